Background: an optimization exercise with open tools, aiming at small area. Do not read the settings as production practice.
At most, simulation tests tie the RTL to the original design; equivalence was not proved.
The runs stand in the order in which they began. Some may have run side by side, so a run need not build on the results above it, and the first need not be the original design.
Not every run is shown, and edits may drop behaviour that the tests do not exercise.
Only the layout flow was run in runs 1 to 4, 6 to 10 and 14; the RTL was not checked for function there.
In runs 10, 11, 13 and 15 to 20 the design's own scripts or RTL, not TritonCTS, make the clock network.
No driver is modelled on the clock port, so clock power and skew are understated where the tree is cut down; a real chip needs a root buffer or a tree.
No activity file was given, so power comes from the tool's default toggle rates.

### config.mk
export PLATFORM = sky130hd
export DESIGN_NAME = VGAanimatedObject
export DESIGN_NICKNAME = VGAanimatedObject
export VERILOG_FILES = /design/flow/design.v
export SDC_FILE = /design/flow/constraint.sdc
export NUM_CORES = 4
export LEC_CHECK = 0
export CAP_MARGIN = 20
export CORE_MARGIN = 2
export CORE_UTILIZATION = 40
export SLEW_MARGIN = 20
### constraint.sdc
create_clock -name core_clock -period 10.0 [get_ports {clk}]
set_input_delay 2.0000 -clock core_clock [delete_from_list [all_inputs] [get_ports {clk}]]
set_output_delay 2.0000 -clock core_clock [all_outputs]
set_load 0.01 [all_outputs]
### design.v
module vgaSync (clk, rst, hsync, vsync, video_on, pixel_x, pixel_y);
input         clk, rst;
output        hsync, vsync, video_on;
output  [9:0] pixel_x, pixel_y;
reg    [11:0] t;
reg     [9:0] v;
reg           h_sync, v_sync;
wire    [9:0] h = t[11:2];
wire          t_end = t[11] & t[10] & (&t[6:0]);    
wire          v_end = v[9] & v[3] & v[2];            
always @(posedge clk) begin
  if (rst) begin
    t <= 12'd3;
    v <= 10'd0;
    h_sync <= 1'b0;
    v_sync <= 1'b0;
  end else begin
    t <= t_end ? 12'd0 : t + 12'd1;
    if (t_end)
      v <= v_end ? 10'd0 : v + 10'd1;
    h_sync <= h[9] & h[7] & (h[6] | h[5] | h[4]) & ~(h[6] & h[5] & h[4]);  
    v_sync <= v[9] & ~v[3] & ~v[2] & (v[1] ^ v[0]);                        
  end
end
assign hsync = h_sync;
assign vsync = v_sync;
assign video_on = ~(h[9] & (h[8] | h[7])) & ~(v[9] | (&v[8:5]));   
assign pixel_x = h;
assign pixel_y = v;
endmodule
module pixelGeneration (clk, rst, switch, pixel_x, pixel_y, push, video_on, rgb);
input               clk, rst, switch;
input       [9:  0] pixel_x, pixel_y;
input               video_on;
input       [3:  0] push;
output      [2:  0] rgb;
localparam [16:0] R0 = 17'h00001;
localparam [16:0] R_LAST = 17'h0938c;
reg  [16:0] r;
reg  [2:0]  q;
reg         s;
reg  [3:0]  push_q1;
reg         mv_y, mv_x, mv_dec;    
reg  [8:0]  xa, ya;                
wire        r_end = (r == R_LAST);
wire        ge_mid = switch ? q[2] : (|q);
wire        ge_max = switch ? (&q & r_end) : (q[2] | q[1] | (q[0] & r_end));
wire        slow_en = ~s & ge_mid;
wire [3:0]  d_next = push & push_q1;
always @(posedge clk) begin
  if (rst) begin
    r <= R0;
    q <= 3'd0;
    s <= 1'b0;
  end else begin
    s <= ge_mid;
    if (ge_max) begin
      r <= R0;
      q <= 3'd0;
    end else if (r_end) begin
      r <= R0;
      q <= q + 3'd1;
    end else begin
      r <= {r[15:0], r[16] ^ r[13]};
    end
  end
end
always @(posedge clk) begin
  if (rst) begin
    push_q1 <= 4'd0;
    mv_y <= 1'b0;
    mv_x <= 1'b0;
    mv_dec <= 1'b0;
    xa <= 9'd160;
    ya <= 9'd110;
  end else if (slow_en) begin
    push_q1 <= push;
    mv_y <= d_next[0] | d_next[3];
    mv_x <= d_next[2] | d_next[1];
    mv_dec <= ~d_next[0] & (d_next[3] | d_next[2]);
    if (mv_y)
      ya <= mv_dec ? ya - 9'd5 : ya + 9'd5;
    else if (mv_x)
      xa <= mv_dec ? xa - 9'd5 : xa + 9'd5;
  end
end
wire [9:0]  dx = {1'b0, pixel_x[9:1]} - {1'b0, xa};
wire [9:0]  dy = {1'b0, pixel_y[9:1]} - {1'b0, ya};
wire        x_on = (dx[9:5] == 5'd0) & (dx[4:0] < 5'd20) & ((|dx[4:0]) | pixel_x[0]);
wire        y_on = (dy[9:5] == 5'd0) & (dy[4:0] < 5'd20) & ((|dy[4:0]) | pixel_y[0]);
wire        square_on = x_on & y_on;
assign rgb = {1'b0, video_on & square_on, video_on & ~square_on};
endmodule
module VGAanimatedObject (clk, rst, switch, push, hsync, vsync, rgb);
input         clk, rst;
input         switch;
input   [3:0] push;
output        hsync, vsync;
output  [2:0] rgb;
wire          video_on;
wire    [9:0] pixel_x, pixel_y;
vgaSync vgaSync(
  .clk(clk),
  .rst(rst),
  .hsync(hsync),
  .vsync(vsync),
  .video_on(video_on),
  .pixel_x(pixel_x),
  .pixel_y(pixel_y)
);
pixelGeneration pixelGeneration(
  .clk(clk),
  .rst(rst),
  .push(push),
  .switch(switch),
  .pixel_x(pixel_x),
  .pixel_y(pixel_y),
  .video_on(video_on),
  .rgb(rgb)
);
endmodule
### run.sh
#!/bin/bash
# synth_recipe.tcl (not shown) runs the flow's synth.tcl, then flattens the netlist and writes it again
# the make line also repeats each setting of config.mk as NAME=value (left out here)
make -C /OpenROAD-flow-scripts/flow DESIGN_CONFIG=/design/flow/config.mk WORK_HOME=/design/flow/orfs CLKGATE_MAP_FILE= SYNTH_SCRIPT=/design/flow/synth_recipe.tcl finish
==> metrics.md, run 1 <==
| Metric | Value |
|---|---|
| Mapped Avg Cell Area | 8.75 um2 |
| Post-detailed-route count of antenna-violating nets | 0 |
| Crit Path Class | flip-flop to output pin |
| Worst-path clk slew | 70 ps |
| # resized after CTS | 0 |
| Clock tree buffer depth | 2 |
| Largest cells by area after synthesis | dfxtp_1, ha_1, nor2_1 |
| Number of placement rows | 37 |
| PortBufs | 10 |
| Synth Net Count | 530 |
| Post-synth EDFFs | 0 |
| FILL cells | 1040 |
| Largest net degree at the start of global routing | 41 |
| Setup crit start | vgaSync.t[3] |
| Worst-Skew Late Latency | 350 ps |
| PD cells | 113 nW/um2 |
| Peak Freq | 191 MHz |
| Max Cap Viol | 0 |
| Total setup buffers inserted after CTS | 0 |
| Initial antenna violation count | 0 |
| H-tree levels | 3 |
| Design area | 4620 um2 |
| Most common cell in the netlist | dfxtp_1 |
| Full die area | 11400 um2 |
| Leakage Power | 1.84 nW |
| Clock sinks | 70 |
| Worst EP arrival | 3240 ps |
| CTS tree | yes |
| Gr usage total | 15.7% |
| Critical Path Sink Type | output pin |
| R2R Path Start | pixelGeneration.mv_dec |
| Synth Warn # | 2 |
| Min Clock Period, post-route | 5240 ps |
| Half-perimeter wire length after placement | 6010 um |
| Antenna cells | 0 |
| HP Class | flip-flop to flip-flop |
| Seq cells post-synth | 70 |
| End of the critical path | rgb[1] |
| Vias in the first global route | 3072 |
| Synth unique cells | 70 |
| Outcome | finished clean |
| DR WL/cell | 13.0 um |
| Minimum setup slack among reg-to-reg paths | 7060 ps |
| Initial Utilization | 41.0% |
| Startpoint Class | flip-flop |
| Overall power | 0.521 mW |
| Worst Max-Slew Pin Slew | 895 ps |
| Unrepaired setup endpoints after global routing | no |
| Post-DP Area | 4440 um2 |
| Max rail drop VDD | 0.109 mV |
| Area Growth Syn to Fin | 9.64% |
| Post-Synthesis Cells | 482 |
| Vias | 3262 |
| R2R Path End | pixelGeneration.ya[8] |
| Endpoints failing setup | 0 |
| Wire length of the first global-routing pass | 14200 um |
| Synth top area share | 33.2% |
| IO Pins | 12 |
| Die Y | 107 um |
| GRT overflow | 0 |
| Vias per cell | 5.15 |
| Pre-antenna DRT Iters | 4 |
| Area of the core | 10300 um2 |
| Seq/Total Area, Yosys | 33.2% |
| Netlist Area Pre-Place | 4220 um2 |
| Async S/R FF share, synth | 0% |
| Layout Nets | 541 |
| Routed wire length | 8260 um |
| Worst-path maximum fanout | 3 |
| Most frequent cells after synthesis | dfxtp_1, nor2_1, ha_1, inv_1, a21oi_1 |
| # hold bufs at CTS | 0 |
| TNS Setup | 0 ps |
| Share of cells above drive strength 1 | 7.03% |
| Area leader, netlist | dfxtp_1 |
| Residual DRC | 0 |
| Period utilization | 52.4% |
| Routability cong. | 0.864 |
| Die X | 107 um |
| Most used DFF post-synth | dfxtp_1 |
| Reg2Reg Depth | 9 |
| Initial DRC count | 94 |
| CP Data Required Time | 8000 ps |
| Final-report hold violation count | 0 |
| Skew final | 5.78 ps |
| Root buf cell | clkbuf_8 |
| Slew HR | 40.2% |
| Final slew viol count | 0 |
| CTS buffer count | 9 |
==> flip-flops by register name, summed over array words and instances, names as in the netlist <==
| name | count |
|---|---|
| pixelGeneration.mv_y | 1 |
| pixelGeneration.s | 1 |
| vgaSync.h_sync | 1 |
| vgaSync.v_sync | 1 |
| pixelGeneration.q | 3 |
| vgaSync.v | 10 |
| pixelGeneration.ya | 9 |
| pixelGeneration.mv_x | 1 |
| pixelGeneration.xa | 9 |
| pixelGeneration.r | 17 |
| pixelGeneration.push_q1 | 4 |
| pixelGeneration.mv_dec | 1 |
| vgaSync.t | 12 |
==> final cells by class <==
class / instances / area (um2) / share of cell area, %
Inverter: 36 / 135 / 2.92
Multi-Input combinational cell: 365 / 2630 / 56.8
Clock buffer: 12 / 135 / 2.92
Timing Repair Buffer: 11 / 108 / 2.33
Clock inverter: 4 / 47.5 / 1.03
Sequential cell: 70 / 1400 / 30.3
Tap cell: 136 / 170 / 3.68
==> placed cells by master, fill, tap and decap left out, types with 3 or more instances in the layout <==
| cell | Yosys | layout |
|---|---|---|
| dfxtp_1 | 70 | 70 |
| nor2_1 | 65 | 65 |
| ha_1 | 37 | 37 |
| inv_1 | 36 | 36 |
| a21oi_1 | 26 | 26 |
| nand2_1 | 23 | 23 |
| xnor2_1 | 21 | 21 |
| xor2_1 | 18 | 18 |
| and2_1 | 17 | 17 |
| o21ai_0 | 14 | 14 |
| mux2i_1 | 14 | 14 |
| nor3_1 | 14 | 14 |
| clkdlybuf4s50_1 | 0 | 10 |
| nand3_1 | 9 | 9 |
| clkbuf_8 | 0 | 9 |
| nand4_1 | 8 | 8 |
| nor2b_1 | 6 | 6 |
| o21bai_1 | 6 | 6 |
| o21a_1 | 5 | 5 |
| nand2b_1 | 5 | 5 |
| nor4_1 | 5 | 5 |
| a211o_1 | 5 | 5 |
| fa_1 | 4 | 4 |
| nor4b_1 | 3 | 3 |
| a22oi_1 | 3 | 3 |
| a211oi_1 | 3 | 3 |
| a21o_1 | 3 | 3 |
| clkbuf_1 | 7 | 3 |
==> report_power, final <==
group | switching (mW) | internal, mW | total (mW)
clock | 0.104 | 0.115 | 0.219
sequential | 0.00312 | 0.282 | 0.285
combinational | 0.00979 | 0.00809 | 0.0179
total | 0.117 | 0.405 | 0.521
==> logic make-up after synthesis <==
| logic type | Yosys count | share of synthesized area [%] |
|---|---|---|
| flip-flops | 70 | 33.2 |
| AND/OR/NAND/NOR | 181 | 23.0 |
| adder cells (fa/ha/maj) | 41 | 12.9 |
| XOR/XNOR | 39 | 8.10 |
| other | 1 | 0.0889 |
| buffers and inverters | 47 | 4.48 |
| AO/OA/AOI/OAI | 88 | 14.7 |
| multiplexers | 15 | 3.59 |
==> through the flow <==
| step | hold slack, ps | std cells | util [%] | setup slack (ps) |
|---|---|---|---|---|
| 2_1_floorplan | 420 | 482 | - | 5770 |
| 3_3_place_gp | 438 | 618 | 43.2 | 5160 |
| 3_5_place_dp | 436 | 618 | 43.2 | 5110 |
| 4_1_cts | 453 | 634 | 45.0 | 4710 |
| 5_1_grt | 472 | 634 | 45.0 | 4480 |
| 6_report | 456 | 634 | 45.0 | 4760 |
==> how the worst min path moves through the flow <==
stage                                from                    end  slack [ps]  depth (start not counted)
floorplan            pixelGeneration.r[5]   pixelGeneration.r[6]         420                          1
global placement    pixelGeneration.r[15]  pixelGeneration.r[16]         440                          1
detailed placement   pixelGeneration.r[5]   pixelGeneration.r[6]         440                          1
CTS                  pixelGeneration.r[2]   pixelGeneration.r[3]         450                          1
global route        pixelGeneration.r[14]  pixelGeneration.r[15]         470                          1
finish               pixelGeneration.r[2]   pixelGeneration.r[3]         460                          1
==> per-layer routing <==
layer / vias to the layer above / wire length [um] / share of wire, % / GRT usage (%)
li1: 1702 / - / - / -
met1: 1527 / 4130 / 50 / 20.2
met2: 31 / 3840 / 47 / 25.2
met3: 2 / 227 / 2.7 / 4.74
met4: 0 / 53 / 0.64 / 5.01
met5: - / 0 / 0 / 0
==> critical path, cell delays in order (launching register included) <==
cell	delay, ps
dfxtp_1	370
inv_1	80
ha_1	210
fa_1	410
nand2b_1	200
a211oi_2	230
o21ai_0	140
mux2i_1	170
o31a_1	140
nand4_1	120
nor4b_2	260
clkdlybuf4s50_1	560
==> run 2: changes to the inputs <==
--- a/config.mk
+++ b/config.mk
@@ -9,3 +9,6 @@
 export CORE_MARGIN = 2
 export CORE_UTILIZATION = 40
+export CTS_BUF_LIST = sky130_fd_sc_hd__clkbuf_4 sky130_fd_sc_hd__clkbuf_8
+export CTS_CLUSTER_DIAMETER = 500
+export CTS_CLUSTER_SIZE = 100
 export SLEW_MARGIN = 20
==> metrics.md, run 2 <==
| Metric | Value |
|---|---|
| Layout Nets | 541 (unchanged) |
| Initial Utilization | 41.0% (unchanged) |
| Number of placement rows | 37 (unchanged) |
| Async S/R FF share, synth | 0% (unchanged) |
| HP Class | flip-flop to flip-flop |
| Area Growth Syn to Fin | 9.91% |
| Synth top area share | 33.2% (unchanged) |
| Largest cells by area after synthesis | dfxtp_1, ha_1, nor2_1 |
| Synth Net Count | 530 (unchanged) |
| Wire length of the first global-routing pass | 14200 um (about the same) |
| Worst-path maximum fanout | 3 (unchanged) |
| CP Data Required Time | 8000 ps (about the same) |
| Crit Path Class | flip-flop to output pin |
| Synth unique cells | 70 (unchanged) |
| Startpoint Class | flip-flop |
| Max FFs per register | 17 (unchanged) |
| Most common cell in the netlist | dfxtp_1 |
| Slew HR | 40.2% (about the same) |
| Post-synth EDFFs | 0 (unchanged) |
| Skew final | 5.62 ps (-0.161 ps) |
| Antenna cells | 0 (unchanged) |
| PortBufs | 10 (unchanged) |
| H-tree levels | 3 (unchanged) |
| Post-Synthesis Cells | 482 (unchanged) |
| Final-report hold violation count | 0 (unchanged) |
| Full die area | 11400 um2 (unchanged) |
| Final slew viol count | 0 (unchanged) |
| Clock sinks | 70 (unchanged) |
| TNS Setup | 0 ps (unchanged) |
| PD cells | 114 nW/um2 (+1.3%) |
| Reg with most FFs | pixelGeneration.r |
| Period utilization | 52.5% (+0.10 points) |
| Mapped Avg Cell Area | 8.75 um2 (unchanged) |
| Seq/Total Area, Yosys | 33.2% (unchanged) |
| Die Y | 107 um (unchanged) |
| # resized after CTS | 0 (unchanged) |
| Routed wire length | 8200 um (-0.64%) |
| Seq cells post-synth | 70 (unchanged) |
| Overall power | 0.530 mW (+1.5%) |
| Synth Warn # | 2 (unchanged) |
| Worst Max-Slew Pin Slew | 895 ps (-0.358 ps) |
| Share of cells above drive strength 1 | 7.63% (+0.60 points) |
| Gr usage total | 15.7% (about the same) |
| Max Cap Viol | 0 (unchanged) |
| # hold bufs at CTS | 0 (unchanged) |
| Unrepaired setup endpoints after global routing | no |
| Area leader, netlist | dfxtp_1 |
| Initial antenna violation count | 0 (unchanged) |
| Peak Freq | 190 MHz (-0.19%) |
| Met3 Wirelength | 232 um (+2.2%) |
| Top layer reached by signal wires | met4 |
| Commonest cells after routing, fill and taps aside | dfxtp_1, nor2_1, ha_1, inv_1, a21oi_1 |
| GRT overflow | 0 (unchanged) |
| Min Clock Period, post-route | 5250 ps (+9.98 ps) |
| Half-perimeter wire length after placement | 6010 um (unchanged) |
| Residual DRC | 0 (unchanged) |
| Vias | 3257 (-0.15%) |
| Post-detailed-route count of antenna-violating nets | 0 (unchanged) |
| Clock tree buffer depth | 2 (unchanged) |
| Worst EP arrival | 3250 ps (about the same) |
| Largest regs | pixelGeneration.r: 17 flops, vgaSync.t: 12 flops, vgaSync.v: 10 flops |
| CTS tree | yes |
| Endpoints failing setup | 0 (unchanged) |
| Initial DRC count | 106 (+13%) |
| Commonest non-fill, non-tap cell in the layout | dfxtp_1 |
| Root buf cell | clkbuf_8 |
| Worst-path clk slew | 70 ps (about the same) |
| M1 WL | 4100 um (-0.73%) |
| Routed met2 length | 3810 um (-0.96%) |
| CTS buffer count | 9 (unchanged) |
| FILL cells | 1039 (-0.096%) |
| Final Core Density | 45.1% (+0.11 points) |
| Pre-antenna DRT Iters | 4 (unchanged) |
| Routability cong. | 0.864 (unchanged) |
| Largest net degree at the start of global routing | 41 (unchanged) |
| IO Pins | 12 (unchanged) |
| Most used DFF post-synth | dfxtp_1 |
| Die X | 107 um (unchanged) |
| Area of the core | 10300 um2 (unchanged) |
| Total setup buffers inserted after CTS | 0 (unchanged) |
| DR WL/cell | 12.9 um (-0.64%) |
| Critical Path Sink Type | output pin |
| Most frequent cells after synthesis | dfxtp_1, nor2_1, ha_1, inv_1, a21oi_1 |
| Vias per cell | 5.14 (-0.15%) |
| Leakage Power | 1.85 nW (+0.56%) |
| Outcome | finished clean |
| Worst-Skew Late Latency | 350 ps (about the same) |
| Max rail drop VDD | 0.114 mV (+5.4%) |
| Vias in the first global route | 3081 (+0.29%) |
| Netlist Area Pre-Place | 4220 um2 (unchanged) |
-- run 2: area by class of cell --
type / count / area [um2] / area share (%)
clock buffer: 12 / 146 / 3.16
clock inverter: 4 / 47.5 / 1.03
inverter: 36 / 135 / 2.91
multi-input combinational: 365 / 2630 / 56.7
sequential: 70 / 1400 / 30.2
tap: 136 / 170 / 3.67
timing repair buffer: 11 / 108 / 2.32
-- run 2: kinds of logic (layout without fill, tap and decap cells) --
family	count (synthesis)	count (layout)	synth area share, %
buffers and inverters	47	63	4.48
muxes	15	15	3.59
DFF	70	70	33.2
and+or+nand+nor	181	181	23.0
other	1	1	0.0889
xor gates and xnor gates	39	39	8.10
AOI/OAI and AO/OA	88	88	14.7
adders and majority gates	41	41	12.9
-- run 2: final timing paths --
path	from	end	slack [ps]	depth (start not counted)
max reg2reg	pixelGeneration.mv_dec	pixelGeneration.ya[8]	7110	9
min reg2reg	pixelGeneration.r[2]	pixelGeneration.r[3]	450	1
max	vgaSync.t[3]	rgb[1]	4750	11
min	pixelGeneration.r[2]	pixelGeneration.r[3]	450	1
-- run 2: metal layers --
metal / global-route usage, % / vias up
li1: - / 1698
met1: 20.1 / 1526
met2: 25.3 / 29
met3: 4.74 / 4
met4: 5.01 / 0
met5: 0 / -
-- run 2: metrics by stage --
stage | cell area (um2) | hold WS (ps) | cells | setup slack [ps]
floorplan | 4220 | 420 | 482 | 5770
global placement | 4440 | 438 | 618 | 5160
detailed placement | 4440 | 436 | 618 | 5110
CTS | 4640 | 452 | 634 | 4710
global route | 4640 | 471 | 634 | 4480
finish | 4640 | 455 | 634 | 4750
-- run 2: where the power goes --
part / leakage, nW / internal [mW] / switching [mW]
clock network: 0.101 / 0.123 / 0.104
registers: 0.566 / 0.282 / 0.00313
logic: 1.19 / 0.00809 / 0.00991
-- run 2: critical path: stages, from the launching register on --
cell and delay, ps:
dfxtp_1 370, inv_1 80, ha_1 210, fa_1 410, nand2b_1 200, a211oi_2 230
o21ai_0 140, mux2i_1 170, o31a_1 140, nand4_1 120, nor4b_2 270, clkdlybuf4s50_1 560
==> run 3: changes to the inputs <==
--- a/config.mk
+++ b/config.mk
@@ -9,5 +9,4 @@
 export CORE_MARGIN = 2
 export CORE_UTILIZATION = 40
-export CTS_BUF_LIST = sky130_fd_sc_hd__clkbuf_4 sky130_fd_sc_hd__clkbuf_8
 export CTS_CLUSTER_DIAMETER = 500
 export CTS_CLUSTER_SIZE = 100
==> metrics.md, run 3 <==
| Metric | Value |
|---|---|
| Max rail drop VDD | 0.109 mV (-5.1%) |
| Final slew viol count | 0 (unchanged) |
| Commonest non-fill, non-tap cell in the layout | dfxtp_1 |
| Netlist Area Pre-Place | 4220 um2 (unchanged) |
| Endpoints failing setup | 0 (unchanged) |
| Worst EP arrival | 3240 ps (about the same) |
| Outcome | finished clean |
| TNS Setup | 0 ps (unchanged) |
| Seq cells post-synth | 70 (unchanged) |
| Final-report hold violation count | 0 (unchanged) |
| Reg with most FFs | pixelGeneration.r |
| Largest cells by area after synthesis | dfxtp_1, ha_1, nor2_1 |
| Wire length of the first global-routing pass | 14200 um (about the same) |
| Initial DRC count | 94 (-11%) |
| Max incr delay on CP | 560 ps (about the same) |
| Mapped Avg Cell Area | 8.75 um2 (unchanged) |
| Commonest cells after routing, fill and taps aside | dfxtp_1, nor2_1, ha_1, inv_1, a21oi_1 |
| Post-detailed-route count of antenna-violating nets | 0 (unchanged) |
| Int Power | 0.405 mW (-2.0%) |
| Vias per cell | 5.15 (+0.15%) |
| Layout Nets | 541 (unchanged) |
| Gr usage total | 15.7% (about the same) |
| WHS Path Cells | 1 (unchanged) |
| DR WL/cell | 13.0 um (+0.65%) |
| Residual DRC | 0 (unchanged) |
| Slew HR | 40.2% (about the same) |
| # hold bufs at CTS | 0 (unchanged) |
| R2R Path Start | pixelGeneration.mv_dec |
| Clock sinks | 70 (unchanged) |
| Minimum setup slack among reg-to-reg paths | 7060 ps (-50 ps) |
| Seq/Total Area, Yosys | 33.2% (unchanged) |
| Clock power share | 41.9% (-0.9 points) |
| Worst-Skew Late Latency | 350 ps (about the same) |
| CP Data Required Time | 8000 ps (about the same) |
| Crit Path Class | flip-flop to output pin |
| Routability cong. | 0.864 (unchanged) |
| Met3 Wirelength | 227 um (-2.2%) |
| Max Cap Viol | 0 (unchanged) |
| Synth Warn # | 2 (unchanged) |
| Top delay family on crit path | buffers and inverters |
| Peak Freq | 191 MHz (+0.19%) |
| Initial antenna violation count | 0 (unchanged) |
| Initial Utilization | 41.0% (unchanged) |
| Final Non-Filler Cells | 634 (unchanged) |
| Min Clock Period, post-route | 5240 ps (-9.98 ps) |
| Largest net degree at the start of global routing | 41 (unchanged) |
| Worst Max-Slew Pin Slew | 895 ps (+0.358 ps) |
| FILL cells | 1040 (+0.096%) |
| Vias in the first global route | 3072 (-0.29%) |
| Routed wire length | 8260 um (+0.65%) |
| Worst-path clk slew | 70 ps (about the same) |
| Total setup buffers inserted after CTS | 0 (unchanged) |
| R2R Path End | pixelGeneration.ya[8] |
| Post-Synthesis Cells | 482 (unchanged) |
| Area leader, netlist | dfxtp_1 |
| WP buf/inv | 2 (unchanged) |
| Leakage Power | 1.84 nW (-0.55%) |
| Most used DFF post-synth | dfxtp_1 |
| Skew final | 5.78 ps (+0.161 ps) |
| Critical Path Sink Type | output pin |
| Post-DP Area | 4440 um2 (unchanged) |
| Root buf cell | clkbuf_8 |
| Post-synth EDFFs | 0 (unchanged) |
| Antenna cells | 0 (unchanged) |
| Most common cell in the netlist | dfxtp_1 |
| Most frequent cells after synthesis | dfxtp_1, nor2_1, ha_1, inv_1, a21oi_1 |
| PD cells | 113 nW/um2 (-1.3%) |
| Synth Net Count | 530 (unchanged) |
| Period utilization | 52.4% (-0.10 points) |
| WHS Endpoint | pixelGeneration.r[3] |
| CTS tree | yes |
| CTS buffer count | 9 (unchanged) |
| Comb pwr share | 3.4% (about the same) |
| Register share of total power | 54.6% (+0.8 points) |
| Unrepaired setup endpoints after global routing | no |
| Vias | 3262 (+0.15%) |
| Sw Share | 22.4% (+0.35 points) |
| Largest regs | pixelGeneration.r: 17 flops, vgaSync.t: 12 flops, vgaSync.v: 10 flops |
| # resized after CTS | 0 (unchanged) |
| Die X | 107 um (unchanged) |
| Startpoint Class | flip-flop |
| Multi-input logic area | 2630 um2 (unchanged) |
| Levels on crit path | 11 (unchanged) |
| IO Pins | 12 (unchanged) |
| Area of the core | 10300 um2 (unchanged) |
| Area Growth Syn to Fin | 9.64% |
| H-tree levels | 3 (unchanged) |
| Number of placement rows | 37 (unchanged) |
| GRT overflow | 0 (unchanged) |
| Clock tree buffer depth | 2 (unchanged) |
| Sw Pwr | 0.117 mW (about the same) |
| Worst-path maximum fanout | 3 (unchanged) |
| PortBufs | 10 (unchanged) |
| Synth unique cells | 70 (unchanged) |
| Half-perimeter wire length after placement | 6010 um (unchanged) |
| Placed insts | 618 (unchanged) |
| CP max stage cell | clkdlybuf4s50_1 |
| Overall power | 0.521 mW (-1.5%) |
| Top layer reached by signal wires | met4 |
| Full die area | 11400 um2 (unchanged) |
| Synth top area share | 33.2% (unchanged) |
| Share of cells above drive strength 1 | 7.03% (-0.60 points) |
| Pre-antenna DRT Iters | 4 (unchanged) |
| Routed met2 length | 3840 um (+0.97%) |
| M1 WL | 4130 um (+0.73%) |
| Die Y | 107 um (unchanged) |
| Reg2Reg Depth | 9 (unchanged) |
| Async S/R FF share, synth | 0% (unchanged) |
| Max FFs per register | 17 (unchanged) |
| HP Class | flip-flop to flip-flop |
| CP Cell Sequence | inv_1, ha_1, fa_1, nand2b_1, a211oi_2, o21ai_0, mux2i_1, o31a_1, nand4_1, nor4b_2, clkdlybuf4s50_1 |
| Critical hold path startpoint | pixelGeneration.r[2] |
| Design area | 4620 um2 (-0.24%) |
| Register area | 1400 um2 (unchanged) |
==> run 3: changes by cell type in the layout (fill, tap and decap cells not counted) <==
cell,before,now
clkbuf_1,0,3
clkbuf_4,3,0
==> run 3: kinds of logic (layout without fill, tap and decap cells) <==
group / count (synthesis) / after routing / share of synthesized area [%]
xor+xnor: 39 / 39 / 8.10
other cells: 1 / 1 / 0.0889
mux: 15 / 15 / 3.59
compound gates: 88 / 88 / 14.7
buf+inv: 47 / 63 / 4.48
fa+ha+maj: 41 / 41 / 12.9
simple gates: 181 / 181 / 23.0
flops: 70 / 70 / 33.2
==> run 3: power by group through the flow <==
stage	clock, mW	sequential [mW]	combinational, mW
finish	0.219	0.285	0.0179
global route	0.240	0.285	0.0208
CTS	0.230	0.285	0.0182
detailed placement	0	0.291	0.0180
global placement	0	0.291	0.0180
floorplan	0	0.291	0.0126
==> run 3: worst max-delay path by stage <==
| stage | start | endpoint | slack (ps) |
|---|---|---|---|
| floorplan | vgaSync.t[3] | rgb[1] | 5770 |
| global placement | vgaSync.t[3] | rgb[1] | 5160 |
| detailed placement | vgaSync.t[3] | rgb[1] | 5110 |
| CTS | vgaSync.t[3] | rgb[1] | 4710 |
| global route | vgaSync.t[3] | rgb[1] | 4480 |
| finish | vgaSync.t[3] | rgb[1] | 4760 |
==> run 3: final cells by class <==
| class | count | share of cell area, % |
|---|---|---|
| Multi-Input combinational cell | 365 | 56.8 |
| Sequential cell | 70 | 30.3 |
| Tap cell | 136 | 3.68 |
| Clock buffer | 12 | 2.92 |
| Inverter | 36 | 2.92 |
| Timing Repair Buffer | 11 | 2.33 |
| Clock inverter | 4 | 1.03 |
==> run 3: layer usage <==
metal | GRT usage (%) | vias to the layer above
met2 | 25.2 | 31
met1 | 20.2 | 1527
li1 | - | 1702
met5 | 0 | -
met3 | 4.74 | 2
met4 | 5.01 | 0
==> run 3: per-stage QoR <==
step / setup WS, ps / utilization, % / hold WS [ps]
2_1_floorplan: 5770 / - / 420
3_3_place_gp: 5160 / 43.2 / 438
3_5_place_dp: 5110 / 43.2 / 436
4_1_cts: 4710 / 45.0 / 453
5_1_grt: 4480 / 45.0 / 472
6_report: 4760 / 45.0 / 456
==> run 4: changes to the inputs <==
==> design.v (replaced) <==
module vgaSync (clk, rst, hsync, vsync, video_on, pixel_x, pixel_y,
                x_step, x_wrap, y_step, y_wrap);
input         clk, rst;
output        hsync, vsync, video_on;
output  [9:0] pixel_x, pixel_y;
output        x_step;    
output        x_wrap;    
output        y_step;    
output        y_wrap;    
reg    [11:0] t;
reg     [9:0] v;
reg           h_sync, v_sync;
wire    [9:0] h = t[11:2];
wire          t_end = t[11] & t[10] & (&t[6:0]);    
wire          v_end = v[9] & v[3] & v[2];            
reg    [11:0] t_inc;
reg     [9:0] v_inc;
reg           c;
integer       i;
always @(*) begin
  c = 1'b1;
  for (i = 0; i < 12; i = i + 1) begin
    t_inc[i] = t[i] ^ c;
    c = t[i] & c;
  end
  c = 1'b1;
  for (i = 0; i < 10; i = i + 1) begin
    v_inc[i] = v[i] ^ c;
    c = v[i] & c;
  end
end
always @(posedge clk) begin
  if (rst) begin
    t <= 12'd3;
    v <= 10'd0;
    h_sync <= 1'b0;
    v_sync <= 1'b0;
  end else begin
    t <= t_end ? 12'd0 : t_inc;
    if (t_end)
      v <= v_end ? 10'd0 : v_inc;
    h_sync <= h[9] & h[7] & (h[6] | h[5] | h[4]) & ~(h[6] & h[5] & h[4]);  
    v_sync <= v[9] & ~v[3] & ~v[2] & (v[1] ^ v[0]);                        
  end
end
assign hsync = h_sync;
assign vsync = v_sync;
assign video_on = ~(h[9] & (h[8] | h[7])) & ~(v[9] | (&v[8:5]));   
assign pixel_x = h;
assign pixel_y = v;
assign x_step = &t[2:0];
assign x_wrap = t_end;
assign y_step = t_end & v[0];
assign y_wrap = t_end & v_end;
endmodule
module pixelGeneration (clk, rst, switch, pixel_x, pixel_y, push,
                        x_step, x_wrap, y_step, y_wrap, video_on, rgb);
input               clk, rst, switch;
input       [9:  0] pixel_x, pixel_y;
input               x_step, x_wrap, y_step, y_wrap;
input               video_on;
input       [3:  0] push;
output      [2:  0] rgb;
localparam [16:0] R0 = 17'h00000;
localparam [16:0] R_LAST = 17'h0f4f8;
reg  [16:0] r;
reg  [2:0]  q;
reg         s;
wire        r_end = (r == R_LAST);
wire        ge_mid = switch ? q[2] : (|q);                                    
wire        ge_max = switch ? (&q & r_end) : (q[2] | q[1] | (q[0] & r_end));  
wire        slow_en = ~rst & ~s & ge_mid;
wire        r_clr = rst | ge_max | r_end;
wire [2:0]  q_inc = {q[2] ^ (q[1] & q[0]), q[1] ^ q[0], ~q[0]};
always @(posedge clk) begin
  r <= r_clr ? R0 : {~r[15:0], r[16] ^ r[13]};
  if (rst | ge_max)
    q <= 3'd0;
  else if (r_end)
    q <= q_inc;
  s <= ~rst & ge_mid;
end
reg  [3:0]  push_q1;
reg         mv_y, mv_x, mv_dec;
wire [3:0]  d_next = push & push_q1;
always @(posedge clk) begin
  if (rst) begin
    push_q1 <= 4'd0;
    mv_y <= 1'b0;
    mv_x <= 1'b0;
    mv_dec <= 1'b0;
  end else if (slow_en) begin
    push_q1 <= push;
    mv_y <= d_next[0] | d_next[3];
    mv_x <= d_next[2] | d_next[1];
    mv_dec <= ~d_next[0] & (d_next[3] | d_next[2]);
  end
end
reg  [8:0]  rx, ry;
wire        move_y = slow_en & mv_y;
wire        move_x = slow_en & ~mv_y & mv_x;
wire [8:0]  kx = (x_wrap ? 9'd113 : x_step ? 9'd1 : 9'd0) + (move_x ? (mv_dec ? 9'd5 : 9'd507) : 9'd0);
wire [8:0]  ky = (y_wrap ? 9'd250 : y_step ? 9'd1 : 9'd0) + (move_y ? (mv_dec ? 9'd5 : 9'd507) : 9'd0);
reg  [8:0]  rx_sum, ry_sum;
reg         cx, cy;
integer     i;
always @(*) begin
  cx = 1'b0;
  cy = 1'b0;
  for (i = 0; i < 9; i = i + 1) begin
    rx_sum[i] = rx[i] ^ kx[i] ^ cx;
    cx = (rx[i] & kx[i]) | ((rx[i] ^ kx[i]) & cx);
    ry_sum[i] = ry[i] ^ ky[i] ^ cy;
    cy = (ry[i] & ky[i]) | ((ry[i] ^ ky[i]) & cy);
  end
end
always @(posedge clk) begin
  if (rst) begin
    rx <= 9'd352;    
    ry <= 9'd402;    
  end else begin
    rx <= rx_sum;
    ry <= ry_sum;
  end
end
function le5;
  input [4:0] a, b;
  integer j;
  reg l;
  begin
    l = 1'b1;
    for (j = 0; j < 5; j = j + 1)
      l = (~a[j] & b[j]) | (~(a[j] ^ b[j]) & l);
    le5 = l;
  end
endfunction
wire        x_on = (rx[8:5] == 4'd0) & ~(rx[4] & (rx[3] | rx[2])) & ((|rx[4:0]) | pixel_x[0]) &
                   ((|pixel_x[9:6]) | le5(rx[4:0], pixel_x[5:1]));
wire        y_on = (ry[8:5] == 4'd0) & ~(ry[4] & (ry[3] | ry[2])) & ((|ry[4:0]) | pixel_y[0]) &
                   ((|pixel_y[9:6]) | le5(ry[4:0], pixel_y[5:1]));
wire        square_on = x_on & y_on;
assign rgb = {1'b0, video_on & square_on, video_on & ~square_on};
endmodule
module VGAanimatedObject (clk, rst, switch, push, hsync, vsync, rgb);
input         clk, rst;
input         switch;
input   [3:0] push;
output        hsync, vsync;
output  [2:0] rgb;
wire          video_on;
wire    [9:0] pixel_x, pixel_y;
wire          x_step, x_wrap, y_step, y_wrap;
vgaSync vgaSync(
  .clk(clk),
  .rst(rst),
  .hsync(hsync),
  .vsync(vsync),
  .video_on(video_on),
  .pixel_x(pixel_x),
  .pixel_y(pixel_y),
  .x_step(x_step),
  .x_wrap(x_wrap),
  .y_step(y_step),
  .y_wrap(y_wrap)
);
pixelGeneration pixelGeneration(
  .clk(clk),
  .rst(rst),
  .push(push),
  .switch(switch),
  .pixel_x(pixel_x),
  .pixel_y(pixel_y),
  .x_step(x_step),
  .x_wrap(x_wrap),
  .y_step(y_step),
  .y_wrap(y_wrap),
  .video_on(video_on),
  .rgb(rgb)
);
endmodule
--- a/config.mk
+++ b/config.mk
@@ -9,5 +9,3 @@
 export CORE_MARGIN = 2
 export CORE_UTILIZATION = 40
-export CTS_CLUSTER_DIAMETER = 500
-export CTS_CLUSTER_SIZE = 100
 export SLEW_MARGIN = 20
==> metrics.md, run 4 <==
| Metric | Value |
|---|---|
| Outcome | finished clean |
| CP Cell Sequence | clkdlybuf4s50_1, nor3_2, and2_2, ha_1, inv_1, fa_1, fa_1, fa_1, fa_1, fa_1, fa_1, fa_1, fa_1, xor2_1, xnor2_1, xnor2_1, nand2b_1 |
| Total setup buffers inserted after CTS | 0 (unchanged) |
| PortBufs | 10 (unchanged) |
| Largest regs | pixelGeneration.r: 17 flops, vgaSync.t: 12 flops, vgaSync.v: 10 flops |
| Reg with most FFs | pixelGeneration.r |
| Final-report hold violation count | 0 (unchanged) |
| Period utilization | 76.9% (+25 points) |
| Initial Utilization | 41.0% (-0.052 points) |
| Max rail drop VDD | 0.0932 mV (-14%) |
| CTS buffer count | 9 (unchanged) |
| Worst-path clk slew | 90 ps (+20 ps) |
| Root buf cell | clkbuf_8 |
| HP Class | flip-flop to flip-flop |
| Initial DRC count | 60 (-36%) |
| Final slew viol count | 0 (unchanged) |
| Clock sinks | 70 (unchanged) |
| Die Y | 98.1 um (-8.1%) |
| H-tree levels | 3 (unchanged) |
| Gr usage total | 14.7% (-0.94 points) |
| Commonest cells after routing, fill and taps aside | dfxtp_1, nor2_1, ha_1, inv_1, fa_1 |
| Antenna cells | 0 (unchanged) |
| Synth Net Count | 413 (-22%) |
| Worst-path maximum fanout | 14 (+11) |
| Slew HR | 43.5% (+3.4 points) |
| Vias in the first global route | 2467 (-20%) |
| Crit Path Class | input pin to flip-flop |
| Synth Warn # | 2 (unchanged) |
| IO Pins | 12 (unchanged) |
| Final Core Density | 45.5% (+0.54 points) |
| Post-synth EDFFs | 0 (unchanged) |
| Worst-Skew Late Latency | 350 ps (about the same) |
| Vias per cell | 5.10 (-0.87%) |
| GRT overflow | 0 (unchanged) |
| Seq cells post-synth | 70 (unchanged) |
| Netlist Area Pre-Place | 3540 um2 (-16%) |
| Skew final | 9.18 ps (+3.41 ps) |
| CTS tree | yes |
| PD cells | 138 nW/um2 (+23%) |
| Max Cap Viol | 0 (unchanged) |
| Routed wire length | 6340 um (-23%) |
| Area of the core | 8640 um2 (-16%) |
| Simple-gate share of the synthesized area | 20.9% (-2.1 points) |
| Synth Area in Adders | 22.3% (+9.5 points) |
| Number of placement rows | 34 (-8.1%) |
| Leakage Power | 1.61 nW (-13%) |
| Post-synthesis compound-gate area fraction | 8.70% (-6.0 points) |
| Unrepaired setup endpoints after global routing | no |
| Most used DFF post-synth | dfxtp_1 |
| Half-perimeter wire length after placement | 4710 um (-22%) |
| Area leader, netlist | dfxtp_1 |
| Full die area | 9620 um2 (-15%) |
| Routability cong. | 0.766 (-11%) |
| Met3 Wirelength | 201 um (-11%) |
| CP max stage cell | nor3_2 |
| Initial antenna violation count | 0 (unchanged) |
| Share of cells above drive strength 1 | 7.03% (about the same) |
| Clock tree buffer depth | 2 (unchanged) |
| Synth top area share | 39.6% (+6.4 points) |
| Wire length of the first global-routing pass | 11500 um (-19%) |
| Routed met2 length | 2990 um (-22%) |
| Post-synthesis mux area share | 0.566% (-3.0 points) |
| Commonest non-fill, non-tap cell in the layout | dfxtp_1 |
| Largest family of logic cells by synthesized area | adder cells |
| Layout Nets | 425 (-21%) |
| Endpoints failing setup | 0 (unchanged) |
| Largest net degree at the start of global routing | 37 (-9.8%) |
| Startpoint Class | input pin |
| Synth unique cells | 54 (-23%) |
| Seq/Total Area, Yosys | 39.6% (+6.4 points) |
| TNS Setup | 0 ps (unchanged) |
| Worst EP arrival | 7940 ps (+4700 ps) |
| Mapped Avg Cell Area | 10.0 um2 (+15%) |
| Area Growth Syn to Fin | 11.1% |
| Die X | 98.1 um (-8.1%) |
| Most common cell in the netlist | dfxtp_1 |
| Peak Freq | 130 MHz (-32%) |
| Top layer reached by signal wires | met4 |
| Worst Max-Slew Pin Slew | 840 ps (-55.7 ps) |
| M1 WL | 3090 um (-25%) |
| # hold bufs at CTS | 0 (unchanged) |
| XOR/XNOR Fraction of Synth Area | 3.61% (-4.5 points) |
| Post-detailed-route count of antenna-violating nets | 0 (unchanged) |
| DR WL/cell | 13.3 um (+1.8%) |
| Most frequent CP cell | fa_1 |
| Largest cells by area after synthesis | dfxtp_1, ha_1, fa_1 |
| Post-Synthesis Cells | 353 (-27%) |
| Min Clock Period, post-route | 7690 ps (+2450 ps) |
| Max incr delay on CP | 730 ps (+170 ps) |
| Residual DRC | 0 (unchanged) |
| Most frequent cells after synthesis | dfxtp_1, nor2_1, ha_1, inv_1, fa_1 |
| CP Data Required Time | 10250 ps (+2250 ps) |
| # resized after CTS | 0 (unchanged) |
| Pre-antenna DRT Iters | 4 (unchanged) |
| Critical Path Sink Type | flip-flop |
| Vias | 2438 (-25%) |
| Async S/R FF share, synth | 0% (unchanged) |
| Max FFs per register | 17 (unchanged) |
-- run 4: routing by layer --
layer,vias up,global-route usage [%]
li1,1234,-
met1,1170,19.5
met2,29,23.2
met3,5,4.01
met4,0,5.56
met5,-,0
-- run 4: through the flow --
step           std cells  power, mW  setup WS, ps  instance area (um2)  hold WS, ps
2_1_floorplan        353      0.312          2890                 3540          383
3_3_place_gp         462      0.321          2050                 3740          392
3_5_place_dp         462      0.322          1890                 3740          395
4_1_cts              478      0.552          2260                 3930          411
5_1_grt              478      0.570          1910                 3930          423
6_report             478      0.544          2310                 3930          407
-- run 4: cell families after synthesis --
| group | count (synthesis) |
|---|---|
| and+or+nand+nor | 127 |
| DFF | 70 |
| adders and majority gates | 53 |
| AOI/OAI and AO/OA | 49 |
| buffers and inverters | 38 |
| xor gates and xnor gates | 13 |
| muxes | 2 |
| other | 1 |
-- run 4: where the power goes --
group,total [mW],internal (mW),switching [mW]
clock,0.229,0.0996,0.130
sequential,0.292,0.287,0.00488
combinational,0.0230,0.0107,0.0123
total,0.544,0.397,0.147
-- run 4: final cells by class --
| type | count | area, um2 |
|---|---|---|
| fillers | 834 | 4700 |
| multi-input cells | 245 | 1990 |
| flip-flops and latches | 70 | 1400 |
| well taps | 108 | 135 |
| clock buffers | 9 | 124 |
| repair buffers | 11 | 108 |
| inverters | 28 | 105 |
| clock inverters | 7 | 71.3 |
-- run 4: worst paths after layout --
check | to | from | slack (ps) | cells after the start
max reg2reg | pixelGeneration.ry[8] | vgaSync.t[0] | 3570 | 18
min reg2reg | pixelGeneration.r[12] | pixelGeneration.r[11] | 410 | 1
min | pixelGeneration.r[12] | pixelGeneration.r[11] | 410 | 1
max | pixelGeneration.ry[8] | rst | 2310 | 17
-- run 4: worst max-delay path: cells and delay by family --
family	cells	cell delay (ps)
adder cells (fa/ha/maj)	9	3680
AND/OR/NAND/NOR	3	1070
buffers and inverters	2	710
XOR/XNOR	3	470
==> run 5: changes to the inputs <==
--- a/design.v
+++ b/design.v
@@ -100,6 +100,22 @@
 wire        move_y = slow_en & mv_y;
 wire        move_x = slow_en & ~mv_y & mv_x;
-wire [8:0]  kx = (x_wrap ? 9'd113 : x_step ? 9'd1 : 9'd0) + (move_x ? (mv_dec ? 9'd5 : 9'd507) : 9'd0);
-wire [8:0]  ky = (y_wrap ? 9'd250 : y_step ? 9'd1 : 9'd0) + (move_y ? (mv_dec ? 9'd5 : 9'd507) : 9'd0);
+wire [8:0]  kx = step_const(x_wrap, x_step, move_x, mv_dec, 9'd113);
+wire [8:0]  ky = step_const(y_wrap, y_step, move_y, mv_dec, 9'd250);
+function [8:0] step_const;
+  input       wrap, step, mv, dec;
+  input [8:0] wk;
+  begin
+    casez ({wrap, step, mv, dec})
+      4'b1?0?: step_const = wk;
+      4'b1?11: step_const = wk + 9'd5;
+      4'b1?10: step_const = wk - 9'd5;
+      4'b010?: step_const = 9'd1;
+      4'b0111: step_const = 9'd6;
+      4'b0110: step_const = 9'd508;
+      4'b001?: step_const = dec ? 9'd5 : 9'd507;
+      default: step_const = 9'd0;
+    endcase
+  end
+endfunction
 reg  [8:0]  rx_sum, ry_sum;
 reg         cx, cy;
==> metrics.md, run 5 <==
| Metric | Value |
|---|---|
| Routability cong. | 0.770 (+0.54%) |
| Leakage Power | 1.63 nW (+1.4%) |
| Synth Net Count | 396 (-4.1%) |
| Most frequent CP cell | fa_1 |
| Seq/Total Area, Yosys | 41.2% (+1.6 points) |
| Post-Synthesis Cells | 344 (-2.5%) |
| Largest regs | pixelGeneration.r: 17 flops, vgaSync.t: 12 flops, vgaSync.v: 10 flops |
| Die Y | 96.2 um (-1.9%) |
| Critical Path Sink Type | flip-flop |
| Final slew viol count | 0 (unchanged) |
| Max incr delay on CP | 470 ps (-260 ps) |
| Root buf cell | clkbuf_8 |
| Most used DFF post-synth | dfxtp_1 |
| Slew HR | 55.2% (+12 points) |
| H-tree levels | 3 (unchanged) |
| Post-detailed-route count of antenna-violating nets | 0 (unchanged) |
| Max rail drop VDD | 0.101 mV (+8.0%) |
| Initial DRC count | 58 (-3.3%) |
| Most frequent cells after synthesis | dfxtp_1, nor2_1, ha_1, a21oi_1 |
| Clock tree buffer depth | 2 (unchanged) |
| Synth top area share | 41.2% (+1.6 points) |
| Largest net degree at the start of global routing | 36 (-2.7%) |
| Most common cell in the netlist | dfxtp_1 |
| Async S/R FF share, synth | 0% (unchanged) |
| Final Non-Filler Cells | 460 (-3.8%) |
| Placed insts | 443 (-4.1%) |
| Layout Nets | 402 (-5.4%) |
| Area leader, netlist | dfxtp_1 |
| Gr usage total | 14.7% (about the same) |
| GRT overflow | 0 (unchanged) |
| Min Clock Period, post-route | 6840 ps (-850 ps) |
| Max FFs per register | 17 (unchanged) |
| Endpoints failing setup | 0 (unchanged) |
| Seq cells post-synth | 70 (unchanged) |
| Share of cells above drive strength 1 | 8.73% (+1.7 points) |
| R2R Path Start | vgaSync.t[0] |
| Antenna cells | 0 (unchanged) |
| # resized after CTS | 0 (unchanged) |
| Full die area | 9260 um2 (-3.7%) |
| Half-perimeter wire length after placement | 4380 um (-7.0%) |
| Netlist Area Pre-Place | 3400 um2 (-3.9%) |
| Initial Utilization | 41.4% (+0.42 points) |
| Total setup buffers inserted after CTS | 0 (unchanged) |
| HP Class | flip-flop to flip-flop |
| Vias in the first global route | 2263 (-8.3%) |
| Period utilization | 68.4% (-8.5 points) |
| Peak Freq | 146 MHz (+12%) |
| Post-synth EDFFs | 0 (unchanged) |
| Routed wire length | 6120 um (-3.4%) |
| Minimum setup slack among reg-to-reg paths | 4540 ps (+970 ps) |
| # hold bufs at CTS | 0 (unchanged) |
| Synth unique cells | 50 (-7.4%) |
| Mapped Avg Cell Area | 9.89 um2 (-1.4%) |
| Worst EP arrival | 7070 ps (-870 ps) |
| Worst-path clk slew | 80 ps (about the same) |
| Commonest non-fill, non-tap cell in the layout | dfxtp_1 |
| PD cells | 146 nW/um2 (+5.4%) |
| Unrepaired setup endpoints after global routing | no |
| Die X | 96.2 um (-1.9%) |
| Pre-antenna DRT Iters | 4 (unchanged) |
| Area of the core | 8220 um2 (-4.9%) |
| Top delay family on crit path | adder cells |
| Commonest cells after routing, fill and taps aside | dfxtp_1, nor2_1, ha_1, a21oi_1 |
| Wire length of the first global-routing pass | 10400 um (-9.7%) |
| Clock sinks | 70 (unchanged) |
| WP buf/inv | 3 (+1) |
| DR WL/cell | 13.3 um (+0.42%) |
| Critical hold path startpoint | pixelGeneration.r[9] |
| Area Growth Syn to Fin | 10.8% |
| CP max stage cell | nor3_2 |
| Skew final | 10.0 ps (+0.858 ps) |
| Max Cap Viol | 0 (unchanged) |
| Final-report hold violation count | 0 (unchanged) |
| Reg with most FFs | pixelGeneration.r |
| CTS tree | yes |
| Setup crit start | switch |
| PortBufs | 10 (unchanged) |
| Vias | 2416 (-0.90%) |
| Worst-path maximum fanout | 10 (-4) |
| Worst-Skew Late Latency | 340 ps (about the same) |
| Synth Warn # | 2 (unchanged) |
| CP Data Required Time | 10230 ps (-20 ps) |
| Startpoint Class | input pin |
| Residual DRC | 0 (unchanged) |
| CTS buffer count | 9 (unchanged) |
| Crit Path Class | input pin to flip-flop |
| IO Pins | 12 (unchanged) |
| Worst Max-Slew Pin Slew | 672 ps (-168 ps) |
| TNS Setup | 0 ps (unchanged) |
| Number of placement rows | 33 (-2.9%) |
| Outcome | finished clean |
| Largest cells by area after synthesis | dfxtp_1, ha_1, fa_1 |
| Initial antenna violation count | 0 (unchanged) |
| Vias per cell | 5.25 (+3.0%) |
| CP Cell Sequence | clkdlybuf4s50_1, o21ba_1, nor3_2, and3b_1, xor2_1, ha_1, inv_1, fa_1, inv_1, fa_1, fa_1, fa_1, fa_1, fa_1, fa_1, xor2_1, a211oi_1, a21oi_1 |
## run 5: changes by cell type after synthesis, sizes merged, moves of 9 or more
| cell | previous run | this run |
|---|---|---|
| and2 | 11 | 1 |
| and3 | 2 | 11 |
| inv | 28 | 15 |
| nand2b | 13 | 1 |
## run 5: cells by family after synthesis
kind of cell    after synthesis  synth area share [%]
fa+ha+maj                    45                  19.6
simple gates                131                  22.1
xor+xnor                      9                  2.32
mux                           2                 0.588
other cells                   1                 0.110
compound gates               54                  9.97
buf+inv                      32                  4.08
flops                        70                  41.2
## run 5: metal layers
layer / global-route usage [%] / vias to the layer above / routed length, um
li1: - / 1224 / -
met1: 19.5 / 1159 / 3100
met2: 22.7 / 27 / 2790
met3: 3.99 / 6 / 167
met4: 6.07 / 0 / 72
met5: 0 / - / 0
## run 5: path summary, 6_finish.rpt
check,end,depth (start not counted)
hold / removal,pixelGeneration.r[10],1
setup / recovery,pixelGeneration.rx[8],18
setup reg to reg,pixelGeneration.ry[8],16
hold reg to reg,pixelGeneration.r[10],1
## run 5: area by class of cell
cell class / instances / area (um2)
flip-flops and latches: 70 / 1400
well taps: 105 / 131
inverters: 15 / 56.3
clock inverters: 7 / 80.1
clock buffers: 9 / 124
repair buffers: 12 / 115
fillers: 776 / 4450
multi-input cells: 242 / 1860
## run 5: worst reg2reg max path: stages (launching register included)
cell	delay [ps]
dfxtp_1	330
ha_1	180
nand4_1	480
or2_2	720
o21bai_1	260
o32a_1	230
fa_1	180
inv_1	50
fa_1	400
fa_1	420
fa_1	420
fa_1	420
fa_1	420
fa_1	410
xnor2_1	190
o311a_1	190
nor2_1	40
## run 5: power breakdown
group          total (mW)  internal [mW]  switching (mW)
Sequential          0.292          0.287         0.00492
Clock               0.236          0.119           0.117
Combinational      0.0221         0.0104          0.0117
Total               0.550          0.416           0.134
## run 5: through the flow
stage          power, mW  setup slack [ps]  util [%]  hold WS (ps)  cell area, um2
2_1_floorplan      0.312              3510         -           384            3400
3_3_place_gp       0.320              2860      43.3           387            3560
3_5_place_dp       0.320              2750      43.3           394            3560
4_1_cts            0.558              3110      45.8           406            3760
5_1_grt            0.574              2830      45.9           418            3770
6_report           0.550              3160      45.9           402            3770
==> run 6: changes to the inputs <==
--- a/design.v
+++ b/design.v
@@ -24,5 +24,5 @@
     c = t[i] & c;
   end
-  c = 1'b1;
+  c = t_end;
   for (i = 0; i < 10; i = i + 1) begin
     v_inc[i] = v[i] ^ c;
@@ -30,4 +30,5 @@
   end
 end
+wire          v_clr = t_end & v_end;
 always @(posedge clk) begin
   if (rst) begin
@@ -37,7 +38,6 @@
     v_sync <= 1'b0;
   end else begin
-    t <= t_end ? 12'd0 : t_inc;
-    if (t_end)
-      v <= v_end ? 10'd0 : v_inc;
+    t <= {t_inc[11:10] & {2{~t_end}}, t_inc[9:8], t_inc[7] & ~t_end, t_inc[6:0]};
+    v <= {v_inc[9] & ~v_clr, v_inc[8:4], v_inc[3:2] & {2{~v_clr}}, v_inc[1], v_inc[0] & ~v_clr};
     h_sync <= h[9] & h[7] & (h[6] | h[5] | h[4]) & ~(h[6] & h[5] & h[4]);  
     v_sync <= v[9] & ~v[3] & ~v[2] & (v[1] ^ v[0]);                        
@@ -72,11 +72,9 @@
 wire        slow_en = ~rst & ~s & ge_mid;
 wire        r_clr = rst | ge_max | r_end;
-wire [2:0]  q_inc = {q[2] ^ (q[1] & q[0]), q[1] ^ q[0], ~q[0]};
+wire        q_clr = rst | ge_max;
+wire [2:0]  q_inc = {q[2] ^ (q[1] & q[0] & r_end), q[1] ^ (q[0] & r_end), q[0] ^ r_end};
 always @(posedge clk) begin
-  r <= r_clr ? R0 : {~r[15:0], r[16] ^ r[13]};
-  if (rst | ge_max)
-    q <= 3'd0;
-  else if (r_end)
-    q <= q_inc;
+  r <= {~(r[15:0] | {16{r_clr}}), (r[16] ^ r[13]) & ~r_clr};    
+  q <= q_inc & {3{~q_clr}};
   s <= ~rst & ge_mid;
 end
==> flow/run.sh (new file) <==
#!/bin/bash
# Standard ORFS layout (standard.sh), with plain buf_1 port buffers and a clock
# tree without dummy loads.
set -euo pipefail
bash standard.sh \
  "BUFFER_PORTS_ARGS=-buffer_cell sky130_fd_sc_hd__buf_1" \
  "CTS_ARGS=-sink_clustering_enable -repair_clock_nets -dont_use_dummy_load" \
  finish > make_finish.log 2>&1
==> standard.sh (new file) <==
#!/bin/bash
# synth_recipe.tcl (not shown) runs the flow's synth.tcl, then flattens the netlist and writes it again
# the make line also repeats each setting of config.mk as NAME=value (left out here)
make -C /OpenROAD-flow-scripts/flow DESIGN_CONFIG=/design/flow/config.mk WORK_HOME=/design/flow/orfs CLKGATE_MAP_FILE= SYNTH_SCRIPT=/design/flow/synth_recipe.tcl "${@:-finish}"
removed: run.sh
==> metrics.md, run 6 <==
| Metric | Value |
|---|---|
| Residual DRC | 0 (unchanged) |
| Worst-path maximum fanout | 40 (+30) |
| Final slew viol count | 0 (unchanged) |
| Initial Utilization | 40.7% (-0.68 points) |
| Max incr delay on CP | 720 ps (+250 ps) |
| Clock sinks | 70 (unchanged) |
| Seq cells post-synth | 70 (unchanged) |
| Full die area | 8980 um2 (-3.0%) |
| Share of cells above drive strength 1 | 7.25% (-1.5 points) |
| GRT overflow | 0 (unchanged) |
| Total setup buffers inserted after CTS | 0 (unchanged) |
| Max rail drop VDD | 0.0908 mV (-9.7%) |
| Synth Net Count | 373 (-5.8%) |
| TNS Setup | 0 ps (unchanged) |
| Design area | 3550 um2 (-5.8%) |
| Clock tree buffer depth | 2 (unchanged) |
| Post-synth EDFFs | 0 (unchanged) |
| Routed wire length | 5700 um (-6.8%) |
| Die X | 94.8 um (-1.5%) |
| # hold bufs at CTS | 0 (unchanged) |
| Largest net degree at the start of global routing | 41 (+14%) |
| IO Pins | 12 (unchanged) |
| Most frequent CP cell | fa_1 |
| Commonest cells after routing, fill and taps aside | dfxtp_1, nor2_1, ha_1, nor2b_1, inv_1 |
| Startpoint Class | input pin |
| HP Class | flip-flop to flip-flop |
| Final-report hold violation count | 0 (unchanged) |
| Slew HR | 38.4% (-17 points) |
| Leakage Power | 1.52 nW (-7.1%) |
| Max FFs per register | 17 (unchanged) |
| Initial DRC count | 29 (-50%) |
| Unrepaired setup endpoints after global routing | no |
| Worst-Skew Late Latency | 340 ps (about the same) |
| CTS tree | yes |
| Max Cap Viol | 0 (unchanged) |
| Period utilization | 68.7% (+0.25 points) |
| Antenna cells | 0 (unchanged) |
| Routability cong. | 0.766 (-0.61%) |
| Largest cells by area after synthesis | dfxtp_1, ha_1, fa_1 |
| Outcome | finished clean |
| Most frequent cells after synthesis | dfxtp_1, nor2_1, ha_1, nor2b_1, inv_1 |
| Synth top area share | 42.5% (+1.3 points) |
| Multi-input logic area | 1780 um2 (-4.4%) |
| Area of the core | 8090 um2 (-1.5%) |
| PD cells | 137 nW/um2 (-6.2%) |
| Skew final | 18.8 ps (+8.80 ps) |
| # resized after CTS | 0 (unchanged) |
| CTS buffer count | 9 (unchanged) |
| Worst EP arrival | 7090 ps (+20 ps) |
| Root buf cell | clkbuf_8 |
| Crit Path Class | input pin to flip-flop |
| H-tree levels | 3 (unchanged) |
| CP max stage cell | a211oi_2 |
| Top delay family on crit path | adder cells |
| Area Growth Syn to Fin | 7.75% |
| DR WL/cell | 13.1 um (-1.7%) |
| Reg with most FFs | pixelGeneration.r |
| Most used DFF post-synth | dfxtp_1 |
| Largest regs | pixelGeneration.r: 17 flops, vgaSync.t: 12 flops, vgaSync.v: 10 flops |
| Layout Nets | 384 (-4.5%) |
| Synth unique cells | 56 (+12%) |
| Mapped Avg Cell Area | 10.2 um2 (+3.5%) |
| Critical Path Sink Type | flip-flop |
| Final Core Density | 43.9% (-2.0 points) |
| Seq/Total Area, Yosys | 42.5% (+1.3 points) |
| Area leader, netlist | dfxtp_1 |
| Gr usage total | 14.6% (-0.088 points) |
| Synth Warn # | 2 (unchanged) |
| Worst-path clk slew | 70 ps (about the same) |
| Wire length of the first global-routing pass | 10200 um (-2.5%) |
| Endpoints failing setup | 0 (unchanged) |
| Min Clock Period, post-route | 6870 ps (+24.8 ps) |
| Vias | 2189 (-9.4%) |
| Async S/R FF share, synth | 0% (unchanged) |
| Post-detailed-route count of antenna-violating nets | 0 (unchanged) |
| CP Cell Sequence | clkbuf_2, buf_4, a211oi_2, nand3_1, xnor2_1, ha_1, inv_1, fa_1, inv_1, fa_1, fa_1, fa_1, fa_1, fa_1, fa_1, xnor2_1, nand2_1, mux2_4 |
| Most common cell in the netlist | dfxtp_1 |
| Peak Freq | 146 MHz (-0.36%) |
| Initial antenna violation count | 0 (unchanged) |
| CP Data Required Time | 10230 ps (about the same) |
| Die Y | 94.8 um (-1.5%) |
| Register area | 1400 um2 (unchanged) |
| Worst Max-Slew Pin Slew | 918 ps (+246 ps) |
| FILL cells | 803 (+3.5%) |
| Vias per cell | 5.02 (-4.4%) |
| PortBufs | 10 (unchanged) |
| WP buf/inv | 4 (+1) |
| Half-perimeter wire length after placement | 4250 um (-2.9%) |
| Number of placement rows | 33 (unchanged) |
| Vias in the first global route | 2208 (-2.4%) |
| Post-Synthesis Cells | 322 (-6.4%) |
| Commonest non-fill, non-tap cell in the layout | dfxtp_1 |
| Netlist Area Pre-Place | 3300 um2 (-3.1%) |
| Pre-antenna DRT Iters | 4 (unchanged) |
| Post-DP Area | 3430 um2 (-3.7%) |
-- run 6: worst reg2reg max path, stage by stage, from the launching register on --
cell and delay, ps:
dfxtp_1 420, o21bai_2 150, a211oi_2 710, nand3_1 280, xnor2_1 190, ha_1 210, inv_1 70, fa_1 170
inv_1 50, fa_1 410, fa_1 420, fa_1 420, fa_1 430, fa_1 440, fa_1 420, xnor2_1 180
nand2_1 70, mux2_4 270
-- run 6: cells by family (layout without fill, tap and decap cells) --
logic type      count (synthesis)  in the layout  synth area share (%)
simple gates                  120            120                  20.3
flops                          70             70                  42.5
fa+ha+maj                      44             44                  19.9
compound gates                 41             41                  8.85
buf+inv                        29             38                  3.45
xor+xnor                       12             12                  3.19
mux                             5              5                  1.71
other cells                     1              1                 0.114
-- run 6: power by group --
part           switching [mW]  total, mW  leakage [nW]  internal (mW)
combinational          0.0126     0.0227         0.883         0.0101
clock                  0.0902      0.170        0.0647         0.0802
sequential            0.00561      0.293         0.571          0.287
-- run 6: cell type report --
type / count / area share (%)
multi-input combinational: 223 / 50.1
sequential: 70 / 39.5
tap: 105 / 3.70
clock buffer: 9 / 3.49
inverter: 18 / 1.90
timing repair buffer: 11 / 1.30
-- run 6: per-stage QoR --
| step | instances | hold WS, ps | setup slack, ps | total power, mW |
|---|---|---|---|---|
| 2_1_floorplan | 322 | 371 | 3530 | 0.315 |
| 3_3_place_gp | 427 | 381 | 2870 | 0.321 |
| 3_5_place_dp | 427 | 390 | 2750 | 0.322 |
| 4_1_cts | 436 | 405 | 3110 | 0.495 |
| 5_1_grt | 436 | 421 | 2720 | 0.510 |
| 6_report | 436 | 400 | 3130 | 0.486 |
-- run 6: final timing paths --
path / start / endpoint / slack (ps) / depth (start not counted)
worst max-delay path: rst / pixelGeneration.rx[8] / 3130 / 18
worst min-delay path: vgaSync.t[0] / vgaSync.t[0] / 400 / 1
worst max register to register: pixelGeneration.q[1] / pixelGeneration.rx[8] / 4570 / 17
worst min register to register: vgaSync.t[0] / vgaSync.t[0] / 400 / 1
-- run 6: layer usage --
layer	routed length, um	vias to the layer above	share of wire, %	global-route usage, %
li1	-	1123	-	-
met2	2550	21	45	22.6
met4	122	0	2.1	6.88
met5	0	-	0	0
met3	148	10	2.6	3.19
met1	2880	1035	50	19.6
==> run 7: changes to the inputs <==
--- a/flow/run.sh
+++ b/flow/run.sh
@@ -5,4 +5,4 @@
 bash standard.sh \
   "BUFFER_PORTS_ARGS=-buffer_cell sky130_fd_sc_hd__buf_1" \
-  "CTS_ARGS=-sink_clustering_enable -repair_clock_nets -dont_use_dummy_load" \
+  "CTS_ARGS=-sink_clustering_enable -repair_clock_nets -dont_use_dummy_load -sink_clustering_size 100 -sink_clustering_max_diameter 500 -root_buf sky130_fd_sc_hd__clkbuf_16 -buf_list sky130_fd_sc_hd__clkbuf_16" \
   finish > make_finish.log 2>&1
==> metrics.md, run 7 <==
| Metric | Value |
|---|---|
| Pre-antenna DRT Iters | 4 (unchanged) |
| Area Growth Syn to Fin | 10.8% |
| Final-report hold violation count | 0 (unchanged) |
| PD cells | 157 nW/um2 (+14%) |
| Layout Nets | 384 (unchanged) |
| Mapped Avg Cell Area | 10.2 um2 (unchanged) |
| Synth top area share | 42.5% (unchanged) |
| Max FFs per register | 17 (unchanged) |
| Netlist Area Pre-Place | 3300 um2 (unchanged) |
| IO Pins | 12 (unchanged) |
| # hold bufs at CTS | 0 (unchanged) |
| Post-Synthesis Cells | 322 (unchanged) |
| Leakage Power | 1.56 nW (+3.0%) |
| Worst hold slack | 397 ps (-2.71 ps) |
| Most frequent cells after synthesis | dfxtp_1, nor2_1, ha_1, nor2b_1, inv_1 |
| Commonest cells after routing, fill and taps aside | dfxtp_1, nor2_1, ha_1, nor2b_1, inv_1 |
| Overall power | 0.572 mW (+18%) |
| Worst EP arrival | 7140 ps (+50 ps) |
| Most Crowded Layer GR | met2 |
| DR WL/cell | 13.3 um (+1.6%) |
| Routability cong. | 0.766 (unchanged) |
| Vias per cell | 5.08 (+1.1%) |
| Final Core Density | 45.1% (+1.3 points) |
| Gr usage total | 14.7% (about the same) |
| Design area | 3650 um2 (+2.9%) |
| Most frequent CP cell | fa_1 |
| HP Class | flip-flop to flip-flop |
| Period utilization | 69.4% (+0.68 points) |
| Place WS | 2750 ps (unchanged) |
| R2R Path Start | pixelGeneration.q[1] |
| Antenna cells | 0 (unchanged) |
| Root buf cell | clkbuf_16 |
| GRT overflow | 0 (unchanged) |
| Endpoints failing setup | 0 (unchanged) |
| Max incr delay on CP | 720 ps (about the same) |
| Critical Path Sink Type | flip-flop |
| Peak Freq | 144 MHz (-0.99%) |
| Placed insts | 427 (unchanged) |
| Skew final | 13.7 ps (-5.14 ps) |
| Outcome | finished clean |
| Startpoint Class | input pin |
| Worst-Skew Late Latency | 320 ps (-20 ps) |
| Final slew viol count | 0 (unchanged) |
| FILL cells | 792 (-1.4%) |
| Largest cells by area after synthesis | dfxtp_1, ha_1, fa_1 |
| Half-perimeter wire length after placement | 4250 um (unchanged) |
| Synth Net Count | 373 (unchanged) |
| Slew HR | 38.5% (+0.12 points) |
| Area of the core | 8090 um2 (unchanged) |
| Met3 Use GR | 4.39% (+1.2 points) |
| Min Clock Period, post-route | 6940 ps (+68.5 ps) |
| Async S/R FF share, synth | 0% (unchanged) |
| Vias in the first global route | 2224 (+0.72%) |
| Worst-path clk slew | 50 ps (-20 ps) |
| Met1 usage | 19.6% (+0.040 points) |
| Setup crit start | rst |
| Wire length of the first global-routing pass | 10200 um (+0.68%) |
| Synth unique cells | 56 (unchanged) |
| Die X | 94.8 um (unchanged) |
| Vias | 2214 (+1.1%) |
| Number of placement rows | 33 (unchanged) |
| Clock sinks | 70 (unchanged) |
| Max rail drop VDD | 0.0901 mV (-0.86%) |
| Routed wire length | 5790 um (+1.6%) |
| End of the critical path | pixelGeneration.rx[8] |
| CTS tree | yes |
| Unrepaired setup endpoints after global routing | no |
| Reg2Reg Depth | 17 (unchanged) |
| Synth Warn # | 2 (unchanged) |
| Initial antenna violation count | 0 (unchanged) |
| Area leader, netlist | dfxtp_1 |
| Final Non-Filler Cells | 436 (unchanged) |
| Largest net degree at the start of global routing | 41 (unchanged) |
| Seq cells post-synth | 70 (unchanged) |
| Clock tree buffer depth | 2 (unchanged) |
| Max Cap Viol | 0 (unchanged) |
| Initial Utilization | 40.7% (unchanged) |
| Worst Max-Slew Pin Slew | 916 ps (-1.84 ps) |
| CTS buffer count | 9 (unchanged) |
| Most used DFF post-synth | dfxtp_1 |
| TNS Setup | 0 ps (unchanged) |
| Met2 Use GR | 22.8% (+0.18 points) |
| Minimum setup slack among reg-to-reg paths | 4530 ps (-40 ps) |
| Crit Path Class | input pin to flip-flop |
| Worst-path maximum fanout | 40 (unchanged) |
| PortBufs | 10 (unchanged) |
| Post-synth EDFFs | 0 (unchanged) |
| CP Data Required Time | 10200 ps (-30 ps) |
| R2R Path End | pixelGeneration.rx[8] |
| CP Cell Sequence | clkbuf_2, buf_4, a211oi_2, nand3_1, xnor2_1, ha_1, inv_1, fa_1, inv_1, fa_1, fa_1, fa_1, fa_1, fa_1, fa_1, xnor2_1, nand2_1, mux2_4 |
| Full die area | 8980 um2 (unchanged) |
| Most common cell in the netlist | dfxtp_1 |
| Post-detailed-route count of antenna-violating nets | 0 (unchanged) |
| Residual DRC | 0 (unchanged) |
| Post-DP Area | 3430 um2 (unchanged) |
| Total setup buffers inserted after CTS | 0 (unchanged) |
| Die Y | 94.8 um (unchanged) |
| Initial DRC count | 41 (+41%) |
| Seq/Total Area, Yosys | 42.5% (unchanged) |
| # resized after CTS | 0 (unchanged) |
| CP max stage cell | a211oi_2 |
| Reg with most FFs | pixelGeneration.r |
| WHS Path Cells | 1 (unchanged) |
| Largest regs | pixelGeneration.r: 17 flops, vgaSync.t: 12 flops, vgaSync.v: 10 flops |
| Share of cells above drive strength 1 | 7.25% (unchanged) |
| H-tree levels | 3 (unchanged) |
| Commonest non-fill, non-tap cell in the layout | dfxtp_1 |
| Worst path setup slack after routing | 3060 ps (-68.5 ps) |
run 7: cell counts after synthesis:
No cell type changed its count.
run 7: area by class of cell:
class,count,area (um2),share of cell area [%]
multi-input combinational,223,1780,48.7
sequential,70,1400,38.4
clock buffer,9,225,6.17
tap,105,131,3.60
inverter,18,67.6,1.85
timing repair buffer,11,46.3,1.27
run 7: per-layer routing:
metal | vias to the layer above | part of all wire, %
met4 | 0 | 1.3
met3 | 8 | 3.6
met5 | - | 0
li1 | 1123 | -
met2 | 29 | 46
met1 | 1054 | 49
run 7: cell families after synthesis:
kind of cell,count (synthesis),synth area share (%)
compound gates,41,8.85
xor+xnor,12,3.19
fa+ha+maj,44,19.9
buf+inv,29,3.45
flops,70,42.5
mux,5,1.71
other cells,1,0.114
simple gates,120,20.3
run 7: worst min-delay path by stage:
stage,endpoint,slack [ps],startpoint
floorplan,vgaSync.t[0],370,vgaSync.t[0]
global placement,vgaSync.t[0],380,vgaSync.t[0]
detailed placement,vgaSync.t[0],390,vgaSync.t[0]
finish,vgaSync.t[0],400,vgaSync.t[0]
global route,vgaSync.t[0],420,vgaSync.t[0]
CTS,vgaSync.t[0],400,vgaSync.t[0]
run 7: power by group:
group	internal, mW	switching, mW	total, mW
Clock	0.157	0.0985	0.256
Combinational	0.0101	0.0127	0.0228
Sequential	0.288	0.00572	0.293
run 7: worst max-delay path: cells and delay by family:
family	cells	cell delay, ps
xor gates and xnor gates	2	380
buffers and inverters	4	450
muxes	1	270
adders and majority gates	8	2950
and+or+nand+nor	2	360
AOI/OAI and AO/OA	1	720
==> run 8: changes to the inputs <==
==> flow/run.sh (replaced) <==
#!/bin/bash
# Standard ORFS layout (standard.sh), with plain buf_1 port buffers and a clock
# tree without dummy loads.
set -euo pipefail
bash standard.sh \
  "BUFFER_PORTS_ARGS=-buffer_cell sky130_fd_sc_hd__buf_1" \
  "CTS_ARGS=-repair_clock_nets -dont_use_dummy_load -root_buf sky130_fd_sc_hd__clkbuf_16 -buf_list sky130_fd_sc_hd__clkbuf_16" \
  finish > make_finish.log 2>&1
==> metrics.md, run 8 <==
| Metric | Value |
|---|---|
| Pre-antenna DRT Iters | 4 (unchanged) |
| Vias per cell | 5.08 (unchanged) |
| Top delay family on crit path | adder cells |
| Clock sinks | 70 (unchanged) |
| Vias in the first global route | 2224 (unchanged) |
| Final-report hold violation count | 0 (unchanged) |
| H-tree levels | 3 (unchanged) |
| Max FFs per register | 17 (unchanged) |
| Slew HR | 38.5% (unchanged) |
| Worst EP arrival | 7140 ps (about the same) |
| Largest net degree at the start of global routing | 41 (unchanged) |
| # resized after CTS | 0 (unchanged) |
| Levels on crit path | 18 (unchanged) |
| Worst hold slack | 397 ps (unchanged) |
| Area leader, netlist | dfxtp_1 |
| Seq/Total Area, Yosys | 42.5% (unchanged) |
| Die X | 94.8 um (unchanged) |
| Number of placement rows | 33 (unchanged) |
| Commonest non-fill, non-tap cell in the layout | dfxtp_1 |
| Total setup buffers inserted after CTS | 0 (unchanged) |
| Critical Path Sink Type | flip-flop |
| Layout Nets | 384 (unchanged) |
| Worst Max-Slew Pin Slew | 916 ps (unchanged) |
| CP max stage cell | a211oi_2 |
| GRT overflow | 0 (unchanged) |
| Reg2Reg Depth | 17 (unchanged) |
| Full die area | 8980 um2 (unchanged) |
| Antenna cells | 0 (unchanged) |
| Half-perimeter wire length after placement | 4250 um (unchanged) |
| Mapped Avg Cell Area | 10.2 um2 (unchanged) |
| Final Core Density | 45.1% (unchanged) |
| Endpoints failing setup | 0 (unchanged) |
| PD cells | 157 nW/um2 (unchanged) |
| Initial Utilization | 40.7% (unchanged) |
| Initial antenna violation count | 0 (unchanged) |
| R2R Path End | pixelGeneration.rx[8] |
| CP Cell Sequence | clkbuf_2, buf_4, a211oi_2, nand3_1, xnor2_1, ha_1, inv_1, fa_1, inv_1, fa_1, fa_1, fa_1, fa_1, fa_1, fa_1, xnor2_1, nand2_1, mux2_4 |
| Commonest cells after routing, fill and taps aside | dfxtp_1, nor2_1, ha_1, nor2b_1, inv_1 |
| Gr usage total | 14.7% (unchanged) |
| Skew final | 13.7 ps (unchanged) |
| Worst-Skew Late Latency | 320 ps (about the same) |
| Final Non-Filler Cells | 436 (unchanged) |
| Routed wire length | 5790 um (unchanged) |
| Peak Freq | 144 MHz (unchanged) |
| Minimum setup slack among reg-to-reg paths | 4530 ps (about the same) |
| Placed insts | 427 (unchanged) |
| # hold bufs at CTS | 0 (unchanged) |
| Root buf cell | clkbuf_16 |
| Most common cell in the netlist | dfxtp_1 |
| R2R Path Start | pixelGeneration.q[1] |
| Min Clock Period, post-route | 6940 ps (unchanged) |
| TNS Setup | 0 ps (unchanged) |
| Vias | 2214 (unchanged) |
| Crit Path Class | input pin to flip-flop |
| CP Data Required Time | 10200 ps (about the same) |
| Post-synth EDFFs | 0 (unchanged) |
| Die Y | 94.8 um (unchanged) |
| CTS tree | yes |
| FILL cells | 792 (unchanged) |
| WP buf/inv | 4 (unchanged) |
| Register area | 1400 um2 (unchanged) |
| Synth unique cells | 56 (unchanged) |
| Largest regs | pixelGeneration.r: 17 flops, vgaSync.t: 12 flops, vgaSync.v: 10 flops |
| Area of the core | 8090 um2 (unchanged) |
| Setup crit start | rst |
| Clock tree buffer depth | 2 (unchanged) |
| Largest cells by area after synthesis | dfxtp_1, ha_1, fa_1 |
| Max Cap Viol | 0 (unchanged) |
| Reg with most FFs | pixelGeneration.r |
| Wire length of the first global-routing pass | 10200 um (unchanged) |
| Seq cells post-synth | 70 (unchanged) |
| IO Pins | 12 (unchanged) |
| Async S/R FF share, synth | 0% (unchanged) |
| Startpoint Class | input pin |
| DR WL/cell | 13.3 um (unchanged) |
| Place WS | 2750 ps (unchanged) |
| Synth Net Count | 373 (unchanged) |
| Initial DRC count | 41 (unchanged) |
| Post-detailed-route count of antenna-violating nets | 0 (unchanged) |
| HP Class | flip-flop to flip-flop |
| Outcome | finished clean |
| Residual DRC | 0 (unchanged) |
| Period utilization | 69.4% (unchanged) |
| Worst path setup slack after routing | 3060 ps (unchanged) |
| Max rail drop VDD | 0.0901 mV (unchanged) |
| Post-Synthesis Cells | 322 (unchanged) |
| Design area | 3650 um2 (unchanged) |
| Netlist Area Pre-Place | 3300 um2 (unchanged) |
| WHS Path Cells | 1 (unchanged) |
| Routability cong. | 0.766 (unchanged) |
| Area Growth Syn to Fin | 10.8% (unchanged) |
| Synth Warn # | 2 (unchanged) |
| Final slew viol count | 0 (unchanged) |
| Unrepaired setup endpoints after global routing | no |
| Overall power | 0.572 mW (unchanged) |
| WHS Endpoint | vgaSync.t[0] |
| Synth top area share | 42.5% (unchanged) |
| Leakage Power | 1.56 nW (unchanged) |
| Worst-path clk slew | 50 ps (about the same) |
| Share of cells above drive strength 1 | 7.25% (unchanged) |
| Worst-path maximum fanout | 40 (unchanged) |
| Most frequent CP cell | fa_1 |
| Post-DP Area | 3430 um2 (unchanged) |
| Most frequent cells after synthesis | dfxtp_1, nor2_1, ha_1, nor2b_1, inv_1 |
| PortBufs | 10 (unchanged) |
| Most used DFF post-synth | dfxtp_1 |
| Critical hold path startpoint | vgaSync.t[0] |
| CTS buffer count | 9 (unchanged) |
| Max incr delay on CP | 720 ps (about the same) |
| Multi-input logic area | 1780 um2 (unchanged) |
## run 8: cell counts after synthesis
No cell type changed its count.
## run 8: how the worst max path moves through the flow
| stage | endpoint |
|---|---|
| after floorplan | pixelGeneration.rx[8] |
| final | pixelGeneration.rx[8] |
| after global placement | pixelGeneration.rx[8] |
| after global routing | pixelGeneration.rx[8] |
| after CTS | pixelGeneration.rx[8] |
| after detailed placement | pixelGeneration.rx[8] |
## run 8: where the power goes
part / internal, mW / total [mW] / switching [mW]
clock network: 0.157 / 0.256 / 0.0985
logic: 0.0101 / 0.0228 / 0.0127
registers: 0.288 / 0.293 / 0.00572
total: 0.455 / 0.572 / 0.117
## run 8: layer usage
metal  GRT usage, %  vias to the layer above  routed length [um]
met1           19.6                     1054                2860
met2           22.8                       29                2650
li1               -                     1123                   -
met4           4.71                        0                  74
met3           4.39                        8                 209
met5              0                        -                   0
## run 8: final cells by class
class                      count  area share, %
clock buffer                   9           6.17
sequential                    70           38.4
multi-input combinational    223           48.7
timing repair buffer          11           1.27
inverter                      18           1.85
tap                          105           3.60
## run 8: cells by family (layout without fill, tap and decap cells)
family	after synthesis	in the layout	share of synthesized area, %
fa+ha+maj	44	44	19.9
xor+xnor	12	12	3.19
other cells	1	1	0.114
flops	70	70	42.5
simple gates	120	120	20.3
mux	5	5	1.71
compound gates	41	41	8.85
buf+inv	29	38	3.45
==> run 9: changes to the inputs <==
==> flow/run.sh (replaced) <==
#!/bin/bash
# Standard ORFS layout (standard.sh), with plain buf_1 port buffers and a clock
# tree without dummy loads.
set -euo pipefail
bash standard.sh \
  "BUFFER_PORTS_ARGS=-buffer_cell sky130_fd_sc_hd__buf_1" \
  "CTS_ARGS=-sink_clustering_enable -repair_clock_nets -dont_use_dummy_load" \
  finish > make_finish.log 2>&1
--- a/config.mk
+++ b/config.mk
@@ -8,4 +8,4 @@
 export CAP_MARGIN = 20
 export CORE_MARGIN = 2
-export CORE_UTILIZATION = 40
+export CORE_UTILIZATION = 70
 export SLEW_MARGIN = 20
==> metrics.md, run 9 <==
| Metric | Value |
|---|---|
| # resized after CTS | 0 (unchanged) |
| Max FFs per register | 17 (unchanged) |
| IO Pins | 12 (unchanged) |
| Vias per cell | 5.69 (+12%) |
| Largest net degree at the start of global routing | 41 (unchanged) |
| Worst EP arrival | 7330 ps (+190 ps) |
| DR WL/cell | 14.6 um (+10%) |
| Clock tree buffer depth | 2 (unchanged) |
| Unrepaired setup endpoints after global routing | no |
| Worst-path clk slew | 70 ps (+20 ps) |
| Root buf cell | clkbuf_8 |
| Commonest cells after routing, fill and taps aside | dfxtp_1, nor2_1, ha_1, nor2b_1, inv_1 |
| CTS buffer count | 9 (unchanged) |
| Seq/Total Area, Yosys | 42.5% (unchanged) |
| Worst Max-Slew Pin Slew | 904 ps (-12.0 ps) |
| Outcome | finished clean |
| Endpoints failing setup | 0 (unchanged) |
| Synth unique cells | 56 (unchanged) |
| Area of the core | 4440 um2 (-45%) |
| Post-synthesis compound-gate area fraction | 8.85% (unchanged) |
| Commonest non-fill, non-tap cell in the layout | dfxtp_1 |
| PortBufs | 10 (unchanged) |
| Gr usage total | 23.4% (+8.8 points) |
| Most used DFF post-synth | dfxtp_1 |
| Routability cong. | 0.782 (+2.1%) |
| Most common cell in the netlist | dfxtp_1 |
| Worst-Skew Late Latency | 330 ps (about the same) |
| Synth top area share | 42.5% (unchanged) |
| Number of placement rows | 24 (-27%) |
| Antenna cells | 0 (unchanged) |
| Min Clock Period, post-route | 7110 ps (+173 ps) |
| Post-Synthesis Cells | 322 (unchanged) |
| Max Cap Viol | 0 (unchanged) |
| CTS tree | yes |
| Peak Freq | 141 MHz (-2.4%) |
| Critical Path Sink Type | flip-flop |
| Total setup buffers inserted after CTS | 0 (unchanged) |
| Final Core Density | 78.2% (+33 points) |
| Largest regs | pixelGeneration.r: 17 flops, vgaSync.t: 12 flops, vgaSync.v: 10 flops |
| Post-detailed-route count of antenna-violating nets | 0 (unchanged) |
| Netlist Area Pre-Place | 3300 um2 (unchanged) |
| Initial DRC count | 78 (+90%) |
| Worst hold slack | 396 ps (-1.91 ps) |
| FILL cells | 297 (-63%) |
| Slew HR | 39.1% (+0.57 points) |
| Multi-input logic area | 1780 um2 (unchanged) |
| Register area | 1400 um2 (unchanged) |
| XOR/XNOR Fraction of Synth Area | 3.19% (unchanged) |
| Leakage Power | 1.51 nW (-3.3%) |
| Mapped Avg Cell Area | 10.2 um2 (unchanged) |
| Pre-antenna DRT Iters | 4 (unchanged) |
| Placed insts | 373 (-13%) |
| Startpoint Class | input pin |
| Residual DRC | 0 (unchanged) |
| Initial Utilization | 74.2% (+33 points) |
| H-tree levels | 3 (unchanged) |
| Reg with most FFs | pixelGeneration.r |
| Share of cells above drive strength 1 | 6.97% (-0.28 points) |
| Synth Warn # | 2 (unchanged) |
| Largest cells by area after synthesis | dfxtp_1, ha_1, fa_1 |
| Synth Net Count | 373 (unchanged) |
| Post-synth EDFFs | 0 (unchanged) |
| Clock sinks | 70 (unchanged) |
| Worst-path maximum fanout | 40 (unchanged) |
| Seq cells post-synth | 70 (unchanged) |
| Final Non-Filler Cells | 382 (-12%) |
| Most frequent cells after synthesis | dfxtp_1, nor2_1, ha_1, nor2b_1, inv_1 |
| Area Growth Syn to Fin | 5.50% |
| Period utilization | 71.1% (+1.7 points) |
| Final-report hold violation count | 0 (unchanged) |
| Routed wire length | 5590 um (-3.4%) |
| Post-synthesis mux area share | 1.71% (unchanged) |
| Skew final | 21.4 ps (+7.69 ps) |
| Largest family of logic cells by synthesized area | simple AND/OR/NAND/NOR gates |
| Final slew viol count | 0 (unchanged) |
| Vias in the first global route | 2187 (-1.7%) |
| CP Data Required Time | 10220 ps (+20 ps) |
| TNS Setup | 0 ps (unchanged) |
| Vias | 2172 (-1.9%) |
| Synth Area in Adders | 19.9% (unchanged) |
| Initial antenna violation count | 0 (unchanged) |
| Die X | 72.6 um (-23%) |
| Area leader, netlist | dfxtp_1 |
| Worst path setup slack after routing | 2890 ps (-173 ps) |
| Half-perimeter wire length after placement | 4130 um (-2.9%) |
| GRT overflow | 0 (unchanged) |
| PD cells | 138 nW/um2 (-12%) |
| Simple-gate share of the synthesized area | 20.3% (unchanged) |
| HP Class | flip-flop to flip-flop |
| Full die area | 5270 um2 (-41%) |
| Wire length of the first global-routing pass | 9520 um (-6.9%) |
| Die Y | 72.6 um (-23%) |
| Place WS | 2510 ps (-239 ps) |
| Max rail drop VDD | 0.102 mV (+13%) |
| # hold bufs at CTS | 0 (unchanged) |
| Async S/R FF share, synth | 0% (unchanged) |
| Crit Path Class | input pin to flip-flop |
| Layout Nets | 383 (-0.26%) |
run 9: changes by cell type in the layout (fill, tap and decap cells not counted), sizes merged:
| cell | previous run | this run |
|---|---|---|
| buf | 10 | 9 |
run 9: metal layers:
metal,global-route usage (%),up-vias,part of all wire [%]
li1,-,1119,-
met1,29.0,1011,47
met2,40.0,31,48
met3,3.73,11,2.1
met4,11.1,0,2.1
met5,0,-,0
run 9: cells by family after synthesis:
kind of cell | count (synthesis)
AO/OA/AOI/OAI | 41
XOR/XNOR | 12
multiplexers | 5
adder cells (fa/ha/maj) | 44
flip-flops | 70
other | 1
AND/OR/NAND/NOR | 120
buffers and inverters | 29
run 9: through the flow:
step	area [um2]	total power [mW]
2_1_floorplan	3300	0.315
3_3_place_gp	3350	0.320
3_5_place_dp	3350	0.321
4_1_cts	3480	0.484
5_1_grt	3480	0.498
6_report	3480	0.479
run 9: worst max-delay path, cell delays in order:
cell	delay, ps
clkbuf_2	460
a211oi_2	850
nand3_1	270
xnor2_1	190
ha_1	200
inv_1	70
fa_1	170
inv_1	50
fa_1	410
fa_1	420
fa_1	430
fa_1	430
fa_1	420
fa_1	410
xnor2_1	190
nand2_1	80
mux2_4	270
run 9: power breakdown:
group          internal (mW)  switching, mW
clock network         0.0801         0.0845
logic                0.00981         0.0123
registers              0.287        0.00560
run 9: worst paths after layout:
check	from	to	slack (ps)	cells past startpoint
hold reg to reg	vgaSync.t[0]	vgaSync.t[0]	400	1
setup / recovery	rst	pixelGeneration.rx[8]	2890	17
hold / removal	vgaSync.t[0]	vgaSync.t[0]	400	1
setup reg to reg	pixelGeneration.q[1]	pixelGeneration.rx[8]	4590	17
run 9: cell type report:
cell class                 instances  area share (%)
clock buffer                       9            3.56
sequential                        70            40.3
inverter                          18            1.94
timing repair buffer              10            1.12
multi-input combinational        223            51.2
tap                               52            1.87
==> run 10: changes to the inputs <==
==> flow/run.sh (replaced) <==
#!/bin/bash
# Standard ORFS layout (standard.sh) with two changes: plain buf_1 port
# buffers, and a clock tree of a few clock buffers straight from the clock port
# (flow/pre_cts.tcl) in place of TritonCTS's H-tree. make's output goes to
# make_finish.log, each ORFS step's to orfs/logs/.
set -euo pipefail
here=$(pwd)
export MANUAL_CTS_GROUPS=4
export MANUAL_CTS_BUF=sky130_fd_sc_hd__clkbuf_8
export MANUAL_CTS_ROOT=
bash standard.sh \
  "BUFFER_PORTS_ARGS=-buffer_cell sky130_fd_sc_hd__buf_1" \
  "PRE_CTS_TCL=$here/flow/pre_cts.tcl" \
  finish > make_finish.log 2>&1
==> flow/manual_cts.tcl (new file) <==
# Manual clock buffering: split the flip-flops into NGROUPS groups by position
# and drive each group from its own clock buffer, placed at the group's centre,
# straight from the clock port.
proc my_manual_cts {ngroups bufcell {rootcell ""}} {

  set block [ord::get_db_block]
  set pts {}
  foreach pin [get_pins -hierarchical */CLK] {
    set inst [[sta::sta_to_db_pin $pin] getInst]
    set bb [$inst getBBox]
    lappend pts [list [expr {([$bb xMin] + [$bb xMax]) / 2}] [expr {([$bb yMin] + [$bb yMax]) / 2}] [get_full_name $pin]]
  }
  # k-means on the pin positions, started from points spread along x
  set pts [lsort -integer -index 0 $pts]
  set n [llength $pts]
  set cs {}
  for {set k 0} {$k < $ngroups} {incr k} {
    set p [lindex $pts [expr {int(($k + 0.5) * $n / $ngroups)}]]
    lappend cs [list [lindex $p 0] [lindex $p 1]]
  }
  for {set it 0} {$it < 50} {incr it} {
    set groups {}
    for {set k 0} {$k < $ngroups} {incr k} { lappend groups {} }
    foreach p $pts {
      set best 0; set bd 1e30
      for {set k 0} {$k < $ngroups} {incr k} {
        set c [lindex $cs $k]
        set d [expr {abs([lindex $p 0] - [lindex $c 0]) + abs([lindex $p 1] - [lindex $c 1])}]
        if {$d < $bd} { set bd $d; set best $k }
      }
      lset groups $best [concat [lindex $groups $best] [list $p]]
    }
    set cs {}
    foreach g $groups {
      set sx 0; set sy 0
      foreach p $g { incr sx [lindex $p 0]; incr sy [lindex $p 1] }
      set m [expr {max(1, [llength $g])}]
      lappend cs [list [expr {$sx / $m}] [expr {$sy / $m}]]
    }
  }
  set src clk
  if {$rootcell ne ""} {
    insert_buffer -buffer_cell $rootcell -net clk -buffer_name clkbuf_root -net_name clknet_root
    set rootinst ""
    foreach inst [$block getInsts] {
      if {[string match clkbuf_root* [$inst getName]]} { set rootinst $inst }
    }
    set src [[[$rootinst findITerm X] getNet] getName]
    puts "root buffer drives net $src"
  }
  set dbu [$block getDbUnitsPerMicron]
  set k 0
  foreach g $groups c $cs {
    if {![llength $g]} continue
    set pins {}
    foreach p $g { lappend pins [get_pins [lindex $p 2]] }
    puts "clock group $k: [llength $pins] sinks at [expr {[lindex $c 0] / double($dbu)}] [expr {[lindex $c 1] / double($dbu)}]"
    insert_buffer -buffer_cell $bufcell -net $src -load_pins $pins \
      -location [list [expr {[lindex $c 0] / double($dbu)}] [expr {[lindex $c 1] / double($dbu)}]] \
      -buffer_name clkbuf_leaf_$k -net_name clknet_leaf_$k
    incr k
  }
  if {$rootcell ne ""} {
    set sx 0; set sy 0; set m 0
    foreach c $cs { incr sx [lindex $c 0]; incr sy [lindex $c 1]; incr m }
    $rootinst setLocation [expr {$sx / $m}] [expr {$sy / $m}]
  }
}
==> flow/pre_cts.tcl (new file) <==
# Sourced by ORFS's cts.tcl (PRE_CTS_TCL) before clock_tree_synthesis: put a
# few clock buffers in by hand, then make the clock_tree_synthesis call that
# follows a no-op.
source [file join [file dirname [info script]] manual_cts.tcl]
my_manual_cts $::env(MANUAL_CTS_GROUPS) $::env(MANUAL_CTS_BUF) $::env(MANUAL_CTS_ROOT)
rename clock_tree_synthesis ""
proc clock_tree_synthesis {args} { puts "clock buffers were placed by pre_cts.tcl" }
==> metrics.md, run 10 <==
| Metric | Value |
|---|---|
| WHS Path Cells | 1 (unchanged) |
| Netlist Area Pre-Place | 3300 um2 (unchanged) |
| Min Clock Period, post-route | 7240 ps (+131 ps) |
| Peak Freq | 138 MHz (-1.8%) |
| Largest net degree at the start of global routing | 41 (unchanged) |
| Total setup buffers inserted after CTS | 0 (unchanged) |
| Worst-Skew Late Latency | 170 ps (-160 ps) |
| Share of cells above drive strength 1 | 5.54% (-1.4 points) |
| Most common cell in the netlist | dfxtp_1 |
| Post-DP Area | 3350 um2 (unchanged) |
| Vias per cell | 5.75 (+1.1%) |
| PortBufs | 10 (unchanged) |
| Max rail drop VDD | 0.108 mV (+6.7%) |
| Layout Nets | 378 (-1.3%) |
| Unrepaired setup endpoints after global routing | no |
| CP Data Required Time | 10080 ps (-140 ps) |
| R2R Path End | pixelGeneration.rx[8] |
| # resized after CTS | 0 (unchanged) |
| Area leader, netlist | dfxtp_1 |
| Final-report hold violation count | 0 (unchanged) |
| Final slew viol count | 0 (unchanged) |
| Area Growth Syn to Fin | 3.42% |
| Number of placement rows | 24 (unchanged) |
| Most frequent cells after synthesis | dfxtp_1, nor2_1, ha_1, nor2b_1, inv_1 |
| Max FFs per register | 17 (unchanged) |
| End of the critical path | pixelGeneration.rx[8] |
| Outcome | finished clean |
| Leakage Power | 1.48 nW (-2.4%) |
| Register area | 1400 um2 (unchanged) |
| Async S/R FF share, synth | 0% (unchanged) |
| Worst hold slack | 411 ps (+15.2 ps) |
| Vias in the first global route | 2119 (-3.1%) |
| Initial Utilization | 74.2% (unchanged) |
| GRT overflow | 0 (unchanged) |
| IO Pins | 12 (unchanged) |
| Multi-input logic area | 1780 um2 (unchanged) |
| Residual DRC | 0 (unchanged) |
| Final Core Density | 76.7% (-1.5 points) |
| Synth Warn # | 2 (unchanged) |
| Startpoint Class | input pin |
| Post-synthesis compound-gate area fraction | 8.85% (unchanged) |
| Seq cells post-synth | 70 (unchanged) |
| Antenna cells | 0 (unchanged) |
| Initial DRC count | 62 (-21%) |
| Half-perimeter wire length after placement | 4130 um (unchanged) |
| Vias | 2168 (-0.18%) |
| Commonest cells after routing, fill and taps aside | dfxtp_1, nor2_1, ha_1, nor2b_1, inv_1 |
| Worst-path clk slew | 120 ps (+50 ps) |
| Overall power | 0.418 mW (-13%) |
| # hold bufs at CTS | 0 (unchanged) |
| XOR/XNOR Fraction of Synth Area | 3.19% (unchanged) |
| Synth Net Count | 373 (unchanged) |
| Largest cells by area after synthesis | dfxtp_1, ha_1, fa_1 |
| Endpoints failing setup | 0 (unchanged) |
| Seq/Total Area, Yosys | 42.5% (unchanged) |
| Reg with most FFs | pixelGeneration.r |
| Initial antenna violation count | 0 (unchanged) |
| Routed wire length | 5390 um (-3.6%) |
| Largest regs | pixelGeneration.r: 17 flops, vgaSync.t: 12 flops, vgaSync.v: 10 flops |
| Routability cong. | 0.782 (unchanged) |
| PD cells | 123 nW/um2 (-11%) |
| FILL cells | 310 (+4.4%) |
| Area of the core | 4440 um2 (unchanged) |
| HP Class | flip-flop to flip-flop |
| Synth Area in Adders | 19.9% (unchanged) |
| Minimum setup slack among reg-to-reg paths | 4580 ps (about the same) |
| Setup crit start | rst |
| TNS Setup | 0 ps (unchanged) |
| Worst EP arrival | 7320 ps (about the same) |
| Mapped Avg Cell Area | 10.2 um2 (unchanged) |
| Max Cap Viol | 0 (unchanged) |
| Crit Path Class | input pin to flip-flop |
| Period utilization | 72.4% (+1.3 points) |
| Worst Max-Slew Pin Slew | 902 ps (-1.72 ps) |
| Post-synthesis mux area share | 1.71% (unchanged) |
| Full die area | 5270 um2 (unchanged) |
| Largest family of logic cells by synthesized area | simple AND/OR/NAND/NOR gates |
| Reg2Reg Depth | 17 (unchanged) |
| Wire length of the first global-routing pass | 9210 um (-3.3%) |
| Post-Synthesis Cells | 322 (unchanged) |
| Skew final | 30.7 ps (+9.30 ps) |
| Most used DFF post-synth | dfxtp_1 |
| Post-synth EDFFs | 0 (unchanged) |
| DR WL/cell | 14.3 um (-2.3%) |
| Pre-antenna DRT Iters | 4 (unchanged) |
| Die Y | 72.6 um (unchanged) |
| Synth unique cells | 56 (unchanged) |
| Critical Path Sink Type | flip-flop |
| Simple-gate share of the synthesized area | 20.3% (unchanged) |
| Die X | 72.6 um (unchanged) |
| Commonest non-fill, non-tap cell in the layout | dfxtp_1 |
| Design area | 3410 um2 (-2.0%) |
| Synth top area share | 42.5% (unchanged) |
| R2R Path Start | pixelGeneration.q[1] |
| Post-detailed-route count of antenna-violating nets | 0 (unchanged) |
| Worst-path maximum fanout | 40 (unchanged) |
| Gr usage total | 21.2% (-2.2 points) |
| Slew HR | 39.2% (+0.12 points) |
==> run 10: cell counts after synthesis <==
Identical to the previous run, type by type.
==> run 10: worst min-delay path by stage <==
stage                       startpoint            to
after floorplan           vgaSync.t[0]  vgaSync.t[0]
after global placement    vgaSync.t[0]  vgaSync.t[0]
after detailed placement  vgaSync.t[0]  vgaSync.t[0]
after CTS                 vgaSync.t[0]  vgaSync.t[0]
after global routing      vgaSync.t[0]  vgaSync.t[0]
final                     vgaSync.t[0]  vgaSync.t[0]
==> run 10: per-stage QoR <==
| stage | setup WS [ps] | instances |
|---|---|---|
| finish | 2760 | 377 |
| CTS | 2510 | 377 |
| floorplan | 3530 | 322 |
| global route | 2320 | 377 |
| detailed placement | 2510 | 373 |
| global placement | 2630 | 373 |
==> run 10: cell families (layout without fill, tap and decap cells) <==
| family | Yosys count | in the layout |
|---|---|---|
| other | 1 | 1 |
| AO/OA/AOI/OAI | 41 | 41 |
| multiplexers | 5 | 5 |
| buffers and inverters | 29 | 32 |
| AND/OR/NAND/NOR | 120 | 120 |
| XOR/XNOR | 12 | 12 |
| adder cells (fa/ha/maj) | 44 | 44 |
| flip-flops | 70 | 70 |
==> run 10: cell type report, without the clock buffers <==
class / count / share of cell area, %
Tap cell: 52 / 1.91
Inverter: 18 / 1.98
Timing Repair Buffer: 10 / 1.14
Sequential cell: 70 / 41.1
Multi-Input combinational cell: 223 / 52.2
==> run 10: power by group <==
| group | switching [mW] | internal, mW | total [mW] |
|---|---|---|---|
| Sequential | 0.00552 | 0.287 | 0.292 |
| Combinational | 0.0123 | 0.00985 | 0.0222 |
| Clock | 0.0662 | 0.0372 | 0.103 |
| Total | 0.0841 | 0.334 | 0.418 |
==> run 10: per-layer routing <==
metal  track usage, %  part of all wire [%]
met1             27.3                    47
met2             40.1                    49
met3             1.38                   2.5
met4             2.47                  0.82
met5                0                     0
==> run 10: worst max-delay path, cell delays in order <==
cell and delay, ps:
clkbuf_2 460, a211oi_2 850, nand3_1 270, xnor2_1 190, ha_1 200, inv_1 70, fa_1 170, inv_1 50
fa_1 410, fa_1 420, fa_1 430, fa_1 430, fa_1 420, fa_1 410, xnor2_1 200, nand2_1 80
mux2_4 270
==> run 11: changes to the inputs <==
--- a/design.v
+++ b/design.v
@@ -1,11 +1,9 @@
 module vgaSync (clk, rst, hsync, vsync, video_on, pixel_x, pixel_y,
-                x_step, x_wrap, y_step, y_wrap);
+                x_step, y_step);
 input         clk, rst;
 output        hsync, vsync, video_on;
 output  [9:0] pixel_x, pixel_y;
 output        x_step;    
-output        x_wrap;    
 output        y_step;    
-output        y_wrap;    
 reg    [11:0] t;
 reg     [9:0] v;
@@ -49,14 +47,14 @@
 assign pixel_x = h;
 assign pixel_y = v;
-assign x_step = &t[2:0];
-assign x_wrap = t_end;
-assign y_step = t_end & v[0];
-assign y_wrap = t_end & v_end;
+wire          h_odd_end = &t[2:0];
+assign x_step = (h_odd_end & ~(h[9] & (h[8] | h[7]))) | (h[9] & h[7] & ~h[6] & ~(h[5] & h[4]));
+assign y_step = (t_end & v[0] & ~(v[9] | (&v[8:5]))) |
+                ((&v[8:5]) & ~(|v[4:0]) & h_odd_end & (~h[9] | ~(|h[8:5])));
 endmodule
 module pixelGeneration (clk, rst, switch, pixel_x, pixel_y, push,
-                        x_step, x_wrap, y_step, y_wrap, video_on, rgb);
+                        x_step, y_step, video_on, rgb);
 input               clk, rst, switch;
 input       [9:  0] pixel_x, pixel_y;
-input               x_step, x_wrap, y_step, y_wrap;
+input               x_step, y_step;
 input               video_on;
 input       [3:  0] push;
@@ -98,18 +96,16 @@
 wire        move_y = slow_en & mv_y;
 wire        move_x = slow_en & ~mv_y & mv_x;
-wire [8:0]  kx = step_const(x_wrap, x_step, move_x, mv_dec, 9'd113);
-wire [8:0]  ky = step_const(y_wrap, y_step, move_y, mv_dec, 9'd250);
+wire [8:0]  kx = step_const(x_step, move_x, mv_dec);
+wire [8:0]  ky = step_const(y_step, move_y, mv_dec);
 function [8:0] step_const;
-  input       wrap, step, mv, dec;
-  input [8:0] wk;
+  input       step, mv, dec;
   begin
-    casez ({wrap, step, mv, dec})
-      4'b1?0?: step_const = wk;
-      4'b1?11: step_const = wk + 9'd5;
-      4'b1?10: step_const = wk - 9'd5;
-      4'b010?: step_const = 9'd1;
-      4'b0111: step_const = 9'd6;
-      4'b0110: step_const = 9'd508;
-      4'b001?: step_const = dec ? 9'd5 : 9'd507;
+    case ({step, mv, dec})
+      3'b100:  step_const = 9'd1;
+      3'b101:  step_const = 9'd1;
+      3'b011:  step_const = 9'd5;
+      3'b010:  step_const = 9'd507;
+      3'b111:  step_const = 9'd6;
+      3'b110:  step_const = 9'd508;
       default: step_const = 9'd0;
     endcase
@@ -164,5 +160,5 @@
 wire          video_on;
 wire    [9:0] pixel_x, pixel_y;
-wire          x_step, x_wrap, y_step, y_wrap;
+wire          x_step, y_step;
 vgaSync vgaSync(
   .clk(clk),
@@ -174,7 +170,5 @@
   .pixel_y(pixel_y),
   .x_step(x_step),
-  .x_wrap(x_wrap),
-  .y_step(y_step),
-  .y_wrap(y_wrap)
+  .y_step(y_step)
 );
 pixelGeneration pixelGeneration(
@@ -186,7 +180,5 @@
   .pixel_y(pixel_y),
   .x_step(x_step),
-  .x_wrap(x_wrap),
   .y_step(y_step),
-  .y_wrap(y_wrap),
   .video_on(video_on),
   .rgb(rgb)
--- a/config.mk
+++ b/config.mk
@@ -8,4 +8,4 @@
 export CAP_MARGIN = 20
 export CORE_MARGIN = 2
-export CORE_UTILIZATION = 70
+export CORE_UTILIZATION = 85
 export SLEW_MARGIN = 20
==> metrics.md, run 11 <==
| Metric | Value |
|---|---|
| Clock power share | 24.8% (about the same) |
| Register area | 1400 um2 (unchanged) |
| Register share of total power | 69.9% (about the same) |
| # hold bufs at CTS | 0 (unchanged) |
| Largest net degree at the start of global routing | 49 (+20%) |
| TNS Setup | 0 ps (unchanged) |
| Pre-antenna DRT Iters | 4 (unchanged) |
| Residual DRC | 0 (unchanged) |
| Full die area | 4290 um2 (-19%) |
| Wire length of the first global-routing pass | 9890 um (+7.4%) |
| Synth unique cells | 45 (-20%) |
| Routability cong. | 0.758 (-3.0%) |
| Area leader, netlist | dfxtp_1 |
| Synth top area share | 43.6% (+1.1 points) |
| Post-synth EDFFs | 0 (unchanged) |
| Leakage Power | 1.44 nW (-2.6%) |
| HP Class | flip-flop to flip-flop |
| Worst hold slack | 407 ps (-3.34 ps) |
| Worst-path maximum fanout | 48 (+20%) |
| Crit Path Class | input pin to flip-flop |
| Synth Warn # | 2 (unchanged) |
| # resized after CTS | 0 (unchanged) |
| Multi-input logic area | 1700 um2 (-4.7%) |
| Comb pwr share | 5.4% (about the same) |
| Vias per cell | 5.90 (+2.5%) |
| CP max stage cell | a211oi_2 |
| Max FFs per register | 17 (unchanged) |
| Min Clock Period, post-route | 7350 ps (+115 ps) |
| Critical hold path startpoint | pixelGeneration.r[2] |
| Vias | 2152 (-0.74%) |
| Seq cells post-synth | 70 (unchanged) |
| Antenna cells | 0 (unchanged) |
| Final Core Density | 91.4% (+15 points) |
| Post-detailed-route count of antenna-violating nets | 0 (unchanged) |
| Period utilization | 73.5% (+1.1 points) |
| Setup crit start | rst |
| Slew HR | 38.9% (-0.34 points) |
| Routed wire length | 5900 um (+9.3%) |
| Worst-Skew Late Latency | 160 ps (about the same) |
| Int Power | 0.334 mW (-0.11%) |
| Outcome | finished clean |
| Startpoint Class | input pin |
| Largest cells by area after synthesis | dfxtp_1, ha_1, fa_1 |
| Initial DRC count | 159 (+160%) |
| Reg with most FFs | pixelGeneration.r |
| Sw Share | 20.2% (+0.037 points) |
| Initial Utilization | 88.4% (+14 points) |
| Critical Path Sink Type | flip-flop |
| Most common cell in the netlist | dfxtp_1 |
| Commonest cells after routing, fill and taps aside | dfxtp_1, nor2_1, ha_1, nor2b_1, inv_1 |
| Peak Freq | 136 MHz (-1.6%) |
| Largest regs | pixelGeneration.r: 17 flops, vgaSync.t: 12 flops, vgaSync.v: 10 flops |
| Mapped Avg Cell Area | 10.3 um2 (+0.54%) |
| Vias in the first global route | 2245 (+5.9%) |
| Initial antenna violation count | 0 (unchanged) |
| Layout Nets | 371 (-1.9%) |
| Most used DFF post-synth | dfxtp_1 |
| PD cells | 126 nW/um2 (+2.6%) |
| Final slew viol count | 0 (unchanged) |
| Gr usage total | 29.1% (+7.9 points) |
| WHS Path Cells | 1 (unchanged) |
| Worst-path clk slew | 100 ps (-20 ps) |
| Endpoints failing setup | 0 (unchanged) |
| PortBufs | 10 (unchanged) |
| Worst EP arrival | 7410 ps (+90 ps) |
| Most frequent cells after synthesis | dfxtp_1, nor2_1, ha_1, nor2b_1, inv_1 |
| DR WL/cell | 16.2 um (+13%) |
| Final-report hold violation count | 0 (unchanged) |
| R2R Path Start | pixelGeneration.q[1] |
| Netlist Area Pre-Place | 3210 um2 (-2.6%) |
| CP Data Required Time | 10050 ps (-30 ps) |
| Sw Pwr | 0.0842 mW (+0.12%) |
| Share of cells above drive strength 1 | 4.42% (-1.1 points) |
| Max Cap Viol | 0 (unchanged) |
| Half-perimeter wire length after placement | 4570 um (+11%) |
| Max rail drop VDD | 0.123 mV (+14%) |
| Total setup buffers inserted after CTS | 0 (unchanged) |
| Die Y | 65.5 um (-9.9%) |
| CP Cell Sequence | clkbuf_2, a211oi_2, nand3b_1, xor2_1, ha_1, inv_1, fa_1, inv_1, fa_1, fa_1, fa_1, fa_1, fa_1, fa_1, xor2_1, xnor2_1, nand2b_1 |
| Async S/R FF share, synth | 0% (unchanged) |
| Design area | 3320 um2 (-2.6%) |
| IO Pins | 12 (unchanged) |
| Minimum setup slack among reg-to-reg paths | 4610 ps (+30 ps) |
| Die X | 65.5 um (-9.9%) |
| Worst Max-Slew Pin Slew | 915 ps (+12.9 ps) |
| Post-DP Area | 3260 um2 (-2.6%) |
| Max incr delay on CP | 960 ps (+110 ps) |
| Area of the core | 3630 um2 (-18%) |
| Seq/Total Area, Yosys | 43.6% (+1.1 points) |
| Commonest non-fill, non-tap cell in the layout | dfxtp_1 |
| Synth Net Count | 364 (-2.4%) |
| Post-Synthesis Cells | 312 (-3.1%) |
| FILL cells | 149 (-52%) |
| Skew final | 19.4 ps (-11.3 ps) |
| Area Growth Syn to Fin | 3.39% (about the same) |
| Most frequent CP cell | fa_1 |
| Number of placement rows | 22 (-8.3%) |
| Reg2Reg Depth | 17 (unchanged) |
| Unrepaired setup endpoints after global routing | no |
| GRT overflow | 0 (unchanged) |
[run 11: cell types whose count changed after synthesis, sizes merged, moves of 4 or more]
cell    before  now
xnor2       10    6
nand2b       3    9
o21ai       12    8
and2         0    7
nor3b        0    4
nand2       16   12
and3         5    1
[run 11: cell type report, without the clock buffers]
cell class                      count  area share, %
Tap cell                           48           1.81
Multi-Input combinational cell    215           51.1
Timing Repair Buffer               10           1.17
Sequential cell                    70           42.2
Inverter                           18           2.04
[run 11: power by group through the flow]
stage | Combinational (mW) | Clock (mW) | Sequential (mW)
after floorplan | 0.0164 | 0 | 0.297
after global placement | 0.0199 | 0 | 0.298
after detailed placement | 0.0222 | 0 | 0.298
after CTS | 0.0225 | 0.0791 | 0.298
after global routing | 0.0249 | 0.113 | 0.293
final | 0.0224 | 0.103 | 0.292
[run 11: worst paths after layout]
path                                               to
worst max-delay path            pixelGeneration.rx[8]
worst min-delay path             pixelGeneration.r[3]
worst max register to register  pixelGeneration.rx[8]
worst min register to register   pixelGeneration.r[3]
[run 11: per-stage QoR]
| step | total power, mW | setup slack (ps) | instances |
|---|---|---|---|
| global placement | 0.318 | 2700 | 361 |
| CTS | 0.400 | 2470 | 365 |
| global route | 0.431 | 2280 | 365 |
| detailed placement | 0.320 | 2480 | 361 |
| finish | 0.418 | 2650 | 365 |
| floorplan | 0.313 | 3690 | 312 |
[run 11: per-layer routing]
| layer | global-route usage (%) | up-vias | share of wire [%] |
|---|---|---|---|
| met4 | 5.21 | 0 | 2.0 |
| met3 | 1.37 | 11 | 3.7 |
| li1 | - | 1064 | - |
| met5 | 0 | - | 0 |
| met1 | 36.3 | 1027 | 41 |
| met2 | 56.3 | 50 | 53 |
[run 11: cells by family (layout without fill, tap and decap cells)]
family	after synthesis	in the layout	share of synthesized area, %
adders and majority gates	45	45	20.8
muxes	2	2	0.624
other	1	1	0.117
DFF	70	70	43.6
AOI/OAI and AO/OA	36	36	7.44
xor gates and xnor gates	11	11	3.00
buffers and inverters	27	32	3.51
and+or+nand+nor	120	120	20.8
[run 11: critical path: cells and delay by family]
kind | cells | cell delay, ps
adders and majority gates | 8 | 2930
AOI/OAI and AO/OA | 1 | 960
buffers and inverters | 3 | 600
xor gates and xnor gates | 3 | 540
and+or+nand+nor | 2 | 340
==> run 12: changes to the inputs <==
==> flow/manual_cts.tcl (replaced) <==
# Hand-made clock tree: split the flip-flops into NGROUPS groups of equal size
# by position (recursive bisection) and drive each group from its own clock
# buffer at the group's centre. The group buffers hang off the clock port, or
# off one root buffer when ROOTCELL is given.
proc my_manual_cts {ngroups bufcell {rootcell ""}} {
  set block [ord::get_db_block]
  set dbu [$block getDbUnitsPerMicron]
  set pts {}
  foreach pin [get_pins -hierarchical */CLK] {
    set inst [[sta::sta_to_db_pin $pin] getInst]
    set bb [$inst getBBox]
    lappend pts [list [expr {([$bb xMin] + [$bb xMax]) / 2}] [expr {([$bb yMin] + [$bb yMax]) / 2}] [get_full_name $pin]]
  }
  set groups [my_bisect $pts $ngroups]
  set cs {}
  foreach g $groups {
    set sx 0; set sy 0
    foreach p $g { incr sx [lindex $p 0]; incr sy [lindex $p 1] }
    set m [expr {max(1, [llength $g])}]
    lappend cs [list [expr {$sx / $m}] [expr {$sy / $m}]]
  }
  set src clk
  if {$rootcell ne ""} {
    insert_buffer -buffer_cell $rootcell -net clk -buffer_name clkbuf_root -net_name clknet_root
    set rootinst ""
    foreach inst [$block getInsts] {
      if {[string match clkbuf_root* [$inst getName]]} { set rootinst $inst }
    }
    set src [[[$rootinst findITerm X] getNet] getName]
    set sx 0; set sy 0; set m 0
    foreach c $cs { incr sx [lindex $c 0]; incr sy [lindex $c 1]; incr m }
    $rootinst setLocation [expr {$sx / $m}] [expr {$sy / $m}]
    puts "root buffer [$rootinst getName] drives net $src"
  }
  set k 0
  foreach g $groups c $cs {
    if {![llength $g]} continue
    set pins {}
    foreach p $g { lappend pins [get_pins [lindex $p 2]] }
    set x [expr {[lindex $c 0] / double($dbu)}]
    set y [expr {[lindex $c 1] / double($dbu)}]
    puts "clock group $k: [llength $pins] sinks at $x $y"
    insert_buffer -buffer_cell $bufcell -net $src -load_pins $pins -location [list $x $y] \
      -buffer_name clkbuf_leaf_$k -net_name clknet_leaf_$k
    incr k
  }
}

proc my_bisect {pts ngroups} {
  if {$ngroups <= 1} { return [list $pts] }
  set xs {}; set ys {}
  foreach p $pts { lappend xs [lindex $p 0]; lappend ys [lindex $p 1] }
  set xs [lsort -integer $xs]; set ys [lsort -integer $ys]
  set ax [expr {([lindex $xs end] - [lindex $xs 0]) >= ([lindex $ys end] - [lindex $ys 0]) ? 0 : 1}]
  set pts [lsort -integer -index $ax $pts]
  set g1 [expr {$ngroups / 2}]
  set n1 [expr {int(round([llength $pts] * double($g1) / $ngroups))}]
  return [concat [my_bisect [lrange $pts 0 [expr {$n1 - 1}]] $g1] \
                 [my_bisect [lrange $pts $n1 end] [expr {$ngroups - $g1}]]]
}
--- a/config.mk
+++ b/config.mk
@@ -8,4 +8,4 @@
 export CAP_MARGIN = 20
 export CORE_MARGIN = 2
-export CORE_UTILIZATION = 85
+export CORE_UTILIZATION = 90
 export SLEW_MARGIN = 20
==> metrics.md, run 12 <==
| Metric | Value |
|---|---|
| Outcome | did not finish |
| Synth unique cells | 45 (unchanged) |
| Most frequent cells after synthesis | dfxtp_1, nor2_1, ha_1, nor2b_1, inv_1 |
| Die X | 63.7 um (-2.7%) |
| Die Y | 63.7 um (-2.7%) |
| Number of placement rows | 21 (-4.5%) |
| Most common cell in the netlist | dfxtp_1 |
| Synth Net Count | 364 (unchanged) |
| Halt Stage | global placement without I/O |
| Most used DFF post-synth | dfxtp_1 |
| Tool error | [ERROR GPL-0301] Utilization 102.621 % exceeds 100%. |
| Initial Utilization | 94.7% (+6.4 points) |
| Seq cells post-synth | 70 (unchanged) |
| Mapped Avg Cell Area | 10.3 um2 (unchanged) |
| Netlist Area Pre-Place | 3210 um2 (unchanged) |
| Area leader, netlist | dfxtp_1 |
| Synth Warn # | 2 (unchanged) |
| Largest cells by area after synthesis | dfxtp_1, ha_1, fa_1 |
| Seq/Total Area, Yosys | 43.6% (unchanged) |
| Post-Synthesis Cells | 312 (unchanged) |
| Synth top area share | 43.6% (unchanged) |
| Async S/R FF share, synth | 0% (unchanged) |
| Post-synth EDFFs | 0 (unchanged) |
## run 12: kinds of logic after synthesis
family,count (synthesis),share of synthesized area (%)
AO/OA/AOI/OAI,36,7.44
XOR/XNOR,11,3.00
flip-flops,70,43.6
multiplexers,2,0.624
other,1,0.117
buffers and inverters,27,3.51
AND/OR/NAND/NOR,120,20.8
adder cells (fa/ha/maj),45,20.8
==> run 13: changes to the inputs <==
--- a/config.mk
+++ b/config.mk
@@ -8,4 +8,4 @@
 export CAP_MARGIN = 20
 export CORE_MARGIN = 2
-export CORE_UTILIZATION = 90
+export CORE_UTILIZATION = 85
 export SLEW_MARGIN = 20
==> metrics.md, run 13 <==
| Metric | Value |
|---|---|
| Vias per cell | 5.95 |
| Async S/R FF share, synth | 0% (unchanged) |
| Worst-path clk slew | 110 ps |
| Endpoints failing setup | 0 |
| Critical Path Sink Type | flip-flop |
| Layout Nets | 371 |
| Final Core Density | 91.4% |
| Max Cap Viol | 0 |
| Post-Synthesis Cells | 312 (unchanged) |
| Largest cells by area after synthesis | dfxtp_1, ha_1, fa_1 |
| Initial antenna violation count | 0 |
| Synth top area share | 43.6% (unchanged) |
| Wire length of the first global-routing pass | 9940 um |
| Most common cell in the netlist | dfxtp_1 |
| Max FFs per register | 17 |
| IO Pins | 12 |
| R2R Path Start | pixelGeneration.q[1] |
| Commonest non-fill, non-tap cell in the layout | dfxtp_1 |
| Vias | 2171 |
| HP Class | flip-flop to flip-flop |
| Area Growth Syn to Fin | 3.39% |
| Leakage Power | 1.44 nW |
| CP Cell Sequence | clkbuf_2, a211oi_2, nand2_1, xor2_1, ha_1, inv_1, fa_1, inv_1, fa_1, fa_1, fa_1, fa_1, fa_1, fa_1, xor2_1, nor2_1, mux2i_1 |
| Final Non-Filler Cells | 365 |
| Netlist Area Pre-Place | 3210 um2 (unchanged) |
| Slew HR | 39.3% |
| Reg with most FFs | pixelGeneration.r |
| Commonest cells after routing, fill and taps aside | dfxtp_1, nor2_1, ha_1, nor2b_1, inv_1 |
| Top delay family on crit path | adder cells |
| Place WS | 2480 ps |
| Die Y | 65.5 um (+2.7%) |
| Worst-Skew Late Latency | 160 ps |
| Mapped Avg Cell Area | 10.3 um2 (unchanged) |
| Worst EP arrival | 7400 ps |
| Worst path setup slack after routing | 2630 ps |
| Worst-path maximum fanout | 48 |
| Routability cong. | 0.758 |
| Area leader, netlist | dfxtp_1 |
| Period utilization | 73.7% |
| Critical hold path startpoint | pixelGeneration.r[2] |
| R2R Path End | pixelGeneration.ry[8] |
| Full die area | 4290 um2 |
| Max rail drop VDD | 0.110 mV |
| Outcome | finished clean |
| Crit Path Class | input pin to flip-flop |
| # resized after CTS | 0 |
| Max incr delay on CP | 950 ps |
| Levels on crit path | 17 |
| DR WL/cell | 16.4 um |
| Antenna cells | 0 |
| # hold bufs at CTS | 0 |
| Unrepaired setup endpoints after global routing | no |
| Placed insts | 361 |
| Largest net degree at the start of global routing | 49 |
| Min Clock Period, post-route | 7370 ps |
| Total setup buffers inserted after CTS | 0 |
| Final slew viol count | 0 |
| Setup crit start | rst |
| End of the critical path | pixelGeneration.ry[8] |
| WP buf/inv | 3 |
| Seq/Total Area, Yosys | 43.6% (unchanged) |
| Routed wire length | 6000 um |
| GRT overflow | 0 |
| Die X | 65.5 um (+2.7%) |
| Largest regs | pixelGeneration.r: 17 flops, vgaSync.t: 12 flops, vgaSync.v: 10 flops |
| Most frequent cells after synthesis | dfxtp_1, nor2_1, ha_1, nor2b_1, inv_1 |
| CP max stage cell | a211oi_2 |
| Worst hold slack | 411 ps |
| Area of the core | 3630 um2 |
| Final-report hold violation count | 0 |
| Skew final | 9.27 ps |
| Worst Max-Slew Pin Slew | 909 ps |
| PortBufs | 10 |
| Synth Warn # | 2 (unchanged) |
| Vias in the first global route | 2271 |
| TNS Setup | 0 ps |
| Most frequent CP cell | fa_1 |
| Pre-antenna DRT Iters | 4 |
| Half-perimeter wire length after placement | 4570 um |
| Seq cells post-synth | 70 (unchanged) |
| CP Data Required Time | 10030 ps |
| Startpoint Class | input pin |
| Reg2Reg Depth | 17 |
| Minimum setup slack among reg-to-reg paths | 4600 ps |
| PD cells | 126 nW/um2 |
| Post-synth EDFFs | 0 (unchanged) |
| Residual DRC | 0 |
| Initial Utilization | 88.4% (-6.4 points) |
| Number of placement rows | 22 (+4.8%) |
| Initial DRC count | 98 |
| Most used DFF post-synth | dfxtp_1 |
| Synth Net Count | 364 (unchanged) |
| Share of cells above drive strength 1 | 4.42% |
| Synth unique cells | 45 (unchanged) |
| Peak Freq | 136 MHz |
| Gr usage total | 29.7% |
| Post-detailed-route count of antenna-violating nets | 0 |
-- run 13: where the power goes --
| group | switching [mW] | total (mW) | internal [mW] | leakage [nW] |
|---|---|---|---|---|
| registers | 0.00492 | 0.292 | 0.287 | 0.571 |
| clock network | 0.0671 | 0.104 | 0.0372 | 0.0288 |
| logic | 0.0132 | 0.0227 | 0.00945 | 0.839 |
-- run 13: area by class of cell, without the clock buffers --
cell class,instances,area (um2)
Multi-Input combinational cell,215,1700
Sequential cell,70,1400
Fill cell,147,314
Inverter,18,67.6
Tap cell,48,60.1
Timing Repair Buffer,10,38.8
-- run 13: worst reg2reg max path, delay by kind of cell (launching register included) --
kind	cells	cell delay, ps
and+or+nand+nor	2	370
AOI/OAI and AO/OA	2	930
muxes	1	80
xor gates and xnor gates	2	390
DFF	1	390
buffers and inverters	2	140
adders and majority gates	8	2980
-- run 13: worst min-delay path by stage --
stage                            end  slack, ps  depth (start not counted)
6_report        pixelGeneration.r[3]        410                          1
5_1_grt        pixelGeneration.r[13]        430                          1
4_1_cts         pixelGeneration.r[3]        400                          1
3_5_place_dp    pixelGeneration.r[3]        400                          1
3_3_place_gp            vgaSync.t[0]        380                          1
2_1_floorplan           vgaSync.t[0]        370                          1
-- run 13: cell families (layout without fill, tap and decap cells) --
| group | after synthesis | in the layout | share of synthesized area (%) |
|---|---|---|---|
| AO/OA/AOI/OAI | 36 | 36 | 7.44 |
| XOR/XNOR | 11 | 11 | 3.00 |
| adder cells (fa/ha/maj) | 45 | 45 | 20.8 |
| buffers and inverters | 27 | 32 | 3.51 |
| flip-flops | 70 | 70 | 43.6 |
| multiplexers | 2 | 2 | 0.624 |
| other | 1 | 1 | 0.117 |
| AND/OR/NAND/NOR | 120 | 120 | 20.8 |
-- run 13: metal layers --
layer | GRT usage [%] | wire length (um)
met3 | 1.71 | 137
met5 | 0 | 0
met1 | 36.2 | 2470
met4 | 8.59 | 163
met2 | 56.5 | 3230
-- run 13: stage by stage --
stage,instance area [um2],power [mW]
after floorplan,3210,0.313
after global routing,3320,0.431
final,3320,0.419
after global placement,3260,0.318
after CTS,3320,0.400
after detailed placement,3260,0.320
==> run 14: changes to the inputs <==
--- a/design.v
+++ b/design.v
@@ -141,5 +141,5 @@
     l = 1'b1;
     for (j = 0; j < 5; j = j + 1)
-      l = (~a[j] & b[j]) | (~(a[j] ^ b[j]) & l);
+      l = (~a[j] & b[j]) | (~a[j] & l) | (b[j] & l);
     le5 = l;
   end
==> flow/run.sh (replaced) <==
#!/bin/bash
# Layout flow: the standard ORFS flow (standard.sh) with three changes.
#  1. After the standard synthesis, the logic between the flip-flops is mapped
#     again by ABC for area (flow/resyn.tcl); the flip-flops stay as the
#     standard synthesis made them. flow/equiv.tcl proves the new netlist
#     equal to the standard one, else the standard netlist is kept.
#  2. Ports are buffered with buf_1.
#  3. The clock tree is four clock buffers, one per quarter of the flip-flops,
#     made by flow/pre_cts.tcl in place of TritonCTS's H-tree.
# Each tool's output goes to a log file in this folder (ORFS's steps also log
# to orfs/logs/).
set -euo pipefail
here=$(pwd)
res=$here/orfs/results/$FLOW_PLATFORM/VGAanimatedObject/base
YOSYS=$(command -v yosys || echo "$FLOW_HOME/../tools/install/yosys/bin/yosys")
export RESYN_LIB=$FLOW_HOME/platforms/$FLOW_PLATFORM/lib/sky130_fd_sc_hd__tt_025C_1v80.lib
export RESYN_DONT_USE=$(awk '/^export DONT_USE_CELLS/{on=1} on{print; if ($0 !~ /\\$/) on=0}' \
  "$FLOW_HOME/platforms/$FLOW_PLATFORM/config.mk" | grep -o 'sky130_fd_sc_hd__[a-z0-9_]*' | tr '\n' ' ')
export RESYN_SCRIPT=$here/flow/area.abc
export RESYN_IN=$here/std_netlist.v
export RESYN_OUT=$here/resyn_netlist.v
export MANUAL_CTS_GROUPS=4
export MANUAL_CTS_BUF=sky130_fd_sc_hd__clkbuf_8
export MANUAL_CTS_ROOT=

bash standard.sh synth > make_synth.log 2>&1
cp "$res/1_2_yosys.v" "$RESYN_IN"
if "$YOSYS" -c flow/resyn.tcl > yosys_resyn.log 2>&1 &&
   "$YOSYS" -c flow/equiv.tcl > yosys_equiv.log 2>&1; then
  echo "using the re-mapped netlist" > resyn_choice.txt
  cp "$RESYN_OUT" "$res/1_2_yosys.v"
else
  echo "re-mapping failed or was not proven: keeping the standard netlist" > resyn_choice.txt
fi

bash standard.sh \
  "BUFFER_PORTS_ARGS=-buffer_cell sky130_fd_sc_hd__buf_1" \
  "PRE_CTS_TCL=$here/flow/pre_cts.tcl" \
  finish > make_finish.log 2>&1
==> flow/area.abc (new file) <==
strash
&get -n
&deepsyn -T 60
&put
amap
topo
==> flow/equiv.tcl (new file) <==
# Proves that the re-mapped netlist does what the standard synthesis netlist
# does: the flip-flops are the same and matched by name, so each flip-flop
# input and each output is proven equal as a function of flip-flop outputs
# and inputs. env: RESYN_LIB, RESYN_IN (gold), RESYN_OUT (gate)
yosys -import
read_liberty -ignore_miss_func $::env(RESYN_LIB)
read_verilog $::env(RESYN_IN)
yosys rename $::env(FLOW_TOP) gold
read_verilog $::env(RESYN_OUT)
yosys rename $::env(FLOW_TOP) gate
flatten gold gate
yosys rename -hide w:_*
opt_clean -purge
equiv_make gold gate equiv
hierarchy -top equiv
equiv_simple -seq 2
equiv_induct -seq 2
equiv_status -assert
==> flow/resyn.tcl (new file) <==
# Area-driven re-mapping of the standard synthesis netlist's logic.
# The flip-flops are kept as they are (same cells, same names); every other
# cell is opened up into its liberty function and mapped again by ABC with an
# area script (the standard synthesis maps for speed).
# env: RESYN_LIB (liberty), RESYN_IN, RESYN_OUT, RESYN_SCRIPT, RESYN_DONT_USE
yosys -import
read_liberty -ignore_miss_func $::env(RESYN_LIB)
blackbox sky130_fd_sc_hd__dfxtp_1
read_verilog $::env(RESYN_IN)
hierarchy -top $::env(FLOW_TOP)
flatten
opt_clean -purge
set dont_use {}
foreach c $::env(RESYN_DONT_USE) { lappend dont_use -dont_use $c }
abc -script $::env(RESYN_SCRIPT) -liberty $::env(RESYN_LIB) {*}$dont_use
opt_clean -purge
splitnets
opt_clean -purge
hilomap -singleton -hicell sky130_fd_sc_hd__conb_1 HI -locell sky130_fd_sc_hd__conb_1 LO
insbuf -buf sky130_fd_sc_hd__buf_1 A X
yosys rename -hide w:_*
opt_clean -purge
tee -o resyn_stat.txt stat -liberty $::env(RESYN_LIB)
write_verilog -noattr -nohex -nodec $::env(RESYN_OUT)
==> metrics.md, run 14 <==
| Metric | Value |
|---|---|
| Outcome | did not finish |
| Initial Utilization | 87.5% (-0.83 points) |
| Tool error | [ERROR GPL-0301] Utilization 100.791 % exceeds 100%. |
| Synth Net Count | 372 (+2.2%) |
| Post-Synthesis Cells | 365 (+17%) |
| Halt Stage | global placement without I/O |
| Synth Warn # | 2 (unchanged) |
| Number of placement rows | 21 (-4.5%) |
| Die Y | 62.4 um (-4.7%) |
| Mapped Avg Cell Area | 7.94 um2 (-23%) |
| Netlist Area Pre-Place | 2900 um2 (-9.7%) |
| Die X | 62.4 um (-4.7%) |
==> run 15: changes to the inputs <==
--- a/design.v
+++ b/design.v
@@ -141,5 +141,5 @@
     l = 1'b1;
     for (j = 0; j < 5; j = j + 1)
-      l = (~a[j] & b[j]) | (~a[j] & l) | (b[j] & l);
+      l = (~a[j] & b[j]) | (~(a[j] ^ b[j]) & l);
     le5 = l;
   end
--- a/config.mk
+++ b/config.mk
@@ -8,4 +8,4 @@
 export CAP_MARGIN = 20
 export CORE_MARGIN = 2
-export CORE_UTILIZATION = 85
+export CORE_UTILIZATION = 70
 export SLEW_MARGIN = 20
==> metrics.md, run 15 <==
| Metric | Value |
|---|---|
| Int Power | 0.333 mW |
| Max rail drop VDD | 0.112 mV |
| Synth Net Count | 366 (-1.6%) |
| Largest regs | pixelGeneration.r: 17 flops, vgaSync.t: 12 flops, vgaSync.v: 10 flops |
| Vias per cell | 5.82 |
| Outcome | finished clean |
| Netlist Area Pre-Place | 2860 um2 (-1.2%) |
| Mapped Avg Cell Area | 7.97 um2 (+0.44%) |
| HP Class | flip-flop to flip-flop |
| Critical hold path startpoint | pixelGeneration.r[5] |
| Post-detailed-route count of antenna-violating nets | 0 |
| Critical Path Sink Type | flip-flop |
| Reg with most FFs | pixelGeneration.r |
| Skew final | 7.86 ps |
| Sw Pwr | 0.0857 mW |
| Worst Max-Slew Pin Slew | 666 ps |
| Register area | 1400 um2 |
| Overall power | 0.419 mW |
| WHS Path Cells | 1 |
| Vias in the first global route | 2168 |
| Die Y | 68.0 um (+8.9%) |
| Initial DRC count | 156 |
| R2R Path Start | vgaSync.t[0] |
| Reg2Reg Depth | 28 |
| Synth Warn # | 2 (unchanged) |
| Pre-antenna DRT Iters | 4 |
| Endpoints failing setup | 0 |
| Minimum setup slack among reg-to-reg paths | 5090 ps |
| Die X | 68.0 um (+8.9%) |
| Full die area | 4620 um2 |
| Worst-path maximum fanout | 23 |
| DR WL/cell | 13.2 um |
| Period utilization | 61.6% |
| Crit Path Class | input pin to flip-flop |
| Max FFs per register | 17 |
| # resized after CTS | 0 |
| Leakage Power | 1.09 nW |
| Half-perimeter wire length after placement | 4160 um |
| WHS Endpoint | pixelGeneration.r[6] |
| Residual DRC | 0 |
| TNS Setup | 0 ps |
| Post-Synthesis Cells | 359 (-1.6%) |
| Routed wire length | 5580 um |
| Total setup buffers inserted after CTS | 0 |
| Initial Utilization | 72.1% (-15 points) |
| GRT overflow | 0 |
| IO Pins | 12 |
| Largest net degree at the start of global routing | 24 |
| Final slew viol count | 0 |
| Slew HR | 55.2% |
| Worst hold slack | 408 ps |
| CP Data Required Time | 10090 ps |
| Gr usage total | 25.3% |
| Worst EP arrival | 6250 ps |
| Setup crit start | rst |
| # hold bufs at CTS | 0 |
| Wire length of the first global-routing pass | 9310 um |
| Peak Freq | 162 MHz |
| Register share of total power | 69.9% |
| Min Clock Period, post-route | 6160 ps |
| Sw Share | 20.4% |
| PD cells | 139 nW/um2 |
| PortBufs | 10 |
| Comb pwr share | 5.4% |
| Area Growth Syn to Fin | 5.55% |
| Routability cong. | 0.808 |
| Multi-input logic area | 1270 um2 |
| Share of cells above drive strength 1 | 1.34% |
| Layout Nets | 382 |
| Final-report hold violation count | 0 |
| Clock power share | 24.7% |
| Vias | 2461 |
| Worst-path clk slew | 100 ps |
| Area of the core | 3970 um2 |
| Commonest cells after routing, fill and taps aside | nor2_1, dfxtp_1, clkinv_1, nand2_1, a21oi_1 |
| Unrepaired setup endpoints after global routing | no |
| R2R Path End | pixelGeneration.ry[8] |
| Commonest non-fill, non-tap cell in the layout | nor2_1 |
| Startpoint Class | input pin |
| Worst-Skew Late Latency | 160 ps |
| Antenna cells | 0 |
| FILL cells | 305 |
| Number of placement rows | 23 (+9.5%) |
| Initial antenna violation count | 0 |
| Max Cap Viol | 0 |
## run 15: power groups by stage
stage / clock [mW] / combinational (mW) / sequential (mW)
finish: 0.103 / 0.0226 / 0.293
CTS: 0.0791 / 0.0226 / 0.299
global placement: 0 / 0.0215 / 0.299
floorplan: 0 / 0.0160 / 0.298
detailed placement: 0 / 0.0225 / 0.299
global route: 0.113 / 0.0260 / 0.294
## run 15: stage by stage
step / setup slack [ps] / instance area, um2 / instances / util, %
after floorplan: 4810 / 2860 / 359 / -
after global placement: 4000 / 2970 / 419 / 74.7
after detailed placement: 3710 / 2970 / 419 / 74.7
after CTS: 3700 / 3020 / 423 / 76.1
after global routing: 3200 / 3020 / 423 / 76.1
final: 3840 / 3020 / 423 / 76.1
## run 15: final cells by class, without the clock buffers
| cell class | count | area share, % |
|---|---|---|
| Inverter | 50 | 6.21 |
| Sequential cell | 70 | 46.4 |
| Tap cell | 50 | 2.07 |
| Multi-Input combinational cell | 238 | 42.0 |
| Timing Repair Buffer | 11 | 1.49 |
## run 15: metal layers
metal  global-route usage (%)  wire [um]  share of wire (%)  vias to the layer above
met2                     46.2       2740                 49                       46
met1                     33.8       2550                 46                     1126
met3                     1.97        256                4.6                        6
met5                        0          0                  0                        -
met4                     2.50         30               0.54                        0
li1                         -          -                  -                     1283
## run 15: critical path, cell delays in order
cell and delay, ps:
buf_1 70, buf_4 210, clkinv_1 370, o21ai_0 210, nor2_1 180, clkinv_1 240, nor2_1 250, clkinv_1 160
nor2_1 150, clkinv_1 190, nand2_1 120, a21oi_1 80, o22a_1 180, a31o_1 200, nor2_1 130, nor2_1 100
nor4_1 270, or2_0 190, o21a_1 170, nor3b_1 260, nor2_1 90, a21oi_1 180, nor3_1 80, a21oi_1 150
## run 15: how the worst max path moves through the flow
stage,end,depth (start not counted)
after CTS,pixelGeneration.ry[8],24
after global routing,pixelGeneration.ry[8],24
after floorplan,pixelGeneration.ry[8],22
final,pixelGeneration.ry[8],24
after detailed placement,pixelGeneration.ry[8],24
after global placement,pixelGeneration.ry[8],24
==> run 16: changes to the inputs <==
--- a/config.mk
+++ b/config.mk
@@ -8,4 +8,4 @@
 export CAP_MARGIN = 20
 export CORE_MARGIN = 2
-export CORE_UTILIZATION = 70
+export CORE_UTILIZATION = 60
 export SLEW_MARGIN = 20
==> metrics.md, run 16 <==
| Metric | Value |
|---|---|
| Unrepaired setup endpoints after global routing | no |
| Synth Net Count | 366 (unchanged) |
| Max incr delay on CP | 360 ps (about the same) |
| Mapped Avg Cell Area | 7.97 um2 (unchanged) |
| Vias | 2386 (-3.0%) |
| # hold bufs at CTS | 0 (unchanged) |
| Top delay family on crit path | simple AND/OR/NAND/NOR gates |
| Initial Utilization | 61.4% (-11 points) |
| PD cells | 139 nW/um2 (about the same) |
| Number of placement rows | 25 (+8.7%) |
| Full die area | 5340 um2 (+16%) |
| Area Growth Syn to Fin | 5.73% |
| Endpoints failing setup | 0 (unchanged) |
| Half-perimeter wire length after placement | 4040 um (-2.9%) |
| Residual DRC | 0 (unchanged) |
| Crit Path Class | input pin to flip-flop |
| Max Cap Viol | 0 (unchanged) |
| Vias per cell | 5.59 (-4.0%) |
| WHS Endpoint | pixelGeneration.r[1] |
| Total setup buffers inserted after CTS | 0 (unchanged) |
| # resized after CTS | 0 (unchanged) |
| Netlist Area Pre-Place | 2860 um2 (unchanged) |
| Synth Warn # | 2 (unchanged) |
| Outcome | finished clean |
| Leakage Power | 1.09 nW (unchanged) |
| CP max stage cell | clkinv_1 |
| Worst-path maximum fanout | 23 (unchanged) |
| Gr usage total | 20.8% (-4.5 points) |
| Initial DRC count | 118 (-24%) |
| Startpoint Class | input pin |
| R2R Path End | pixelGeneration.ry[8] |
| Post-Synthesis Cells | 359 (unchanged) |
| CP Cell Sequence | buf_1, buf_4, clkinv_1, o21ai_0, nor2_1, clkinv_1, nor2_1, clkinv_1, nor2_1, clkinv_1, nand2_1, a21oi_1, o22a_1, a31o_1, nor2_1, nor2_1, nor4_1, or2_0, o21a_1, nor3b_1, nor2_1, a21oi_1, nor3_1, a21oi_1 |
| Worst-path clk slew | 100 ps (about the same) |
| Worst EP arrival | 6090 ps (-160 ps) |
| Commonest non-fill, non-tap cell in the layout | nor2_1 |
| Layout Nets | 382 (unchanged) |
| WHS Path Cells | 1 (unchanged) |
| Die Y | 73.1 um (+7.5%) |
| Min Clock Period, post-route | 5990 ps (-167 ps) |
| Peak Freq | 167 MHz (+2.8%) |
| DR WL/cell | 12.5 um (-5.3%) |
| WP buf/inv | 6 (unchanged) |
| Slew HR | 56.7% (+1.4 points) |
| Critical hold path startpoint | pixelGeneration.r[0] |
| Final Non-Filler Cells | 427 (+0.95%) |
| Initial antenna violation count | 0 (unchanged) |
| Worst Max-Slew Pin Slew | 644 ps (-21.4 ps) |
| Vias in the first global route | 2133 (-1.6%) |
| Routed wire length | 5330 um (-4.4%) |
| Reg2Reg Depth | 28 (unchanged) |
| CP Data Required Time | 10100 ps (about the same) |
| PortBufs | 10 (unchanged) |
| Final-report hold violation count | 0 (unchanged) |
| Most frequent CP cell | nor2_1 |
| Commonest cells after routing, fill and taps aside | nor2_1, dfxtp_1, clkinv_1, nand2_1, a21oi_1 |
| HP Class | flip-flop to flip-flop |
| Die X | 73.1 um (+7.5%) |
| Skew final | 10.9 ps (+3.01 ps) |
| Max FFs per register | 17 (unchanged) |
| Share of cells above drive strength 1 | 1.34% (unchanged) |
| Max rail drop VDD | 0.0967 mV (-14%) |
| Period utilization | 59.9% (-1.7 points) |
| Final slew viol count | 0 (unchanged) |
| Worst-Skew Late Latency | 160 ps (about the same) |
| TNS Setup | 0 ps (unchanged) |
| Largest net degree at the start of global routing | 24 (unchanged) |
| Antenna cells | 0 (unchanged) |
| Critical Path Sink Type | flip-flop |
| Pre-antenna DRT Iters | 5 (+1) |
| Area of the core | 4660 um2 (+17%) |
| Largest regs | pixelGeneration.r: 17 flops, vgaSync.t: 12 flops, vgaSync.v: 10 flops |
| R2R Path Start | vgaSync.t[0] |
| IO Pins | 12 (unchanged) |
| Routability cong. | 0.846 (+4.7%) |
| Placed insts | 423 (+0.95%) |
| Wire length of the first global-routing pass | 9260 um (-0.53%) |
| Post-detailed-route count of antenna-violating nets | 0 (unchanged) |
| GRT overflow | 0 (unchanged) |
| Reg with most FFs | pixelGeneration.r |
| Minimum setup slack among reg-to-reg paths | 5290 ps (+200 ps) |
run 16: per-stage QoR:
stage / setup WS, ps / hold WS [ps] / area, um2 / utilization [%] / total power [mW]
floorplan: 4810 / 376 / 2860 / - / 0.314
global placement: 3960 / 387 / 2970 / 63.8 / 0.321
detailed placement: 3810 / 395 / 2970 / 63.8 / 0.321
CTS: 3790 / 397 / 3030 / 64.9 / 0.401
global route: 3360 / 425 / 3030 / 64.9 / 0.436
finish: 4010 / 409 / 3030 / 64.9 / 0.419
run 16: worst max path at each step:
stage               start               endpoint  slack, ps  depth (start not counted)
detailed placement    rst  pixelGeneration.ry[8]       3810                         24
global placement      rst  pixelGeneration.ry[8]       3960                         24
finish                rst  pixelGeneration.ry[8]       4010                         24
global route          rst  pixelGeneration.ry[8]       3360                         24
floorplan             rst  pixelGeneration.ry[8]       4810                         22
CTS                   rst  pixelGeneration.ry[8]       3790                         24
run 16: layer usage:
layer / part of all wire (%) / GRT usage (%) / routed length (um) / vias to the layer above
li1: - / - / - / 1281
met1: 50 / 29.6 / 2680 / 1082
met2: 47 / 35.3 / 2480 / 19
met3: 2.3 / 1.80 / 123 / 4
met4: 0.84 / 2.67 / 45 / 0
met5: 0 / 0 / 0 / -
run 16: area by class of cell, without the clock buffers:
cell class	instances	area [um2]
inverter	50	188
fill	423	1630
multi-input combinational	238	1270
sequential	70	1400
tap	54	67.6
timing repair buffer	11	45.0
run 16: report_power, final:
part           switching (mW)  total [mW]  internal (mW)
Clock                  0.0674       0.105         0.0372
Combinational          0.0134      0.0221        0.00869
Sequential            0.00523       0.293          0.287
==> run 17: changes to the inputs <==
--- a/config.mk
+++ b/config.mk
@@ -8,4 +8,4 @@
 export CAP_MARGIN = 20
 export CORE_MARGIN = 2
-export CORE_UTILIZATION = 60
+export CORE_UTILIZATION = 78
 export SLEW_MARGIN = 20
==> metrics.md, run 17 <==
| Metric | Value |
|---|---|
| Mapped Avg Cell Area | 7.97 um2 (unchanged) |
| Minimum setup slack among reg-to-reg paths | 4880 ps (-410 ps) |
| Most frequent CP cell | nor2_1 |
| # hold bufs at CTS | 0 (unchanged) |
| CP Data Required Time | 10090 ps (about the same) |
| Placed insts | 417 (-1.4%) |
| Worst-path clk slew | 100 ps (about the same) |
| Register share of total power | 69.7% (about the same) |
| Share of cells above drive strength 1 | 1.34% (unchanged) |
| Antenna cells | 0 (unchanged) |
| Int Power | 0.333 mW (about the same) |
| Synth Warn # | 2 (unchanged) |
| Area Growth Syn to Fin | 5.46% |
| R2R Path Start | vgaSync.t[0] |
| Pre-antenna DRT Iters | 9 (+4) |
| Residual DRC | 0 (unchanged) |
| PD cells | 139 nW/um2 (+0.46%) |
| Crit Path Class | input pin to flip-flop |
| Unrepaired setup endpoints after global routing | no |
| Vias in the first global route | 2392 (+12%) |
| Initial antenna violation count | 0 (unchanged) |
| Worst hold slack | 417 ps (+8.37 ps) |
| WHS Path Cells | 1 (unchanged) |
| Levels on crit path | 25 (+4.2%) |
| Min Clock Period, post-route | 6220 ps (+233 ps) |
| Max FFs per register | 17 (unchanged) |
| Reg with most FFs | pixelGeneration.r |
| Worst Max-Slew Pin Slew | 728 ps (+84.2 ps) |
| Largest regs | pixelGeneration.r: 17 flops, vgaSync.t: 12 flops, vgaSync.v: 10 flops |
| Final Non-Filler Cells | 421 (-1.4%) |
| Max rail drop VDD | 0.138 mV (+42%) |
| Top delay family on crit path | simple AND/OR/NAND/NOR gates |
| Final Core Density | 83.7% (+19 points) |
| DR WL/cell | 14.2 um (+14%) |
| Area of the core | 3610 um2 (-23%) |
| Gr usage total | 29.1% (+8.3 points) |
| WHS Endpoint | pixelGeneration.r[16] |
| Post-Synthesis Cells | 359 (unchanged) |
| Sw Share | 20.7% (+0.17 points) |
| Vias per cell | 6.03 (+8.0%) |
| Overall power | 0.420 mW (+0.22%) |
| Worst-Skew Late Latency | 160 ps (about the same) |
| GRT overflow | 0 (unchanged) |
| Commonest non-fill, non-tap cell in the layout | nor2_1 |
| Routability cong. | 0.838 (-1.0%) |
| Critical Path Sink Type | flip-flop |
| Endpoints failing setup | 0 (unchanged) |
| Initial DRC count | 210 (+78%) |
| Final-report hold violation count | 0 (unchanged) |
| PortBufs | 10 (unchanged) |
| Reg2Reg Depth | 29 (+3.6%) |
| Initial Utilization | 79.4% (+18 points) |
| WP buf/inv | 6 (unchanged) |
| Number of placement rows | 22 (-12%) |
| Half-perimeter wire length after placement | 4420 um (+9.4%) |
| Worst EP arrival | 6320 ps (+230 ps) |
| Full die area | 4170 um2 (-22%) |
| Comb pwr share | 5.5% (+0.2 points) |
| Slew HR | 51.0% (-5.7 points) |
| Routed wire length | 5990 um (+12%) |
| Peak Freq | 161 MHz (-3.7%) |
| Worst-path maximum fanout | 23 (unchanged) |
| Layout Nets | 382 (unchanged) |
| Max Cap Viol | 0 (unchanged) |
| Clock power share | 24.8% (about the same) |
| Vias | 2540 (+6.5%) |
| Wire length of the first global-routing pass | 10000 um (+8.5%) |
| Largest net degree at the start of global routing | 24 (unchanged) |
| R2R Path End | pixelGeneration.ry[8] |
| Die Y | 64.6 um (-12%) |
| TNS Setup | 0 ps (unchanged) |
| Max incr delay on CP | 370 ps (about the same) |
| Netlist Area Pre-Place | 2860 um2 (unchanged) |
| Critical hold path startpoint | pixelGeneration.r[15] |
| Startpoint Class | input pin |
| Post-detailed-route count of antenna-violating nets | 0 (unchanged) |
| # resized after CTS | 0 (unchanged) |
| Synth Net Count | 366 (unchanged) |
| Die X | 64.6 um (-12%) |
| IO Pins | 12 (unchanged) |
| Outcome | finished clean |
| FILL cells | 233 (-45%) |
| Sw Pwr | 0.0869 mW (+1.0%) |
| Leakage Power | 1.09 nW (unchanged) |
| CP max stage cell | clkinv_1 |
| HP Class | flip-flop to flip-flop |
| Skew final | 6.01 ps (-4.86 ps) |
| Total setup buffers inserted after CTS | 0 (unchanged) |
| Final slew viol count | 0 (unchanged) |
| Period utilization | 62.2% (+2.3 points) |
| Commonest cells after routing, fill and taps aside | nor2_1, dfxtp_1, clkinv_1, nand2_1, a21oi_1 |
-- run 17: metal layers --
metal | part of all wire (%) | vias up | global-route usage [%]
li1 | - | 1281 | -
met1 | 44 | 1179 | 37.4
met2 | 50 | 76 | 53.5
met3 | 5.4 | 4 | 2.08
met4 | 0.70 | 0 | 6.65
met5 | 0 | - | 0
-- run 17: worst max path at each step --
stage / start / to
after floorplan: rst / pixelGeneration.ry[8]
after global placement: rst / pixelGeneration.ry[8]
after detailed placement: rst / pixelGeneration.ry[8]
after CTS: rst / pixelGeneration.ry[8]
after global routing: rst / pixelGeneration.ry[8]
final: rst / pixelGeneration.ry[8]
-- run 17: cell type report, without the clock buffers --
cell class              count  area [um2]  area share, %
flip-flops and latches     70        1400           46.4
multi-input cells         238        1270           42.1
inverters                  50         188           6.22
well taps                  48        60.1           1.99
repair buffers             11        45.0           1.49
-- run 17: stage by stage --
stage | area [um2] | setup WS [ps]
after detailed placement | 2960 | 3660
final | 3020 | 3780
after CTS | 3020 | 3650
after global routing | 3020 | 3200
after global placement | 2960 | 4030
after floorplan | 2860 | 4810
-- run 17: power by group through the flow --
stage | clock network (mW) | logic, mW | registers [mW]
finish | 0.104 | 0.0230 | 0.293
global route | 0.114 | 0.0261 | 0.294
CTS | 0.0791 | 0.0229 | 0.299
detailed placement | 0 | 0.0226 | 0.299
global placement | 0 | 0.0214 | 0.299
floorplan | 0 | 0.0160 | 0.298
==> run 18: changes to the inputs <==
==> flow/run.sh (replaced) <==
#!/bin/bash
# Layout flow: the standard ORFS flow (standard.sh) with three changes.
#  1. After the standard synthesis, the logic between the flip-flops is mapped
#     again by ABC for area (flow/resyn.tcl, three runs: flow/area*.abc);
#     the flip-flops stay as the
#     standard synthesis made them. flow/equiv.tcl proves each new netlist
#     equal to the standard one; the smallest proven one is used, else the
#     standard netlist is kept.
#  2. Ports are buffered with buf_1.
#  3. The clock tree is four clock buffers, one per quarter of the flip-flops,
#     made by flow/pre_cts.tcl in place of TritonCTS's H-tree.
# Each tool's output goes to a log file in this folder (ORFS's steps also log
# to orfs/logs/).
set -euo pipefail
here=$(pwd)
res=$here/orfs/results/$FLOW_PLATFORM/VGAanimatedObject/base
YOSYS=$(command -v yosys || echo "$FLOW_HOME/../tools/install/yosys/bin/yosys")
export RESYN_LIB=$FLOW_HOME/platforms/$FLOW_PLATFORM/lib/sky130_fd_sc_hd__tt_025C_1v80.lib
export RESYN_DONT_USE=$(awk '/^export DONT_USE_CELLS/{on=1} on{print; if ($0 !~ /\\$/) on=0}' \
  "$FLOW_HOME/platforms/$FLOW_PLATFORM/config.mk" | grep -o 'sky130_fd_sc_hd__[a-z0-9_]*' | tr '\n' ' ')
export MANUAL_CTS_GROUPS=4
export MANUAL_CTS_BUF=sky130_fd_sc_hd__clkbuf_8
export MANUAL_CTS_ROOT=

bash standard.sh synth > make_synth.log 2>&1
export RESYN_IN=$here/std_netlist.v
cp "$res/1_2_yosys.v" "$RESYN_IN"
# Three ABC runs from different starting points, side by side; the smallest
# netlist that is proven equal to the standard one is used.
best=""
best_area=""
for k in area area_s1 area_b; do
  (
    export RESYN_SCRIPT=$here/flow/$k.abc RESYN_OUT=$here/resyn_$k.v RESYN_STAT=$here/resyn_stat_$k.txt
    "$YOSYS" -c flow/resyn.tcl > yosys_resyn_$k.log 2>&1 &&
      "$YOSYS" -c flow/equiv.tcl > yosys_equiv_$k.log 2>&1 &&
      touch resyn_ok_$k
  ) &
done
wait
for k in area area_s1 area_b; do
  if [[ -f resyn_ok_$k ]]; then
    a=$(awk '/Chip area/ {print $NF}' resyn_stat_$k.txt)
    echo "$k: $a" >> resyn_choice.txt
    if [[ -z "$best" ]] || awk -v a="$a" -v b="$best_area" 'BEGIN {exit !(a < b)}'; then
      best=$k; best_area=$a
    fi
  else
    echo "$k: failed or not proven" >> resyn_choice.txt
  fi
done
if [[ -n "$best" ]]; then
  echo "using resyn_$best.v" >> resyn_choice.txt
  cp "$here/resyn_$best.v" "$res/1_2_yosys.v"
else
  echo "keeping the standard netlist" >> resyn_choice.txt
fi

bash standard.sh \
  "BUFFER_PORTS_ARGS=-buffer_cell sky130_fd_sc_hd__buf_1" \
  "PRE_CTS_TCL=$here/flow/pre_cts.tcl" \
  finish > make_finish.log 2>&1
==> flow/area_b.abc (new file) <==
strash
balance
&get -n
&deepsyn -T 60
&put
amap
topo
==> flow/area_s1.abc (new file) <==
strash
&get -n
&deepsyn -T 60 -S 1
&put
amap
topo
--- a/flow/resyn.tcl
+++ b/flow/resyn.tcl
@@ -21,4 +21,4 @@
 yosys rename -hide w:_*
 opt_clean -purge
-tee -o resyn_stat.txt stat -liberty $::env(RESYN_LIB)
+tee -o $::env(RESYN_STAT) stat -liberty $::env(RESYN_LIB)
 write_verilog -noattr -nohex -nodec $::env(RESYN_OUT)
--- a/config.mk
+++ b/config.mk
@@ -8,4 +8,4 @@
 export CAP_MARGIN = 20
 export CORE_MARGIN = 2
-export CORE_UTILIZATION = 78
+export CORE_UTILIZATION = 70
 export SLEW_MARGIN = 20
==> metrics.md, run 18 <==
| Metric | Value |
|---|---|
| Outcome | finished clean |
| Half-perimeter wire length after placement | 4010 um (-9.4%) |
| Routed wire length | 5370 um (-10%) |
| Routability cong. | 0.861 (+2.7%) |
| Number of placement rows | 23 (+4.5%) |
| IO Pins | 12 (unchanged) |
| Minimum setup slack among reg-to-reg paths | 5870 ps (+990 ps) |
| Leakage Power | 1.08 nW (-1.1%) |
| Reg with most FFs | pixelGeneration.r |
| GRT overflow | 0 (unchanged) |
| Place WS | 3330 ps (-325 ps) |
| Min Clock Period, post-route | 6510 ps (+284 ps) |
| Worst-path maximum fanout | 25 (+8.7%) |
| Peak Freq | 154 MHz (-4.4%) |
| Commonest non-fill, non-tap cell in the layout | nor2_1 |
| Critical Path Sink Type | flip-flop |
| Initial antenna violation count | 0 (unchanged) |
| # resized after CTS | 0 (unchanged) |
| Largest net degree at the start of global routing | 26 (+8.3%) |
| Final slew viol count | 0 (unchanged) |
| Post-detailed-route count of antenna-violating nets | 0 (unchanged) |
| Overall power | 0.412 mW (-2.0%) |
| Worst path setup slack after routing | 3490 ps (-284 ps) |
| Vias per cell | 5.84 (-3.2%) |
| Pre-antenna DRT Iters | 4 (-5) |
| Vias | 2454 (-3.4%) |
| Initial Utilization | 72.2% (-7.2 points) |
| Period utilization | 65.1% (+2.8 points) |
| Vias in the first global route | 2093 (-13%) |
| Max Cap Viol | 0 (unchanged) |
| Max rail drop VDD | 0.130 mV (-5.8%) |
| Crit Path Class | input pin to flip-flop |
| Residual DRC | 0 (unchanged) |
| FILL cells | 309 (+33%) |
| Area of the core | 3940 um2 (+9.3%) |
| Die Y | 67.8 um (+4.9%) |
| Slew HR | 35.5% (-16 points) |
| DR WL/cell | 12.8 um (-10%) |
| Register area | 1400 um2 (unchanged) |
| Multi-input logic area | 1290 um2 (+1.3%) |
| Max FFs per register | 17 (unchanged) |
| Full die area | 4590 um2 (+10%) |
| Post-Synthesis Cells | 357 (-0.56%) |
| Worst-path clk slew | 100 ps (about the same) |
| Largest regs | pixelGeneration.r: 17 flops, vgaSync.t: 12 flops, vgaSync.v: 10 flops |
| Layout Nets | 379 (-0.79%) |
| Worst Max-Slew Pin Slew | 968 ps (+239 ps) |
| Mapped Avg Cell Area | 7.97 um2 (about the same) |
| Wire length of the first global-routing pass | 8940 um (-11%) |
| Initial DRC count | 186 (-11%) |
| Synth Warn # | 2 (unchanged) |
| PortBufs | 10 (unchanged) |
| Synth Net Count | 364 (-0.55%) |
| HP Class | flip-flop to flip-flop |
| Design area | 3000 um2 (-0.75%) |
| Skew final | 8.96 ps (+2.95 ps) |
| Commonest cells after routing, fill and taps aside | nor2_1, dfxtp_1, clkinv_1, nand2_1, a21oi_1 |
| Area Growth Syn to Fin | 5.32% |
| Gr usage total | 24.3% (-4.8 points) |
| Worst-Skew Late Latency | 160 ps (about the same) |
| Total setup buffers inserted after CTS | 0 (unchanged) |
| TNS Setup | 0 ps (unchanged) |
| # hold bufs at CTS | 0 (unchanged) |
| Startpoint Class | input pin |
| Netlist Area Pre-Place | 2850 um2 (-0.61%) |
| Die X | 67.8 um (+4.9%) |
| Worst EP arrival | 6560 ps (+240 ps) |
| Antenna cells | 0 (unchanged) |
| Unrepaired setup endpoints after global routing | no |
| Endpoints failing setup | 0 (unchanged) |
| CP Data Required Time | 10050 ps (-40 ps) |
| Post-DP Area | 2940 um2 (-0.76%) |
| Share of cells above drive strength 1 | 1.08% (-0.26 points) |
| PD cells | 137 nW/um2 (-1.3%) |
| Final-report hold violation count | 0 (unchanged) |
run 18: area by class of cell, without the clock buffers:
| cell class | count | area share, % |
|---|---|---|
| timing repair buffer | 10 | 1.25 |
| multi-input combinational | 245 | 42.9 |
| sequential | 70 | 46.8 |
| tap | 50 | 2.09 |
| inverter | 41 | 5.14 |
run 18: routing by layer:
metal | track usage (%) | routed length [um]
met1 | 33.4 | 2620
met2 | 42.0 | 2470
met3 | 2.17 | 167
met4 | 4.34 | 100
met5 | 0 | 0
run 18: worst max-delay path, cell delays in order:
cell,delay [ps]
buf_1,700
clkinv_1,900
o21ai_0,370
nor2_1,180
nand3_1,190
nor2_1,90
a21oi_1,180
nor2_1,90
a21oi_1,180
nor2_1,90
nor2_1,130
nor2_1,70
a21oi_1,200
a21oi_1,150
and3_1,210
nand2_1,60
nand2_1,60
nand2_1,90
nor2_1,60
o22ai_1,230
nor2_1,80
a21oi_1,140
o21ai_0,100
run 18: per-stage QoR:
step                util [%]  hold WS (ps)  cells
finish                  76.0           410    420
global route            76.0           429    420
CTS                     76.0           392    420
detailed placement      74.6           392    416
global placement        74.6           390    416
floorplan                  -           376    357
run 18: path summary, 6_finish.rpt:
kind,end,cells after the start,startpoint
setup / recovery,pixelGeneration.rx[8],23,rst
setup reg to reg,pixelGeneration.ry[7],19,vgaSync.t[0]
hold reg to reg,pixelGeneration.r[3],1,pixelGeneration.r[2]
hold / removal,pixelGeneration.r[3],1,pixelGeneration.r[2]
run 18: power breakdown:
group	total [mW]	internal, mW	switching [mW]
combinational	0.0177	0.00636	0.0113
clock	0.104	0.0372	0.0667
sequential	0.290	0.286	0.00428
==> run 19: changes to the inputs <==
--- a/flow/run.sh
+++ b/flow/run.sh
@@ -2,5 +2,5 @@
 # Layout flow: the standard ORFS flow (standard.sh) with three changes.
 #  1. After the standard synthesis, the logic between the flip-flops is mapped
-#     again by ABC for area (flow/resyn.tcl, three runs: flow/area*.abc);
+#     again by ABC for area (flow/resyn.tcl, six runs: flow/area*.abc);
 #     the flip-flops stay as the
 #     standard synthesis made them. flow/equiv.tcl proves each new netlist
@@ -26,9 +26,9 @@
 export RESYN_IN=$here/std_netlist.v
 cp "$res/1_2_yosys.v" "$RESYN_IN"
-# Three ABC runs from different starting points, side by side; the smallest
+# Six ABC runs from different starting points, side by side; the smallest
 # netlist that is proven equal to the standard one is used.
 best=""
 best_area=""
-for k in area area_s1 area_b; do
+for k in area area_s1 area_s2 area_s3 area_s4 area_b; do
   (
     export RESYN_SCRIPT=$here/flow/$k.abc RESYN_OUT=$here/resyn_$k.v RESYN_STAT=$here/resyn_stat_$k.txt
@@ -39,5 +39,5 @@
 done
 wait
-for k in area area_s1 area_b; do
+for k in area area_s1 area_s2 area_s3 area_s4 area_b; do
   if [[ -f resyn_ok_$k ]]; then
     a=$(awk '/Chip area/ {print $NF}' resyn_stat_$k.txt)
==> flow/area_s2.abc (new file) <==
strash
&get -n
&deepsyn -T 60 -S 2
&put
amap
topo
==> flow/area_s3.abc (new file) <==
strash
&get -n
&deepsyn -T 60 -S 3
&put
amap
topo
==> flow/area_s4.abc (new file) <==
strash
&get -n
&deepsyn -T 60 -S 4
&put
amap
topo
==> metrics.md, run 19 <==
| Metric | Value |
|---|---|
| Outcome | finished clean |
| CP max stage cell | clkinv_1 |
| Post-Synthesis Cells | 358 (+0.28%) |
| Antenna cells | 0 (unchanged) |
| Number of placement rows | 23 (unchanged) |
| Max FFs per register | 17 (unchanged) |
| Leakage Power | 1.03 nW (-4.3%) |
| Endpoints failing setup | 0 (unchanged) |
| Reg with most FFs | pixelGeneration.r |
| CP Data Required Time | 10060 ps (about the same) |
| Final slew viol count | 0 (unchanged) |
| WHS Path Cells | 1 (unchanged) |
| Die Y | 67.9 um (+0.14%) |
| Worst-Skew Late Latency | 160 ps (about the same) |
| Synth Warn # | 2 (unchanged) |
| GRT overflow | 0 (unchanged) |
| Total setup buffers inserted after CTS | 0 (unchanged) |
| Post-detailed-route count of antenna-violating nets | 0 (unchanged) |
| PortBufs | 10 (unchanged) |
| Pre-antenna DRT Iters | 4 (unchanged) |
| Peak Freq | 166 MHz (+8.1%) |
| Max Cap Viol | 0 (unchanged) |
| Largest regs | pixelGeneration.r: 17 flops, vgaSync.t: 12 flops, vgaSync.v: 10 flops |
| Skew final | 10.8 ps (+1.80 ps) |
| Die X | 67.9 um (+0.14%) |
| WHS Endpoint | pixelGeneration.r[3] |
| Worst Max-Slew Pin Slew | 789 ps (-179 ps) |
| Final Non-Filler Cells | 422 (+0.48%) |
| Vias in the first global route | 2233 (+6.7%) |
| Layout Nets | 381 (+0.53%) |
| R2R Path Start | vgaSync.t[0] |
| Unrepaired setup endpoints after global routing | no |
| Min Clock Period, post-route | 6020 ps (-490 ps) |
| Critical Path Sink Type | flip-flop |
| Startpoint Class | input pin |
| Synth Net Count | 365 (+0.27%) |
| Residual DRC | 0 (unchanged) |
| IO Pins | 12 (unchanged) |
| DR WL/cell | 13.2 um (+2.9%) |
| Max rail drop VDD | 0.134 mV (+3.1%) |
| Reg2Reg Depth | 27 (+8) |
| Mapped Avg Cell Area | 7.97 um2 (about the same) |
| Period utilization | 60.2% (-4.9 points) |
| Full die area | 4600 um2 (+0.28%) |
| PD cells | 137 nW/um2 (about the same) |
| Routed wire length | 5550 um (+3.4%) |
| Routability cong. | 0.832 (-3.3%) |
| Critical hold path startpoint | pixelGeneration.r[2] |
| HP Class | flip-flop to flip-flop |
| Levels on crit path | 23 (unchanged) |
| M1 WL | 2670 um (+1.7%) |
| Minimum setup slack among reg-to-reg paths | 5770 ps (-100 ps) |
| Worst-path clk slew | 110 ps (about the same) |
| Worst EP arrival | 6080 ps (-480 ps) |
| Area of the core | 3970 um2 (+0.73%) |
| Routed met2 length | 2700 um (+9.1%) |
| Gr usage total | 24.2% (-0.12 points) |
| FILL cells | 309 (unchanged) |
| Commonest non-fill, non-tap cell in the layout | nor2_1 |
| Met3 Wirelength | 119 um (-29%) |
| Max incr delay on CP | 450 ps (-450 ps) |
| Worst-path maximum fanout | 29 (+16%) |
| Initial DRC count | 108 (-42%) |
| # hold bufs at CTS | 0 (unchanged) |
| Crit Path Class | input pin to flip-flop |
| Wire length of the first global-routing pass | 9000 um (+0.77%) |
| Half-perimeter wire length after placement | 4130 um (+3.0%) |
| TNS Setup | 0 ps (unchanged) |
| Commonest cells after routing, fill and taps aside | nor2_1, dfxtp_1, clkinv_1, nand2_1, o21ai_0 |
| Largest net degree at the start of global routing | 30 (+15%) |
| Initial antenna violation count | 0 (unchanged) |
| CP Cell Sequence | buf_1, buf_4, clkinv_1, o21ai_0, nor2_1, clkinv_1, nor3_1, clkinv_1, o21ai_0, o311ai_0, nor2_1, clkinv_1, nand2_1, nand2b_1, nand2_1, nand2_1, or3_1, o21ai_0, nand2_1, nor2_1, nor2_1, o21ai_0, a21oi_1 |
| Share of cells above drive strength 1 | 1.34% (+0.26 points) |
| Slew HR | 47.1% (+12 points) |
| Final-report hold violation count | 0 (unchanged) |
| Top layer reached by signal wires | met4 |
| Vias per cell | 5.83 (-0.15%) |
| # resized after CTS | 0 (unchanged) |
| Area Growth Syn to Fin | 5.57% |
| Top delay family on crit path | simple AND/OR/NAND/NOR gates |
| Placed insts | 418 (+0.48%) |
| R2R Path End | pixelGeneration.ry[8] |
| Netlist Area Pre-Place | 2850 um2 (+0.31%) |
| Initial Utilization | 71.9% (-0.30 points) |
| WP buf/inv | 6 (+4) |
| Vias | 2462 (+0.33%) |
## run 19: worst max-delay path by stage
stage	endpoint	slack, ps	from
CTS	pixelGeneration.rx[8]	3800	rst
finish	pixelGeneration.rx[7]	3980	rst
global route	pixelGeneration.rx[8]	3390	rst
global placement	pixelGeneration.rx[7]	4090	rst
floorplan	pixelGeneration.rx[8]	4790	rst
detailed placement	pixelGeneration.rx[8]	3810	rst
## run 19: cell type report, without the clock buffers
cell class	instances	area, um2	share of cell area, %
inverters	49	184	6.10
flip-flops and latches	70	1400	46.5
repair buffers	11	45.0	1.50
well taps	50	62.6	2.08
multi-input cells	238	1260	42.0
## run 19: layer usage
metal | vias up | global-route usage (%)
met5 | - | 0
met4 | 0 | 4.75
met3 | 7 | 2.14
met2 | 23 | 46.0
met1 | 1138 | 29.9
li1 | 1294 | -
## run 19: stage by stage
stage	cell area, um2	hold slack (ps)	setup slack (ps)	total power [mW]	util (%)
after detailed placement	2960	393	3810	0.315	74.5
after floorplan	2850	376	4790	0.308	-
after global routing	3010	424	3390	0.423	75.9
final	3010	403	3980	0.414	75.9
after CTS	3010	394	3800	0.394	75.9
after global placement	2960	387	4090	0.314	74.5
## run 19: power by group
group | internal, mW | switching [mW] | leakage [nW]
Combinational | 0.00646 | 0.0119 | 0.434
Clock | 0.0372 | 0.0685 | 0.0288
Sequential | 0.286 | 0.00426 | 0.571
==> run 20: changes to the inputs <==
==> flow/area.abc (replaced) <==
strash
&get -n
&deepsyn -T 240
&put
amap
topo
==> flow/area_b.abc (replaced) <==
strash
balance
&get -n
&deepsyn -T 240
&put
amap
topo
==> flow/area_s1.abc (replaced) <==
strash
&get -n
&deepsyn -T 240 -S 1
&put
amap
topo
==> flow/area_s2.abc (replaced) <==
strash
&get -n
&deepsyn -T 240 -S 2
&put
amap
topo
==> flow/area_s3.abc (replaced) <==
strash
&get -n
&deepsyn -T 240 -S 3
&put
amap
topo
==> flow/area_s4.abc (replaced) <==
strash
&get -n
&deepsyn -T 240 -S 4
&put
amap
topo
==> metrics.md, run 20 <==
| Metric | Value |
|---|---|
| Outcome | finished clean |
| Netlist Area Pre-Place | 2850 um2 (-0.31%) |
| R2R Path End | pixelGeneration.ry[7] |
| Post-detailed-route count of antenna-violating nets | 0 (unchanged) |
| Synth Net Count | 364 (-0.27%) |
| Initial Utilization | 72.2% (+0.30 points) |
| Pre-antenna DRT Iters | 4 (unchanged) |
| Crit Path Class | input pin to flip-flop |
| R2R Path Start | vgaSync.t[0] |
| Antenna cells | 0 (unchanged) |
| Min Clock Period, post-route | 6510 ps (+490 ps) |
| Gr usage total | 24.3% (+0.12 points) |
| WHS Path Cells | 1 (unchanged) |
| Vias per cell | 5.84 (+0.15%) |
| Initial antenna violation count | 0 (unchanged) |
| Final-report hold violation count | 0 (unchanged) |
| # hold bufs at CTS | 0 (unchanged) |
| Wire length of the first global-routing pass | 8940 um (-0.77%) |
| Die Y | 67.8 um (-0.14%) |
| # resized after CTS | 0 (unchanged) |
| Startpoint Class | input pin |
| Half-perimeter wire length after placement | 4010 um (-2.9%) |
| Top layer reached by signal wires | met4 |
| Max rail drop VDD | 0.130 mV (-3.0%) |
| WHS Endpoint | pixelGeneration.r[3] |
| Skew final | 8.96 ps (-1.80 ps) |
| TNS Setup | 0 ps (unchanged) |
| Final Core Density | 76.0% (+0.14 points) |
| Vias | 2454 (-0.32%) |
| Minimum setup slack among reg-to-reg paths | 5870 ps (+100 ps) |
| Met3 Wirelength | 167 um (+40%) |
| Slew HR | 35.5% (-12 points) |
| CP Data Required Time | 10050 ps (about the same) |
| Full die area | 4590 um2 (-0.28%) |
| Largest net degree at the start of global routing | 26 (-13%) |
| Vias in the first global route | 2093 (-6.3%) |
| Routability cong. | 0.861 (+3.4%) |
| Reg2Reg Depth | 19 (-30%) |
| Max Cap Viol | 0 (unchanged) |
| Final slew viol count | 0 (unchanged) |
| Residual DRC | 0 (unchanged) |
| Layout Nets | 379 (-0.52%) |
| Initial DRC count | 186 (+72%) |
| PD cells | 137 nW/um2 (about the same) |
| Commonest cells after routing, fill and taps aside | nor2_1, dfxtp_1, clkinv_1, nand2_1, a21oi_1 |
| Area Growth Syn to Fin | 5.32% |
| Worst-path maximum fanout | 25 (-14%) |
| Leakage Power | 1.08 nW (+4.5%) |
| Total setup buffers inserted after CTS | 0 (unchanged) |
| Worst Max-Slew Pin Slew | 968 ps (+179 ps) |
| M1 WL | 2620 um (-1.6%) |
| Commonest non-fill, non-tap cell in the layout | nor2_1 |
| Reg with most FFs | pixelGeneration.r |
| Routed wire length | 5370 um (-3.3%) |
| HP Class | flip-flop to flip-flop |
| Share of cells above drive strength 1 | 1.08% (-0.26 points) |
| PortBufs | 10 (unchanged) |
| Endpoints failing setup | 0 (unchanged) |
| Post-Synthesis Cells | 357 (-0.28%) |
| Mapped Avg Cell Area | 7.97 um2 (about the same) |
| Place WS | 3330 ps (-475 ps) |
| Worst path setup slack after routing | 3490 ps (-490 ps) |
| Routed met2 length | 2470 um (-8.3%) |
| GRT overflow | 0 (unchanged) |
| Critical Path Sink Type | flip-flop |
| Peak Freq | 154 MHz (-7.5%) |
| Synth Warn # | 2 (unchanged) |
| Period utilization | 65.1% (+4.9 points) |
| Area of the core | 3940 um2 (-0.72%) |
| IO Pins | 12 (unchanged) |
| FILL cells | 309 (unchanged) |
| Worst-Skew Late Latency | 160 ps (about the same) |
| Die X | 67.8 um (-0.14%) |
| Worst-path clk slew | 100 ps (about the same) |
| Number of placement rows | 23 (unchanged) |
| Unrepaired setup endpoints after global routing | no |
| Max FFs per register | 17 (unchanged) |
| Worst EP arrival | 6560 ps (+480 ps) |
| DR WL/cell | 12.8 um (-2.9%) |
| Critical hold path startpoint | pixelGeneration.r[2] |
| Largest regs | pixelGeneration.r: 17 flops, vgaSync.t: 12 flops, vgaSync.v: 10 flops |
| Setup crit start | rst |
run 20: stage by stage:
| stage | hold slack [ps] | std cells | power, mW | cell area [um2] |
|---|---|---|---|---|
| 2_1_floorplan | 376 | 357 | 0.307 | 2850 |
| 3_3_place_gp | 390 | 416 | 0.313 | 2940 |
| 3_5_place_dp | 392 | 416 | 0.314 | 2940 |
| 4_1_cts | 392 | 420 | 0.393 | 3000 |
| 5_1_grt | 429 | 420 | 0.426 | 3000 |
| 6_report | 410 | 420 | 0.412 | 3000 |
run 20: worst max path at each step:
stage / end / slack [ps] / cells past startpoint
after global placement: pixelGeneration.rx[8] / 3560 / 23
after detailed placement: pixelGeneration.rx[8] / 3330 / 23
after global routing: pixelGeneration.rx[8] / 2920 / 23
after CTS: pixelGeneration.rx[8] / 3360 / 23
final: pixelGeneration.rx[8] / 3490 / 23
after floorplan: pixelGeneration.rx[8] / 5130 / 21
run 20: report_power, final:
part | internal [mW] | leakage, nW | switching, mW
logic | 0.00636 | 0.481 | 0.0113
clock network | 0.0372 | 0.0288 | 0.0667
registers | 0.286 | 0.571 | 0.00428
total | 0.329 | 1.08 | 0.0823
run 20: layout make-up, without the clock buffers:
type	count	area [um2]	share of cell area [%]
well taps	50	62.6	2.09
inverters	41	154	5.14
repair buffers	10	37.5	1.25
multi-input cells	245	1290	42.9
flip-flops and latches	70	1400	46.8
run 20: worst max-delay path: stages:
cell and delay (ps):
buf_1 700, clkinv_1 900, o21ai_0 370, nor2_1 180
nand3_1 190, nor2_1 90, a21oi_1 180, nor2_1 90
a21oi_1 180, nor2_1 90, nor2_1 130, nor2_1 70
a21oi_1 200, a21oi_1 150, and3_1 210, nand2_1 60
nand2_1 60, nand2_1 90, nor2_1 60, o22ai_1 230
nor2_1 80, a21oi_1 140, o21ai_0 100
run 20: per-layer routing:
metal  vias up  GRT usage (%)
met1      1121           33.4
met5         -              0
li1       1282              -
met2        40           42.0
met3        11           2.17
met4         0           4.34

port drivers added, routing unchanged:
How much do the figures lean on ideal ports? The routed layouts below were timed once more, with nothing changed but the port constraints.
Step 1 sets driving cells, clkbuf_16 on the clock port and buf_2 on the other inputs (assumed; they add their load-dependent delay and slew).
Step 2 adds t to the input delays and takes it off the output delays; t is the mean of the earliest and latest rising clock arrival at the registers after step 1. Input paths then give back, and output paths get back, about the clock's delay inside the block.
a / b / c = ideal / step 1 / step 2; a / b = the first two.
run | t, ns | setup slack, ns | worst register clock-pin slew, ns
run 1 | 0.379 | 4.758 / 4.725 / 5.104 | 0.07 / 0.07
run 2 | 0.382 | 4.748 / 4.714 / 5.096 | 0.07 / 0.07
run 3 | 0.379 | 4.758 / 4.725 / 5.104 | 0.07 / 0.07
run 4 | 0.377 | 2.308 / 2.319 / 1.942 | 0.09 / 0.09
run 5 | 0.369 | 3.158 / 3.169 / 2.800 | 0.08 / 0.08
run 6 | 0.360 | 3.133 / 3.142 / 2.782 | 0.08 / 0.08
run 7 | 0.348 | 3.065 / 3.078 / 2.730 | 0.06 / 0.06
run 8 | 0.348 | 3.065 / 3.078 / 2.730 | 0.06 / 0.06
run 9 | 0.350 | 2.892 / 2.899 / 2.549 | 0.07 / 0.07
run 10 | 0.217 | 2.760 / 2.800 / 2.583 | 0.12 / 0.12
run 11 | 0.213 | 2.646 / 2.687 / 2.473 | 0.11 / 0.11
run 13 | 0.217 | 2.629 / 2.656 / 2.439 | 0.11 / 0.11
run 15 | 0.212 | 3.841 / 3.877 / 3.665 | 0.10 / 0.10
run 16 | 0.217 | 4.009 / 4.047 / 3.829 | 0.11 / 0.11
run 17 | 0.212 | 3.776 / 3.812 / 3.600 | 0.10 / 0.10
run 18 | 0.211 | 3.491 / 3.516 / 3.304 | 0.10 / 0.10
run 19 | 0.214 | 3.981 / 4.018 / 3.803 | 0.11 / 0.11
run 20 | 0.211 | 3.491 / 3.516 / 3.304 | 0.10 / 0.10
After both steps every run listed still meets setup and hold. The setup slack of run 4, which loses most, moves by +0.011 ns with the drivers and by -0.366 ns with both steps.
